Background: an optimization exercise with open tools, aiming at small area. Do not read the settings as production practice.
RTL that was checked went through simulation tests only; none was proved equivalent to the original.
Runs are listed by start time; runs that overlapped did not see each other's results, and the first one shown may already differ from the original design.
Not every run is shown, and edits may drop behaviour that the tests do not exercise.
For run 1, only the layout was checked, not whether the RTL still works.
The flow treats the clock pin as an ideal source. Dropping or thinning the clock tree relies on that and would not hold on a real chip.
Power figures rest on the tool's default switching activity, not on a simulated workload.

[config.mk]
export PLATFORM = sky130hd
export DESIGN_NAME = Top_Level2
export DESIGN_NICKNAME = Top_Level2
export VERILOG_FILES = /design/flow/design.v
export SDC_FILE = /design/flow/constraint.sdc
export NUM_CORES = 4
export LEC_CHECK = 0
export CAP_MARGIN = 20
export CORE_MARGIN = 2
export CORE_UTILIZATION = 40
export PLACE_DENSITY = 0.6
export SLEW_MARGIN = 20
[constraint.sdc]
create_clock -name core_clock -period 10.0 [get_ports {CLK}]
set_input_delay 2.0000 -clock core_clock [delete_from_list [all_inputs] [get_ports {CLK}]]
set_output_delay 2.0000 -clock core_clock [all_outputs]
set_load 0.01 [all_outputs]
[design.v]
module clr_mux(input logic d0,
					input logic sel,
					input logic d1,
					output logic y);
					assign y= sel? d1:d0;
endmodule
module comparator #(parameter N = 8, M = 17, F = 2)
							(input logic [N-1:0] a,
							 input logic [M-1:0]c,
							output logic eq, neq, lt, lte, gt, gte);
			assign eq = (a == c);
			assign neq = (a != c);
			assign lt = (a < c);
			assign lte = (a <= F*c);
			assign gt = (a > c);
			assign gte = (a >= F*c);
endmodule
module counter #(parameter N = 8)
						(input logic clk,
						input logic reset,
						output logic [N-1:0] q);
				always_ff @(posedge clk)
					if (reset)		q <= 0;
					else				q <= q + 1;
endmodule
module decoder #(parameter N = 8, M = 10)(input logic [N-1:0] in,
														 output logic [16:0] y);
			always_comb	
			case(in)
			28: y = 22727;  
			27: y = 21452;  
			35: y = 20248;  
			43: y = 19111;  
			52: y = 18038;  
			51: y = 17026;  
			59: y = 16071;  
			66: y = 15169;  
			75: y = 14317;  
			76: y = 13513;  
			82: y = 12755;  
			90: y = 12039;  
			21: y = 23393;  
			29: y = 22080;  
			36: y = 20841;  
			45: y = 19671;  
			44: y = 18567;  
			53: y = 17525;  
			60: y = 16543;  
			67: y = 15613;  
			68: y = 14737;  
			77: y = 13910;  
			84: y = 13129;  
			91: y = 12392;  
			18: y = 22080;  
			26: y = 20841;  
			34: y = 19671;  
			33: y = 18567;  
			42: y = 17525;  
			50: y = 16542;  
			49: y = 15613;  
			58: y = 14736;  
			65: y = 13910;  
			73: y = 13129;  
			74: y = 12391;  
			89: y = 11697;  
			default: y=0;
			endcase
endmodule
				module SIPO2 #(parameter N = 10) (input logic in, clk, en, res,
										   output logic [7:0] out);
				logic [3:0] count;
				logic [N-1: 0] inter;
				logic [7:0] previous; 
				logic trigger;
				always_ff @ (posedge clk)
				begin 
					if (res)
					begin
						count <= 0;
						trigger <= 1'b0;
						previous <= 8'b0;
						inter <= '0;
					end
					else if (en)
					begin
						if (count == N)
						begin
							count <= 0;
							trigger <= (previous == 8'b11110000);
							previous <= inter[8:1];
						end
						else
						begin
							inter[count] <= in;
							count <= count + 1;
						end
					end
				end
				always_comb
				case(trigger)
				0: out = inter[8:1];
				1: out = 8'b0;
				endcase
endmodule
module Top_Level2(
	CLK,
	rst,
	ps2_clk,
	Data,
	out
);
input wire	CLK;
input wire	rst;
input wire	ps2_clk;
input wire	Data;
output wire	out;
wire	wire_1;
wire	wire_2;
wire	[16:0] y;
wire	SYNTHESIZED_WIRE_7;
wire	[16:0] SYNTHESIZED_WIRE_8;
wire	[16:0] SYNTHESIZED_WIRE_3;
wire	[7:0] SYNTHESIZED_WIRE_4;
wire	SYNTHESIZED_WIRE_6;
reg	[2:0] kclk_s;
reg	[1:0] kdat_s;
wire	kclk_fall;
always @(posedge CLK)
begin
	if (rst)
	begin
		kclk_s <= 3'b111;
		kdat_s <= 2'b11;
	end
	else
	begin
		kclk_s <= {kclk_s[1:0], ps2_clk};
		kdat_s <= {kdat_s[0], Data};
	end
end
assign	kclk_fall = kclk_s[2] & ~kclk_s[1];
SIPO2	b2v_inst(
	.in(kdat_s[1]),
	.clk(CLK),
	.en(kclk_fall),
	.res(rst),
	.out(SYNTHESIZED_WIRE_4));
	defparam	b2v_inst.N = 10;
assign	wire_2 =  ~SYNTHESIZED_WIRE_7;
comparator	b2v_inst14(
	.a(SYNTHESIZED_WIRE_8),
	.c(y),
	.lte(SYNTHESIZED_WIRE_6)
	);
	defparam	b2v_inst14.F = 1;
	defparam	b2v_inst14.M = 17;
	defparam	b2v_inst14.N = 17;
comparator	b2v_inst15(
	.a(SYNTHESIZED_WIRE_8),
	.c(y),
	.gte(wire_1));
	defparam	b2v_inst15.F = 2;
	defparam	b2v_inst15.M = 17;
	defparam	b2v_inst15.N = 17;
comparator	b2v_inst16(
	.a(SYNTHESIZED_WIRE_3),
	.c(y),
	.lte(SYNTHESIZED_WIRE_7)
	);
	defparam	b2v_inst16.F = 2;
	defparam	b2v_inst16.M = 17;
	defparam	b2v_inst16.N = 17;
counter	b2v_inst3(
	.clk(CLK),
	.reset(wire_1 | rst),
	.q(SYNTHESIZED_WIRE_8));
	defparam	b2v_inst3.N = 17;
counter	b2v_inst5(
	.clk(CLK),
	.reset(wire_2 | rst),
	.q(SYNTHESIZED_WIRE_3));
	defparam	b2v_inst5.N = 17;
decoder	b2v_inst8(
	.in(SYNTHESIZED_WIRE_4),
	.y(y));
	defparam	b2v_inst8.M = 10;
	defparam	b2v_inst8.N = 8;
clr_mux	b2v_inst9(
	.d0(SYNTHESIZED_WIRE_7),
	.sel(SYNTHESIZED_WIRE_6),
	.d1(wire_1),
	.y(out));
endmodule
[run.sh]
#!/bin/bash
# synth_recipe.tcl (not shown) runs the flow's synth.tcl, then flattens the netlist and writes it again
# the make line also repeats each setting of config.mk as NAME=value (left out here)
make -C /OpenROAD-flow-scripts/flow DESIGN_CONFIG=/design/flow/config.mk WORK_HOME=/design/flow/orfs CLKGATE_MAP_FILE= SYNTH_SCRIPT=/design/flow/synth_recipe.tcl finish
==> run notes, run 1 <==
- For this run, asynchronously set or reset flops after synthesis account for 0%.
- Synthesis produced a netlist with a net count of 692.
- The tree is rooted in a sky130_fd_sc_hd__clkbuf_16.
- The worst register-to-register path ends at b2v_inst3.q[12].
- Gates resized during post-CTS repair numbered 0.
- The area of the mapped netlist is 0.00482 sq mm.
- The number of flip-flops and latches in the synthesized netlist is 60.
- After detailed placement, the total cell area comes to 0.00491 sq mm.
- The setup path with the least slack is of type reg -> out.
- The analysis attributes to cell leakage a power of 2.02 nW.
- The post-route setup TNS is 0 ns.
- The worst relative slew slack is 35.8%.
- The count of final hold-check violations came to 0.
- The startpoint identified for the worst hold timing path is kdat_s[0].
- The first global-routing pass estimated 22.4 mm of wire.
- The cell family contributing the most delay on the critical path is compound AO/OA/AOI/OAI gates.
- The die boundary height is 114 um.
- The final weighted congestion of routability-driven global placement is 0.984.
- For this block, the initial DRC count from the detailed router was 310.
- The highest-delay cell along the critical path is sky130_fd_sc_hd__dfxtp_1.
- The arrival time at the worst endpoint is 5.53 ns.
- Of the available clock period, the critical path in the final layout requires 75.3%.
- The worst reg-to-reg setup slack is 4.95 ns.
- The number of post-CTS setup repair buffers is 0.
- The post-CTS clock slew at the launch and capture registers of the worst setup and hold paths is 0.05 ns.
- The clock reaches the later pin of the worst-skew pair after 0.33 ns.
- The highest net fanout along the worst path is 24.
- Subtracting the final worst setup slack from the clock period gives 7.53 ns.
- Sorting the synthesized cells by area gives the leading types as sky130_fd_sc_hd__dfxtp_1, sky130_fd_sc_hd__ha_1, sky130_fd_sc_hd__nor2_1, sky130_fd_sc_hd__a21oi_1, sky130_fd_sc_hd__o21ai_0.
- The via count of the first global-routing pass was 4310.
- Global routing used 30.4% of the available met1 tracks.
- After detailed routing, the average wire length per cell comes to 17.6 um.
- The mean number of vias per cell is 5.95.
- At the end of the flow, the number of nets in the layout was 676.
- In this run the worst hold path is classified as reg -> reg.
- The worst setup path is captured at a primary output.
- The number of pins with negative max-slew slack in the final report is 0.
- The die is 114 um wide.
- The measured slew at the worst slew-check pin is 0.959 ns.
- The pre-antenna-repair detailed-routing pass consisted of 7 iterations.
- The met2 track demand over resource in global routing is 32.8%.
- Global routing consumed, over all layers together, 21.8% of the routing resources.
- The endpoint of the worst hold path is kdat_s[1].
- Walking the worst path, the cells encountered are nor2b_1 > inv_1 > ha_1 > and3b_1 > a21oi_1 > o21ai_0 > o22ai_1 > ha_1 > a21o_1 > a21o_1 > a211o_1 > a221oi_2 > o21ai_0 > mux2_2 > clkdlybuf4s50_1.
- The clock tree synthesis step divided the H-tree into 3 levels.
- Buffers inserted during clock tree synthesis total 9.
- The area growth from synthesis to layout is 9.19%.
- The clock tree from TritonCTS is built.
- Once layout is complete, the utilization of the core stands at 44.3%.
- The global routing stage identified its most utilized layer as met2.
- The depth of the worst register-to-register path is 16.
- With fillers left out, the area of the finished cells amounts to 0.00526 sq mm.
- The number of enable-type register cells in the synthesized netlist is 0.
- The initial antenna violation count is 0.
- The flip-flop cell with the highest count after synthesis is sky130_fd_sc_hd__dfxtp_1.
- The commonest cells after synthesis are sky130_fd_sc_hd__nor2_1, sky130_fd_sc_hd__dfxtp_1, sky130_fd_sc_hd__ha_1.
- The overflow left after global routing is 0.
- The die covers 0.0129 sq mm.
- Setup repair after global routing left no endpoint under its margin.
- Cells with a size suffix above 1 make up 5.98% of the layout.
- The number of instances in the synthesized netlist is 630.
- The sort of element at the start of the critical path is a register.
- The power density over cell area is 123 mW/mm^2.
- The count of hold-fix buffers inserted at cts is 0.
- The number of violations of the max-capacitance limit is 0.
- The detailed placer's ending HPWL is 9.94 mm.
- The maximum number of pins on one net before global-route repair is 28.
- The worst reg2reg path startpoint is b2v_inst.trigger.
- Summed over all instances, the cell type with the most area after synthesis is sky130_fd_sc_hd__dfxtp_1.
- The unique cell type count in the Yosys netlist is 61.
- The area of the placeable core is 0.0119 sq mm.
- After the flow finishes, the layout carries non-filler instances totaling 766.
- For met3 alone, demand over resource in global routing was 3.99%.
- STA puts the critical path data required time at 8.00 ns.
- The count of input and output buffers is 4.
- The maximum clock insertion buffer count is 2.
- Pin placement for this block handled 5 I/O pins.
- The worst vdd rail ir drop is 116 uV.
- Along the worst hold path, the cell count comes to 1.
- On the worst path, the slowest cell contributes a delay of 0.54 ns.
- For this block, the routed nets add up to 13.5 mm of wire.
- Once detail routing completed, the nets flagged for antenna violations numbered 0.
- The number of failing setup endpoints in the final timing report is 0.
- For the final database, setup skew stands at 0.00561 ns.
- The most common cell in the synthesized netlist is sky130_fd_sc_hd__nor2_1.
- The run finished with no timing, DRC or antenna violations.
- The via count is 4555.
- The antenna diode instance count is 0.
- For this run, the register share of the synthesized area comes to 24.9%.
- Derived from the worst setup path, the maximum achievable clock frequency is 0.133 GHz.
- In the routed design, unresolved DRC markers number 0.
- The row count is 40.
- CTS saw 60 sinks.
- The buffer and inverter count on the worst path is 2.
- Of the post-synthesis cell area, the dominant cell type holds 24.9%.
- After synthesis, the mean cell area works out to 7.65 sq um.
- The initial utilization of the core area, before any placement, comes to 40.6%.
- The number of synthesis warnings is 4.
- The number of cells in the design after placement is 750.
[cells in the final DEF, fill, tap and decap left out, types with 4 or more instances in the layout]
| master | Yosys | routed |
|---|---|---|
| sky130_fd_sc_hd__a21oi_1 | 53 | 53 |
| sky130_fd_sc_hd__nand3_1 | 29 | 29 |
| sky130_fd_sc_hd__inv_1 | 17 | 17 |
| sky130_fd_sc_hd__a21o_1 | 12 | 12 |
| sky130_fd_sc_hd__and3_1 | 4 | 4 |
| sky130_fd_sc_hd__dfxtp_1 | 60 | 60 |
| sky130_fd_sc_hd__nor2b_1 | 12 | 12 |
| sky130_fd_sc_hd__or2_2 | 7 | 7 |
| sky130_fd_sc_hd__ha_1 | 58 | 58 |
| sky130_fd_sc_hd__a31oi_1 | 7 | 7 |
| sky130_fd_sc_hd__clkdlybuf4s50_1 | 0 | 4 |
| sky130_fd_sc_hd__xor2_1 | 18 | 18 |
| sky130_fd_sc_hd__o21ai_0 | 38 | 38 |
| sky130_fd_sc_hd__clkbuf_16 | 0 | 9 |
| sky130_fd_sc_hd__nor3_1 | 8 | 8 |
| sky130_fd_sc_hd__mux2i_1 | 12 | 12 |
| sky130_fd_sc_hd__and4_1 | 4 | 4 |
| sky130_fd_sc_hd__nor2_1 | 92 | 92 |
| sky130_fd_sc_hd__nand2b_1 | 11 | 11 |
| sky130_fd_sc_hd__a311oi_1 | 4 | 4 |
| sky130_fd_sc_hd__a211oi_1 | 6 | 6 |
| sky130_fd_sc_hd__or3_1 | 5 | 5 |
| sky130_fd_sc_hd__xnor2_1 | 15 | 15 |
| sky130_fd_sc_hd__nand4_1 | 16 | 16 |
| sky130_fd_sc_hd__and2_1 | 4 | 4 |
| sky130_fd_sc_hd__nand2_1 | 48 | 48 |
| sky130_fd_sc_hd__o22ai_1 | 9 | 9 |
[flip-flops by register name (all words and copies together), names as in the netlist]
signal / count
b2v_inst.count: 4
b2v_inst.inter: 8
b2v_inst.previous: 8
b2v_inst.trigger: 1
b2v_inst3.q: 17
b2v_inst5.q: 17
kclk_s: 3
kdat_s: 2
[per-layer routing]
layer | routed length [um] | part of all wire [%]
met4 | 458 | 3.4
met5 | 0 | 0
met2 | 5970 | 44
met1 | 6150 | 46
met3 | 875 | 6.5
[cell families after synthesis]
kind of cell	after synthesis	share of synthesized area [%]
AND/OR/NAND/NOR	257	26.2
AO/OA/AOI/OAI	155	19.9
flip-flops	60	24.9
adder cells (fa/ha/maj)	58	15.1
buffers and inverters	53	4.70
XOR/XNOR	33	6.00
multiplexers	14	3.19
[worst max-delay path by stage]
stage          depth (start not counted)  slack (ns)  end        startpoint
3_5_place_dp                          15        2.89  out  b2v_inst.trigger
4_1_cts                               15        2.53  out  b2v_inst.trigger
2_1_floorplan                         16        4.01  out  b2v_inst.trigger
5_1_grt                               15        2.11  out  b2v_inst.trigger
3_3_place_gp                          15        2.96  out  b2v_inst.trigger
6_report                              15        2.47  out  b2v_inst.trigger
[where the power goes]
part           total, mW  internal [mW]  switching (mW)
registers          0.250          0.245         0.00530
clock network      0.363          0.256           0.107
logic             0.0348         0.0123          0.0225
[layout make-up]
cell class / instances / area (sq um)
multi-input combinational: 517 / 3390
tap: 147 / 184
timing repair buffer: 7 / 62.6
clock inverter: 4 / 95.1
sequential: 60 / 1200
fill: 1150 / 6600
inverter: 19 / 71.3
clock buffer: 12 / 256
[metrics by stage]
stage | hold WS [ns] | total power [mW] | setup WS (ns)
floorplan | 0.389 | 0.280 | 4.01
global placement | 0.395 | 0.289 | 2.96
detailed placement | 0.405 | 0.289 | 2.89
CTS | 0.419 | 0.654 | 2.53
global route | 0.433 | 0.669 | 2.11
finish | 0.412 | 0.648 | 2.47
==> inputs of run 2 (changes only) <==
==> design.v (replaced) <==
module Top_Level2(
	CLK,
	rst,
	ps2_clk,
	Data,
	out
);
input wire	CLK;
input wire	rst;
input wire	ps2_clk;
input wire	Data;
output wire	out;
reg	[2:0] kclk_s;
reg	[1:0] kdat_s;
always @(posedge CLK)
begin
	kdat_s <= {kdat_s[0], Data};
	kclk_s[2] <= kclk_s[1];
	if (rst)
		kclk_s[1:0] <= 2'b11;
	else
		kclk_s[1:0] <= {kclk_s[0], ps2_clk};
end
wire	kclk_fall = kclk_s[2] & ~kclk_s[1];
reg	[3:0] count;
reg	[8:1] inter;
reg	prev_f0;	 
reg	trigger;
wire	stop = count[3] & count[1];
always @(posedge CLK)
begin
	if (rst)
	begin
		count <= 4'd0;
		inter <= 8'd0;
		prev_f0 <= 1'b0;
		trigger <= 1'b0;
	end
	else if (kclk_fall)
	begin
		if (stop)
		begin
			count <= 4'd0;
			trigger <= prev_f0;
			prev_f0 <= (inter == 8'hF0);
		end
		else
		begin
			count <= count + 4'd1;
			if (~count[3] & (count[2:0] == 3'd1)) inter[1] <= kdat_s[1];
			if (~count[3] & (count[2:0] == 3'd2)) inter[2] <= kdat_s[1];
			if (~count[3] & (count[2:0] == 3'd3)) inter[3] <= kdat_s[1];
			if (~count[3] & (count[2:0] == 3'd4)) inter[4] <= kdat_s[1];
			if (~count[3] & (count[2:0] == 3'd5)) inter[5] <= kdat_s[1];
			if (~count[3] & (count[2:0] == 3'd6)) inter[6] <= kdat_s[1];
			if (~count[3] & (count[2:0] == 3'd7)) inter[7] <= kdat_s[1];
			if (count[3] & ~count[0]) inter[8] <= kdat_s[1];
		end
	end
end
wire	[7:0] code = trigger ? 8'd0 : inter;
reg	[14:0] y;
always @(*)
	case (code)
	28: y = 22727; 27: y = 21452; 35: y = 20248; 43: y = 19111;
	52: y = 18038; 51: y = 17026; 59: y = 16071; 66: y = 15169;
	75: y = 14317; 76: y = 13513; 82: y = 12755; 90: y = 12039;
	21: y = 23393; 29: y = 22080; 36: y = 20841; 45: y = 19671;
	44: y = 18567; 53: y = 17525; 60: y = 16543; 67: y = 15613;
	68: y = 14737; 77: y = 13910; 84: y = 13129; 91: y = 12392;
	18: y = 22080; 26: y = 20841; 34: y = 19671; 33: y = 18567;
	42: y = 17525; 50: y = 16542; 49: y = 15613; 58: y = 14736;
	65: y = 13910; 73: y = 13129; 74: y = 12391; 89: y = 11697;
	default: y = 0;
	endcase
reg	[15:0] a;
reg	[15:0] b;
wire	a_ge_2y = (a >= {y, 1'b0});
wire	b_gt_2y = (b > {y, 1'b0});
wire	a_le_y = (a <= {1'b0, y});
always @(posedge CLK)
begin
	if (rst | a_ge_2y)
		a <= 16'd0;
	else
		a <= a + 16'd1;
	if (rst | b_gt_2y)
		b <= 16'd0;
	else
		b <= b + 16'd1;
end
assign	out = a_le_y ? a_ge_2y : ~b_gt_2y;
endmodule
==> run 2 against run 1 <==
  * Wire length shrank 12%
  * Via count shrank 8.5%
  * Synthesized cell count shrank 11%
  * Non-clock buffer count shrank 1
  * First-iteration DRC count grew 35%
  * Setup slack gained 0.44 ns
  * Clock skew grew 0.010 ns
  * Count of clock-buffer cells in the layout shrank 6
  * Synthesized area shrank 11%
  * Die area shrank 11%
  * Global-route usage shrank 0.74 points
  * Critical path depth shrank 2
  * Critical path type unchanged
  * Largest power group is now sequential cells
==> run notes, run 2 <==
- The run finished with no timing, DRC or antenna violations.
- The count of hold-fix buffers inserted at cts is 0 (unchanged).
- The number of violations of the max-capacitance limit was 0 (unchanged).
- The cell chosen for the clock root is sky130_fd_sc_hd__clkbuf_8.
- The wire length of the first global-routing pass is 19.3 mm (-14%).
- The number of synthesis warnings is 1 (-3).
- The initial standard-cell utilization of the core is 41.3% (+0.66 points).
- The worst setup margin was 2.91 ns (+0.441 ns).
- The number of flip-flops and latches in the synthesized netlist is 51 (-15%).
- The area of the placeable core is 0.0104 sq mm (-13%).
- The post-CTS clock slew at the launch and capture registers of the worst setup and hold paths came to 0.09 ns (+0.04 ns).
- The area of the mapped netlist is 0.00428 sq mm (-11%).
- The total of fill cells in the finished design is 1102 (-4.2%).
- The count of input and output buffers is 4 (unchanged).
- In the final layout, the registers with the most flip-flops are a (16), b (16), inter (8).
- The antenna diode instance count is 0 (unchanged).
- The worst relative slew slack came to 36.7% (+0.82 points).
- The cell family contributing the most delay on the critical path is compound AO/OA/AOI/OAI gates.
- By instance count, the leading cell after synthesis is sky130_fd_sc_hd__nor2_1.
- The worst clock skew on the final layout is 0.0161 ns (+0.0104 ns).
- The maximum clock insertion buffer count is 2 (unchanged).
- The DRC marker count from the first detailed-route iteration came to 418 (+35%).
- The cell type with the largest total area after synthesis is sky130_fd_sc_hd__dfxtp_1.
- Leaving out fill and tap cells, the most frequent cells in the layout are sky130_fd_sc_hd__nor2_1, sky130_fd_sc_hd__ha_1, sky130_fd_sc_hd__nand2_1, sky130_fd_sc_hd__dfxtp_1, sky130_fd_sc_hd__a21oi_1.
- The clock tree from TritonCTS is built.
- The number of post-CTS setup repair buffers came to 0 (unchanged).
- The final weighted congestion of routability-driven global placement is 0.995 (+1.1%).
- The row count was 37 (-7.5%).
- The kind of end point of the critical path is a primary output.
- The global-route total usage across every layer is 21.1% (-0.74 points).
- The average footprint of a synthesized cell is 7.62 sq um (-0.39%).
- The detailed placer's ending HPWL is 9.06 mm (-8.8%).
- The highest net fanout along the worst path is 22 (-8.3%).
- The overflow left after global routing is 0 (unchanged).
- The share of the clock period used by the worst path came to 70.9% (-4.4 points).
- After synthesis, the cell types taking the most area are sky130_fd_sc_hd__dfxtp_1, sky130_fd_sc_hd__ha_1, sky130_fd_sc_hd__nor2_1, sky130_fd_sc_hd__a21oi_1, sky130_fd_sc_hd__nand2_1.
- The mean number of vias per cell came to 6.08 (+2.3%).
- Compared with the post-synthesis result, the final layout area differs by 4.97%.
- The initial antenna violation count is 0 (unchanged).
- The via count of the first global-routing pass is 3777 (-12%).
- The leakage power of the design is 1.80 nW (-11%).
- The post-detailed-routing wire length is 11.9 mm (-12%).
- Among the stages of the critical path, the cell type that occurs most often is sky130_fd_sc_hd__a21oi_1.
- The number of sinks on the clock net was 51 (-15%).
- The measured slew at the worst slew-check pin was 0.944 ns (-0.0156 ns).
- The full die area is 0.0115 sq mm (-11%).
- The maximum clock frequency was 0.141 GHz (+6.2%).
- The insertion delay of the later-clocked pin in the worst-skew pair came to 0.31 ns (-0.02 ns).
- The delay of the slowest cell on the worst path is 0.78 ns (+0.24 ns).
- The number of pins with negative max-slew slack in the final report was 0 (unchanged).
- The wire length per cell after detailed routing came to 17.4 um (-1.1%).
- The area fraction of the dominant cell type after synthesis is 23.9% (-1.1 points).
- The total DRC errors in the routed layout is 0 (unchanged).
- The unique cell type count in the Yosys netlist came to 59 (-3.3%).
- The number of ports placed on the die boundary was 5 (unchanged).
- Traced cell by cell, the critical path runs through clkinv_1 > nand2_1 > o21ai_0 > o21ai_0 > a21oi_1 > o32ai_1 > ha_1 > a21oi_1 > a21oi_1 > o31a_1 > o41a_1 > mux2i_1 > clkdlybuf4s50_1.
- Setup repair after global routing left no endpoint under its margin.
- The share of the yosys chip area belonging to registers is 23.9% (-1.1 points).
- The via count is 4167 (-8.5%).
- The number of instances in the synthesized netlist was 562 (-11%).
- The buffer and inverter count on the worst path is 2 (unchanged).
- The count of final hold-check violations was 0 (unchanged).
- The count of nets after finishing is 608 (-10%).
- The share of layout cells above drive strength 1 is 4.01% (-2.0 points).
- The horizontal extent of the die was 107 um (-5.5%).
- The number of buffers created by CTS came to 5 (-4).
- The minimum period implied by the final worst setup slack is 7.09 ns (-0.441 ns).
- The die boundary height is 107 um (-5.5%).
- The proportion of synthesized flip-flops having asynchronous set or reset is 0% (unchanged).
- The number of failing setup endpoints in the final timing report came to 0 (unchanged).
- The power density over cell area is 88.8 mW/mm^2 (-28%).
- After synthesis, the most frequently instantiated cells are sky130_fd_sc_hd__nor2_1, sky130_fd_sc_hd__ha_1, sky130_fd_sc_hd__dfxtp_1, sky130_fd_sc_hd__nand2_1, sky130_fd_sc_hd__a21oi_1.
- The worst vdd rail ir drop came to 77.8 uV (-33%).
- The depth of the CTS H-tree is 2 (-1).
- The critical path data required time came to 8.00 ns (about the same).
- The worst setup slack before clock tree synthesis came to 3.36 ns (+0.464 ns).
- The type of the worst setup path is reg -> out.
- The post-route setup TNS is 0 ns (unchanged).
- The maximum number of pins on one net before global-route repair is 30 (+7.1%).
- The highest-delay cell along the critical path is sky130_fd_sc_hd__dfxtp_1.
- The min-delay analysis places its worst path in the category reg -> reg.
- Leaving out fill and tap cells, the most frequent cell in the layout is sky130_fd_sc_hd__nor2_1.
- The arrival time at the worst endpoint was 5.09 ns (-0.44 ns).
- The detailed-router iteration count before antenna repair is 6 (-1).
- The sort of element at the start of the critical path is a register.
- The number of enable-type register cells in the synthesized netlist is 0 (unchanged).
- The number of nets with antenna violations after routing is 0 (unchanged).
- The number of gates resized after CTS came to 0 (unchanged).
- The post-synthesis net count was 622 (-10%).
- The flip-flop cell with the highest count after synthesis is sky130_fd_sc_hd__dfxtp_1.
-- run 2: power breakdown --
group	internal [mW]	leakage, nW	switching, mW
Sequential	0.208	0.413	0.00603
Clock	0.0811	0.0612	0.0691
Combinational	0.0135	1.33	0.0211
-- run 2: metrics by stage --
step / hold slack [ns] / instance area [sq um] / power [mW] / std cells / utilization [%]
6_report: 0.337 / 4490 / 0.399 / 685 / 43.3
5_1_grt: 0.349 / 4490 / 0.420 / 685 / 43.3
4_1_cts: 0.339 / 4490 / 0.407 / 685 / 43.3
3_5_place_dp: 0.320 / 4380 / 0.254 / 677 / 42.2
3_3_place_gp: 0.312 / 4380 / 0.253 / 677 / 42.2
2_1_floorplan: 0.310 / 4280 / 0.252 / 562 / -
-- run 2: final timing paths --
path	cells after the start	end	slack [ns]	startpoint
hold / removal	0	kdat_s[1]	0.34	kdat_s[0]
setup / recovery	13	out	2.91	trigger
hold reg to reg	0	kdat_s[1]	0.34	kdat_s[0]
setup reg to reg	13	b[2]	5.28	trigger
-- run 2: cells by family after synthesis --
family                   synth area share (%)
AO/OA/AOI/OAI                            19.7
adder cells (fa/ha/maj)                  16.4
AND/OR/NAND/NOR                          26.3
multiplexers                             3.07
buffers and inverters                    4.36
XOR/XNOR                                 6.34
flip-flops                               23.9
-- run 2: layout make-up --
cell class	instances	area [sq um]	share of cell area, %
timing repair buffer	6	55.1	1.23
multi-input combinational	469	3070	68.4
tap	136	170	3.79
sequential	51	1020	22.7
inverter	15	56.3	1.25
clock buffer	6	82.6	1.84
clock inverter	2	35.0	0.780
-- run 2: per-layer routing --
layer  vias to the layer above  global-route usage [%]  share of wire, %
li1                       1998                       -                 -
met1                      1918                    28.4                46
met2                       197                    31.4                42
met3                        54                    4.54               7.1
met4                         0                    11.1               5.1
met5                         -                       0                 0
-- run 2: worst reg2reg max path, delay by kind of cell, from the launching register on --
kind / cells / cell delay [ns]
and+or+nand+nor: 3 / 0.97
buffers and inverters: 1 / 0.51
DFF: 1 / 0.78
adders and majority gates: 1 / 0.39
AOI/OAI and AO/OA: 8 / 2.00
==> inputs of run 3 (changes only) <==
==> flow/run.sh (new file) <==
#!/bin/bash
# Standard synthesis, then an area-oriented re-mapping of its combinational
# logic (registers untouched), then the standard layout from that netlist.
set -euo pipefail
R=orfs/results/${FLOW_PLATFORM}/Top_Level2/base
bash standard.sh synth > synth_std.log 2>&1
cp $R/1_2_yosys.v std.v
cp $FLOW_HOME/platforms/${FLOW_PLATFORM}/lib/sky130_fd_sc_hd__tt_025C_1v80.lib lib.lib
yosys -s flow/reopt.ys > reopt.log 2>&1
cp new.v $R/1_2_yosys.v
bash standard.sh finish > layout.log 2>&1
==> flow/deep.abc (new file) <==
strash
&get -n
&deepsyn -T 60
&put
dch -f
map -a
topo
==> flow/reopt.ys (new file) <==
# Re-map the combinational logic of the standard synthesis for area.
# Flip-flops (and tie cells) are kept as black boxes, so every register
# keeps its instance name and cell type.
read_liberty -ignore_miss_func lib.lib
blackbox sky130_fd_sc_hd__df* sky130_fd_sc_hd__sdf* sky130_fd_sc_hd__edf* sky130_fd_sc_hd__dl* sky130_fd_sc_hd__conb*
read_verilog std.v
hierarchy -top Top_Level2
flatten
opt -purge
abc -liberty lib.lib -dont_use sky130_fd_sc_hd__probe_p_8 -dont_use sky130_fd_sc_hd__probec_p_8 -dont_use sky130_fd_sc_hd__lpflow_bleeder_1 -dont_use sky130_fd_sc_hd__lpflow_clkbufkapwr_1 -dont_use sky130_fd_sc_hd__lpflow_clkbufkapwr_16 -dont_use sky130_fd_sc_hd__lpflow_clkbufkapwr_2 -dont_use sky130_fd_sc_hd__lpflow_clkbufkapwr_4 -dont_use sky130_fd_sc_hd__lpflow_clkbufkapwr_8 -dont_use sky130_fd_sc_hd__lpflow_clkinvkapwr_1 -dont_use sky130_fd_sc_hd__lpflow_clkinvkapwr_16 -dont_use sky130_fd_sc_hd__lpflow_clkinvkapwr_2 -dont_use sky130_fd_sc_hd__lpflow_clkinvkapwr_4 -dont_use sky130_fd_sc_hd__lpflow_clkinvkapwr_8 -dont_use sky130_fd_sc_hd__lpflow_decapkapwr_12 -dont_use sky130_fd_sc_hd__lpflow_decapkapwr_3 -dont_use sky130_fd_sc_hd__lpflow_decapkapwr_4 -dont_use sky130_fd_sc_hd__lpflow_decapkapwr_6 -dont_use sky130_fd_sc_hd__lpflow_decapkapwr_8 -dont_use sky130_fd_sc_hd__lpflow_inputiso0n_1 -dont_use sky130_fd_sc_hd__lpflow_inputiso0p_1 -dont_use sky130_fd_sc_hd__lpflow_inputiso1n_1 -dont_use sky130_fd_sc_hd__lpflow_inputiso1p_1 -dont_use sky130_fd_sc_hd__lpflow_inputisolatch_1 -dont_use sky130_fd_sc_hd__lpflow_isobufsrc_1 -dont_use sky130_fd_sc_hd__lpflow_isobufsrc_16 -dont_use sky130_fd_sc_hd__lpflow_isobufsrc_2 -dont_use sky130_fd_sc_hd__lpflow_isobufsrc_4 -dont_use sky130_fd_sc_hd__lpflow_isobufsrc_8 -dont_use sky130_fd_sc_hd__lpflow_isobufsrckapwr_16 -dont_use sky130_fd_sc_hd__lpflow_lsbuf_lh_hl_isowell_tap_1 -dont_use sky130_fd_sc_hd__lpflow_lsbuf_lh_hl_isowell_tap_2 -dont_use sky130_fd_sc_hd__lpflow_lsbuf_lh_hl_isowell_tap_4 -dont_use sky130_fd_sc_hd__lpflow_lsbuf_lh_isowell_4 -dont_use sky130_fd_sc_hd__lpflow_lsbuf_lh_isowell_tap_1 -dont_use sky130_fd_sc_hd__lpflow_lsbuf_lh_isowell_tap_2 -dont_use sky130_fd_sc_hd__lpflow_lsbuf_lh_isowell_tap_4  -script flow/deep.abc
opt_clean -purge
hilomap -singleton -hicell sky130_fd_sc_hd__conb_1 HI -locell sky130_fd_sc_hd__conb_1 LO
splitnets
opt_clean -purge
stat -liberty lib.lib
write_verilog -noattr -nohex -nodec new.v
==> standard.sh (new file) <==
#!/bin/bash
# synth_recipe.tcl (not shown) runs the flow's synth.tcl, then flattens the netlist and writes it again
# the make line also repeats each setting of config.mk as NAME=value (left out here)
make -C /OpenROAD-flow-scripts/flow DESIGN_CONFIG=/design/flow/config.mk WORK_HOME=/design/flow/orfs CLKGATE_MAP_FILE= SYNTH_SCRIPT=/design/flow/synth_recipe.tcl "${@:-finish}"
removed: run.sh
==> run 3 against run 2 <==
  * Critical path type unchanged
  * Sequential share of layout area is 7.9 points higher
  * Worst hold slack got worse by 0.0084 ns
  * Synthesized cell count is 12% lower
  * Still clean
  * Cell count decreased by 11%
==> run notes, run 3 <==
- The area of the placeable core came to 0.00761 sq mm (-27%).
- The most common cell after layout, fill and taps aside is sky130_fd_sc_hd__nor2_1.
- The post-detailed-routing wire length is 8.57 mm (-28%).
- The detailed placer's ending HPWL was 6.84 mm (-25%).
- The final weighted congestion of routability-driven global placement came to 1.00 (+0.75%).
- The share of layout cells above drive strength 1 came to 2.77% (-1.2 points).
- The total of fill cells in the finished design came to 828 (-25%).
- The horizontal extent of the die was 92.0 um (-14%).
- The highest net fanout along the worst path is 9 (-59%).
- The highest-delay cell along the critical path is sky130_fd_sc_hd__dfxtp_1.
- The flow ran to the end and the layout has no timing, DRC or antenna violations.
- The full die area came to 0.00846 sq mm (-27%).
- The via count of the first global-routing pass is 3019 (-20%).
- The antenna diode instance count was 0 (unchanged).
- The maximum clock frequency came to 0.126 GHz (-11%).
- The cell sitting at the root of the clock tree is a sky130_fd_sc_hd__clkbuf_8.
- The row count is 32 (-14%).
- The insertion delay of the later-clocked pin in the worst-skew pair was 0.30 ns (about the same).
- The top cell types in the final layout, fill and taps aside, are sky130_fd_sc_hd__nor2_1, sky130_fd_sc_hd__clkinv_1, sky130_fd_sc_hd__nand2_1, sky130_fd_sc_hd__dfxtp_1, sky130_fd_sc_hd__nor3_1.
- The count of input and output buffers is 4 (unchanged).
- The wire length of the first global-routing pass came to 14.5 mm (-25%).
- The DRC marker count from the first detailed-route iteration is 198 (-53%).
- The initial antenna violation count is 0 (unchanged).
- The net switching power is 0.0826 mW (-14%).
- The via count is 3337 (-20%).
- The number of synthesis warnings was 1 (unchanged).
- The post-CTS clock slew at the launch and capture registers of the worst setup and hold paths is 0.09 ns (about the same).
- Counting stages on the worst path, the most repeated cell is sky130_fd_sc_hd__nand2_1.
- The mean number of vias per cell is 5.49 (-9.8%).
- The tightest min-delay check is of the reg -> reg type.
- TritonCTS built the clock tree.
- The count of final hold-check violations was 0 (unchanged).
- The count of nets after finishing is 511 (-16%).
- The number of failing setup endpoints in the final timing report is 0 (unchanged).
- The sequential standard cell area is 0.00102 sq mm (unchanged).
- The delay of the slowest cell on the worst path is 0.57 ns (-0.21 ns).
- The worst setup slack before clock tree synthesis is 2.58 ns (-0.779 ns).
- The area growth from synthesis to layout is 7.76%.
- The kind of end point of the critical path is a primary output.
- The sequential power share is 60.3% (+6.6 points).
- The global-route total usage across every layer is 21.0% (-0.099 points).
- The arrival time at the worst endpoint is 5.94 ns (+0.85 ns).
- The depth of the CTS H-tree is 2 (unchanged).
- The average footprint of a synthesized cell was 6.24 sq um (-18%).
- The initial standard-cell utilization of the core is 40.7% (-0.57 points).
- The wire length per cell after detailed routing is 14.1 um (-19%).
- The type of the worst setup path is reg -> out.
- The power density over cell area is 104 mW/mm^2 (+17%).
- The detailed-router iteration count before antenna repair is 6 (unchanged).
- The number of violations of the max-capacitance limit was 0 (unchanged).
- The number of sinks on the clock net was 51 (unchanged).
- Setup repair after global routing left no endpoint under its margin.
- The number of ports placed on the die boundary is 5 (unchanged).
- The number of pins with negative max-slew slack in the final report came to 0 (unchanged).
- The number of post-CTS setup repair buffers came to 0 (unchanged).
- The leakage power of the design was 1.09 nW (-40%).
- The post-synthesis net count is 500 (-20%).
- The relative contribution of the clock network to total power came to 30.9% (-6.7 points).
- The count of hold-fix buffers inserted at cts is 0 (unchanged).
- The footprint of the multi-input gates is 0.00178 sq mm (-42%).
- The worst setup margin is 2.06 ns (-0.844 ns).
- The worst relative slew slack is 56.7% (+20 points).
- The number of instances in the synthesized netlist is 496 (-12%).
- The maximum clock insertion buffer count was 2 (unchanged).
- The combinational group share of total power is 8.8% (about the same).
- The number of nets with antenna violations after routing came to 0 (unchanged).
- The share of the clock period used by the worst path is 79.4% (+8.4 points).
- The minimum period implied by the final worst setup slack is 7.94 ns (+0.844 ns).
- The die boundary height came to 92.0 um (-14%).
- The post-route setup TNS was 0 ns (unchanged).
- The measured slew at the worst slew-check pin is 0.645 ns (-0.298 ns).
- The overflow left after global routing is 0 (unchanged).
- The internal power component is 0.265 mW (-13%).
- The worst vdd rail ir drop was 74.8 uV (-3.9%).
- The area of the mapped netlist came to 0.00310 sq mm (-28%).
- The number of buffers created by CTS is 5 (unchanged).
- The fraction of the core area covered by cells at the end of the flow came to 43.9% (+0.54 points).
- The total DRC errors in the routed layout was 0 (unchanged).
- The sort of element at the start of the critical path is a register.
- The number of gates resized after CTS was 0 (unchanged).
- The maximum number of pins on one net before global-route repair is 17 (-43%).
- The largest registers in the layout are a (16), b (16), inter (8).
- The critical path data required time is 8.00 ns (about the same).
- The worst clock skew on the final layout is 0.0140 ns (-0.00207 ns).
- The fraction of power spent switching nets is 23.8% (-0.30 points).
[run 3: cell count changes in the layout (fill, tap and decap cells not counted), sizes merged, moves of 13 or more]
cell / change
nor3: +21
inv: -13
nor2: +22
a21oi: -20
xor2: -20
nand2: +23
clkinv: +75
ha: -56
[run 3: metal layers]
metal  track usage [%]  vias to the layer above  wire length, um
met5                 0                        -                0
met4              6.97                        0              163
met3              3.70                       12              571
met2              32.8                      124             3750
met1              29.2                     1488             4090
li1                  -                     1713                -
[run 3: per-stage QoR]
step                      total power [mW]  instances  area (sq um)  hold WS, ns
after floorplan                      0.236        496          3100        0.310
after global placement               0.245        602          3260        0.313
after detailed placement             0.245        602          3260        0.314
after CTS                            0.354        608          3340        0.333
after global routing                 0.365        608          3340        0.348
final                                0.347        608          3340        0.329
[run 3: worst max-delay path: cells and delay by family, from the launching register on]
family / cells / cell delay (ns)
and+or+nand+nor: 12 / 1.94
AOI/OAI and AO/OA: 12 / 1.98
DFF: 1 / 0.57
buffers and inverters: 4 / 1.16
[run 3: power by group through the flow]
| stage | logic [mW] | clock network (mW) | registers, mW |
|---|---|---|---|
| 3_5_place_dp | 0.0305 | 0 | 0.214 |
| 5_1_grt | 0.0342 | 0.121 | 0.210 |
| 6_report | 0.0305 | 0.107 | 0.210 |
| 4_1_cts | 0.0307 | 0.113 | 0.210 |
| 2_1_floorplan | 0.0221 | 0 | 0.214 |
| 3_3_place_gp | 0.0307 | 0 | 0.214 |
[run 3: final timing paths]
kind / slack, ns / to / startpoint / cells after the start
worst max-delay path: 2.06 / out / inter[1] / 28
worst min-delay path: 0.33 / kdat_s[1] / kdat_s[0] / 0
worst max register to register: 4.32 / a[4] / inter[1] / 28
worst min register to register: 0.33 / kdat_s[1] / kdat_s[0] / 0
[run 3: cell type report]
type | count | share of cell area [%]
clock buffer | 6 | 2.17
inverter | 78 | 8.77
multi-input combinational | 367 | 53.4
sequential | 51 | 30.6
tap | 102 | 3.82
timing repair buffer | 4 | 1.20
==> inputs of run 4 (changes only) <==
==> flow/run.sh (replaced) <==
#!/bin/bash
# Standard synthesis; an area search over ABC resynthesis of its
# combinational logic (registers untouched, checked equivalent); then the
# standard layout from that netlist.
set -euo pipefail
R=orfs/results/${FLOW_PLATFORM}/Top_Level2/base
bash standard.sh synth > synth_std.log 2>&1
cp $R/1_2_yosys.v std.v
cp $FLOW_HOME/platforms/${FLOW_PLATFORM}/lib/sky130_fd_sc_hd__tt_025C_1v80.lib lib.lib
yosys -s flow/p1.ys > p1.log 2>&1
python3 flow/search.py lib.lib 3 40 ${NUM_CORES:-4} > search.log 2>&1
yosys -s flow/p2.ys > p2.log 2>&1
yosys -s flow/equiv.ys > equiv.log 2>&1
cp new.v $R/1_2_yosys.v
bash standard.sh finish > layout.log 2>&1
rm -f lib.lib
==> flow/dont_use.txt (new file) <==
sky130_fd_sc_hd__probe_p_8 sky130_fd_sc_hd__probec_p_8 sky130_fd_sc_hd__lpflow_bleeder_1 sky130_fd_sc_hd__lpflow_clkbufkapwr_1 sky130_fd_sc_hd__lpflow_clkbufkapwr_16 sky130_fd_sc_hd__lpflow_clkbufkapwr_2 sky130_fd_sc_hd__lpflow_clkbufkapwr_4 sky130_fd_sc_hd__lpflow_clkbufkapwr_8 sky130_fd_sc_hd__lpflow_clkinvkapwr_1 sky130_fd_sc_hd__lpflow_clkinvkapwr_16 sky130_fd_sc_hd__lpflow_clkinvkapwr_2 sky130_fd_sc_hd__lpflow_clkinvkapwr_4 sky130_fd_sc_hd__lpflow_clkinvkapwr_8 sky130_fd_sc_hd__lpflow_decapkapwr_12 sky130_fd_sc_hd__lpflow_decapkapwr_3 sky130_fd_sc_hd__lpflow_decapkapwr_4 sky130_fd_sc_hd__lpflow_decapkapwr_6 sky130_fd_sc_hd__lpflow_decapkapwr_8 sky130_fd_sc_hd__lpflow_inputiso0n_1 sky130_fd_sc_hd__lpflow_inputiso0p_1 sky130_fd_sc_hd__lpflow_inputiso1n_1 sky130_fd_sc_hd__lpflow_inputiso1p_1 sky130_fd_sc_hd__lpflow_inputisolatch_1 sky130_fd_sc_hd__lpflow_isobufsrc_1 sky130_fd_sc_hd__lpflow_isobufsrc_16 sky130_fd_sc_hd__lpflow_isobufsrc_2 sky130_fd_sc_hd__lpflow_isobufsrc_4 sky130_fd_sc_hd__lpflow_isobufsrc_8 sky130_fd_sc_hd__lpflow_isobufsrckapwr_16 sky130_fd_sc_hd__lpflow_lsbuf_lh_hl_isowell_tap_1 sky130_fd_sc_hd__lpflow_lsbuf_lh_hl_isowell_tap_2 sky130_fd_sc_hd__lpflow_lsbuf_lh_hl_isowell_tap_4 sky130_fd_sc_hd__lpflow_lsbuf_lh_isowell_4 sky130_fd_sc_hd__lpflow_lsbuf_lh_isowell_tap_1 sky130_fd_sc_hd__lpflow_lsbuf_lh_isowell_tap_2 sky130_fd_sc_hd__lpflow_lsbuf_lh_isowell_tap_4 
==> flow/dump.abc (new file) <==
strash
write_blif raw.blif
==> flow/equiv.ys (new file) <==
# Check that the re-mapped netlist does what the standard netlist does
# (registers are matched by name).
read_liberty -ignore_miss_func lib.lib
read_verilog std.v
rename Top_Level2 gold
read_verilog new.v
rename Top_Level2 gate
hierarchy -check
flatten
opt_clean
equiv_make gold gate equiv
hierarchy -top equiv
equiv_simple -seq 1
equiv_induct
equiv_status -assert
==> flow/load.abc (new file) <==
read_blif best.blif
==> flow/p1.ys (new file) <==
# Pass 1: the standard synthesis's netlist, with flip-flops and tie cells as
# black boxes; ABC only writes out the combinational logic between them.
read_liberty -ignore_miss_func lib.lib
blackbox sky130_fd_sc_hd__df* sky130_fd_sc_hd__sdf* sky130_fd_sc_hd__edf* sky130_fd_sc_hd__dl* sky130_fd_sc_hd__conb*
read_verilog std.v
hierarchy -top Top_Level2
flatten
opt -purge
stat -liberty lib.lib
abc -liberty lib.lib -script flow/dump.abc
==> flow/p2.ys (new file) <==
# Pass 2: the same extraction, with ABC returning the searched netlist
# (best.blif); registers keep their instance names and cell types.
read_liberty -ignore_miss_func lib.lib
blackbox sky130_fd_sc_hd__df* sky130_fd_sc_hd__sdf* sky130_fd_sc_hd__edf* sky130_fd_sc_hd__dl* sky130_fd_sc_hd__conb*
read_verilog std.v
hierarchy -top Top_Level2
flatten
opt -purge
abc -liberty lib.lib -script flow/load.abc
opt_clean -purge
hilomap -singleton -hicell sky130_fd_sc_hd__conb_1 HI -locell sky130_fd_sc_hd__conb_1 LO
splitnets
opt_clean -purge
stat -liberty lib.lib
write_verilog -noattr -nohex -nodec new.v
==> flow/search.py (new file) <==
#!/usr/bin/env python3
"""Area search over ABC resynthesis of the combinational logic.

Reads raw.blif (the standard synthesis's combinational logic, written by
p1.ys), runs rounds of parallel ABC jobs (deepsyn with different seeds, then
area mapping) starting from the best netlist so far, and writes best.blif.
Each ABC run's output goes to abc_R_S.log in the current folder.
"""
import os, re, subprocess, sys
from concurrent.futures import ThreadPoolExecutor

lib, rounds, secs, jobs = sys.argv[1], int(sys.argv[2]), int(sys.argv[3]), int(sys.argv[4])
dont_use = open(os.path.join(os.path.dirname(__file__), "dont_use.txt")).read().split()
readlib = "read_lib " + " ".join("-X " + c for c in dont_use) + " -w " + lib

def run(src, dst, script, log):
    cmd = f"{readlib}; read_blif {src}; {script}; print_stats; write_blif {dst}"
    out = subprocess.run(["yosys-abc", "-c", cmd], capture_output=True, text=True).stdout
    open(log, "w").write(out)
    m = re.findall(r"area =\s*([0-9.]+)", out)
    return float(m[-1]) if m and os.path.exists(dst) else float("inf")

best, best_area = "raw.blif", float("inf")
# plain area mapping of the input as a fallback
a = run("raw.blif", "cand_0_0.blif", "strash; dch -f; map -a", "abc_0_0.log")
best, best_area = "cand_0_0.blif", a
print(f"start: {a}", flush=True)
for r in range(1, rounds + 1):
    def job(s):
        dst = f"cand_{r}_{s}.blif"
        script = f"strash; &get -n; &deepsyn -T {secs} -S {s + r * jobs}; &dch -f; &nf -R 1000; &put"
        return run(best, dst, script, f"abc_{r}_{s}.log"), dst
    with ThreadPoolExecutor(jobs) as ex:
        res = list(ex.map(job, range(1, jobs + 1)))
    a, dst = min(res)
    print(f"round {r}: " + " ".join(f"{x:.1f}" for x, _ in res), flush=True)
    if a < best_area:
        best, best_area = dst, a
print(f"best: {best} {best_area}", flush=True)
subprocess.run(["cp", best, "best.blif"], check=True)
removed: flow/deep.abc
removed: flow/reopt.ys
==> run 4 against run 3 <==
  * Highest routed layer unchanged
  * Non-clock buffer count unchanged
  * Synthesized cell count decreased by 21%
  * Combinational power increased by 56%
  * Power increased by 19%
  * Sequential power about the same
  * Clock power increased by 43%
  * Global-route usage decreased by 1.5 points
  * Still clean
  * Wire length decreased by 9.8%
  * Cell count decreased by 17%
  * Setup slack got worse by 0.81 ns
==> run notes, run 4 <==
- The flow ran to the end and the layout has no timing, DRC or antenna violations.
- The arrival time at the worst endpoint is 6.75 ns (+0.81 ns).
- The path class of the tightest hold or removal check is reg -> reg.
- The via count is 2979 (-11%).
- The initial antenna violation count came to 0 (unchanged).
- The detailed-router iteration count before antenna repair is 7 (+1).
- The count of nets after finishing is 409 (-20%).
- The number of ports placed on the die boundary came to 5 (unchanged).
- The sort of element at the start of the critical path is a register.
- Leaving out fill and tap cells, the most frequent cell in the layout is sky130_fd_sc_hd__nor2_1.
- The die boundary height is 89.1 um (-3.1%).
- The depth of the CTS H-tree is 2 (unchanged).
- The power density over cell area is 129 mW/mm^2 (+24%).
- The area of the placeable core was 0.00714 sq mm (-6.2%).
- The worst reg-to-reg setup slack is 3.80 ns (-0.52 ns).
- The depth of the worst register-to-register path was 24 (-14%).
- The detailed placer's ending HPWL was 5.61 mm (-18%).
- The full die area was 0.00794 sq mm (-6.1%).
- The maximum number of pins on one net before global-route repair is 18 (+1).
- The path with the worst hold slack has its endpoint at kdat_s[1].
- The maximum clock insertion buffer count is 2 (unchanged).
- The number of pins with negative max-slew slack in the final report was 0 (unchanged).
- The overflow left after global routing is 0 (unchanged).
- The number of failing setup endpoints in the final timing report was 0 (unchanged).
- The clock tree from TritonCTS is built.
- The number of instances in the synthesized netlist came to 394 (-21%).
- The share of layout cells above drive strength 1 is 2.22% (-0.55 points).
- The via count of the first global-routing pass is 2587 (-14%).
- The post-detailed-routing wire length is 7.73 mm (-9.8%).
- The count of input and output buffers is 4 (unchanged).
- The post-route setup TNS is 0 ns (unchanged).
- In the layout the commonest cells are sky130_fd_sc_hd__nor2_1, sky130_fd_sc_hd__dfxtp_1, sky130_fd_sc_hd__nand2_1, sky130_fd_sc_hd__a21oi_1, sky130_fd_sc_hd__o21ai_0.
- The wire length of the first global-routing pass was 12.3 mm (-15%).
- The cell family contributing the most delay on the critical path is compound AO/OA/AOI/OAI gates.
- The leakage power of the design is 1.09 nW (-0.41%).
- Counting stages on the worst path, the most repeated cell is sky130_fd_sc_hd__o21ai_0.
- The global-route total usage across every layer is 19.4% (-1.5 points).
- The wire length per cell after detailed routing is 15.3 um (+8.6%).
- The horizontal extent of the die is 89.1 um (-3.1%).
- The insertion delay of the later-clocked pin in the worst-skew pair is 0.31 ns (about the same).
- The row count is 31 (-3.1%).
- The number of nets with antenna violations after routing is 0 (unchanged).
- The highest net fanout along the worst path is 14 (+5).
- The final non-filler cell area is 0.00320 sq mm (-4.1%).
- The critical path is of the reg -> out type.
- The worst clock skew on the final layout is 0.0163 ns (+0.00235 ns).
- The number of synthesis warnings is 1 (unchanged).
- The delay of the slowest cell on the worst path was 0.67 ns (+0.10 ns).
- The measured slew at the worst slew-check pin came to 0.805 ns (+0.160 ns).
- The hold-critical path depth came to 0 (unchanged).
- The maximum clock frequency is 0.114 GHz (-9.3%).
- The final weighted congestion of routability-driven global placement is 1.01 (+0.68%).
- The number of gates resized after CTS was 0 (unchanged).
- The total of fill cells in the finished design is 754 (-8.9%).
- In the final layout, the registers with the most flip-flops are a (16), b (16), inter (8).
- The share of the clock period used by the worst path is 87.5% (+8.1 points).
- The count of final hold-check violations is 0 (unchanged).
- The worst vdd rail ir drop is 104 uV (+39%).
- The worst register-to-register path ends at b[10].
- The worst setup slack before clock tree synthesis is 1.75 ns (-0.830 ns).
- The average footprint of a synthesized cell is 7.35 sq um (+18%).
- The total DRC errors in the routed layout was 0 (unchanged).
- The number of buffers created by CTS was 5 (unchanged).
- The synthesis-to-layout area growth is 10.4%.
- The antenna diode instance count is 0 (unchanged).
- In this run the critical register-to-register path is launched from inter[4].
- The number of post-CTS setup repair buffers is 0 (unchanged).
- The cell area after placement is 0.00307 sq mm (-6.0%).
- The kind of end point of the critical path is a primary output.
- The critical path data required time is 8.00 ns (about the same).
- The worst relative slew slack is 45.7% (-11 points).
- The buffer and inverter count on the worst path is 1 (-3).
- The worst hold path begins at kdat_s[0].
- The DRC marker count from the first detailed-route iteration came to 291 (+47%).
- The area of the mapped netlist is 0.00290 sq mm (-6.4%).
- The minimum period implied by the final worst setup slack is 8.75 ns (+0.812 ns).
- Setup repair after global routing left no endpoint under its margin.
- The number of violations of the max-capacitance limit is 0 (unchanged).
- The number of sinks on the clock net came to 51 (unchanged).
- The post-CTS clock slew at the launch and capture registers of the worst setup and hold paths is 0.08 ns (about the same).
- The initial standard-cell utilization of the core is 40.6% (-0.10 points).
- The slowest stage of the critical path is the sky130_fd_sc_hd__dfxtp_1 cell.
- The mean number of vias per cell came to 5.90 (+7.5%).
- The count of hold-fix buffers inserted at cts is 0 (unchanged).
- The root buffer cell chosen for the clock tree is sky130_fd_sc_hd__clkbuf_8.
- The post-synthesis net count is 398 (-20%).
- The worst setup margin is 1.25 ns (-0.812 ns).
run 4: how the worst max path moves through the flow:
stage | startpoint | end | slack, ns | depth (start not counted)
global route | inter[4] | out | 0.86 | 25
CTS | inter[4] | out | 1.37 | 25
global placement | inter[4] | out | 1.60 | 25
floorplan | inter[5] | out | 3.40 | 25
finish | inter[4] | out | 1.25 | 25
detailed placement | inter[4] | out | 1.75 | 25
run 4: worst reg2reg max path, cell delays in order (launching register included):
cell and delay (ns):
sky130_fd_sc_hd__dfxtp_1 0.67, sky130_fd_sc_hd__nand2b_1 0.26, sky130_fd_sc_hd__or2_0 0.25, sky130_fd_sc_hd__o21bai_1 0.19, sky130_fd_sc_hd__nand2_1 0.11, sky130_fd_sc_hd__nor3_1 0.52, sky130_fd_sc_hd__o21ai_0 0.34, sky130_fd_sc_hd__a21oi_1 0.21
sky130_fd_sc_hd__o221ai_1 0.20, sky130_fd_sc_hd__nor3b_1 0.24, sky130_fd_sc_hd__a311oi_1 0.44, sky130_fd_sc_hd__o31a_1 0.33, sky130_fd_sc_hd__nor2b_1 0.16, sky130_fd_sc_hd__o21ai_0 0.09, sky130_fd_sc_hd__o31ai_1 0.18, sky130_fd_sc_hd__o22ai_1 0.17
sky130_fd_sc_hd__o21ai_0 0.16, sky130_fd_sc_hd__o21ai_0 0.11, sky130_fd_sc_hd__a21oi_1 0.14, sky130_fd_sc_hd__a21oi_1 0.06, sky130_fd_sc_hd__o21ai_0 0.22, sky130_fd_sc_hd__a222oi_1 0.11, sky130_fd_sc_hd__o21ai_0 0.26, sky130_fd_sc_hd__nand2b_1 0.54
sky130_fd_sc_hd__nor3_1 0.13
run 4: area by class of cell:
cell class                 count  area [sq um]  share of cell area (%)
sequential                    51          1020                    31.9
inverter                       5          18.8                   0.586
timing repair buffer           4          40.0                    1.25
tap                           99           124                    3.87
clock inverter                 2          38.8                    1.21
clock buffer                   6          82.6                    2.58
multi-input combinational    338          1880                    58.6
run 4: power breakdown:
group / switching (mW) / total, mW / internal (mW) / leakage, nW
combinational: 0.0273 / 0.0475 / 0.0202 / 0.611
sequential: 0.00479 / 0.213 / 0.208 / 0.413
clock: 0.0703 / 0.153 / 0.0824 / 0.0618
total: 0.102 / 0.413 / 0.311 / 1.09
run 4: metal layers:
layer / global-route usage [%] / wire length (um) / up-vias
met3: 3.79 / 438 / 35
met5: 0 / 0 / -
met1: 25.7 / 3620 / 1341
li1: - / - / 1482
met2: 30.4 / 3380 / 121
met4: 9.36 / 296 / 0
run 4: stage by stage:
step                      std cells  util [%]  hold slack (ns)  total power, mW
final                           505      44.8            0.331            0.413
after global routing            505      44.8            0.345            0.432
after CTS                       505      44.7            0.335            0.417
after detailed placement        497      43.0            0.315            0.265
after global placement          497      43.0            0.312            0.264
after floorplan                 394         -            0.310            0.253
==> inputs of run 5 (changes only) <==
--- a/flow/run.sh
+++ b/flow/run.sh
@@ -14,2 +14,3 @@
 cp new.v $R/1_2_yosys.v
+export BUFFER_PORTS_ARGS="-buffer_cell sky130_fd_sc_hd__buf_1"
 bash standard.sh finish > layout.log 2>&1
--- a/config.mk
+++ b/config.mk
@@ -10,2 +10,4 @@
 export CORE_UTILIZATION = 40
+export CTS_CLUSTER_DIAMETER = 500
+export CTS_CLUSTER_SIZE = 100
 export PLACE_DENSITY = 0.6
==> run 5 against run 4 <==
  * Maximum frequency rose by 2.6%
  * Worst hold slack improved by 0.00076 ns
  * Via count is the same
  * Cell count down 0.20%
==> run notes, run 5 <==
- The run finished with no timing, DRC or antenna violations.
- The number of sinks on the clock net is 51 (unchanged).
- The area of the mapped netlist came to 0.00290 sq mm (unchanged).
- The kind of end point of the critical path is a primary output.
- The depth of the CTS H-tree is 2 (unchanged).
- The final weighted congestion of routability-driven global placement is 0.982 (-2.7%).
- The worst hold margin was 0.332 ns (+0.000758 ns).
- The global-route total usage across every layer is 20.0% (+0.55 points).
- The worst clock skew on the final layout is 0.0219 ns (+0.00559 ns).
- The post-CTS clock slew at the launch and capture registers of the worst setup and hold paths is 0.08 ns (about the same).
- The row count is 31 (unchanged).
- The worst relative slew slack is 51.1% (+5.4 points).
- The share of the clock period used by the worst path is 85.3% (-2.2 points).
- The maximum number of pins on one net before global-route repair is 18 (unchanged).
- The worst setup path is launched from a register.
- The number of failing setup endpoints in the final timing report is 0 (unchanged).
- In this run the clock root is driven by a sky130_fd_sc_hd__clkbuf_8.
- The top cell types in the final layout, fill and taps aside, are sky130_fd_sc_hd__nor2_1, sky130_fd_sc_hd__dfxtp_1, sky130_fd_sc_hd__nand2_1, sky130_fd_sc_hd__a21oi_1, sky130_fd_sc_hd__o21ai_0.
- The fraction of the core area covered by cells at the end of the flow was 44.0% (-0.89 points).
- The most common cell after layout, fill and taps aside is sky130_fd_sc_hd__nor2_1.
- The number of nets with antenna violations after routing is 0 (unchanged).
- The count of final hold-check violations is 0 (unchanged).
- The horizontal extent of the die is 89.1 um (unchanged).
- The initial antenna violation count is 0 (unchanged).
- The wire length per cell after detailed routing is 15.1 um (-1.1%).
- The measured slew at the worst slew-check pin was 0.731 ns (-0.0739 ns).
- The critical path data required time is 8.00 ns (about the same).
- The maximum clock frequency is 0.117 GHz (+2.6%).
- The mean number of vias per cell was 5.91 (+0.20%).
- The DRC marker count from the first detailed-route iteration came to 321 (+10%).
- The area of the placeable core was 0.00714 sq mm (unchanged).
- The number of pins with negative max-slew slack in the final report is 0 (unchanged).
- The arrival time at the worst endpoint is 6.53 ns (-0.22 ns).
- The antenna diode instance count came to 0 (unchanged).
- The full die area is 0.00794 sq mm (unchanged).
- The clock tree from TritonCTS is built.
- The number of post-CTS setup repair buffers is 0 (unchanged).
- The total of fill cells in the finished design is 754 (unchanged).
- The via count of the first global-routing pass is 2633 (+1.8%).
- The number of instances in the synthesized netlist is 394 (unchanged).
- The average footprint of a synthesized cell is 7.35 sq um (unchanged).
- The wire length of the first global-routing pass was 12.7 mm (+3.4%).
- The insertion delay of the later-clocked pin in the worst-skew pair is 0.31 ns (about the same).
- The total DRC errors in the routed layout is 0 (unchanged).
- The number of ports placed on the die boundary is 5 (unchanged).
- The number of buffers created by CTS is 5 (unchanged).
- The path class of the tightest hold or removal check is reg -> reg.
- The highest net fanout along the worst path is 14 (unchanged).
- The worst vdd rail ir drop is 74.7 uV (-28%).
- The count of hold-fix buffers inserted at cts is 0 (unchanged).
- The number of synthesis warnings is 1 (unchanged).
- The leakage power of the design is 1.06 nW (-2.7%).
- The power density over cell area is 120 mW/mm^2 (-7.0%).
- Setup repair after global routing left no endpoint under its margin.
- The post-route setup TNS is 0 ns (unchanged).
- The maximum clock insertion buffer count is 2 (unchanged).
- The overflow left after global routing is 0 (unchanged).
- The worst setup slack before clock tree synthesis came to 2.07 ns (+0.322 ns).
- The minimum period implied by the final worst setup slack is 8.53 ns (-0.220 ns).
- The number of violations of the max-capacitance limit is 0 (unchanged).
- Relative to the synthesized area, the layout overhead comes to 8.25%.
- The count of nets after finishing came to 409 (unchanged).
- The detailed placer's ending HPWL is 5.63 mm (+0.26%).
- In the final layout, the registers with the most flip-flops are a (16), b (16), inter (8).
- The share of layout cells above drive strength 1 is 1.98% (-0.24 points).
- The post-detailed-routing wire length was 7.63 mm (-1.3%).
- The post-synthesis net count is 398 (unchanged).
- The initial standard-cell utilization of the core is 40.6% (unchanged).
- The worst setup path is of the reg -> out kind.
- The die boundary height came to 89.1 um (unchanged).
- The worst setup margin is 1.47 ns (+0.220 ns).
- The detailed-router iteration count before antenna repair came to 5 (-2).
- The count of input and output buffers is 4 (unchanged).
- The number of gates resized after CTS is 0 (unchanged).
- The via count is 2979 (unchanged).
==> run 5: final timing paths <==
| path | slack [ns] | cells past startpoint | start | endpoint |
|---|---|---|---|---|
| setup / recovery | 1.47 | 25 | inter[4] | out |
| hold / removal | 0.33 | 0 | kdat_s[0] | kdat_s[1] |
| setup reg to reg | 3.61 | 24 | inter[4] | b[5] |
| hold reg to reg | 0.33 | 0 | kdat_s[0] | kdat_s[1] |
==> run 5: report_power, final <==
part	leakage [nW]	internal (mW)	switching, mW
combinational	0.600	0.0194	0.0270
clock	0.0440	0.0480	0.0688
sequential	0.413	0.208	0.00516
==> run 5: stage by stage <==
| step | power [mW] | cells | instance area (sq um) |
|---|---|---|---|
| global route | 0.398 | 504 | 3140 |
| global placement | 0.264 | 497 | 3040 |
| detailed placement | 0.264 | 497 | 3040 |
| CTS | 0.381 | 504 | 3130 |
| floorplan | 0.253 | 394 | 2900 |
| finish | 0.377 | 504 | 3140 |
==> run 5: cell type report <==
class / instances / area, sq um / share of cell area [%]
clock buffer: 5 / 68.8 / 2.19
clock inverter: 2 / 13.8 / 0.439
inverter: 5 / 18.8 / 0.598
multi-input combinational: 338 / 1880 / 59.8
sequential: 51 / 1020 / 32.5
tap: 99 / 124 / 3.95
timing repair buffer: 4 / 15.0 / 0.479
==> run 5: layer usage <==
| layer | global-route usage [%] | share of wire [%] | vias to the layer above |
|---|---|---|---|
| met5 | 0 | 0 | - |
| met4 | 7.73 | 2.9 | 0 |
| met3 | 3.42 | 5.1 | 25 |
| met2 | 31.6 | 45 | 113 |
| met1 | 27.2 | 47 | 1361 |
| li1 | - | - | 1480 |
==> run 5: critical path, stage by stage, from the launching register on <==
cell                       delay, ns
sky130_fd_sc_hd__dfxtp_1        0.67
sky130_fd_sc_hd__nand2b_1       0.27
sky130_fd_sc_hd__or2_0          0.26
sky130_fd_sc_hd__o21bai_1       0.17
sky130_fd_sc_hd__nand2_1        0.10
sky130_fd_sc_hd__nor3_1         0.59
sky130_fd_sc_hd__o21ai_0        0.35
sky130_fd_sc_hd__a21oi_1        0.21
sky130_fd_sc_hd__o221ai_1       0.20
sky130_fd_sc_hd__nor3b_1        0.24
sky130_fd_sc_hd__a311oi_1       0.47
sky130_fd_sc_hd__o31a_1         0.34
sky130_fd_sc_hd__o21ai_0        0.11
sky130_fd_sc_hd__o21ai_0        0.17
sky130_fd_sc_hd__o31ai_1        0.18
sky130_fd_sc_hd__a221oi_1       0.35
sky130_fd_sc_hd__o21ai_0        0.12
sky130_fd_sc_hd__o21ai_0        0.10
sky130_fd_sc_hd__a21oi_1        0.10
sky130_fd_sc_hd__maj3_1         0.35
sky130_fd_sc_hd__o21ai_0        0.08
sky130_fd_sc_hd__a21oi_1        0.09
sky130_fd_sc_hd__a221oi_1       0.23
sky130_fd_sc_hd__o22ai_1        0.15
sky130_fd_sc_hd__mux2i_1        0.16
sky130_fd_sc_hd__buf_1          0.17
==> inputs of run 6 (changes only) <==
--- a/flow/run.sh
+++ b/flow/run.sh
@@ -10,3 +10,3 @@
 yosys -s flow/p1.ys > p1.log 2>&1
-python3 flow/search.py lib.lib 3 40 ${NUM_CORES:-4} > search.log 2>&1
+python3 flow/search.py lib.lib 4 90 ${NUM_CORES:-4} > search.log 2>&1
 yosys -s flow/p2.ys > p2.log 2>&1
@@ -15,3 +15,3 @@
 export BUFFER_PORTS_ARGS="-buffer_cell sky130_fd_sc_hd__buf_1"
-bash standard.sh finish > layout.log 2>&1
+bash standard.sh POST_CTS_TCL=$PWD/flow/post_cts.tcl finish > layout.log 2>&1
 rm -f lib.lib
==> flow/post_cts.tcl (new file) <==
set block [ord::get_db_block]
set clk_net [$block findNet CLK]
set root ""
set n 0
foreach it [$clk_net getITerms] { set root [$it getInst]; incr n }
if { $n == 1 && [string match "*clkbuf*" [[$root getMaster] getName]] } {
  set root_out [[$root findITerm X] getNet]
  set leaves {}
  set others 0
  foreach it [$root_out getITerms] {
    set l [$it getInst]
    if { $l == $root || [string match "clkload*" [$l getName]] } { continue }
    if { [string match "*clkbuf*" [[$l getMaster] getName]] && [$it isInputSignal] } {
      lappend leaves $l
    } else {
      incr others
    }
  }
  if { $others == 0 && [llength $leaves] >= 1 && [llength $leaves] <= 4 } {
    foreach it [$root_out getITerms] {
      set l [$it getInst]
      if { [string match "clkload*" [$l getName]] } { odb::dbInst_destroy $l }
    }
    foreach l $leaves {
      set it [$l findITerm A]
      $it disconnect
      $it connect $clk_net
      foreach lit [[[$l findITerm X] getNet] getITerms] {
        if { [string match "clkload*" [[$lit getInst] getName]] } {
          odb::dbInst_destroy [$lit getInst]
        }
      }
    }
    odb::dbInst_destroy $root
    odb::dbNet_destroy $root_out
    puts "post_cts: removed the root buffer; [llength $leaves] leaf buffers on the clock port"
    foreach l $leaves {
      set name [$l getName]
      set pins [get_pins -of_objects [get_nets -of_objects [get_pins $name/X]] -filter "direction == input"]
      foreach c {clkbuf_4 clkbuf_8 clkbuf_16} {
        replace_cell $name sky130_fd_sc_hd__$c
        estimate_parasitics -placement
        set mx 0
        foreach p $pins {
          set s [get_property $p slew_max]
          if { $s > $mx } { set mx $s }
        }
        if { $mx < 0.105 } { break }
      }
      puts "post_cts: $name -> $c ([llength $pins] sinks, slew $mx)"
    }
    detailed_placement
    check_placement -verbose
    estimate_parasitics -placement
    report_clock_skew
  }
}
==> run 6 against run 5 <==
  * Register-to-register slack better by 0.52 ns
  * Setup slack better by 1.2 ns
  * First-iteration DRC count is 2.5% lower
  * Via count is 5.6% lower
  * Wire length is 8.0% lower
  * Final area is 3.9% lower
  * Sequential power hardly changed
  * Highest routed layer unchanged
  * Flip-flop and latch count stayed put
  * Non-clock buffer count stayed put
  * Clock skew is 0.0060 ns lower
  * Power is 9.3% lower
  * Critical endpoint unchanged
  * Still clean
  * Cell count is 6.3% lower
==> run notes, run 6 <==
- The measured slew at the worst slew-check pin is 0.902 ns (+0.170 ns).
- The number of pins with negative max-slew slack in the final report is 0 (unchanged).
- The initial standard-cell utilization of the core is 41.4% (+0.84 points).
- The wire length per cell after detailed routing is 14.9 um (-1.7%).
- The post-synthesis net count was 372 (-6.5%).
- For this design, the slowest cell found on the critical path is sky130_fd_sc_hd__dfxtp_1.
- The cell type with the highest occurrence count on the critical path is sky130_fd_sc_hd__o21ai_0.
- The number of sinks on the clock net came to 51 (unchanged).
- The number of nets with antenna violations after routing is 0 (unchanged).
- The tightest min-delay check is of the reg -> reg type.
- The delay of the slowest cell on the worst path is 0.57 ns (-0.10 ns).
- The number of violations of the max-capacitance limit was 0 (unchanged).
- The number of failing setup endpoints in the final timing report is 0 (unchanged).
- The arrival time at the worst endpoint is 5.37 ns (-1.16 ns).
- The sequential standard cell area is 0.00102 sq mm (unchanged).
- The highest net fanout along the worst path is 11 (-3).
- The minimum period implied by the final worst setup slack is 7.37 ns (-1.16 ns).
- The initial antenna violation count is 0 (unchanged).
- The worst setup path is launched from a register.
- The overflow left after global routing is 0 (unchanged).
- Setup repair after global routing left no endpoint under its margin.
- The synthesis-to-layout area growth is 6.50%.
- The footprint of the multi-input gates came to 0.00179 sq mm (-4.5%).
- The worst clock skew on the final layout was 0.0159 ns (-0.00601 ns).
- The most common cell after layout, fill and taps aside is sky130_fd_sc_hd__nor2_1.
- The worst relative slew slack is 39.9% (-11 points).
- The horizontal extent of the die is 88.1 um (-1.1%).
- The wire length of the first global-routing pass is 12.0 mm (-5.3%).
- The average footprint of a synthesized cell came to 7.69 sq um (+4.6%).
- The number of ports placed on the die boundary is 5 (unchanged).
- The share of layout cells above drive strength 1 was 1.06% (-0.91 points).
- The area of the placeable core is 0.00683 sq mm (-4.3%).
- The post-detailed-routing wire length is 7.02 mm (-8.0%).
- The worst setup slack before clock tree synthesis is 2.93 ns (+0.861 ns).
- The full die area was 0.00777 sq mm (-2.2%).
- The number of instances in the synthesized netlist is 368 (-6.6%).
- The post-CTS clock slew at the launch and capture registers of the worst setup and hold paths is 0.10 ns (+0.02 ns).
- The run finished with no timing, DRC or antenna violations.
- The worst setup margin was 2.63 ns (+1.16 ns).
- The count of input and output buffers came to 4 (unchanged).
- The area of the mapped netlist is 0.00283 sq mm (-2.3%).
- The share of the clock period used by the worst path is 73.7% (-12 points).
- The largest registers in the layout are a (16), b (16), inter (8).
- The total DRC errors in the routed layout is 0 (unchanged).
- The post-route setup TNS was 0 ns (unchanged).
- The leakage power of the design is 1.00 nW (-5.3%).
- In the layout the commonest cells are sky130_fd_sc_hd__nor2_1, sky130_fd_sc_hd__dfxtp_1, sky130_fd_sc_hd__a21oi_1, sky130_fd_sc_hd__nand2_1, sky130_fd_sc_hd__o21ai_0.
- The critical path data required time is 8.00 ns (about the same).
- The worst hold margin is 0.348 ns (+0.0166 ns).
- The die boundary height is 88.1 um (-1.1%).
- The total of fill cells in the finished design was 705 (-6.5%).
- The worst vdd rail ir drop came to 86.3 uV (+16%).
- The DRC marker count from the first detailed-route iteration came to 313 (-2.5%).
- The detailed placer's ending HPWL is 5.19 mm (-7.8%).
- The antenna diode instance count was 0 (unchanged).
- The detailed-router iteration count before antenna repair is 5 (unchanged).
- The count of nets after finishing was 382 (-6.6%).
- The worst setup path is captured at a primary output.
- The mean number of vias per cell is 5.96 (+0.83%).
- The power density over cell area was 113 mW/mm^2 (-5.7%).
- The final weighted congestion of routability-driven global placement is 0.900 (-8.3%).
- The maximum clock frequency is 0.136 GHz (+16%).
- The via count of the first global-routing pass is 2603 (-1.1%).
- The global-route total usage across every layer is 18.9% (-1.1 points).
- The number of synthesis warnings was 1 (unchanged).
- The row count was 30 (-3.2%).
- The insertion delay of the later-clocked pin in the worst-skew pair is 0.16 ns (-0.15 ns).
- The maximum number of pins on one net before global-route repair is 17 (-1).
- Traced cell by cell, the critical path runs through nor2_1 > o21ai_0 > o311ai_0 > o21ai_0 > clkinv_1 > o21ai_0 > nand3_1 > a21o_1 > o21ai_0 > nand2_1 > nand2_1 > nand2_1 > a221oi_1 > o21ai_0 > o221ai_1 > a21oi_1 > a221oi_1 > o21ai_0 > o221ai_1 > a21oi_1 > maj3_1 > maj3_1 > mux2i_1 > buf_1.
- The count of final hold-check violations is 0 (unchanged).
- The type of the worst setup path is reg -> out.
- The via count came to 2813 (-5.6%).
[run 6: report_power, final]
part           switching [mW]  leakage [nW]  internal [mW]
registers             0.00665         0.413          0.208
clock network          0.0509        0.0262         0.0324
logic                  0.0235         0.561         0.0197
[run 6: critical path: cells and delay by family, from the launching register on]
family / cells / cell delay [ns]
buf+inv: 2 / 0.26
mux: 1 / 0.13
compound gates: 14 / 2.87
simple gates: 5 / 0.64
fa+ha+maj: 2 / 0.74
flops: 1 / 0.57
[run 6: worst paths after layout]
| kind | from | end | slack (ns) | cells after the start |
|---|---|---|---|---|
| setup / recovery | inter[1] | out | 2.63 | 24 |
| hold / removal | kdat_s[0] | kdat_s[1] | 0.35 | 0 |
| setup reg to reg | inter[1] | b[6] | 4.13 | 24 |
| hold reg to reg | kdat_s[0] | kdat_s[1] | 0.35 | 0 |
[run 6: final cells by class]
class                           count  area share, %
Sequential cell                    51           33.9
Timing Repair Buffer                4          0.498
Clock buffer                        4           1.62
Inverter                            5          0.622
Multi-Input combinational cell    312           59.4
Tap cell                           96           3.98
[run 6: metrics by stage]
step	instances	instance area [sq um]	util (%)	total power [mW]
final	472	3020	44.1	0.341
after detailed placement	468	2970	43.4	0.262
after global routing	472	3020	44.1	0.358
after floorplan	368	2830	-	0.253
after global placement	468	2970	43.4	0.262
[run 6: layer usage]
metal	vias to the layer above	part of all wire (%)	GRT usage (%)
li1	1403	-	-
met1	1287	49	26.5
met2	101	43	30.2
met3	22	4.8	2.26
met4	0	2.6	6.47
met5	-	0	0
==> inputs of run 7 (changes only) <==
--- a/flow/run.sh
+++ b/flow/run.sh
@@ -10,3 +10,3 @@
 yosys -s flow/p1.ys > p1.log 2>&1
-python3 flow/search.py lib.lib 4 90 ${NUM_CORES:-4} > search.log 2>&1
+python3 flow/search.py lib.lib 4 60 ${NUM_CORES:-4} > search.log 2>&1
 yosys -s flow/p2.ys > p2.log 2>&1
--- a/flow/search.py
+++ b/flow/search.py
@@ -12,2 +12,3 @@
 lib, rounds, secs, jobs = sys.argv[1], int(sys.argv[2]), int(sys.argv[3]), int(sys.argv[4])
+remaps = int(sys.argv[5]) if len(sys.argv) > 5 else 8
 dont_use = open(os.path.join(os.path.dirname(__file__), "dont_use.txt")).read().split()
@@ -15,10 +16,22 @@
 
-def run(src, dst, script, log):
-    cmd = f"{readlib}; read_blif {src}; {script}; print_stats; write_blif {dst}"
+MAP = "&get -n; &dch -f; &nf -R 1000; &put"
+
+def run(src, dst, script, log, remaps=0):
+    """Run script on src, then remap the result remaps times; every mapped
+    netlist is written out, and the smallest is copied to dst. Returns its area."""
+    cmd = f"{readlib}; read_blif {src}; {script}; print_stats; write_blif {dst}.0"
+    for i in range(1, remaps + 1):
+        cmd += f"; strash; {MAP}; print_stats; write_blif {dst}.{i}"
     out = subprocess.run(["yosys-abc", "-c", cmd], capture_output=True, text=True).stdout
     open(log, "w").write(out)
-    m = re.findall(r"area =\s*([0-9.]+)", out)
-    return float(m[-1]) if m and os.path.exists(dst) else float("inf")
+    areas = [float(x) for x in re.findall(r"area =\s*([0-9.]+)", out)]
+    best = None
+    for i, a in enumerate(areas):
+        if os.path.exists(f"{dst}.{i}") and (best is None or a < areas[best]):
+            best = i
+    if best is None:
+        return float("inf")
+    subprocess.run(["cp", f"{dst}.{best}", dst], check=True)
+    return areas[best]
 
-best, best_area = "raw.blif", float("inf")
 # plain area mapping of the input as a fallback
@@ -30,4 +43,4 @@
         dst = f"cand_{r}_{s}.blif"
-        script = f"strash; &get -n; &deepsyn -T {secs} -S {s + r * jobs}; &dch -f; &nf -R 1000; &put"
-        return run(best, dst, script, f"abc_{r}_{s}.log"), dst
+        script = f"strash; &get -n; &deepsyn -T {secs} -S {s + r * jobs}; {MAP}"
+        return run(best, dst, script, f"abc_{r}_{s}.log", remaps), dst
     with ThreadPoolExecutor(jobs) as ex:
==> run 7 against run 6 <==
  * Cell count increased by 0.21%
  * Combinational power decreased by 25%
  * Sequential power decreased by 2%
  * Sequential share of layout area decreased by 0.098 points
  * Critical path depth increased by 7
  * Core utilization increased by 0.37 points
  * Wire length decreased by 0.31%
  * Register-to-register slack got worse by 1.6 ns
  * Count of clock-buffer cells in the layout unchanged
  * Critical path type unchanged
  * Largest cell class unchanged
  * Largest power group unchanged
  * Highest routed layer unchanged
==> run notes, run 7 <==
- The number of ports placed on the die boundary is 5 (unchanged).
- The post-CTS clock slew at the launch and capture registers of the worst setup and hold paths came to 0.10 ns (about the same).
- The largest registers in the layout are a (16), b (16), inter (8).
- The met2 track demand over resource in global routing is 29.2% (-0.96 points).
- The endpoint of the worst hold path is kclk_s[2].
- The measured slew at the worst slew-check pin is 0.880 ns (-0.0215 ns).
- The worst hold margin was 0.356 ns (+0.00799 ns).
- The overflow left after global routing is 0 (unchanged).
- The insertion delay of the later-clocked pin in the worst-skew pair is 0.16 ns (about the same).
- The power density over cell area is 108 mW/mm^2 (-4.9%).
- The number of synthesis warnings came to 1 (unchanged).
- The count of input and output buffers came to 4 (unchanged).
- The worst register-to-register path begins at inter[4].
- The kind of end point of the critical path is a primary output.
- Setup repair after global routing left no endpoint under its margin.
- The via count is 2697 (-4.1%).
- The post-synthesis net count is 371 (-0.27%).
- The met1 global-route usage is 24.6% (-1.9 points).
- By startpoint and endpoint, the worst setup path is classified as reg -> out.
- The synthesis-to-layout area growth is 7.28%.
- The leakage power of the design is 1.02 nW (+2.2%).
- The wire length of the first global-routing pass was 11.3 mm (-5.9%).
- The highest net fanout along the worst path was 12 (+1).
- The minimum period implied by the final worst setup slack is 8.91 ns (+1.54 ns).
- The worst min-delay path category is reg -> reg.
- The number of failing setup endpoints in the final timing report is 0 (unchanged).
- The arrival time at the worst endpoint was 6.91 ns (+1.54 ns).
- The average footprint of a synthesized cell is 7.68 sq um (-0.17%).
- The hold-critical path depth came to 0 (unchanged).
- The number of instances in the synthesized netlist is 367 (-0.27%).
- The critical path data required time is 8.00 ns (about the same).
- The post-detailed-routing wire length is 7.00 mm (-0.31%).
- The initial antenna violation count is 0 (unchanged).
- The initial standard-cell utilization of the core was 41.5% (+0.045 points).
- The full die area is 0.00774 sq mm (-0.42%).
- The via count of the first global-routing pass is 2422 (-7.0%).
- The worst vdd rail ir drop was 53.7 uV (-38%).
- In this run the most critical hold path is launched from kclk_s[1].
- The count of nets after finishing was 383 (+0.26%).
- The worst relative slew slack is 40.9% (+1.0 points).
- The highest-delay cell along the critical path is sky130_fd_sc_hd__dfxtp_1.
- The row count is 30 (unchanged).
- The area of the placeable core is 0.00679 sq mm (-0.55%).
- The number of pins with negative max-slew slack in the final report is 0 (unchanged).
- The DRC marker count from the first detailed-route iteration came to 121 (-61%).
- The run finished with no timing, DRC or antenna violations.
- The share of layout cells above drive strength 1 is 1.86% (+0.79 points).
- The detailed placer's ending HPWL was 5.26 mm (+1.5%).
- The fraction of met3 tracks used by global routing is 3.02% (+0.75 points).
- The share of the clock period used by the worst path is 89.1% (+15 points).
- The delay of the slowest cell on the worst path is 0.61 ns (+0.04 ns).
- The antenna diode instance count is 0 (unchanged).
- The depth of the worst register-to-register path is 32 (+33%).
- The wire length per cell after detailed routing is 14.8 um (-0.52%).
- The sort of element at the start of the critical path is a register.
- The final weighted congestion of routability-driven global placement is 0.881 (-2.1%).
- The die boundary height came to 88.0 um (-0.21%).
- The worst clock skew on the final layout came to 0.0184 ns (+0.00250 ns).
- Tracing the worst setup path back leads to its startpoint at inter[4].
- The horizontal extent of the die is 88.0 um (-0.21%).
- The area of the mapped netlist is 0.00282 sq mm (-0.44%).
- The count of final hold-check violations is 0 (unchanged).
- After global routing, the most crowded layer is met2.
- The post-route setup TNS came to 0 ns (unchanged).
- The mean number of vias per cell is 5.70 (-4.3%).
- The number of nets with antenna violations after routing is 0 (unchanged).
- The global-route total usage across every layer is 18.2% (-0.68 points).
- The worst reg-to-reg setup slack was 2.51 ns (-1.62 ns).
- Leaving out fill and tap cells, the most frequent cells in the layout are sky130_fd_sc_hd__nor2_1, sky130_fd_sc_hd__dfxtp_1, sky130_fd_sc_hd__a21oi_1, sky130_fd_sc_hd__nand2_1, sky130_fd_sc_hd__o21ai_0.
- The number of sinks on the clock net is 51 (unchanged).
- The maximum number of pins on one net before global-route repair is 19 (+2).
- The maximum clock frequency is 0.112 GHz (-17%).
- The number of violations of the max-capacitance limit is 0 (unchanged).
- The endpoint of the worst-slack reg-to-reg timing path is b[13].
- The detailed-router iteration count before antenna repair is 4 (-1).
- The total DRC errors in the routed layout is 0 (unchanged).
[run 7: worst max path at each step]
stage / to / slack, ns / cells after the start
final: out / 1.09 / 31
after global routing: out / 0.28 / 31
after detailed placement: out / 1.13 / 31
after global placement: out / 1.36 / 31
after floorplan: out / 2.08 / 27
[run 7: per-stage QoR]
stage / total power, mW / area [sq um] / util (%) / setup WS, ns / std cells
floorplan: 0.240 / 2820 / - / 2.08 / 367
global placement: 0.248 / 2970 / 43.7 / 1.36 / 469
detailed placement: 0.248 / 2970 / 43.7 / 1.13 / 469
global route: 0.343 / 3020 / 44.5 / 0.281 / 473
finish: 0.326 / 3020 / 44.5 / 1.09 / 473
[run 7: report_power, final]
part | switching [mW] | internal (mW)
Combinational | 0.0189 | 0.0136
Clock | 0.0502 | 0.0324
Sequential | 0.00365 | 0.207
[run 7: final cells by class]
cell class	instances	area, sq um
clock buffer	4	48.8
fill	687	3770
sequential	51	1020
inverter	7	26.3
tap	96	120
multi-input combinational	309	1780
timing repair buffer	6	30.0
[run 7: layer usage]
| metal | share of wire [%] | up-vias |
|---|---|---|
| met5 | 0 | - |
| met4 | 1.2 | 0 |
| met3 | 4.2 | 9 |
| met2 | 46 | 58 |
| met1 | 49 | 1223 |
| li1 | - | 1407 |
[run 7: worst max-delay path: cells and delay by family (launching register included)]
family / cells / cell delay (ns)
buf+inv: 2 / 0.41
simple gates: 6 / 0.83
fa+ha+maj: 1 / 0.17
flops: 1 / 0.61
compound gates: 21 / 4.52
xor+xnor: 1 / 0.19
==> inputs of run 8 (changes only) <==
--- a/flow/run.sh
+++ b/flow/run.sh
@@ -10,3 +10,3 @@
 yosys -s flow/p1.ys > p1.log 2>&1
-python3 flow/search.py lib.lib 4 60 ${NUM_CORES:-4} > search.log 2>&1
+python3 flow/search.py lib.lib 6 60 ${NUM_CORES:-4} > search.log 2>&1
 yosys -s flow/p2.ys > p2.log 2>&1
--- a/flow/search.py
+++ b/flow/search.py
@@ -38,5 +38,9 @@
 a = run("raw.blif", "cand_0_0.blif", "strash; dch -f; map -a", "abc_0_0.log")
-best, best_area = "cand_0_0.blif", a
+pool = [(a, "cand_0_0.blif")]
 print(f"start: {a}", flush=True)
 for r in range(1, rounds + 1):
+    # half the jobs start from the best netlist so far, the rest from the
+    # next best ones, so that the search does not stall in one optimum
+    srcs = [pool[0][1] if s % 2 == 1 or len(pool) == 1 else pool[min(s // 2, len(pool) - 1)][1]
+            for s in range(1, jobs + 1)]
     def job(s):
@@ -44,9 +48,8 @@
         script = f"strash; &get -n; &deepsyn -T {secs} -S {s + r * jobs}; {MAP}"
-        return run(best, dst, script, f"abc_{r}_{s}.log", remaps), dst
+        return run(srcs[s - 1], dst, script, f"abc_{r}_{s}.log", remaps), dst
     with ThreadPoolExecutor(jobs) as ex:
         res = list(ex.map(job, range(1, jobs + 1)))
-    a, dst = min(res)
     print(f"round {r}: " + " ".join(f"{x:.1f}" for x, _ in res), flush=True)
-    if a < best_area:
-        best, best_area = dst, a
+    pool = sorted(pool + [x for x in res if x[0] < float("inf")])[:jobs]
+best_area, best = pool[0]
 print(f"best: {best} {best_area}", flush=True)
==> run 8 against run 7 <==
  * Critical endpoint unchanged
  * Via count increased by 4.0%
  * Critical path depth decreased by 2
  * Flip-flop and latch count unchanged
  * Power increased by 2.4%
  * Clock skew increased by 0.0041 ns
  * First-iteration DRC count increased by 140%
  * Register-to-register slack improved by 2.1 ns
  * Highest routed layer unchanged
  * Die area decreased by 0.56%
==> run notes, run 8 <==
- The overall power is 0.334 mW (+2.4%).
- The count of nets after finishing came to 388 (+1.3%).
- The count of input and output buffers is 4 (unchanged).
- The net switching power is 0.0763 mW (+4.9%).
- The sort of element at the start of the critical path is a register.
- The detailed-router iteration count before antenna repair came to 5 (+1).
- The depth of the worst register-to-register path is 28 (-13%).
- The mean number of vias per cell came to 5.87 (+3.0%).
- The row count is 30 (unchanged).
- The post-route setup TNS is 0 ns (unchanged).
- In this run the most critical hold path is launched from kdat_s[0].
- In this run the worst setup path begins at inter[2].
- The library cells used most frequently in the layout, excluding fill and tap cells, are sky130_fd_sc_hd__nor2_1, sky130_fd_sc_hd__dfxtp_1, sky130_fd_sc_hd__nand2_1, sky130_fd_sc_hd__a21oi_1, sky130_fd_sc_hd__o21ai_0.
- The maximum clock frequency came to 0.140 GHz (+24%).
- The fraction of the core area covered by cells at the end of the flow is 44.4% (-0.092 points).
- The wire length per cell after detailed routing came to 14.1 um (-4.7%).
- The number of failing setup endpoints in the final timing report is 0 (unchanged).
- The post-synthesis net count is 377 (+1.6%).
- The antenna diode instance count was 0 (unchanged).
- The number of stages on the worst setup path is 29 (-6.5%).
- The wire length of the first global-routing pass is 11.7 mm (+3.2%).
- The total DRC errors in the routed layout is 0 (unchanged).
- The DRC marker count from the first detailed-route iteration is 293 (+140%).
- The share of the clock period used by the worst path is 71.7% (-17 points).
- The detailed placer's ending HPWL is 5.02 mm (-4.7%).
- The cell area after placement is 0.00295 sq mm (-0.55%).
- By startpoint and endpoint, the worst setup path is classified as reg -> out.
- The power density over cell area is 111 mW/mm^2 (+2.6%).
- The area of the placeable core is 0.00679 sq mm (unchanged).
- The worst relative slew slack is 50.5% (+9.5 points).
- The sequential power share came to 63.4% (-1.3 points).
- The measured slew at the worst slew-check pin came to 0.735 ns (-0.145 ns).
- The critical path data required time is 8.00 ns (about the same).
- Setup repair after global routing left no endpoint under its margin.
- The buffer and inverter count on the worst path came to 2 (unchanged).
- The worst vdd rail ir drop was 67.8 uV (+26%).
- The maximum number of pins on one net before global-route repair came to 17 (-2).
- The full die area is 0.00769 sq mm (-0.56%).
- The library cell used most frequently in the layout, excluding fill and tap cells, is sky130_fd_sc_hd__nor2_1.
- The post-detailed-routing wire length is 6.74 mm (-3.7%).
- The via count of the first global-routing pass was 2476 (+2.2%).
- The average footprint of a synthesized cell is 7.51 sq um (-2.2%).
- The arrival time at the worst endpoint is 5.17 ns (-1.74 ns).
- The combinational group share of total power was 9.6% (-0.4 points).
- On the critical path, the stage with the largest delay is an instance of sky130_fd_sc_hd__dfxtp_1.
- The global-route total usage across every layer is 18.5% (+0.30 points).
- The via count is 2806 (+4.0%).
- The final weighted congestion of routability-driven global placement is 1.04 (+18%).
- The number of synthesis warnings came to 1 (unchanged).
- The fraction of power spent switching nets came to 22.9% (+0.54 points).
- The number of violations of the max-capacitance limit came to 0 (unchanged).
- Relative to the synthesized area, the layout overhead comes to 7.68%.
- The initial antenna violation count was 0 (unchanged).
- The delay of the slowest cell on the worst path is 0.57 ns (-0.04 ns).
- The sequential standard cell area is 0.00102 sq mm (unchanged).
- The post-CTS clock slew at the launch and capture registers of the worst setup and hold paths came to 0.09 ns (about the same).
- The worst clock skew on the final layout is 0.0225 ns (+0.00410 ns).
- The final non-filler cell area is 0.00302 sq mm (-0.21%).
- The cell family contributing the most delay on the critical path is compound AO/OA/AOI/OAI gates.
- The overflow left after global routing was 0 (unchanged).
- The worst setup slack before clock tree synthesis is 3.10 ns (+1.97 ns).
- The number of sinks on the clock net was 51 (unchanged).
- The initial standard-cell utilization of the core came to 41.3% (-0.24 points).
- The internal power component is 0.257 mW (+1.7%).
- The insertion delay of the later-clocked pin in the worst-skew pair is 0.15 ns (about the same).
- In the final layout, the registers with the most flip-flops are a (16), b (16), inter (8).
- The run finished with no timing, DRC or antenna violations.
- The die boundary height was 87.7 um (-0.28%).
- The count of final hold-check violations is 0 (unchanged).
- The minimum period implied by the final worst setup slack came to 7.17 ns (-1.75 ns).
- The number of pins with negative max-slew slack in the final report came to 0 (unchanged).
- The area of the mapped netlist came to 0.00280 sq mm (-0.58%).
- The horizontal extent of the die is 87.7 um (-0.28%).
- The number of instances in the synthesized netlist is 373 (+1.6%).
- The relative contribution of the clock network to total power is 27.0% (+1.6 points).
- The worst setup margin is 2.83 ns (+1.75 ns).
- The total of fill cells in the finished design is 697 (+1.5%).
- The hold-critical path depth was 0 (unchanged).
- The kind of end point of the critical path is a primary output.
- The most numerous cell type found on the critical path is sky130_fd_sc_hd__nor2_1.
- The number of nets with antenna violations after routing is 0 (unchanged).
- The leakage power of the design is 0.974 nW (-4.7%).
- The share of layout cells above drive strength 1 is 1.57% (-0.29 points).
- The tightest min-delay check is of the reg -> reg type.
- The number of ports placed on the die boundary was 5 (unchanged).
- The worst reg2reg path startpoint is inter[2].
- The highest net fanout along the worst path came to 12 (unchanged).
- The footprint of the multi-input gates is 0.00178 sq mm (+0.14%).
==> run 8: cell types whose count changed in the layout (fill, tap and decap cells not counted), sizes merged, moves of 5 or more <==
cell    before  now
nand3        5   16
a311oi       5    0
nand2       32   42
nor3        20   14
a31oi        8    2
o21ai       21   33
==> run 8: worst paths after layout <==
check | endpoint | slack, ns
setup reg to reg | b[1] | 4.57
hold / removal | kdat_s[1] | 0.35
setup / recovery | out | 2.83
hold reg to reg | kdat_s[1] | 0.35
==> run 8: per-stage QoR <==
stage	hold slack (ns)	std cells
floorplan	0.310	373
global placement	0.313	474
finish	0.349	478
detailed placement	0.314	474
global route	0.359	478
==> run 8: layer usage <==
metal	global-route usage, %	wire length (um)	vias to the layer above	part of all wire [%]
met4	5.87	150	0	2.2
met2	28.5	2930	93	43
met3	3.11	373	16	5.5
met1	26.5	3290	1276	49
met5	0	0	-	0
li1	-	-	1421	-
==> run 8: power groups by stage <==
stage	logic, mW	registers (mW)	clock network [mW]
after detailed placement	0.0321	0.216	0
after floorplan	0.0255	0.215	0
after global placement	0.0320	0.216	0
after global routing	0.0382	0.213	0.101
final	0.0322	0.211	0.0901
==> run 8: cell type report <==
class | instances | share of cell area (%)
Multi-Input combinational cell | 317 | 59.0
Sequential cell | 51 | 33.8
Tap cell | 96 | 3.98
Clock buffer | 4 | 1.82
Timing Repair Buffer | 5 | 0.746
Inverter | 5 | 0.622
==> run 8: worst reg2reg max path, delay by kind of cell (launching register included) <==
| family | cells | cell delay, ns |
|---|---|---|
| buffers and inverters | 1 | 0.20 |
| AND/OR/NAND/NOR | 12 | 2.32 |
| AO/OA/AOI/OAI | 15 | 2.27 |
| flip-flops | 1 | 0.57 |
==> inputs of run 9 (changes only) <==
--- a/flow/run.sh
+++ b/flow/run.sh
@@ -1,5 +1,2 @@
 #!/bin/bash
-# Standard synthesis; an area search over ABC resynthesis of its
-# combinational logic (registers untouched, checked equivalent); then the
-# standard layout from that netlist.
 set -euo pipefail
@@ -10,3 +7,3 @@
 yosys -s flow/p1.ys > p1.log 2>&1
-python3 flow/search.py lib.lib 6 60 ${NUM_CORES:-4} > search.log 2>&1
+python3 flow/search.py lib.lib 3 60 ${NUM_CORES:-4} > search.log 2>&1
 yosys -s flow/p2.ys > p2.log 2>&1
--- a/flow/search.py
+++ b/flow/search.py
@@ -8,3 +8,3 @@
 """
-import os, re, subprocess, sys
+import glob, os, re, subprocess, sys
 from concurrent.futures import ThreadPoolExecutor
@@ -13,2 +13,3 @@
 remaps = int(sys.argv[5]) if len(sys.argv) > 5 else 8
+offset = int(sys.argv[6]) if len(sys.argv) > 6 else 0
 dont_use = open(os.path.join(os.path.dirname(__file__), "dont_use.txt")).read().split()
@@ -40,2 +41,15 @@
 print(f"start: {a}", flush=True)
+# netlists kept from earlier runs of this search (flow/seed*.blif) join the
+# pool if ABC proves them equivalent to this run's logic
+for seed in sorted(glob.glob(os.path.join(os.path.dirname(__file__), "seed*.blif"))):
+    out = subprocess.run(["yosys-abc", "-c", f"{readlib}; read_blif {seed}; print_stats; cec raw.blif"],
+                         capture_output=True, text=True).stdout
+    m = re.findall(r"area =\s*([0-9.]+)", out)
+    ok = "Networks are equivalent" in out and m
+    print(f"seed {os.path.basename(seed)}: " + (f"equivalent, {m[-1]}" if ok else "not used"), flush=True)
+    if ok:
+        dst = "cand_seed_" + os.path.basename(seed)
+        subprocess.run(["cp", seed, dst], check=True)
+        pool.append((float(m[-1]), dst))
+pool.sort()
 for r in range(1, rounds + 1):
@@ -47,3 +61,3 @@
         dst = f"cand_{r}_{s}.blif"
-        script = f"strash; &get -n; &deepsyn -T {secs} -S {s + r * jobs}; {MAP}"
+        script = f"strash; &get -n; &deepsyn -T {secs} -S {(s + r * jobs + offset) % 101}; {MAP}"
         return run(srcs[s - 1], dst, script, f"abc_{r}_{s}.log", remaps), dst
==> flow/seed1.blif (new file) <==
.model netlist
.inputs ys__n29 ys__n57 ys__n64 ys__n90 ys__n118 ys__n142 ys__n160 ys__n176 \
 ys__n182 ys__n209 ys__n214 ys__n253 ys__n286 ys__n331 ys__n364 ys__n375 \
 ys__n395 ys__n422 ys__n431 ys__n436 ys__n445 ys__n519 ys__n521 ys__n549 \
 ys__n555 ys__n569 ys__n590 ys__n636 ys__n637 ys__n703 ys__n710 ys__n718 \
 ys__n743 ys__n769 ys__n795 ys__n803 ys__n842 ys__n844 ys__n872 ys__n884 \
 ys__n1034 ys__n1061 ys__n1063 ys__n1104 ys__n1233 ys__n1294 ys__n1325 \
 ys__n1384 ys__n1434 ys__n1442 ys__n1475 ys__n1596
.outputs ys__n284 ys__n386 ys__n528 ys__n595 ys__n655 ys__n713 ys__n750 \
 ys__n821 ys__n868 ys__n906 ys__n931 ys__n962 ys__n1008 ys__n1017 ys__n1039 \
 ys__n1098 ys__n1100 ys__n1137 ys__n1164 ys__n1188 ys__n1245 ys__n1276 \
 ys__n1284 ys__n1300 ys__n1307 ys__n1342 ys__n1354 ys__n1370 ys__n1385 \
 ys__n1388 ys__n1418 ys__n1435 ys__n1446 ys__n1460 ys__n1470 ys__n1484 \
 ys__n1495 ys__n1519 ys__n1533 ys__n1545 ys__n1561 ys__n1569 ys__n1571 \
 ys__n1575 ys__n1592 ys__n1608 ys__n1626 ys__n1631 ys__n1635
.gate sky130_fd_sc_hd__clkinv_1        A=ys__n364 Y=new_n102
.gate sky130_fd_sc_hd__clkinv_1        A=ys__n1063 Y=new_n103
.gate sky130_fd_sc_hd__nor2_1          A=ys__n182 B=ys__n1233 Y=new_n104
.gate sky130_fd_sc_hd__nand2b_1        A_N=ys__n160 B=ys__n286 Y=new_n105
.gate sky130_fd_sc_hd__nor2_1          A=ys__n436 B=new_n103 Y=new_n106
.gate sky130_fd_sc_hd__nand2b_1        A_N=ys__n436 B=ys__n1063 Y=new_n107
.gate sky130_fd_sc_hd__nor2_1          A=ys__n176 B=ys__n182 Y=new_n108
.gate sky130_fd_sc_hd__nor4_1          A=ys__n176 B=ys__n182 C=ys__n519 D=new_n107 Y=new_n109
.gate sky130_fd_sc_hd__nor2_1          A=ys__n286 B=ys__n519 Y=new_n110
.gate sky130_fd_sc_hd__nor2_1          A=ys__n519 B=ys__n1063 Y=new_n111
.gate sky130_fd_sc_hd__nand3_1         A=ys__n436 B=new_n103 C=new_n110 Y=new_n112
.gate sky130_fd_sc_hd__nand2_1         A=ys__n286 B=ys__n519 Y=new_n113
.gate sky130_fd_sc_hd__and2_0          A=ys__n160 B=ys__n1063 X=new_n114
.gate sky130_fd_sc_hd__o31ai_1         A1=ys__n436 A2=new_n113 A3=new_n114 B1=new_n112 Y=new_n115
.gate sky130_fd_sc_hd__a22oi_1         A1=new_n105 A2=new_n109 B1=new_n115 B2=new_n108 Y=new_n116
.gate sky130_fd_sc_hd__o21ai_0         A1=ys__n182 A2=ys__n1233 B1=new_n116 Y=new_n117
.gate sky130_fd_sc_hd__nand2_1         A=ys__n160 B=ys__n519 Y=new_n118
.gate sky130_fd_sc_hd__nand3_1         A=new_n106 B=new_n108 C=new_n118 Y=new_n119
.gate sky130_fd_sc_hd__xnor2_1         A=ys__n519 B=ys__n1063 Y=new_n120
.gate sky130_fd_sc_hd__nand2_1         A=ys__n436 B=ys__n519 Y=new_n121
.gate sky130_fd_sc_hd__or2_0           A=ys__n436 B=ys__n519 X=new_n122
.gate sky130_fd_sc_hd__nand3_1         A=new_n120 B=new_n121 C=new_n122 Y=new_n123
.gate sky130_fd_sc_hd__nor4_1          A=ys__n160 B=ys__n176 C=ys__n182 D=new_n123 Y=new_n124
.gate sky130_fd_sc_hd__nor2_1          A=new_n117 B=new_n124 Y=new_n125
.gate sky130_fd_sc_hd__and2_0          A=new_n119 B=new_n125 X=new_n126
.gate sky130_fd_sc_hd__nand2_1         A=new_n119 B=new_n125 Y=new_n127
.gate sky130_fd_sc_hd__a21oi_1         A1=new_n121 A2=new_n122 B1=new_n120 Y=new_n128
.gate sky130_fd_sc_hd__nor2b_1         A=ys__n549 B_N=ys__n160 Y=new_n129
.gate sky130_fd_sc_hd__nor2b_1         A=ys__n176 B_N=new_n129 Y=new_n130
.gate sky130_fd_sc_hd__nand2_1         A=new_n128 B=new_n130 Y=new_n131
.gate sky130_fd_sc_hd__nor2b_1         A=ys__n549 B_N=ys__n1233 Y=new_n132
.gate sky130_fd_sc_hd__nor2_1          A=new_n107 B=new_n113 Y=new_n133
.gate sky130_fd_sc_hd__nor2b_1         A=ys__n1063 B_N=ys__n286 Y=new_n134
.gate sky130_fd_sc_hd__a31oi_1         A1=ys__n436 A2=new_n118 A3=new_n134 B1=new_n133 Y=new_n135
.gate sky130_fd_sc_hd__nor2b_1         A=new_n135 B_N=new_n130 Y=new_n136
.gate sky130_fd_sc_hd__or2_0           A=new_n132 B=new_n136 X=new_n137
.gate sky130_fd_sc_hd__nand2b_1        A_N=new_n137 B=new_n131 Y=new_n138
.gate sky130_fd_sc_hd__o21ai_0         A1=ys__n160 A2=new_n122 B1=new_n105 Y=new_n139
.gate sky130_fd_sc_hd__nor2_1          A=ys__n286 B=ys__n1063 Y=new_n140
.gate sky130_fd_sc_hd__a21oi_1         A1=ys__n286 A2=new_n106 B1=new_n140 Y=new_n141
.gate sky130_fd_sc_hd__o21ai_0         A1=new_n118 A2=new_n141 B1=new_n112 Y=new_n142
.gate sky130_fd_sc_hd__a21oi_1         A1=new_n128 A2=new_n139 B1=new_n142 Y=new_n143
.gate sky130_fd_sc_hd__nand2b_1        A_N=ys__n549 B=ys__n176 Y=new_n144
.gate sky130_fd_sc_hd__nor2_1          A=ys__n436 B=new_n111 Y=new_n145
.gate sky130_fd_sc_hd__or3_1           A=ys__n286 B=ys__n436 C=new_n120 X=new_n146
.gate sky130_fd_sc_hd__a21oi_1         A1=new_n135 A2=new_n146 B1=new_n144 Y=new_n147
.gate sky130_fd_sc_hd__clkinv_1        A=new_n147 Y=new_n148
.gate sky130_fd_sc_hd__a21oi_1         A1=new_n131 A2=new_n148 B1=new_n143 Y=new_n149
.gate sky130_fd_sc_hd__nor2_1          A=new_n143 B=new_n144 Y=new_n150
.gate sky130_fd_sc_hd__nor2_1          A=new_n147 B=new_n150 Y=new_n151
.gate sky130_fd_sc_hd__nand2_1         A=new_n113 B=new_n118 Y=new_n152
.gate sky130_fd_sc_hd__nor2_1          A=new_n144 B=new_n152 Y=new_n153
.gate sky130_fd_sc_hd__a31oi_1         A1=new_n106 A2=new_n151 A3=new_n153 B1=new_n149 Y=new_n154
.gate sky130_fd_sc_hd__o21ai_0         A1=ys__n176 A2=new_n134 B1=new_n129 Y=new_n155
.gate sky130_fd_sc_hd__o21bai_1        A1=new_n123 A2=new_n155 B1_N=new_n132 Y=new_n156
.gate sky130_fd_sc_hd__nor4_1          A=ys__n160 B=ys__n286 C=new_n123 D=new_n144 Y=new_n157
.gate sky130_fd_sc_hd__mux2i_1         A0=ys__n160 A1=new_n157 S=new_n154 Y=new_n158
.gate sky130_fd_sc_hd__clkinv_1        A=new_n158 Y=new_n159
.gate sky130_fd_sc_hd__a21oi_1         A1=new_n147 A2=new_n158 B1=new_n156 Y=new_n160
.gate sky130_fd_sc_hd__a21oi_1         A1=ys__n436 A2=new_n134 B1=new_n145 Y=new_n161
.gate sky130_fd_sc_hd__nor2_1          A=ys__n160 B=new_n161 Y=new_n162
.gate sky130_fd_sc_hd__nor2_1          A=new_n137 B=new_n162 Y=new_n163
.gate sky130_fd_sc_hd__o21ai_0         A1=new_n160 A2=new_n163 B1=new_n154 Y=new_n164
.gate sky130_fd_sc_hd__nor2b_1         A=ys__n519 B_N=ys__n286 Y=new_n165
.gate sky130_fd_sc_hd__o21ai_0         A1=new_n164 A2=new_n165 B1=new_n138 Y=new_n166
.gate sky130_fd_sc_hd__clkinv_1        A=new_n166 Y=new_n167
.gate sky130_fd_sc_hd__a21oi_1         A1=ys__n160 A2=new_n110 B1=new_n151 Y=new_n168
.gate sky130_fd_sc_hd__o21ai_0         A1=new_n167 A2=new_n168 B1=new_n127 Y=new_n169
.gate sky130_fd_sc_hd__or2_0           A=new_n133 B=new_n162 X=new_n170
.gate sky130_fd_sc_hd__nand2_1         A=new_n108 B=new_n170 Y=new_n171
.gate sky130_fd_sc_hd__o21ai_0         A1=ys__n182 A2=ys__n1233 B1=new_n171 Y=new_n172
.gate sky130_fd_sc_hd__nand2_1         A=ys__n1233 B=new_n121 Y=new_n173
.gate sky130_fd_sc_hd__o21ai_0         A1=new_n140 A2=new_n173 B1=new_n172 Y=new_n174
.gate sky130_fd_sc_hd__o21ai_0         A1=ys__n160 A2=ys__n286 B1=new_n109 Y=new_n175
.gate sky130_fd_sc_hd__a21o_1          A1=new_n174 A2=new_n175 B1=new_n160 X=new_n176
.gate sky130_fd_sc_hd__a22oi_1         A1=ys__n872 A2=new_n169 B1=new_n176 B2=ys__n90 Y=new_n177
.gate sky130_fd_sc_hd__o21ai_0         A1=new_n110 A2=new_n119 B1=new_n174 Y=new_n178
.gate sky130_fd_sc_hd__nor2_1          A=new_n151 B=new_n157 Y=new_n179
.gate sky130_fd_sc_hd__o21ai_0         A1=new_n137 A2=new_n179 B1=new_n178 Y=new_n180
.gate sky130_fd_sc_hd__o22ai_1         A1=ys__n90 A2=new_n176 B1=new_n180 B2=ys__n57 Y=new_n181
.gate sky130_fd_sc_hd__o21ai_0         A1=ys__n519 A2=new_n103 B1=new_n174 Y=new_n182
.gate sky130_fd_sc_hd__nand2_1         A=ys__n1233 B=new_n182 Y=new_n183
.gate sky130_fd_sc_hd__a311oi_1        A1=ys__n286 A2=new_n106 A3=new_n130 B1=new_n132 C1=new_n157 Y=new_n184
.gate sky130_fd_sc_hd__o21ai_0         A1=new_n148 A2=new_n170 B1=new_n184 Y=new_n185
.gate sky130_fd_sc_hd__nand2b_1        A_N=ys__n286 B=ys__n160 Y=new_n186
.gate sky130_fd_sc_hd__o21bai_1        A1=new_n116 A2=new_n186 B1_N=new_n172 Y=new_n187
.gate sky130_fd_sc_hd__nand3_1         A=new_n183 B=new_n185 C=new_n187 Y=new_n188
.gate sky130_fd_sc_hd__a22oi_1         A1=ys__n57 A2=new_n180 B1=new_n188 B2=ys__n209 Y=new_n189
.gate sky130_fd_sc_hd__o21ai_0         A1=new_n177 A2=new_n181 B1=new_n189 Y=new_n190
.gate sky130_fd_sc_hd__nand2_1         A=new_n104 B=new_n106 Y=new_n191
.gate sky130_fd_sc_hd__a21boi_0        A1=new_n116 A2=new_n171 B1_N=new_n156 Y=new_n192
.gate sky130_fd_sc_hd__a22oi_1         A1=ys__n286 A2=new_n114 B1=new_n140 B2=ys__n160 Y=new_n193
.gate sky130_fd_sc_hd__nand2_1         A=new_n192 B=new_n193 Y=new_n194
.gate sky130_fd_sc_hd__o221ai_1        A1=ys__n160 A2=ys__n286 B1=new_n147 B2=new_n150 C1=new_n104 Y=new_n195
.gate sky130_fd_sc_hd__a22oi_1         A1=new_n121 A2=new_n139 B1=new_n194 B2=new_n195 Y=new_n196
.gate sky130_fd_sc_hd__mux2i_1         A0=new_n153 A1=new_n196 S=new_n191 Y=new_n197
.gate sky130_fd_sc_hd__o221ai_1        A1=ys__n209 A2=new_n188 B1=new_n197 B2=ys__n422 C1=new_n190 Y=new_n198
.gate sky130_fd_sc_hd__o21ai_0         A1=new_n114 A2=new_n151 B1=new_n166 Y=new_n199
.gate sky130_fd_sc_hd__nor2_1          A=ys__n160 B=new_n120 Y=new_n200
.gate sky130_fd_sc_hd__nor3_1          A=ys__n160 B=ys__n286 C=new_n120 Y=new_n201
.gate sky130_fd_sc_hd__o22ai_1         A1=new_n126 A2=new_n172 B1=new_n201 B2=new_n134 Y=new_n202
.gate sky130_fd_sc_hd__o311ai_0        A1=new_n134 A2=new_n172 A3=new_n201 B1=new_n202 C1=new_n199 Y=new_n203
.gate sky130_fd_sc_hd__a22oi_1         A1=ys__n422 A2=new_n197 B1=new_n203 B2=ys__n29 Y=new_n204
.gate sky130_fd_sc_hd__o21ai_0         A1=new_n138 A2=new_n150 B1=new_n187 Y=new_n205
.gate sky130_fd_sc_hd__o22ai_1         A1=ys__n29 A2=new_n203 B1=new_n205 B2=ys__n64 Y=new_n206
.gate sky130_fd_sc_hd__a21oi_1         A1=new_n198 A2=new_n204 B1=new_n206 Y=new_n207
.gate sky130_fd_sc_hd__nor2_1          A=new_n107 B=new_n155 Y=new_n208
.gate sky130_fd_sc_hd__o31a_1          A1=new_n137 A2=new_n147 A3=new_n208 B1=new_n104 X=new_n209
.gate sky130_fd_sc_hd__nor2_1          A=new_n194 B=new_n200 Y=new_n210
.gate sky130_fd_sc_hd__nor2_1          A=new_n209 B=new_n210 Y=new_n211
.gate sky130_fd_sc_hd__a221oi_1        A1=ys__n64 A2=new_n205 B1=new_n211 B2=ys__n118 C1=new_n207 Y=new_n212
.gate sky130_fd_sc_hd__o21ai_0         A1=new_n147 A2=new_n158 B1=new_n184 Y=new_n213
.gate sky130_fd_sc_hd__nand2_1         A=new_n117 B=new_n213 Y=new_n214
.gate sky130_fd_sc_hd__o22ai_1         A1=ys__n118 A2=new_n211 B1=new_n214 B2=ys__n142 Y=new_n215
.gate sky130_fd_sc_hd__o21bai_1        A1=new_n123 A2=new_n144 B1_N=new_n138 Y=new_n216
.gate sky130_fd_sc_hd__o21ai_0         A1=new_n116 A2=new_n196 B1=new_n174 Y=new_n217
.gate sky130_fd_sc_hd__o311ai_0        A1=ys__n519 A2=new_n169 A3=new_n174 B1=new_n216 C1=new_n217 Y=new_n218
.gate sky130_fd_sc_hd__a22oi_1         A1=ys__n142 A2=new_n214 B1=new_n218 B2=ys__n214 Y=new_n219
.gate sky130_fd_sc_hd__o21ai_0         A1=new_n212 A2=new_n215 B1=new_n219 Y=new_n220
.gate sky130_fd_sc_hd__o21ai_0         A1=new_n131 A2=new_n164 B1=new_n184 Y=new_n221
.gate sky130_fd_sc_hd__o31ai_1         A1=new_n110 A2=new_n126 A3=new_n200 B1=new_n174 Y=new_n222
.gate sky130_fd_sc_hd__o221ai_1        A1=new_n164 A2=new_n184 B1=new_n221 B2=new_n150 C1=new_n222 Y=new_n223
.gate sky130_fd_sc_hd__o221ai_1        A1=ys__n214 A2=new_n218 B1=new_n223 B2=ys__n253 C1=new_n220 Y=new_n224
.gate sky130_fd_sc_hd__a21bo_1         A1=new_n105 A2=new_n186 B1_N=ys__n1233 X=new_n225
.gate sky130_fd_sc_hd__nand3_1         A=new_n127 B=new_n164 C=new_n225 Y=new_n226
.gate sky130_fd_sc_hd__a22oi_1         A1=ys__n253 A2=new_n223 B1=new_n226 B2=ys__n331 Y=new_n227
.gate sky130_fd_sc_hd__o22ai_1         A1=new_n138 A2=new_n159 B1=new_n187 B2=new_n124 Y=new_n228
.gate sky130_fd_sc_hd__o22ai_1         A1=ys__n331 A2=new_n226 B1=new_n228 B2=ys__n375 Y=new_n229
.gate sky130_fd_sc_hd__a21oi_1         A1=new_n224 A2=new_n227 B1=new_n229 Y=new_n230
.gate sky130_fd_sc_hd__a21oi_1         A1=new_n159 A2=new_n209 B1=new_n192 Y=new_n231
.gate sky130_fd_sc_hd__a221oi_1        A1=ys__n375 A2=new_n228 B1=new_n231 B2=ys__n555 C1=new_n230 Y=new_n232
.gate sky130_fd_sc_hd__o311ai_0        A1=new_n147 A2=new_n150 A3=new_n216 B1=new_n231 C1=new_n104 Y=new_n233
.gate sky130_fd_sc_hd__o22ai_1         A1=ys__n555 A2=new_n231 B1=new_n233 B2=ys__n590 Y=new_n234
.gate sky130_fd_sc_hd__a21oi_1         A1=ys__n590 A2=new_n233 B1=ys__n637 Y=new_n235
.gate sky130_fd_sc_hd__o21ai_0         A1=new_n232 A2=new_n234 B1=new_n235 Y=new_n236
.gate sky130_fd_sc_hd__o22ai_1         A1=ys__n90 A2=new_n169 B1=new_n176 B2=ys__n57 Y=new_n237
.gate sky130_fd_sc_hd__a22oi_1         A1=ys__n57 A2=new_n176 B1=new_n180 B2=ys__n209 Y=new_n238
.gate sky130_fd_sc_hd__o22ai_1         A1=ys__n209 A2=new_n180 B1=new_n188 B2=ys__n422 Y=new_n239
.gate sky130_fd_sc_hd__a21oi_1         A1=new_n237 A2=new_n238 B1=new_n239 Y=new_n240
.gate sky130_fd_sc_hd__a221oi_1        A1=ys__n422 A2=new_n188 B1=new_n197 B2=ys__n29 C1=new_n240 Y=new_n241
.gate sky130_fd_sc_hd__o22ai_1         A1=ys__n29 A2=new_n197 B1=new_n203 B2=ys__n64 Y=new_n242
.gate sky130_fd_sc_hd__nor2_1          A=new_n241 B=new_n242 Y=new_n243
.gate sky130_fd_sc_hd__a221oi_1        A1=ys__n64 A2=new_n203 B1=new_n205 B2=ys__n118 C1=new_n243 Y=new_n244
.gate sky130_fd_sc_hd__o22ai_1         A1=ys__n118 A2=new_n205 B1=new_n211 B2=ys__n142 Y=new_n245
.gate sky130_fd_sc_hd__a22oi_1         A1=ys__n142 A2=new_n211 B1=new_n214 B2=ys__n214 Y=new_n246
.gate sky130_fd_sc_hd__o21ai_0         A1=new_n244 A2=new_n245 B1=new_n246 Y=new_n247
.gate sky130_fd_sc_hd__o221ai_1        A1=ys__n214 A2=new_n214 B1=new_n218 B2=ys__n253 C1=new_n247 Y=new_n248
.gate sky130_fd_sc_hd__a22oi_1         A1=ys__n253 A2=new_n218 B1=new_n223 B2=ys__n331 Y=new_n249
.gate sky130_fd_sc_hd__o22ai_1         A1=ys__n331 A2=new_n223 B1=new_n226 B2=ys__n375 Y=new_n250
.gate sky130_fd_sc_hd__a21oi_1         A1=new_n248 A2=new_n249 B1=new_n250 Y=new_n251
.gate sky130_fd_sc_hd__a221oi_1        A1=ys__n375 A2=new_n226 B1=new_n228 B2=ys__n555 C1=new_n251 Y=new_n252
.gate sky130_fd_sc_hd__o22ai_1         A1=ys__n555 A2=new_n228 B1=new_n231 B2=ys__n590 Y=new_n253
.gate sky130_fd_sc_hd__nor2_1          A=new_n252 B=new_n253 Y=new_n254
.gate sky130_fd_sc_hd__o21ai_0         A1=ys__n637 A2=new_n233 B1=new_n254 Y=new_n255
.gate sky130_fd_sc_hd__o21ai_0         A1=ys__n431 A2=ys__n445 B1=new_n169 Y=new_n256
.gate sky130_fd_sc_hd__a22oi_1         A1=ys__n431 A2=ys__n445 B1=ys__n844 B2=new_n176 Y=new_n257
.gate sky130_fd_sc_hd__o22ai_1         A1=ys__n844 A2=new_n176 B1=new_n180 B2=ys__n803 Y=new_n258
.gate sky130_fd_sc_hd__a21oi_1         A1=new_n256 A2=new_n257 B1=new_n258 Y=new_n259
.gate sky130_fd_sc_hd__a221oi_1        A1=ys__n803 A2=new_n180 B1=new_n188 B2=ys__n743 C1=new_n259 Y=new_n260
.gate sky130_fd_sc_hd__o22ai_1         A1=ys__n743 A2=new_n188 B1=new_n197 B2=ys__n703 Y=new_n261
.gate sky130_fd_sc_hd__a22oi_1         A1=ys__n703 A2=new_n197 B1=new_n203 B2=ys__n636 Y=new_n262
.gate sky130_fd_sc_hd__o21ai_0         A1=new_n260 A2=new_n261 B1=new_n262 Y=new_n263
.gate sky130_fd_sc_hd__o221ai_1        A1=ys__n636 A2=new_n203 B1=new_n205 B2=ys__n521 C1=new_n263 Y=new_n264
.gate sky130_fd_sc_hd__a22oi_1         A1=ys__n521 A2=new_n205 B1=new_n211 B2=ys__n1325 Y=new_n265
.gate sky130_fd_sc_hd__o22ai_1         A1=ys__n1325 A2=new_n211 B1=new_n214 B2=ys__n795 Y=new_n266
.gate sky130_fd_sc_hd__a21oi_1         A1=new_n264 A2=new_n265 B1=new_n266 Y=new_n267
.gate sky130_fd_sc_hd__a221oi_1        A1=ys__n795 A2=new_n214 B1=new_n218 B2=ys__n1294 C1=new_n267 Y=new_n268
.gate sky130_fd_sc_hd__o22ai_1         A1=ys__n1294 A2=new_n218 B1=new_n223 B2=ys__n884 Y=new_n269
.gate sky130_fd_sc_hd__a22oi_1         A1=ys__n884 A2=new_n223 B1=new_n226 B2=ys__n1061 Y=new_n270
.gate sky130_fd_sc_hd__o21ai_0         A1=new_n268 A2=new_n269 B1=new_n270 Y=new_n271
.gate sky130_fd_sc_hd__o22a_1          A1=ys__n1061 A2=new_n226 B1=new_n228 B2=ys__n769 X=new_n272
.gate sky130_fd_sc_hd__a222oi_1        A1=ys__n769 A2=new_n228 B1=new_n271 B2=new_n272 C1=new_n231 C2=ys__n569 Y=new_n273
.gate sky130_fd_sc_hd__o22ai_1         A1=ys__n569 A2=new_n231 B1=new_n233 B2=ys__n395 Y=new_n274
.gate sky130_fd_sc_hd__nand2_1         A=ys__n395 B=new_n233 Y=new_n275
.gate sky130_fd_sc_hd__o21ai_0         A1=new_n273 A2=new_n274 B1=new_n275 Y=new_n276
.gate sky130_fd_sc_hd__mux2i_1         A0=new_n255 A1=new_n276 S=new_n236 Y=ys__n284
.gate sky130_fd_sc_hd__o21ai_0         A1=ys__n590 A2=new_n233 B1=ys__n637 Y=new_n278
.gate sky130_fd_sc_hd__nand3_1         A=new_n102 B=new_n255 C=new_n278 Y=new_n279
.gate sky130_fd_sc_hd__nor2_1          A=ys__n872 B=new_n279 Y=ys__n386
.gate sky130_fd_sc_hd__nand2b_1        A_N=new_n276 B=new_n102 Y=new_n281
.gate sky130_fd_sc_hd__and3_1          A=ys__n431 B=ys__n445 C=ys__n844 X=new_n282
.gate sky130_fd_sc_hd__and3_1          A=ys__n743 B=ys__n803 C=new_n282 X=new_n283
.gate sky130_fd_sc_hd__and3_1          A=ys__n636 B=ys__n703 C=new_n283 X=new_n284
.gate sky130_fd_sc_hd__xnor2_1         A=ys__n521 B=new_n284 Y=new_n285
.gate sky130_fd_sc_hd__nor2_1          A=new_n281 B=new_n285 Y=ys__n528
.gate sky130_fd_sc_hd__nor2b_1         A=ys__n1475 B_N=ys__n842 Y=new_n287
.gate sky130_fd_sc_hd__nor2b_1         A=ys__n1104 B_N=ys__n1034 Y=new_n288
.gate sky130_fd_sc_hd__nand2_1         A=ys__n718 B=new_n288 Y=new_n289
.gate sky130_fd_sc_hd__nor2_1          A=ys__n710 B=new_n289 Y=new_n290
.gate sky130_fd_sc_hd__nand2_1         A=new_n287 B=new_n290 Y=new_n291
.gate sky130_fd_sc_hd__nand2_1         A=new_n102 B=ys__n1442 Y=new_n292
.gate sky130_fd_sc_hd__nand3_1         A=ys__n160 B=new_n102 C=new_n291 Y=new_n293
.gate sky130_fd_sc_hd__o21ai_0         A1=new_n291 A2=new_n292 B1=new_n293 Y=ys__n595
.gate sky130_fd_sc_hd__a21oi_1         A1=ys__n703 A2=new_n283 B1=ys__n636 Y=new_n295
.gate sky130_fd_sc_hd__nor3_1          A=new_n281 B=new_n284 C=new_n295 Y=ys__n655
.gate sky130_fd_sc_hd__xnor2_1         A=ys__n703 B=new_n283 Y=new_n297
.gate sky130_fd_sc_hd__nor2_1          A=new_n281 B=new_n297 Y=ys__n713
.gate sky130_fd_sc_hd__a21oi_1         A1=ys__n803 A2=new_n282 B1=ys__n743 Y=new_n299
.gate sky130_fd_sc_hd__nor3_1          A=new_n281 B=new_n283 C=new_n299 Y=ys__n750
.gate sky130_fd_sc_hd__xnor2_1         A=ys__n803 B=new_n282 Y=new_n301
.gate sky130_fd_sc_hd__nor2_1          A=new_n281 B=new_n301 Y=ys__n821
.gate sky130_fd_sc_hd__a21oi_1         A1=ys__n431 A2=ys__n445 B1=ys__n844 Y=new_n303
.gate sky130_fd_sc_hd__nor3_1          A=new_n281 B=new_n282 C=new_n303 Y=ys__n868
.gate sky130_fd_sc_hd__xnor2_1         A=ys__n90 B=ys__n872 Y=new_n305
.gate sky130_fd_sc_hd__nor2_1          A=new_n279 B=new_n305 Y=ys__n906
.gate sky130_fd_sc_hd__a21oi_1         A1=ys__n90 A2=ys__n872 B1=ys__n57 Y=new_n307
.gate sky130_fd_sc_hd__and3_1          A=ys__n57 B=ys__n90 C=ys__n872 X=new_n308
.gate sky130_fd_sc_hd__nor3_1          A=new_n279 B=new_n307 C=new_n308 Y=ys__n931
.gate sky130_fd_sc_hd__xnor2_1         A=ys__n209 B=new_n308 Y=new_n310
.gate sky130_fd_sc_hd__nor2_1          A=new_n279 B=new_n310 Y=ys__n962
.gate sky130_fd_sc_hd__a21oi_1         A1=ys__n209 A2=new_n308 B1=ys__n422 Y=new_n312
.gate sky130_fd_sc_hd__and3_1          A=ys__n209 B=ys__n422 C=new_n308 X=new_n313
.gate sky130_fd_sc_hd__nor3_1          A=new_n279 B=new_n312 C=new_n313 Y=ys__n1008
.gate sky130_fd_sc_hd__and3_1          A=ys__n521 B=ys__n1325 C=new_n284 X=new_n315
.gate sky130_fd_sc_hd__and3_1          A=ys__n795 B=ys__n1294 C=new_n315 X=new_n316
.gate sky130_fd_sc_hd__and3_1          A=ys__n884 B=ys__n1061 C=new_n316 X=new_n317
.gate sky130_fd_sc_hd__nand3_1         A=ys__n569 B=ys__n769 C=new_n317 Y=new_n318
.gate sky130_fd_sc_hd__xor2_1          A=ys__n395 B=new_n318 X=new_n319
.gate sky130_fd_sc_hd__nor2_1          A=new_n281 B=new_n319 Y=ys__n1017
.gate sky130_fd_sc_hd__xnor2_1         A=ys__n29 B=new_n313 Y=new_n321
.gate sky130_fd_sc_hd__nor2_1          A=new_n279 B=new_n321 Y=ys__n1039
.gate sky130_fd_sc_hd__nand3_1         A=ys__n710 B=ys__n1475 C=new_n288 Y=new_n323
.gate sky130_fd_sc_hd__a31oi_1         A1=ys__n710 A2=ys__n1475 A3=new_n288 B1=ys__n364 Y=new_n324
.gate sky130_fd_sc_hd__nand2_1         A=new_n102 B=new_n323 Y=new_n325
.gate sky130_fd_sc_hd__nor2_1          A=ys__n364 B=new_n323 Y=new_n326
.gate sky130_fd_sc_hd__a22o_1          A1=ys__n549 A2=new_n324 B1=new_n326 B2=ys__n1596 X=ys__n1098
.gate sky130_fd_sc_hd__a21oi_1         A1=ys__n29 A2=new_n313 B1=ys__n64 Y=new_n328
.gate sky130_fd_sc_hd__and3_1          A=ys__n29 B=ys__n64 C=new_n313 X=new_n329
.gate sky130_fd_sc_hd__nor3_1          A=new_n279 B=new_n328 C=new_n329 Y=ys__n1100
.gate sky130_fd_sc_hd__xnor2_1         A=ys__n118 B=new_n329 Y=new_n331
.gate sky130_fd_sc_hd__nor2_1          A=new_n279 B=new_n331 Y=ys__n1137
.gate sky130_fd_sc_hd__and3_1          A=ys__n710 B=ys__n718 C=new_n288 X=new_n333
.gate sky130_fd_sc_hd__a21oi_1         A1=ys__n842 A2=new_n333 B1=ys__n1475 Y=new_n334
.gate sky130_fd_sc_hd__nor2_1          A=new_n325 B=new_n334 Y=ys__n1164
.gate sky130_fd_sc_hd__a21oi_1         A1=ys__n118 A2=new_n329 B1=ys__n142 Y=new_n336
.gate sky130_fd_sc_hd__and3_1          A=ys__n118 B=ys__n142 C=new_n329 X=new_n337
.gate sky130_fd_sc_hd__nor3_1          A=new_n279 B=new_n336 C=new_n337 Y=ys__n1188
.gate sky130_fd_sc_hd__nor2_1          A=ys__n214 B=new_n337 Y=new_n339
.gate sky130_fd_sc_hd__nand2_1         A=ys__n214 B=new_n337 Y=new_n340
.gate sky130_fd_sc_hd__nor3b_1         A=new_n279 B=new_n339 C_N=new_n340 Y=ys__n1245
.gate sky130_fd_sc_hd__nor3_1          A=ys__n718 B=ys__n842 C=ys__n1475 Y=new_n342
.gate sky130_fd_sc_hd__nand3_1         A=ys__n710 B=new_n288 C=new_n342 Y=new_n343
.gate sky130_fd_sc_hd__nand3_1         A=new_n102 B=ys__n1063 C=new_n343 Y=new_n344
.gate sky130_fd_sc_hd__o21ai_0         A1=new_n292 A2=new_n343 B1=new_n344 Y=ys__n1276
.gate sky130_fd_sc_hd__xor2_1          A=ys__n253 B=new_n340 X=new_n346
.gate sky130_fd_sc_hd__nor2_1          A=new_n279 B=new_n346 Y=ys__n1284
.gate sky130_fd_sc_hd__xnor2_1         A=ys__n842 B=new_n333 Y=new_n348
.gate sky130_fd_sc_hd__nor2_1          A=new_n325 B=new_n348 Y=ys__n1561
.gate sky130_fd_sc_hd__nand2_1         A=new_n333 B=ys__n1561 Y=new_n350
.gate sky130_fd_sc_hd__nand2_1         A=ys__n436 B=new_n350 Y=new_n351
.gate sky130_fd_sc_hd__nand3_1         A=ys__n1442 B=new_n333 C=ys__n1561 Y=new_n352
.gate sky130_fd_sc_hd__o21ai_0         A1=ys__n364 A2=new_n351 B1=new_n352 Y=ys__n1300
.gate sky130_fd_sc_hd__nor3b_1         A=ys__n710 B=ys__n718 C_N=new_n288 Y=new_n354
.gate sky130_fd_sc_hd__nand2_1         A=new_n287 B=new_n354 Y=new_n355
.gate sky130_fd_sc_hd__nand3_1         A=ys__n286 B=new_n102 C=new_n355 Y=new_n356
.gate sky130_fd_sc_hd__o21ai_0         A1=new_n292 A2=new_n355 B1=new_n356 Y=ys__n1307
.gate sky130_fd_sc_hd__a31oi_1         A1=ys__n214 A2=ys__n253 A3=new_n337 B1=ys__n331 Y=new_n358
.gate sky130_fd_sc_hd__and4_1          A=ys__n214 B=ys__n253 C=ys__n331 D=new_n337 X=new_n359
.gate sky130_fd_sc_hd__nor3_1          A=new_n279 B=new_n358 C=new_n359 Y=ys__n1342
.gate sky130_fd_sc_hd__xnor2_1         A=ys__n375 B=new_n359 Y=new_n361
.gate sky130_fd_sc_hd__nor2_1          A=new_n279 B=new_n361 Y=ys__n1354
.gate sky130_fd_sc_hd__a21oi_1         A1=ys__n375 A2=new_n359 B1=ys__n555 Y=new_n363
.gate sky130_fd_sc_hd__and3_1          A=ys__n375 B=ys__n555 C=new_n359 X=new_n364
.gate sky130_fd_sc_hd__nor3_1          A=new_n279 B=new_n363 C=new_n364 Y=ys__n1370
.gate sky130_fd_sc_hd__or2_0           A=ys__n364 B=ys__n1384 X=ys__n1385
.gate sky130_fd_sc_hd__xnor2_1         A=ys__n590 B=new_n364 Y=new_n367
.gate sky130_fd_sc_hd__nor2_1          A=new_n279 B=new_n367 Y=ys__n1388
.gate sky130_fd_sc_hd__a21oi_1         A1=ys__n521 A2=new_n284 B1=ys__n1325 Y=new_n369
.gate sky130_fd_sc_hd__nor3_1          A=new_n281 B=new_n315 C=new_n369 Y=ys__n1418
.gate sky130_fd_sc_hd__or2_0           A=ys__n364 B=ys__n1434 X=ys__n1435
.gate sky130_fd_sc_hd__xnor2_1         A=ys__n795 B=new_n315 Y=new_n372
.gate sky130_fd_sc_hd__nor2_1          A=new_n281 B=new_n372 Y=ys__n1446
.gate sky130_fd_sc_hd__a21oi_1         A1=ys__n795 A2=new_n315 B1=ys__n1294 Y=new_n374
.gate sky130_fd_sc_hd__nor3_1          A=new_n281 B=new_n316 C=new_n374 Y=ys__n1460
.gate sky130_fd_sc_hd__xnor2_1         A=ys__n884 B=new_n316 Y=new_n376
.gate sky130_fd_sc_hd__nor2_1          A=new_n281 B=new_n376 Y=ys__n1470
.gate sky130_fd_sc_hd__a21oi_1         A1=ys__n884 A2=new_n316 B1=ys__n1061 Y=new_n378
.gate sky130_fd_sc_hd__nor3_1          A=new_n281 B=new_n317 C=new_n378 Y=ys__n1484
.gate sky130_fd_sc_hd__a21oi_1         A1=ys__n769 A2=new_n317 B1=new_n281 Y=new_n380
.gate sky130_fd_sc_hd__o21a_1          A1=ys__n769 A2=new_n317 B1=new_n380 X=ys__n1495
.gate sky130_fd_sc_hd__a21oi_1         A1=ys__n769 A2=new_n317 B1=ys__n569 Y=new_n382
.gate sky130_fd_sc_hd__nor3b_1         A=new_n382 B=new_n281 C_N=new_n318 Y=ys__n1519
.gate sky130_fd_sc_hd__o21ai_0         A1=ys__n718 A2=new_n288 B1=new_n324 Y=new_n384
.gate sky130_fd_sc_hd__a21oi_1         A1=ys__n718 A2=new_n288 B1=new_n384 Y=ys__n1533
.gate sky130_fd_sc_hd__a21oi_1         A1=ys__n718 A2=new_n288 B1=ys__n710 Y=new_n386
.gate sky130_fd_sc_hd__nor3_1          A=new_n325 B=new_n333 C=new_n386 Y=ys__n1545
.gate sky130_fd_sc_hd__nor2_1          A=ys__n431 B=new_n281 Y=ys__n1569
.gate sky130_fd_sc_hd__xnor2_1         A=ys__n431 B=ys__n445 Y=new_n389
.gate sky130_fd_sc_hd__nor2_1          A=new_n281 B=new_n389 Y=ys__n1571
.gate sky130_fd_sc_hd__a21oi_1         A1=ys__n590 A2=new_n364 B1=ys__n637 Y=new_n391
.gate sky130_fd_sc_hd__nor2_1          A=new_n279 B=new_n391 Y=ys__n1575
.gate sky130_fd_sc_hd__nand2_1         A=ys__n1596 B=new_n324 Y=new_n393
.gate sky130_fd_sc_hd__nand3_1         A=ys__n182 B=ys__n1233 C=new_n326 Y=new_n394
.gate sky130_fd_sc_hd__nand4_1         A=ys__n160 B=ys__n176 C=new_n140 D=new_n143 Y=new_n395
.gate sky130_fd_sc_hd__o21ai_0         A1=new_n394 A2=new_n395 B1=new_n393 Y=ys__n1592
.gate sky130_fd_sc_hd__nand2_1         A=ys__n1475 B=new_n354 Y=new_n397
.gate sky130_fd_sc_hd__nand3_1         A=ys__n182 B=new_n102 C=new_n397 Y=new_n398
.gate sky130_fd_sc_hd__o21ai_0         A1=new_n292 A2=new_n397 B1=new_n398 Y=ys__n1608
.gate sky130_fd_sc_hd__nand2_1         A=new_n287 B=new_n333 Y=new_n400
.gate sky130_fd_sc_hd__nand3_1         A=new_n102 B=ys__n1233 C=new_n400 Y=new_n401
.gate sky130_fd_sc_hd__o21ai_0         A1=new_n292 A2=new_n400 B1=new_n401 Y=ys__n1626
.gate sky130_fd_sc_hd__nor4_1          A=ys__n710 B=ys__n842 C=ys__n1475 D=new_n289 Y=new_n403
.gate sky130_fd_sc_hd__nand2_1         A=new_n102 B=ys__n519 Y=new_n404
.gate sky130_fd_sc_hd__mux2i_1         A0=new_n404 A1=new_n292 S=new_n403 Y=ys__n1631
.gate sky130_fd_sc_hd__nand4b_1        A_N=ys__n718 B=new_n287 C=new_n288 D=ys__n710 Y=new_n406
.gate sky130_fd_sc_hd__nand3_1         A=ys__n176 B=new_n102 C=new_n406 Y=new_n407
.gate sky130_fd_sc_hd__o21ai_0         A1=new_n292 A2=new_n406 B1=new_n407 Y=ys__n1635
.end
--- a/config.mk
+++ b/config.mk
@@ -12,2 +12,3 @@
 export CTS_CLUSTER_SIZE = 100
+export GPL_TIMING_DRIVEN = 0
 export PLACE_DENSITY = 0.6
==> run 9 against run 8 <==
  * Still clean
  * Cell count fell by 6.7%
  * Non-clock buffer count shrank 1
  * Maximum frequency fell by 10%
  * Power is 3.5% higher
  * Critical endpoint unchanged
==> run notes, run 9 <==
- The arrival time at the worst endpoint is 5.98 ns (+0.81 ns).
- The area of the mapped netlist came to 0.00278 sq mm (-0.80%).
- The count of final hold-check violations is 0 (unchanged).
- The number of ports placed on the die boundary is 5 (unchanged).
- The sequential power share is 62.0% (-1.4 points).
- The share of layout cells above drive strength 1 is 1.09% (-0.48 points).
- The overall power was 0.345 mW (+3.5%).
- The count of nets after finishing came to 372 (-4.1%).
- The total DRC errors in the routed layout is 0 (unchanged).
- The fraction of power spent switching nets is 23.9% (+1.0 points).
- The wire length per cell after detailed routing is 15.3 um (+8.3%).
- The maximum number of pins on one net before global-route repair came to 19 (+2).
- The average footprint of a synthesized cell is 7.77 sq um (+3.4%).
- The minimum period implied by the final worst setup slack is 7.98 ns (+0.818 ns).
- The maximum clock frequency is 0.125 GHz (-10%).
- The type of the worst setup path is reg -> out.
- The wire length of the first global-routing pass is 11.5 mm (-1.5%).
- The most common cell after layout, fill and taps aside is sky130_fd_sc_hd__dfxtp_1.
- The number of failing setup endpoints in the final timing report is 0 (unchanged).
- The die boundary height is 87.4 um (-0.38%).
- The full die area is 0.00763 sq mm (-0.76%).
- The via count is 2747 (-2.1%).
- The final weighted congestion of routability-driven global placement is 0.901 (-13%).
- Setup repair after global routing left no endpoint under its margin.
- The number of nets with antenna violations after routing is 0 (unchanged).
- The share of the clock period used by the worst path was 79.8% (+8.2 points).
- The post-route setup TNS is 0 ns (unchanged).
- The count of input and output buffers is 4 (unchanged).
- The number of violations of the max-capacitance limit came to 0 (unchanged).
- The area of the placeable core is 0.00676 sq mm (-0.55%).
- The library cells used most frequently in the layout, excluding fill and tap cells, are sky130_fd_sc_hd__dfxtp_1, sky130_fd_sc_hd__nor2_1, sky130_fd_sc_hd__o21ai_0, sky130_fd_sc_hd__a21oi_1, sky130_fd_sc_hd__nand2_1.
- The row count came to 30 (unchanged).
- The critical path data required time is 8.00 ns (about the same).
- The number of instances in the synthesized netlist was 358 (-4.0%).
- The post-CTS clock slew at the launch and capture registers of the worst setup and hold paths came to 0.07 ns (-0.02 ns).
- The relative contribution of the clock network to total power is 25.9% (-1.1 points).
- The worst reg-to-reg setup slack is 3.67 ns (-0.90 ns).
- The area growth from synthesis to layout is 6.12%.
- The depth of the worst register-to-register path is 25 (-11%).
- The post-synthesis net count is 362 (-4.0%).
- The mean number of vias per cell is 6.16 (+4.9%).
- STA classifies the critical path startpoint as a register.
- The kind of end point of the critical path is a primary output.
- The measured slew at the worst slew-check pin is 0.808 ns (+0.0725 ns).
- The insertion delay of the later-clocked pin in the worst-skew pair came to 0.16 ns (about the same).
- The startpoint identified for the worst register-to-register timing path is inter[1].
- The antenna diode instance count is 0 (unchanged).
- In this run the worst setup path terminates at out.
- The detailed placer's ending HPWL came to 4.94 mm (-1.6%).
- The highest net fanout along the worst path is 12 (unchanged).
- The horizontal extent of the die came to 87.4 um (-0.38%).
- The endpoint identified for the worst register-to-register timing path is b[13].
- The post-detailed-routing wire length is 6.81 mm (+1.1%).
- The power density over cell area is 117 mW/mm^2 (+5.9%).
- The internal power component was 0.263 mW (+2.1%).
- The initial antenna violation count is 0 (unchanged).
- The number of sinks on the clock net is 51 (unchanged).
- The global-route total usage across every layer came to 18.5% (-0.071 points).
- The leakage power of the design is 0.919 nW (-5.6%).
- In the final layout, the registers with the most flip-flops are a (16), b (16), inter (8).
- The via count of the first global-routing pass is 2426 (-2.0%).
- The combinational group share of total power was 12.1% (+2.5 points).
- The net switching power came to 0.0826 mW (+8.2%).
- The worst clock skew on the final layout is 0.0337 ns (+0.0112 ns).
- The flow ran to the end and the layout has no timing, DRC or antenna violations.
- The number of pins with negative max-slew slack in the final report is 0 (unchanged).
- The hold-critical path depth came to 0 (unchanged).
- The initial standard-cell utilization of the core is 41.1% (-0.10 points).
- The worst relative slew slack is 45.3% (-5.2 points).
- The number of synthesis warnings is 1 (unchanged).
- In this run the worst hold path is classified as reg -> reg.
- The startpoint of the most critical setup path is inter[1].
- The DRC marker count from the first detailed-route iteration was 326 (+11%).
- The overflow left after global routing came to 0 (unchanged).
- The worst vdd rail ir drop came to 71.8 uV (+5.8%).
- The detailed-router iteration count before antenna repair is 5 (unchanged).
==> run 9: power by group through the flow <==
stage                     Combinational (mW)  Sequential [mW]  Clock, mW
final                                 0.0419            0.214     0.0893
after global routing                  0.0489            0.215     0.0997
after global placement                0.0411            0.219          0
after floorplan                       0.0327            0.217          0
after detailed placement              0.0412            0.219          0
==> run 9: final cells by class <==
| cell class | instances | area (sq um) |
|---|---|---|
| flip-flops and latches | 51 | 1020 |
| well taps | 80 | 100 |
| multi-input cells | 302 | 1740 |
| inverters | 5 | 18.8 |
| repair buffers | 4 | 15.0 |
| clock buffers | 4 | 55.1 |
| fillers | 696 | 3810 |
==> run 9: critical path, stage by stage, from the launching register on <==
cell and delay [ns]:
sky130_fd_sc_hd__dfxtp_1 0.63, sky130_fd_sc_hd__xnor2_1 0.30, sky130_fd_sc_hd__or3_1 0.37, sky130_fd_sc_hd__a21oi_1 0.51, sky130_fd_sc_hd__clkinv_1 0.18, sky130_fd_sc_hd__a21oi_1 0.20
sky130_fd_sc_hd__a31oi_1 0.09, sky130_fd_sc_hd__mux2i_1 0.20, sky130_fd_sc_hd__a21oi_1 0.24, sky130_fd_sc_hd__o21ai_0 0.22, sky130_fd_sc_hd__o21ai_0 0.28, sky130_fd_sc_hd__clkinv_1 0.09
sky130_fd_sc_hd__o21ai_0 0.52, sky130_fd_sc_hd__a22oi_1 0.17, sky130_fd_sc_hd__o21ai_0 0.22, sky130_fd_sc_hd__o221ai_1 0.15, sky130_fd_sc_hd__a21oi_1 0.18, sky130_fd_sc_hd__a221oi_1 0.07
sky130_fd_sc_hd__o21ai_0 0.22, sky130_fd_sc_hd__o221ai_1 0.14, sky130_fd_sc_hd__a21oi_1 0.17, sky130_fd_sc_hd__a221oi_1 0.06, sky130_fd_sc_hd__o21ai_0 0.24, sky130_fd_sc_hd__mux2i_1 0.21
sky130_fd_sc_hd__buf_1 0.17
==> run 9: metal layers <==
metal	part of all wire [%]	up-vias	global-route usage (%)
met4	1.9	0	6.43
met3	5.0	15	3.41
li1	-	1385	-
met5	0	-	0
met2	44	87	28.2
met1	49	1260	26.0
==> run 9: stage by stage <==
step	std cells	setup WS, ns	hold slack (ns)	utilization [%]	instance area, sq um
6_report	446	2.02	0.331	43.7	2950
5_1_grt	446	1.46	0.356	43.7	2950
3_5_place_dp	442	2.13	0.317	42.9	2900
3_3_place_gp	442	1.92	0.314	42.9	2900
2_1_floorplan	358	3.54	0.310	-	2780
==> run 9: worst min-delay path by stage <==
stage	startpoint	to	slack, ns
after floorplan	kdat_s[0]	kdat_s[1]	0.31
after global placement	kdat_s[0]	kdat_s[1]	0.31
after detailed placement	kdat_s[0]	kdat_s[1]	0.32
after global routing	kdat_s[0]	kdat_s[1]	0.36
final	kdat_s[0]	kdat_s[1]	0.33
==> inputs of run 10 (changes only) <==
--- a/flow/post_cts.tcl
+++ b/flow/post_cts.tcl
@@ -35,2 +35,45 @@
     odb::dbNet_destroy $root_out
+    # with 4 leaves, hand the smallest leaf's registers to the nearest of
+    # the others and move each remaining leaf to the middle of its registers
+    if { [llength $leaves] == 4 } {
+      set small ""
+      set nsmall 1000000
+      foreach l $leaves {
+        set k [expr {[llength [[[$l findITerm X] getNet] getITerms]] - 1}]
+        if { $k < $nsmall } { set small $l; set nsmall $k }
+      }
+      set rest {}
+      foreach l $leaves { if { $l != $small } { lappend rest $l } }
+      set small_out [[$small findITerm X] getNet]
+      foreach it [$small_out getITerms] {
+        if { [$it getInst] == $small } { continue }
+        set xy [[$it getInst] getLocation]
+        set best ""
+        set bd 1e18
+        foreach l $rest {
+          set lxy [$l getLocation]
+          set d [expr {abs([lindex $xy 0] - [lindex $lxy 0]) + abs([lindex $xy 1] - [lindex $lxy 1])}]
+          if { $d < $bd } { set bd $d; set best $l }
+        }
+        $it disconnect
+        $it connect [[$best findITerm X] getNet]
+      }
+      odb::dbInst_destroy $small
+      odb::dbNet_destroy $small_out
+      set leaves $rest
+      foreach l $leaves {
+        set sx 0
+        set sy 0
+        set n 0
+        foreach it [[[$l findITerm X] getNet] getITerms] {
+          if { [$it getInst] == $l } { continue }
+          set xy [[$it getInst] getLocation]
+          set sx [expr {$sx + [lindex $xy 0]}]
+          set sy [expr {$sy + [lindex $xy 1]}]
+          incr n
+        }
+        $l setLocation [expr {$sx / $n}] [expr {$sy / $n}]
+      }
+      puts "post_cts: merged the smallest leaf into the other [llength $leaves]"
+    }
     puts "post_cts: removed the root buffer; [llength $leaves] leaf buffers on the clock port"
@@ -47,3 +90,3 @@
         }
-        if { $mx < 0.105 } { break }
+        if { $mx < 0.115 } { break }
       }
==> run 10 against run 9 <==
  * Critical path type unchanged
  * Critical endpoint unchanged
  * Wire length shrank 0.32%
  * Non-clock buffer count is the same
  * Core utilization shrank 0.20 points
  * Cell count shrank 0.22%
  * Die area is the same
==> run notes, run 10 <==
- The flow ran to the end and the layout has no timing, DRC or antenna violations.
- The area of the placeable core is 0.00676 sq mm (unchanged).
- The mean number of vias per cell came to 6.16 (about the same).
- The worst clock skew on the final layout is 0.00507 ns (-0.0287 ns).
- The number of sinks on the clock net came to 51 (unchanged).
- The row count is 30 (unchanged).
- The global-route total usage across every layer came to 18.5% (unchanged).
- The detailed-router iteration count before antenna repair is 5 (unchanged).
- The number of instances in the synthesized netlist came to 358 (unchanged).
- The synthesis-to-layout area growth is 5.63%.
- The cell type with the highest occurrence count on the critical path is sky130_fd_sc_hd__o21ai_0.
- The wire length of the first global-routing pass was 11.4 mm (-0.60%).
- The antenna diode instance count is 0 (unchanged).
- The detailed placer's ending HPWL is 4.94 mm (unchanged).
- The worst relative slew slack is 44.2% (-1.1 points).
- The number of nets with antenna violations after routing came to 0 (unchanged).
- The area of the mapped netlist was 0.00278 sq mm (unchanged).
- The post-detailed-routing wire length is 6.79 mm (-0.32%).
- The initial standard-cell utilization of the core is 41.1% (unchanged).
- Setup repair after global routing left no endpoint under its margin.
- The full die area came to 0.00763 sq mm (unchanged).
- Leaving out fill and tap cells, the most frequent cells in the layout are sky130_fd_sc_hd__dfxtp_1, sky130_fd_sc_hd__nor2_1, sky130_fd_sc_hd__o21ai_0, sky130_fd_sc_hd__a21oi_1, sky130_fd_sc_hd__nand2_1.
- The insertion delay of the later-clocked pin in the worst-skew pair is 0.16 ns (about the same).
- The worst vdd rail ir drop is 123 uV (+71%).
- In this run the worst hold path is classified as reg -> reg.
- The buffer and inverter count on the worst path is 3 (unchanged).
- The number of ports placed on the die boundary is 5 (unchanged).
- The DRC marker count from the first detailed-route iteration was 386 (+18%).
- The sort of element at the start of the critical path is a register.
- The overall power is 0.334 mW (-3.3%).
- Traced cell by cell, the critical path runs through xnor2_1 > or3_1 > a21oi_1 > clkinv_1 > a21oi_1 > a31oi_1 > mux2i_1 > a21oi_1 > o21ai_0 > o21ai_0 > clkinv_1 > o21ai_0 > a22oi_1 > o21ai_0 > o221ai_1 > a21oi_1 > a221oi_1 > o21ai_0 > o221ai_1 > a21oi_1 > a221oi_1 > o21ai_0 > mux2i_1 > buf_1.
- The final weighted congestion of routability-driven global placement came to 0.901 (unchanged).
- The horizontal extent of the die is 87.4 um (unchanged).
- The count of input and output buffers is 4 (unchanged).
- The average footprint of a synthesized cell is 7.77 sq um (unchanged).
- The post-route setup TNS was 0 ns (unchanged).
- The minimum period implied by the final worst setup slack was 8.03 ns (+0.0497 ns).
- The worst hold margin was 0.340 ns (+0.00975 ns).
- The number of violations of the max-capacitance limit came to 0 (unchanged).
- The kind of end point of the critical path is a primary output.
- The total DRC errors in the routed layout is 0 (unchanged).
- The post-synthesis net count is 362 (unchanged).
- Leaving out fill and tap cells, the most frequent cell in the layout is sky130_fd_sc_hd__dfxtp_1.
- The setup path with the least slack is of type reg -> out.
- The critical path data required time was 8.00 ns (about the same).
- The count of nets after finishing is 371 (-0.27%).
- The arrival time at the worst endpoint is 6.03 ns (+0.05 ns).
- The overflow left after global routing was 0 (unchanged).
- The via count is 2743 (-0.15%).
- The highest net fanout along the worst path is 12 (unchanged).
- The number of failing setup endpoints in the final timing report came to 0 (unchanged).
- The leakage power of the design came to 0.912 nW (-0.78%).
- The power density over cell area is 114 mW/mm^2 (-2.9%).
- The post-CTS clock slew at the launch and capture registers of the worst setup and hold paths is 0.10 ns (+0.03 ns).
- The die boundary height is 87.4 um (unchanged).
- The highest-delay cell along the critical path is sky130_fd_sc_hd__dfxtp_1.
- The wire length per cell after detailed routing is 15.2 um (about the same).
- The count of final hold-check violations is 0 (unchanged).
- The share of the clock period used by the worst path came to 80.3% (+0.50 points).
- The initial antenna violation count was 0 (unchanged).
- The cell family contributing the most delay on the critical path is compound AO/OA/AOI/OAI gates.
- The number of synthesis warnings is 1 (unchanged).
- The share of layout cells above drive strength 1 was 0.822% (-0.27 points).
- The largest registers in the layout are a (16), b (16), inter (8).
- The maximum clock frequency is 0.124 GHz (-0.62%).
- The delay of the slowest cell on the worst path is 0.63 ns (about the same).
- The via count of the first global-routing pass is 2419 (-0.29%).
- The measured slew at the worst slew-check pin is 0.824 ns (+0.0159 ns).
- The number of pins with negative max-slew slack in the final report is 0 (unchanged).
- The maximum number of pins on one net before global-route repair was 20 (+1).
run 10: changes by cell type in the layout (fill, tap and decap cells not counted):
cell	change
sky130_fd_sc_hd__clkbuf_8	-1
run 10: area by class of cell:
type	instances	area, sq um
clock buffers	3	41.3
fillers	695	3820
inverters	5	18.8
multi-input cells	302	1740
flip-flops and latches	51	1020
well taps	80	100
repair buffers	4	15.0
run 10: metal layers:
layer	vias up	GRT usage, %	part of all wire, %
li1	1387	-	-
met1	1259	25.8	49
met2	82	28.0	43
met3	15	3.41	5.0
met4	0	7.27	2.3
met5	-	0	0
run 10: metrics by stage:
step / std cells / cell area [sq um] / utilization [%] / worst slack, ns
finish: 445 / 2940 / 43.5 / 1.97
global route: 445 / 2940 / 43.5 / 1.41
detailed placement: 442 / 2900 / 42.9 / 2.13
global placement: 442 / 2900 / 42.9 / 1.92
floorplan: 358 / 2780 / - / 3.54
run 10: final timing paths:
kind | startpoint | endpoint | slack [ns] | depth (start not counted)
hold / removal | kdat_s[0] | kdat_s[1] | 0.34 | 0
setup / recovery | inter[1] | out | 1.97 | 24
setup reg to reg | inter[1] | b[13] | 3.62 | 25
hold reg to reg | kdat_s[0] | kdat_s[1] | 0.34 | 0
run 10: power breakdown:
part	internal, mW	switching (mW)	total, mW
registers	0.208	0.00599	0.214
clock network	0.0279	0.0499	0.0778
logic	0.0178	0.0242	0.0420
==> inputs of run 11 (changes only) <==
--- a/flow/run.sh
+++ b/flow/run.sh
@@ -7,3 +7,3 @@
 yosys -s flow/p1.ys > p1.log 2>&1
-python3 flow/search.py lib.lib 3 60 ${NUM_CORES:-4} > search.log 2>&1
+python3 flow/search.py lib.lib 1 60 ${NUM_CORES:-4} > search.log 2>&1
 yosys -s flow/p2.ys > p2.log 2>&1
==> flow/seed1.blif (replaced) <==
.model netlist
.inputs ys__n29 ys__n57 ys__n64 ys__n90 ys__n118 ys__n142 ys__n160 ys__n176 \
 ys__n182 ys__n209 ys__n214 ys__n253 ys__n286 ys__n331 ys__n364 ys__n375 \
 ys__n395 ys__n422 ys__n431 ys__n436 ys__n445 ys__n519 ys__n521 ys__n549 \
 ys__n555 ys__n569 ys__n590 ys__n636 ys__n637 ys__n703 ys__n710 ys__n718 \
 ys__n743 ys__n769 ys__n795 ys__n803 ys__n842 ys__n844 ys__n872 ys__n884 \
 ys__n1034 ys__n1061 ys__n1063 ys__n1104 ys__n1233 ys__n1294 ys__n1325 \
 ys__n1384 ys__n1434 ys__n1442 ys__n1475 ys__n1596
.outputs ys__n284 ys__n386 ys__n528 ys__n595 ys__n655 ys__n713 ys__n750 \
 ys__n821 ys__n868 ys__n906 ys__n931 ys__n962 ys__n1008 ys__n1017 ys__n1039 \
 ys__n1098 ys__n1100 ys__n1137 ys__n1164 ys__n1188 ys__n1245 ys__n1276 \
 ys__n1284 ys__n1300 ys__n1307 ys__n1342 ys__n1354 ys__n1370 ys__n1385 \
 ys__n1388 ys__n1418 ys__n1435 ys__n1446 ys__n1460 ys__n1470 ys__n1484 \
 ys__n1495 ys__n1519 ys__n1533 ys__n1545 ys__n1561 ys__n1569 ys__n1571 \
 ys__n1575 ys__n1592 ys__n1608 ys__n1626 ys__n1631 ys__n1635
.gate sky130_fd_sc_hd__clkinv_1        A=ys__n176 Y=new_n102
.gate sky130_fd_sc_hd__clkinv_1        A=ys__n286 Y=new_n103
.gate sky130_fd_sc_hd__clkinv_1        A=ys__n364 Y=new_n104
.gate sky130_fd_sc_hd__clkinv_1        A=ys__n1063 Y=new_n105
.gate sky130_fd_sc_hd__or2_0           A=ys__n519 B=ys__n1063 X=new_n106
.gate sky130_fd_sc_hd__nor2_1          A=ys__n436 B=new_n106 Y=new_n107
.gate sky130_fd_sc_hd__a2111oi_0       A1=ys__n436 A2=ys__n1063 B1=new_n107 C1=ys__n549 D1=ys__n182 Y=new_n108
.gate sky130_fd_sc_hd__nor2b_1         A=ys__n1233 B_N=new_n108 Y=new_n109
.gate sky130_fd_sc_hd__a21oi_1         A1=ys__n286 A2=ys__n1063 B1=ys__n436 Y=new_n110
.gate sky130_fd_sc_hd__nor2_1          A=ys__n286 B=ys__n519 Y=new_n111
.gate sky130_fd_sc_hd__nand2_1         A=ys__n436 B=new_n111 Y=new_n112
.gate sky130_fd_sc_hd__a21oi_1         A1=ys__n519 A2=new_n110 B1=ys__n176 Y=new_n113
.gate sky130_fd_sc_hd__and3_1          A=ys__n160 B=new_n112 C=new_n113 X=new_n114
.gate sky130_fd_sc_hd__nand2_1         A=new_n109 B=new_n114 Y=new_n115
.gate sky130_fd_sc_hd__nor2_1          A=new_n103 B=ys__n436 Y=new_n116
.gate sky130_fd_sc_hd__o311ai_0        A1=new_n103 A2=ys__n436 A3=ys__n1063 B1=new_n109 C1=ys__n176 Y=new_n117
.gate sky130_fd_sc_hd__nor2_1          A=ys__n160 B=ys__n1063 Y=new_n118
.gate sky130_fd_sc_hd__nand2_1         A=ys__n160 B=ys__n1063 Y=new_n119
.gate sky130_fd_sc_hd__clkinv_1        A=new_n119 Y=new_n120
.gate sky130_fd_sc_hd__o21ai_0         A1=ys__n286 A2=new_n120 B1=ys__n519 Y=new_n121
.gate sky130_fd_sc_hd__xor2_1          A=new_n118 B=new_n121 X=new_n122
.gate sky130_fd_sc_hd__nand2b_1        A_N=new_n117 B=new_n122 Y=new_n123
.gate sky130_fd_sc_hd__nand2_1         A=ys__n519 B=ys__n1063 Y=new_n124
.gate sky130_fd_sc_hd__a21oi_1         A1=new_n106 A2=new_n124 B1=new_n102 Y=new_n125
.gate sky130_fd_sc_hd__o22ai_1         A1=new_n103 A2=ys__n519 B1=new_n114 B2=new_n125 Y=new_n126
.gate sky130_fd_sc_hd__nor2_1          A=ys__n286 B=new_n105 Y=new_n127
.gate sky130_fd_sc_hd__nor2_1          A=ys__n286 B=ys__n1063 Y=new_n128
.gate sky130_fd_sc_hd__o21ai_0         A1=ys__n286 A2=ys__n1063 B1=ys__n160 Y=new_n129
.gate sky130_fd_sc_hd__o21ai_0         A1=ys__n286 A2=new_n105 B1=new_n129 Y=new_n130
.gate sky130_fd_sc_hd__nor2b_1         A=ys__n286 B_N=ys__n160 Y=new_n131
.gate sky130_fd_sc_hd__o21ai_0         A1=ys__n519 A2=new_n131 B1=new_n130 Y=new_n132
.gate sky130_fd_sc_hd__nor2_1          A=new_n111 B=new_n116 Y=new_n133
.gate sky130_fd_sc_hd__nand2_1         A=ys__n160 B=new_n133 Y=new_n134
.gate sky130_fd_sc_hd__and3_1          A=new_n103 B=ys__n436 C=ys__n519 X=new_n135
.gate sky130_fd_sc_hd__nand2_1         A=ys__n1233 B=new_n134 Y=new_n136
.gate sky130_fd_sc_hd__nor3_1          A=ys__n176 B=new_n135 C=new_n136 Y=new_n137
.gate sky130_fd_sc_hd__nand2_1         A=new_n132 B=new_n137 Y=new_n138
.gate sky130_fd_sc_hd__o21ai_0         A1=ys__n1233 A2=new_n126 B1=new_n138 Y=new_n139
.gate sky130_fd_sc_hd__nand2_1         A=new_n108 B=new_n139 Y=new_n140
.gate sky130_fd_sc_hd__o21ai_0         A1=new_n102 A2=new_n140 B1=new_n123 Y=new_n141
.gate sky130_fd_sc_hd__nand3_1         A=new_n109 B=new_n114 C=new_n132 Y=new_n142
.gate sky130_fd_sc_hd__o31ai_1         A1=ys__n160 A2=new_n117 A3=new_n135 B1=new_n142 Y=new_n143
.gate sky130_fd_sc_hd__nor2_1          A=new_n141 B=new_n143 Y=new_n144
.gate sky130_fd_sc_hd__nand2_1         A=ys__n160 B=new_n141 Y=new_n145
.gate sky130_fd_sc_hd__nor3_1          A=ys__n436 B=new_n127 C=new_n145 Y=new_n146
.gate sky130_fd_sc_hd__a21o_1          A1=new_n115 A2=new_n144 B1=new_n146 X=new_n147
.gate sky130_fd_sc_hd__o311ai_0        A1=ys__n160 A2=ys__n519 A3=new_n127 B1=new_n139 C1=new_n108 Y=new_n148
.gate sky130_fd_sc_hd__and3_1          A=ys__n286 B=ys__n1063 C=new_n148 X=new_n149
.gate sky130_fd_sc_hd__nor2_1          A=new_n144 B=new_n149 Y=new_n150
.gate sky130_fd_sc_hd__nor3_1          A=new_n103 B=new_n105 C=new_n140 Y=new_n151
.gate sky130_fd_sc_hd__nand2_1         A=new_n108 B=new_n137 Y=new_n152
.gate sky130_fd_sc_hd__o31ai_1         A1=new_n111 A2=new_n116 A3=new_n152 B1=new_n123 Y=new_n153
.gate sky130_fd_sc_hd__xnor2_1         A=ys__n519 B=new_n152 Y=new_n154
.gate sky130_fd_sc_hd__nor2_1          A=new_n120 B=new_n154 Y=new_n155
.gate sky130_fd_sc_hd__a221oi_1        A1=new_n140 A2=new_n150 B1=new_n153 B2=new_n155 C1=new_n151 Y=new_n156
.gate sky130_fd_sc_hd__a21oi_1         A1=new_n108 A2=new_n137 B1=new_n146 Y=new_n157
.gate sky130_fd_sc_hd__nor2b_1         A=new_n143 B_N=new_n157 Y=new_n158
.gate sky130_fd_sc_hd__nand2b_1        A_N=new_n156 B=new_n158 Y=new_n159
.gate sky130_fd_sc_hd__nor2_1          A=new_n115 B=new_n159 Y=new_n160
.gate sky130_fd_sc_hd__a21oi_1         A1=ys__n286 A2=new_n115 B1=new_n158 Y=new_n161
.gate sky130_fd_sc_hd__a21oi_1         A1=new_n156 A2=new_n161 B1=new_n160 Y=new_n162
.gate sky130_fd_sc_hd__or2_0           A=ys__n519 B=new_n162 X=new_n163
.gate sky130_fd_sc_hd__a21oi_1         A1=ys__n160 A2=new_n124 B1=new_n152 Y=new_n164
.gate sky130_fd_sc_hd__clkinv_1        A=new_n164 Y=new_n165
.gate sky130_fd_sc_hd__nand3_1         A=new_n115 B=new_n163 C=new_n165 Y=new_n166
.gate sky130_fd_sc_hd__nor2_1          A=new_n146 B=new_n166 Y=new_n167
.gate sky130_fd_sc_hd__a21oi_1         A1=ys__n519 A2=ys__n1063 B1=new_n148 Y=new_n168
.gate sky130_fd_sc_hd__nor3_1          A=new_n149 B=new_n152 C=new_n168 Y=new_n169
.gate sky130_fd_sc_hd__nand3_1         A=ys__n1063 B=new_n163 C=new_n169 Y=new_n170
.gate sky130_fd_sc_hd__nor3_1          A=ys__n286 B=new_n114 C=new_n164 Y=new_n171
.gate sky130_fd_sc_hd__a21oi_1         A1=ys__n286 A2=new_n164 B1=new_n171 Y=new_n172
.gate sky130_fd_sc_hd__nor2_1          A=new_n158 B=new_n172 Y=new_n173
.gate sky130_fd_sc_hd__nor3_1          A=ys__n1233 B=new_n125 C=new_n143 Y=new_n174
.gate sky130_fd_sc_hd__or2_0           A=new_n156 B=new_n174 X=new_n175
.gate sky130_fd_sc_hd__clkinv_1        A=new_n175 Y=new_n176
.gate sky130_fd_sc_hd__nand2_1         A=new_n173 B=new_n175 Y=new_n177
.gate sky130_fd_sc_hd__o21ai_0         A1=new_n128 A2=new_n159 B1=new_n177 Y=new_n178
.gate sky130_fd_sc_hd__o21ai_0         A1=new_n103 A2=new_n163 B1=new_n170 Y=new_n179
.gate sky130_fd_sc_hd__nor2_1          A=new_n178 B=new_n179 Y=new_n180
.gate sky130_fd_sc_hd__o31ai_1         A1=new_n118 A2=new_n130 A3=new_n144 B1=new_n163 Y=new_n181
.gate sky130_fd_sc_hd__clkinv_1        A=new_n181 Y=new_n182
.gate sky130_fd_sc_hd__a21oi_1         A1=new_n152 A2=new_n182 B1=ys__n1063 Y=new_n183
.gate sky130_fd_sc_hd__a21oi_1         A1=new_n163 A2=new_n175 B1=new_n183 Y=new_n184
.gate sky130_fd_sc_hd__a21oi_1         A1=new_n175 A2=new_n183 B1=new_n184 Y=new_n185
.gate sky130_fd_sc_hd__o21ai_0         A1=ys__n431 A2=ys__n445 B1=new_n185 Y=new_n186
.gate sky130_fd_sc_hd__a21oi_1         A1=ys__n519 A2=ys__n1063 B1=new_n152 Y=new_n187
.gate sky130_fd_sc_hd__o22ai_1         A1=new_n120 A2=new_n176 B1=new_n187 B2=new_n150 Y=new_n188
.gate sky130_fd_sc_hd__a22oi_1         A1=ys__n431 A2=ys__n445 B1=ys__n844 B2=new_n188 Y=new_n189
.gate sky130_fd_sc_hd__o22ai_1         A1=ys__n803 A2=new_n156 B1=new_n188 B2=ys__n844 Y=new_n190
.gate sky130_fd_sc_hd__a21oi_1         A1=new_n186 A2=new_n189 B1=new_n190 Y=new_n191
.gate sky130_fd_sc_hd__nand2_1         A=new_n169 B=new_n173 Y=new_n192
.gate sky130_fd_sc_hd__o21ai_0         A1=new_n153 A2=new_n169 B1=new_n192 Y=new_n193
.gate sky130_fd_sc_hd__nand2_1         A=ys__n703 B=new_n193 Y=new_n194
.gate sky130_fd_sc_hd__a221o_1         A1=ys__n803 A2=new_n156 B1=new_n180 B2=ys__n743 C1=new_n191 X=new_n195
.gate sky130_fd_sc_hd__o21ai_0         A1=ys__n743 A2=new_n180 B1=new_n195 Y=new_n196
.gate sky130_fd_sc_hd__a211oi_1        A1=ys__n160 A2=new_n176 B1=new_n181 C1=new_n118 Y=new_n197
.gate sky130_fd_sc_hd__mux2i_1         A0=new_n197 A1=new_n181 S=new_n152 Y=new_n198
.gate sky130_fd_sc_hd__o22ai_1         A1=ys__n703 A2=new_n193 B1=new_n198 B2=ys__n636 Y=new_n199
.gate sky130_fd_sc_hd__a21oi_1         A1=new_n194 A2=new_n196 B1=new_n199 Y=new_n200
.gate sky130_fd_sc_hd__nand2_1         A=ys__n436 B=new_n164 Y=new_n201
.gate sky130_fd_sc_hd__or2_0           A=new_n146 B=new_n169 X=new_n202
.gate sky130_fd_sc_hd__nor2b_1         A=new_n129 B_N=new_n168 Y=new_n203
.gate sky130_fd_sc_hd__a221oi_1        A1=new_n129 A2=new_n153 B1=new_n202 B2=ys__n519 C1=new_n203 Y=new_n204
.gate sky130_fd_sc_hd__nand2_1         A=ys__n519 B=new_n116 Y=new_n205
.gate sky130_fd_sc_hd__xnor2_1         A=new_n119 B=new_n205 Y=new_n206
.gate sky130_fd_sc_hd__o21a_1          A1=new_n157 A2=new_n206 B1=new_n162 X=new_n207
.gate sky130_fd_sc_hd__nor2b_1         A=new_n204 B_N=new_n207 Y=new_n208
.gate sky130_fd_sc_hd__a21oi_1         A1=new_n166 A2=new_n201 B1=new_n208 Y=new_n209
.gate sky130_fd_sc_hd__a221oi_1        A1=ys__n636 A2=new_n198 B1=new_n209 B2=ys__n521 C1=new_n200 Y=new_n210
.gate sky130_fd_sc_hd__a21oi_1         A1=new_n150 A2=new_n162 B1=new_n202 Y=new_n211
.gate sky130_fd_sc_hd__mux2_1          A0=new_n128 A1=new_n211 S=new_n159 X=new_n212
.gate sky130_fd_sc_hd__o22ai_1         A1=ys__n521 A2=new_n209 B1=new_n212 B2=ys__n1325 Y=new_n213
.gate sky130_fd_sc_hd__a22oi_1         A1=ys__n795 A2=new_n207 B1=new_n212 B2=ys__n1325 Y=new_n214
.gate sky130_fd_sc_hd__o21ai_0         A1=new_n210 A2=new_n213 B1=new_n214 Y=new_n215
.gate sky130_fd_sc_hd__o221ai_1        A1=ys__n1294 A2=new_n148 B1=new_n207 B2=ys__n795 C1=new_n215 Y=new_n216
.gate sky130_fd_sc_hd__a22oi_1         A1=ys__n1294 A2=new_n148 B1=new_n204 B2=ys__n884 Y=new_n217
.gate sky130_fd_sc_hd__a2111oi_0       A1=new_n105 A2=new_n152 B1=new_n209 C1=new_n127 D1=new_n146 Y=new_n218
.gate sky130_fd_sc_hd__nor2_1          A=new_n158 B=new_n218 Y=new_n219
.gate sky130_fd_sc_hd__o21ai_0         A1=new_n163 A2=new_n164 B1=new_n219 Y=new_n220
.gate sky130_fd_sc_hd__o22ai_1         A1=ys__n884 A2=new_n204 B1=new_n220 B2=ys__n1061 Y=new_n221
.gate sky130_fd_sc_hd__a21oi_1         A1=new_n216 A2=new_n217 B1=new_n221 Y=new_n222
.gate sky130_fd_sc_hd__a221o_1         A1=ys__n769 A2=new_n167 B1=new_n220 B2=ys__n1061 C1=new_n222 X=new_n223
.gate sky130_fd_sc_hd__o21ai_0         A1=ys__n769 A2=new_n167 B1=new_n223 Y=new_n224
.gate sky130_fd_sc_hd__nand2_1         A=ys__n569 B=new_n157 Y=new_n225
.gate sky130_fd_sc_hd__o22ai_1         A1=ys__n395 A2=new_n147 B1=new_n157 B2=ys__n569 Y=new_n226
.gate sky130_fd_sc_hd__a21oi_1         A1=new_n224 A2=new_n225 B1=new_n226 Y=new_n227
.gate sky130_fd_sc_hd__a21oi_1         A1=ys__n395 A2=new_n147 B1=new_n227 Y=new_n228
.gate sky130_fd_sc_hd__nor2_1          A=ys__n118 B=new_n212 Y=new_n229
.gate sky130_fd_sc_hd__a22oi_1         A1=ys__n872 A2=new_n185 B1=new_n188 B2=ys__n90 Y=new_n230
.gate sky130_fd_sc_hd__o22ai_1         A1=ys__n57 A2=new_n156 B1=new_n188 B2=ys__n90 Y=new_n231
.gate sky130_fd_sc_hd__a22oi_1         A1=ys__n57 A2=new_n156 B1=new_n180 B2=ys__n209 Y=new_n232
.gate sky130_fd_sc_hd__o21ai_0         A1=new_n230 A2=new_n231 B1=new_n232 Y=new_n233
.gate sky130_fd_sc_hd__o221ai_1        A1=ys__n209 A2=new_n180 B1=new_n193 B2=ys__n422 C1=new_n233 Y=new_n234
.gate sky130_fd_sc_hd__a22oi_1         A1=ys__n422 A2=new_n193 B1=new_n198 B2=ys__n29 Y=new_n235
.gate sky130_fd_sc_hd__o22ai_1         A1=ys__n29 A2=new_n198 B1=new_n209 B2=ys__n64 Y=new_n236
.gate sky130_fd_sc_hd__a21oi_1         A1=new_n234 A2=new_n235 B1=new_n236 Y=new_n237
.gate sky130_fd_sc_hd__a21oi_1         A1=ys__n64 A2=new_n209 B1=new_n237 Y=new_n238
.gate sky130_fd_sc_hd__a22oi_1         A1=ys__n142 A2=new_n207 B1=new_n212 B2=ys__n118 Y=new_n239
.gate sky130_fd_sc_hd__o21ai_0         A1=new_n229 A2=new_n238 B1=new_n239 Y=new_n240
.gate sky130_fd_sc_hd__o221ai_1        A1=ys__n214 A2=new_n148 B1=new_n207 B2=ys__n142 C1=new_n240 Y=new_n241
.gate sky130_fd_sc_hd__a22oi_1         A1=ys__n214 A2=new_n148 B1=new_n204 B2=ys__n253 Y=new_n242
.gate sky130_fd_sc_hd__o22ai_1         A1=ys__n253 A2=new_n204 B1=new_n220 B2=ys__n331 Y=new_n243
.gate sky130_fd_sc_hd__a21oi_1         A1=new_n241 A2=new_n242 B1=new_n243 Y=new_n244
.gate sky130_fd_sc_hd__a221oi_1        A1=ys__n375 A2=new_n167 B1=new_n220 B2=ys__n331 C1=new_n244 Y=new_n245
.gate sky130_fd_sc_hd__nor2_1          A=ys__n375 B=new_n167 Y=new_n246
.gate sky130_fd_sc_hd__a21oi_1         A1=ys__n555 A2=new_n147 B1=ys__n590 Y=new_n247
.gate sky130_fd_sc_hd__or3_1           A=new_n245 B=new_n246 C=new_n247 X=new_n248
.gate sky130_fd_sc_hd__o21a_1          A1=ys__n590 A2=new_n157 B1=new_n147 X=new_n249
.gate sky130_fd_sc_hd__nor2_1          A=ys__n637 B=new_n249 Y=new_n250
.gate sky130_fd_sc_hd__nand2_1         A=ys__n555 B=ys__n590 Y=new_n251
.gate sky130_fd_sc_hd__nand3_1         A=new_n248 B=new_n250 C=new_n251 Y=new_n252
.gate sky130_fd_sc_hd__nor3_1          A=ys__n555 B=ys__n590 C=ys__n637 Y=new_n253
.gate sky130_fd_sc_hd__a32o_1          A1=new_n245 A2=new_n249 A3=new_n253 B1=new_n252 B2=new_n228 X=ys__n284
.gate sky130_fd_sc_hd__nor2_1          A=ys__n253 B=new_n148 Y=new_n255
.gate sky130_fd_sc_hd__a211oi_1        A1=ys__n57 A2=new_n188 B1=new_n185 C1=ys__n90 Y=new_n256
.gate sky130_fd_sc_hd__o22ai_1         A1=ys__n209 A2=new_n156 B1=new_n188 B2=ys__n57 Y=new_n257
.gate sky130_fd_sc_hd__nor2_1          A=new_n256 B=new_n257 Y=new_n258
.gate sky130_fd_sc_hd__a221oi_1        A1=ys__n209 A2=new_n156 B1=new_n180 B2=ys__n422 C1=new_n258 Y=new_n259
.gate sky130_fd_sc_hd__o22ai_1         A1=ys__n422 A2=new_n180 B1=new_n193 B2=ys__n29 Y=new_n260
.gate sky130_fd_sc_hd__nand2_1         A=ys__n29 B=new_n193 Y=new_n261
.gate sky130_fd_sc_hd__o21ai_0         A1=new_n259 A2=new_n260 B1=new_n261 Y=new_n262
.gate sky130_fd_sc_hd__maj3_1          A=ys__n64 B=new_n198 C=new_n262 X=new_n263
.gate sky130_fd_sc_hd__o21ai_0         A1=ys__n118 A2=new_n209 B1=new_n263 Y=new_n264
.gate sky130_fd_sc_hd__a22oi_1         A1=ys__n118 A2=new_n209 B1=new_n212 B2=ys__n142 Y=new_n265
.gate sky130_fd_sc_hd__o22ai_1         A1=ys__n214 A2=new_n207 B1=new_n212 B2=ys__n142 Y=new_n266
.gate sky130_fd_sc_hd__a21oi_1         A1=new_n264 A2=new_n265 B1=new_n266 Y=new_n267
.gate sky130_fd_sc_hd__a21oi_1         A1=ys__n214 A2=new_n207 B1=new_n267 Y=new_n268
.gate sky130_fd_sc_hd__a22oi_1         A1=ys__n253 A2=new_n148 B1=new_n204 B2=ys__n331 Y=new_n269
.gate sky130_fd_sc_hd__o21ai_0         A1=new_n255 A2=new_n268 B1=new_n269 Y=new_n270
.gate sky130_fd_sc_hd__o22a_1          A1=ys__n331 A2=new_n204 B1=new_n220 B2=ys__n375 X=new_n271
.gate sky130_fd_sc_hd__a222oi_1        A1=ys__n555 A2=new_n167 B1=new_n270 B2=new_n271 C1=new_n220 C2=ys__n375 Y=new_n272
.gate sky130_fd_sc_hd__nor2_1          A=ys__n555 B=new_n167 Y=new_n273
.gate sky130_fd_sc_hd__o21ai_0         A1=ys__n590 A2=new_n147 B1=ys__n637 Y=new_n274
.gate sky130_fd_sc_hd__o311ai_0        A1=new_n250 A2=new_n272 A3=new_n273 B1=new_n274 C1=new_n104 Y=new_n275
.gate sky130_fd_sc_hd__nor2_1          A=ys__n872 B=new_n275 Y=ys__n386
.gate sky130_fd_sc_hd__nand2_1         A=new_n104 B=new_n228 Y=new_n277
.gate sky130_fd_sc_hd__and3_1          A=ys__n431 B=ys__n445 C=ys__n844 X=new_n278
.gate sky130_fd_sc_hd__and3_1          A=ys__n743 B=ys__n803 C=new_n278 X=new_n279
.gate sky130_fd_sc_hd__and3_1          A=ys__n636 B=ys__n703 C=new_n279 X=new_n280
.gate sky130_fd_sc_hd__xnor2_1         A=ys__n521 B=new_n280 Y=new_n281
.gate sky130_fd_sc_hd__nor2_1          A=new_n277 B=new_n281 Y=ys__n528
.gate sky130_fd_sc_hd__nor2b_1         A=ys__n1475 B_N=ys__n842 Y=new_n283
.gate sky130_fd_sc_hd__nand2b_1        A_N=ys__n1475 B=ys__n842 Y=new_n284
.gate sky130_fd_sc_hd__nor2b_1         A=ys__n1104 B_N=ys__n1034 Y=new_n285
.gate sky130_fd_sc_hd__nand2_1         A=ys__n718 B=new_n285 Y=new_n286
.gate sky130_fd_sc_hd__nor3_1          A=ys__n710 B=new_n284 C=new_n286 Y=new_n287
.gate sky130_fd_sc_hd__nand2_1         A=new_n104 B=ys__n1442 Y=new_n288
.gate sky130_fd_sc_hd__nand2_1         A=ys__n160 B=new_n104 Y=new_n289
.gate sky130_fd_sc_hd__mux2i_1         A0=new_n289 A1=new_n288 S=new_n287 Y=ys__n595
.gate sky130_fd_sc_hd__a21oi_1         A1=ys__n703 A2=new_n279 B1=ys__n636 Y=new_n291
.gate sky130_fd_sc_hd__nor3_1          A=new_n277 B=new_n280 C=new_n291 Y=ys__n655
.gate sky130_fd_sc_hd__xnor2_1         A=ys__n703 B=new_n279 Y=new_n293
.gate sky130_fd_sc_hd__nor2_1          A=new_n277 B=new_n293 Y=ys__n713
.gate sky130_fd_sc_hd__a21oi_1         A1=ys__n803 A2=new_n278 B1=ys__n743 Y=new_n295
.gate sky130_fd_sc_hd__nor3_1          A=new_n277 B=new_n279 C=new_n295 Y=ys__n750
.gate sky130_fd_sc_hd__xnor2_1         A=ys__n803 B=new_n278 Y=new_n297
.gate sky130_fd_sc_hd__nor2_1          A=new_n277 B=new_n297 Y=ys__n821
.gate sky130_fd_sc_hd__a21oi_1         A1=ys__n431 A2=ys__n445 B1=ys__n844 Y=new_n299
.gate sky130_fd_sc_hd__nor3_1          A=new_n277 B=new_n278 C=new_n299 Y=ys__n868
.gate sky130_fd_sc_hd__xnor2_1         A=ys__n90 B=ys__n872 Y=new_n301
.gate sky130_fd_sc_hd__nor2_1          A=new_n275 B=new_n301 Y=ys__n906
.gate sky130_fd_sc_hd__a21oi_1         A1=ys__n90 A2=ys__n872 B1=ys__n57 Y=new_n303
.gate sky130_fd_sc_hd__and3_1          A=ys__n57 B=ys__n90 C=ys__n872 X=new_n304
.gate sky130_fd_sc_hd__nor3_1          A=new_n275 B=new_n303 C=new_n304 Y=ys__n931
.gate sky130_fd_sc_hd__xnor2_1         A=ys__n209 B=new_n304 Y=new_n306
.gate sky130_fd_sc_hd__nor2_1          A=new_n275 B=new_n306 Y=ys__n962
.gate sky130_fd_sc_hd__a21oi_1         A1=ys__n209 A2=new_n304 B1=ys__n422 Y=new_n308
.gate sky130_fd_sc_hd__and3_1          A=ys__n209 B=ys__n422 C=new_n304 X=new_n309
.gate sky130_fd_sc_hd__nor3_1          A=new_n275 B=new_n308 C=new_n309 Y=ys__n1008
.gate sky130_fd_sc_hd__and3_1          A=ys__n521 B=ys__n1325 C=new_n280 X=new_n311
.gate sky130_fd_sc_hd__and3_1          A=ys__n795 B=ys__n1294 C=new_n311 X=new_n312
.gate sky130_fd_sc_hd__and3_1          A=ys__n884 B=ys__n1061 C=new_n312 X=new_n313
.gate sky130_fd_sc_hd__nand2_1         A=ys__n769 B=new_n313 Y=new_n314
.gate sky130_fd_sc_hd__a31oi_1         A1=ys__n569 A2=ys__n769 A3=new_n313 B1=ys__n395 Y=new_n315
.gate sky130_fd_sc_hd__nor2_1          A=new_n277 B=new_n315 Y=ys__n1017
.gate sky130_fd_sc_hd__xnor2_1         A=ys__n29 B=new_n309 Y=new_n317
.gate sky130_fd_sc_hd__nor2_1          A=new_n275 B=new_n317 Y=ys__n1039
.gate sky130_fd_sc_hd__nand2_1         A=ys__n710 B=new_n285 Y=new_n319
.gate sky130_fd_sc_hd__nand3_1         A=ys__n710 B=ys__n1475 C=new_n285 Y=new_n320
.gate sky130_fd_sc_hd__mux2i_1         A0=ys__n1596 A1=ys__n549 S=new_n320 Y=new_n321
.gate sky130_fd_sc_hd__nor2_1          A=ys__n364 B=new_n321 Y=ys__n1098
.gate sky130_fd_sc_hd__a21oi_1         A1=ys__n29 A2=new_n309 B1=ys__n64 Y=new_n323
.gate sky130_fd_sc_hd__and3_1          A=ys__n29 B=ys__n64 C=new_n309 X=new_n324
.gate sky130_fd_sc_hd__nor3_1          A=new_n275 B=new_n323 C=new_n324 Y=ys__n1100
.gate sky130_fd_sc_hd__xnor2_1         A=ys__n118 B=new_n324 Y=new_n326
.gate sky130_fd_sc_hd__nor2_1          A=new_n275 B=new_n326 Y=ys__n1137
.gate sky130_fd_sc_hd__nand2_1         A=new_n104 B=new_n320 Y=new_n328
.gate sky130_fd_sc_hd__and3_1          A=ys__n710 B=ys__n718 C=new_n285 X=new_n329
.gate sky130_fd_sc_hd__nor2_1          A=ys__n842 B=ys__n1475 Y=new_n330
.gate sky130_fd_sc_hd__a21oi_1         A1=ys__n842 A2=new_n329 B1=ys__n1475 Y=new_n331
.gate sky130_fd_sc_hd__nor2_1          A=new_n328 B=new_n331 Y=ys__n1164
.gate sky130_fd_sc_hd__a21oi_1         A1=ys__n118 A2=new_n324 B1=ys__n142 Y=new_n333
.gate sky130_fd_sc_hd__and3_1          A=ys__n118 B=ys__n142 C=new_n324 X=new_n334
.gate sky130_fd_sc_hd__nor3_1          A=new_n275 B=new_n333 C=new_n334 Y=ys__n1188
.gate sky130_fd_sc_hd__nor2_1          A=ys__n214 B=new_n334 Y=new_n336
.gate sky130_fd_sc_hd__and2_0          A=ys__n214 B=new_n334 X=new_n337
.gate sky130_fd_sc_hd__nor3_1          A=new_n275 B=new_n336 C=new_n337 Y=ys__n1245
.gate sky130_fd_sc_hd__nor4_1          A=ys__n718 B=ys__n842 C=ys__n1475 D=new_n319 Y=new_n339
.gate sky130_fd_sc_hd__nand2_1         A=new_n104 B=ys__n1063 Y=new_n340
.gate sky130_fd_sc_hd__mux2i_1         A0=new_n340 A1=new_n288 S=new_n339 Y=ys__n1276
.gate sky130_fd_sc_hd__xnor2_1         A=ys__n253 B=new_n337 Y=new_n342
.gate sky130_fd_sc_hd__nor2_1          A=new_n275 B=new_n342 Y=ys__n1284
.gate sky130_fd_sc_hd__nand2_1         A=new_n329 B=new_n330 Y=new_n344
.gate sky130_fd_sc_hd__nand3_1         A=ys__n1442 B=new_n329 C=new_n330 Y=new_n345
.gate sky130_fd_sc_hd__nand2_1         A=ys__n436 B=new_n344 Y=new_n346
.gate sky130_fd_sc_hd__a21oi_1         A1=new_n345 A2=new_n346 B1=ys__n364 Y=ys__n1300
.gate sky130_fd_sc_hd__nor3b_1         A=ys__n710 B=ys__n718 C_N=new_n285 Y=new_n348
.gate sky130_fd_sc_hd__nand2_1         A=new_n283 B=new_n348 Y=new_n349
.gate sky130_fd_sc_hd__nand3_1         A=ys__n286 B=new_n104 C=new_n349 Y=new_n350
.gate sky130_fd_sc_hd__o21ai_0         A1=new_n288 A2=new_n349 B1=new_n350 Y=ys__n1307
.gate sky130_fd_sc_hd__a21oi_1         A1=ys__n253 A2=new_n337 B1=ys__n331 Y=new_n352
.gate sky130_fd_sc_hd__and3_1          A=ys__n253 B=ys__n331 C=new_n337 X=new_n353
.gate sky130_fd_sc_hd__nor3_1          A=new_n275 B=new_n352 C=new_n353 Y=ys__n1342
.gate sky130_fd_sc_hd__nor2_1          A=ys__n375 B=new_n353 Y=new_n355
.gate sky130_fd_sc_hd__nand2_1         A=ys__n375 B=new_n353 Y=new_n356
.gate sky130_fd_sc_hd__nor3b_1         A=new_n275 B=new_n355 C_N=new_n356 Y=ys__n1354
.gate sky130_fd_sc_hd__xor2_1          A=ys__n555 B=new_n356 X=new_n358
.gate sky130_fd_sc_hd__nor2_1          A=new_n275 B=new_n358 Y=ys__n1370
.gate sky130_fd_sc_hd__or2_0           A=ys__n364 B=ys__n1384 X=ys__n1385
.gate sky130_fd_sc_hd__a31oi_1         A1=ys__n375 A2=ys__n555 A3=new_n353 B1=ys__n590 Y=new_n361
.gate sky130_fd_sc_hd__nor2_1          A=new_n251 B=new_n356 Y=new_n362
.gate sky130_fd_sc_hd__nor3_1          A=new_n275 B=new_n361 C=new_n362 Y=ys__n1388
.gate sky130_fd_sc_hd__a21oi_1         A1=ys__n521 A2=new_n280 B1=ys__n1325 Y=new_n364
.gate sky130_fd_sc_hd__nor3_1          A=new_n277 B=new_n311 C=new_n364 Y=ys__n1418
.gate sky130_fd_sc_hd__or2_0           A=ys__n364 B=ys__n1434 X=ys__n1435
.gate sky130_fd_sc_hd__xnor2_1         A=ys__n795 B=new_n311 Y=new_n367
.gate sky130_fd_sc_hd__nor2_1          A=new_n277 B=new_n367 Y=ys__n1446
.gate sky130_fd_sc_hd__a21oi_1         A1=ys__n795 A2=new_n311 B1=ys__n1294 Y=new_n369
.gate sky130_fd_sc_hd__nor3_1          A=new_n277 B=new_n312 C=new_n369 Y=ys__n1460
.gate sky130_fd_sc_hd__xnor2_1         A=ys__n884 B=new_n312 Y=new_n371
.gate sky130_fd_sc_hd__nor2_1          A=new_n277 B=new_n371 Y=ys__n1470
.gate sky130_fd_sc_hd__a21oi_1         A1=ys__n884 A2=new_n312 B1=ys__n1061 Y=new_n373
.gate sky130_fd_sc_hd__nor3_1          A=new_n277 B=new_n313 C=new_n373 Y=ys__n1484
.gate sky130_fd_sc_hd__nor2_1          A=ys__n769 B=new_n313 Y=new_n375
.gate sky130_fd_sc_hd__nor3b_1         A=new_n375 B=new_n277 C_N=new_n314 Y=ys__n1495
.gate sky130_fd_sc_hd__xor2_1          A=ys__n569 B=new_n314 X=new_n377
.gate sky130_fd_sc_hd__nor2_1          A=new_n277 B=new_n377 Y=ys__n1519
.gate sky130_fd_sc_hd__nor2_1          A=ys__n718 B=new_n285 Y=new_n379
.gate sky130_fd_sc_hd__nor3b_1         A=new_n328 B=new_n379 C_N=new_n286 Y=ys__n1533
.gate sky130_fd_sc_hd__a21oi_1         A1=ys__n718 A2=new_n285 B1=ys__n710 Y=new_n381
.gate sky130_fd_sc_hd__nor3_1          A=new_n328 B=new_n329 C=new_n381 Y=ys__n1545
.gate sky130_fd_sc_hd__nand2_1         A=new_n283 B=new_n329 Y=new_n383
.gate sky130_fd_sc_hd__nand3_1         A=ys__n842 B=new_n320 C=new_n383 Y=new_n384
.gate sky130_fd_sc_hd__a21oi_1         A1=new_n344 A2=new_n384 B1=ys__n364 Y=ys__n1561
.gate sky130_fd_sc_hd__nor2_1          A=ys__n431 B=new_n277 Y=ys__n1569
.gate sky130_fd_sc_hd__xnor2_1         A=ys__n431 B=ys__n445 Y=new_n387
.gate sky130_fd_sc_hd__nor2_1          A=new_n277 B=new_n387 Y=ys__n1571
.gate sky130_fd_sc_hd__nor2_1          A=ys__n637 B=new_n362 Y=new_n389
.gate sky130_fd_sc_hd__nor2_1          A=new_n275 B=new_n389 Y=ys__n1575
.gate sky130_fd_sc_hd__nand3_1         A=new_n104 B=ys__n1596 C=new_n320 Y=new_n391
.gate sky130_fd_sc_hd__nand2_1         A=ys__n182 B=new_n104 Y=new_n392
.gate sky130_fd_sc_hd__nor2_1          A=ys__n286 B=new_n392 Y=new_n393
.gate sky130_fd_sc_hd__nand4_1         A=ys__n160 B=new_n107 C=new_n328 D=new_n393 Y=new_n394
.gate sky130_fd_sc_hd__o21ai_0         A1=new_n139 A2=new_n394 B1=new_n391 Y=ys__n1592
.gate sky130_fd_sc_hd__nand2_1         A=ys__n1475 B=new_n348 Y=new_n396
.gate sky130_fd_sc_hd__mux2i_1         A0=new_n288 A1=new_n392 S=new_n396 Y=ys__n1608
.gate sky130_fd_sc_hd__nand3_1         A=ys__n1442 B=new_n283 C=new_n329 Y=new_n398
.gate sky130_fd_sc_hd__nand2_1         A=ys__n1233 B=new_n383 Y=new_n399
.gate sky130_fd_sc_hd__a21oi_1         A1=new_n398 A2=new_n399 B1=ys__n364 Y=ys__n1626
.gate sky130_fd_sc_hd__nor4_1          A=ys__n710 B=ys__n842 C=ys__n1475 D=new_n286 Y=new_n401
.gate sky130_fd_sc_hd__nand2_1         A=new_n104 B=ys__n519 Y=new_n402
.gate sky130_fd_sc_hd__mux2i_1         A0=new_n402 A1=new_n288 S=new_n401 Y=ys__n1631
.gate sky130_fd_sc_hd__nor3_1          A=ys__n718 B=new_n284 C=new_n319 Y=new_n404
.gate sky130_fd_sc_hd__nand2_1         A=ys__n176 B=new_n104 Y=new_n405
.gate sky130_fd_sc_hd__mux2i_1         A0=new_n405 A1=new_n288 S=new_n404 Y=ys__n1635
.end
==> run 11 against run 10 <==
  * Wire length down 9.0%
  * Clock power is 13% higher
  * Power shrank 1.2%
  * Count of clock-buffer cells in the layout stayed put
  * Critical path depth increased by 4
  * Synthesized area shrank 1.9%
  * Register-to-register slack worse by 0.47 ns
  * Cell count shrank 0.67%
  * Flip-flop and latch count unchanged
  * Via count shrank 5.2%
  * Synthesized cell count fell by 1.1%
  * Worst hold slack lost 0.0063 ns
==> run notes, run 11 <==
- The flow ran to the end and the layout has no timing, DRC or antenna violations.
- The leakage power of the design is 0.965 nW (+5.8%).
- The number of pins with negative max-slew slack in the final report came to 0 (unchanged).
- The delay of the slowest cell on the worst path came to 0.83 ns (+0.20 ns).
- The highest net fanout along the worst path came to 12 (unchanged).
- The initial standard-cell utilization of the core was 40.8% (-0.34 points).
- The number of violations of the max-capacitance limit is 0 (unchanged).
- The measured slew at the worst slew-check pin is 1.04 ns (+0.218 ns).
- The top cell types in the final layout, fill and taps aside, are sky130_fd_sc_hd__nor2_1, sky130_fd_sc_hd__dfxtp_1, sky130_fd_sc_hd__a21oi_1, sky130_fd_sc_hd__nand2_1, sky130_fd_sc_hd__nor3_1.
- The horizontal extent of the die was 86.6 um (-0.93%).
- The critical path data required time came to 8.00 ns (about the same).
- The global-route total usage across every layer is 17.4% (-1.0 points).
- The count of final hold-check violations is 0 (unchanged).
- The critical path is of the reg -> out type.
- The cell that appears most often on the critical path is sky130_fd_sc_hd__a21oi_1.
- The total DRC errors in the routed layout came to 0 (unchanged).
- The wire length per cell after detailed routing came to 14.0 um (-8.4%).
- The number of ports placed on the die boundary is 5 (unchanged).
- The number of sinks on the clock net is 51 (unchanged).
- The detailed placer's ending HPWL is 4.45 mm (-9.9%).
- The number of nets with antenna violations after routing was 0 (unchanged).
- The worst clock skew on the final layout is 0.00834 ns (+0.00327 ns).
- In this run the worst hold path is classified as reg -> reg.
- The worst setup slack before clock tree synthesis was 1.29 ns (-0.842 ns).
- The library cell used most frequently in the layout, excluding fill and tap cells, is sky130_fd_sc_hd__nor2_1.
- The power density over cell area is 113 mW/mm^2 (-0.31%).
- The area of the placeable core came to 0.00668 sq mm (-1.1%).
- The final non-filler cell area is 0.00291 sq mm (-0.94%).
- The full die area came to 0.00749 sq mm (-1.8%).
- The share of the clock period used by the worst path came to 89.9% (+9.6 points).
- The number of failing setup endpoints in the final timing report is 0 (unchanged).
- The overflow left after global routing is 0 (unchanged).
- The met2 track demand over resource in global routing is 25.5% (-2.5 points).
- The sort of element at the start of the critical path is a register.
- The insertion delay of the later-clocked pin in the worst-skew pair is 0.15 ns (about the same).
- The number of instances in the synthesized netlist is 354 (-1.1%).
- The arrival time at the worst endpoint is 6.99 ns (+0.96 ns).
- The post-CTS clock slew at the launch and capture registers of the worst setup and hold paths was 0.09 ns (about the same).
- The final weighted congestion of routability-driven global placement is 0.891 (-1.1%).
- The post-detailed-routing wire length is 6.17 mm (-9.0%).
- The minimum period implied by the final worst setup slack is 8.99 ns (+0.960 ns).
- The met1 global-route usage came to 26.3% (+0.52 points).
- The antenna diode instance count came to 0 (unchanged).
- The area of the mapped netlist came to 0.00273 sq mm (-1.9%).
- The worst setup margin is 1.01 ns (-0.960 ns).
- The cell area after placement is 0.00286 sq mm (-1.3%).
- The fraction of the core area covered by cells at the end of the flow is 43.5% (+0.076 points).
- The global routing stage identified its most utilized layer as met1.
- The buffer and inverter count on the worst path is 3 (unchanged).
- The via count of the first global-routing pass is 2297 (-5.0%).
- The row count is 30 (unchanged).
- The mean number of vias per cell is 5.88 (-4.6%).
- The post-synthesis net count is 358 (-1.1%).
- The average footprint of a synthesized cell was 7.70 sq um (-0.83%).
- Among all stages on the critical path, the largest delay is contributed by sky130_fd_sc_hd__a221oi_1.
- The DRC marker count from the first detailed-route iteration is 246 (-36%).
- The maximum number of pins on one net before global-route repair is 24 (+20%).
- The fraction of met3 tracks used by global routing is 3.43% (+0.016 points).
- The number of synthesis warnings is 1 (unchanged).
- The via count came to 2600 (-5.2%).
- The share of layout cells above drive strength 1 is 1.38% (+0.56 points).
- Setup repair after global routing left no endpoint under its margin.
- The worst relative slew slack is 30.6% (-14 points).
- The detailed-router iteration count before antenna repair is 5 (unchanged).
- The largest registers in the layout are a (16), b (16), inter (8).
- The cell family contributing the most delay on the critical path is compound AO/OA/AOI/OAI gates.
- The post-route setup TNS is 0 ns (unchanged).
- The die boundary height came to 86.6 um (-0.93%).
- The kind of end point of the critical path is a primary output.
- The count of input and output buffers is 4 (unchanged).
- The synthesis-to-layout area growth is 6.70%.
- The wire length of the first global-routing pass was 10.8 mm (-5.0%).
- The maximum clock frequency came to 0.111 GHz (-11%).
- The count of nets after finishing is 368 (-0.81%).
- The worst vdd rail ir drop is 95.4 uV (-23%).
- The initial antenna violation count is 0 (unchanged).
-- run 11: stage by stage --
step	std cells	total power, mW	hold slack, ns
final	442	0.330	0.334
after detailed placement	439	0.246	0.315
after global routing	442	0.345	0.352
after floorplan	354	0.239	0.310
after global placement	438	0.246	0.311
-- run 11: worst paths after layout --
path / start / endpoint / slack [ns] / depth (start not counted)
max: inter[2] / out / 1.01 / 28
min: kdat_s[0] / kdat_s[1] / 0.33 / 0
max reg2reg: inter[2] / a[4] / 3.15 / 27
min reg2reg: kdat_s[0] / kdat_s[1] / 0.33 / 0
-- run 11: report_power, final --
| group | switching, mW | total, mW | internal (mW) | leakage, nW |
|---|---|---|---|---|
| sequential | 0.00425 | 0.211 | 0.207 | 0.413 |
| combinational | 0.0185 | 0.0305 | 0.0120 | 0.526 |
| clock | 0.0512 | 0.0880 | 0.0368 | 0.0267 |
| total | 0.0740 | 0.330 | 0.256 | 0.965 |
-- run 11: routing by layer --
layer / wire length (um) / vias up
met5: 0 / -
met4: 76 / 0
met3: 232 / 9
met2: 2590 / 56
met1: 3270 / 1182
li1: - / 1353
-- run 11: area by class of cell --
class / count / area, sq um
multi-input cells: 289 / 1660
flip-flops and latches: 51 / 1020
inverters: 14 / 52.6
repair buffers: 5 / 22.5
fillers: 683 / 3770
well taps: 80 / 100
clock buffers: 3 / 52.6
==> inputs of run 12 (changes only) <==
--- a/flow/search.py
+++ b/flow/search.py
@@ -4,4 +4,6 @@
 Reads raw.blif (the standard synthesis's combinational logic, written by
-p1.ys), runs rounds of parallel ABC jobs (deepsyn with different seeds, then
-area mapping) starting from the best netlist so far, and writes best.blif.
+p1.ys), runs rounds of parallel ABC jobs (deepsyn or eslim with different
+seeds, then area mapping) starting from the best netlists so far, and writes
+best.blif.
+usage: search.py LIB ROUNDS SECONDS JOBS [REMAPS [SEED_OFFSET [deepsyn|eslim]]]
 Each ABC run's output goes to abc_R_S.log in the current folder.
@@ -14,2 +16,4 @@
 offset = int(sys.argv[6]) if len(sys.argv) > 6 else 0
+# resynthesis engine: ABC's &deepsyn (default) or &eslim (SAT-based local improvement)
+engine = sys.argv[7] if len(sys.argv) > 7 else "deepsyn"
 dont_use = open(os.path.join(os.path.dirname(__file__), "dont_use.txt")).read().split()
@@ -61,3 +65,6 @@
         dst = f"cand_{r}_{s}.blif"
-        script = f"strash; &get -n; &deepsyn -T {secs} -S {(s + r * jobs + offset) % 101}; {MAP}"
+        if engine == "eslim":
+            script = f"strash; &get -n; &eslim -T {secs} -D 30 -Z {s + r * jobs + offset} -V 0; {MAP}"
+        else:
+            script = f"strash; &get -n; &deepsyn -T {secs} -S {(s + r * jobs + offset) % 101}; {MAP}"
         return run(srcs[s - 1], dst, script, f"abc_{r}_{s}.log", remaps), dst
==> flow/seed1.blif (replaced) <==
.model netlist
.inputs ys__n29 ys__n57 ys__n64 ys__n90 ys__n118 ys__n142 ys__n160 ys__n176 \
 ys__n182 ys__n209 ys__n214 ys__n253 ys__n286 ys__n331 ys__n364 ys__n375 \
 ys__n395 ys__n422 ys__n431 ys__n436 ys__n445 ys__n519 ys__n521 ys__n549 \
 ys__n555 ys__n569 ys__n590 ys__n636 ys__n637 ys__n703 ys__n710 ys__n718 \
 ys__n743 ys__n769 ys__n795 ys__n803 ys__n842 ys__n844 ys__n872 ys__n884 \
 ys__n1034 ys__n1061 ys__n1063 ys__n1104 ys__n1233 ys__n1294 ys__n1325 \
 ys__n1384 ys__n1434 ys__n1442 ys__n1475 ys__n1596
.outputs ys__n284 ys__n386 ys__n528 ys__n595 ys__n655 ys__n713 ys__n750 \
 ys__n821 ys__n868 ys__n906 ys__n931 ys__n962 ys__n1008 ys__n1017 ys__n1039 \
 ys__n1098 ys__n1100 ys__n1137 ys__n1164 ys__n1188 ys__n1245 ys__n1276 \
 ys__n1284 ys__n1300 ys__n1307 ys__n1342 ys__n1354 ys__n1370 ys__n1385 \
 ys__n1388 ys__n1418 ys__n1435 ys__n1446 ys__n1460 ys__n1470 ys__n1484 \
 ys__n1495 ys__n1519 ys__n1533 ys__n1545 ys__n1561 ys__n1569 ys__n1571 \
 ys__n1575 ys__n1592 ys__n1608 ys__n1626 ys__n1631 ys__n1635
.gate sky130_fd_sc_hd__clkinv_1        A=ys__n364 Y=new_n102
.gate sky130_fd_sc_hd__clkinv_1        A=ys__n436 Y=new_n103
.gate sky130_fd_sc_hd__clkinv_1        A=ys__n519 Y=new_n104
.gate sky130_fd_sc_hd__a211oi_1        A1=ys__n436 A2=ys__n1063 B1=ys__n549 C1=ys__n182 Y=new_n105
.gate sky130_fd_sc_hd__nor2_1          A=ys__n436 B=ys__n1063 Y=new_n106
.gate sky130_fd_sc_hd__nor2_1          A=ys__n519 B=ys__n1063 Y=new_n107
.gate sky130_fd_sc_hd__nand2_1         A=new_n104 B=new_n106 Y=new_n108
.gate sky130_fd_sc_hd__nand2_1         A=new_n105 B=new_n108 Y=new_n109
.gate sky130_fd_sc_hd__nand2_1         A=ys__n286 B=new_n103 Y=new_n110
.gate sky130_fd_sc_hd__or2_0           A=ys__n286 B=ys__n519 X=new_n111
.gate sky130_fd_sc_hd__nand2_1         A=ys__n436 B=ys__n519 Y=new_n112
.gate sky130_fd_sc_hd__nand2_1         A=ys__n286 B=ys__n519 Y=new_n113
.gate sky130_fd_sc_hd__nor2_1          A=ys__n286 B=new_n112 Y=new_n114
.gate sky130_fd_sc_hd__a311oi_1        A1=ys__n160 A2=new_n110 A3=new_n111 B1=new_n114 C1=ys__n176 Y=new_n115
.gate sky130_fd_sc_hd__nand2_1         A=ys__n1233 B=new_n115 Y=new_n116
.gate sky130_fd_sc_hd__nor2_1          A=new_n109 B=new_n116 Y=new_n117
.gate sky130_fd_sc_hd__nor2_1          A=ys__n1063 B=new_n110 Y=new_n118
.gate sky130_fd_sc_hd__nor4b_1         A=ys__n1233 B=new_n109 C=new_n118 D_N=ys__n176 Y=new_n119
.gate sky130_fd_sc_hd__nand3_1         A=ys__n160 B=new_n112 C=new_n119 Y=new_n120
.gate sky130_fd_sc_hd__nor2b_1         A=ys__n286 B_N=ys__n1063 Y=new_n121
.gate sky130_fd_sc_hd__nor3_1          A=ys__n436 B=new_n120 C=new_n121 Y=new_n122
.gate sky130_fd_sc_hd__nor2_1          A=new_n117 B=new_n122 Y=new_n123
.gate sky130_fd_sc_hd__nor2_1          A=ys__n286 B=ys__n1063 Y=new_n124
.gate sky130_fd_sc_hd__and2_0          A=ys__n519 B=ys__n1063 X=new_n125
.gate sky130_fd_sc_hd__nand2_1         A=ys__n519 B=ys__n1063 Y=new_n126
.gate sky130_fd_sc_hd__o21a_1          A1=new_n107 A2=new_n125 B1=ys__n286 X=new_n127
.gate sky130_fd_sc_hd__nor3_1          A=ys__n160 B=new_n124 C=new_n127 Y=new_n128
.gate sky130_fd_sc_hd__a21o_1          A1=ys__n160 A2=new_n124 B1=new_n128 X=new_n129
.gate sky130_fd_sc_hd__a32o_1          A1=new_n110 A2=new_n111 A3=new_n117 B1=new_n119 B2=new_n129 X=new_n130
.gate sky130_fd_sc_hd__nor2_1          A=ys__n160 B=new_n114 Y=new_n131
.gate sky130_fd_sc_hd__nor2_1          A=ys__n176 B=ys__n1233 Y=new_n132
.gate sky130_fd_sc_hd__nand3_1         A=ys__n160 B=new_n105 C=new_n132 Y=new_n133
.gate sky130_fd_sc_hd__nor2_1          A=ys__n286 B=new_n126 Y=new_n134
.gate sky130_fd_sc_hd__nor3_1          A=new_n106 B=new_n133 C=new_n134 Y=new_n135
.gate sky130_fd_sc_hd__a32oi_1         A1=new_n111 A2=new_n113 A3=new_n135 B1=new_n131 B2=new_n119 Y=new_n136
.gate sky130_fd_sc_hd__o21a_1          A1=new_n106 A2=new_n120 B1=new_n136 X=new_n137
.gate sky130_fd_sc_hd__nand2_1         A=new_n110 B=new_n112 Y=new_n138
.gate sky130_fd_sc_hd__a21oi_1         A1=new_n113 A2=new_n138 B1=new_n137 Y=new_n139
.gate sky130_fd_sc_hd__nor2_1          A=new_n130 B=new_n139 Y=new_n140
.gate sky130_fd_sc_hd__and2_0          A=new_n123 B=new_n136 X=new_n141
.gate sky130_fd_sc_hd__or2_0           A=ys__n519 B=new_n121 X=new_n142
.gate sky130_fd_sc_hd__a21oi_1         A1=ys__n160 A2=new_n142 B1=new_n134 Y=new_n143
.gate sky130_fd_sc_hd__nand2_1         A=new_n104 B=new_n124 Y=new_n144
.gate sky130_fd_sc_hd__nand2_1         A=ys__n176 B=new_n125 Y=new_n145
.gate sky130_fd_sc_hd__a21oi_1         A1=new_n144 A2=new_n145 B1=ys__n1233 Y=new_n146
.gate sky130_fd_sc_hd__a311oi_1        A1=ys__n1233 A2=new_n115 A3=new_n143 B1=new_n146 C1=new_n135 Y=new_n147
.gate sky130_fd_sc_hd__nor3_1          A=ys__n176 B=ys__n1233 C=new_n142 Y=new_n148
.gate sky130_fd_sc_hd__nor3_1          A=new_n109 B=new_n147 C=new_n148 Y=new_n149
.gate sky130_fd_sc_hd__nand2_1         A=ys__n1063 B=new_n149 Y=new_n150
.gate sky130_fd_sc_hd__nand2_1         A=new_n140 B=new_n150 Y=new_n151
.gate sky130_fd_sc_hd__nand2_1         A=ys__n286 B=ys__n1063 Y=new_n152
.gate sky130_fd_sc_hd__nor2_1          A=ys__n160 B=ys__n519 Y=new_n153
.gate sky130_fd_sc_hd__o211ai_1        A1=ys__n1063 A2=new_n153 B1=new_n152 C1=new_n149 Y=new_n154
.gate sky130_fd_sc_hd__nand2_1         A=new_n151 B=new_n154 Y=new_n155
.gate sky130_fd_sc_hd__nand2b_1        A_N=new_n141 B=new_n155 Y=new_n156
.gate sky130_fd_sc_hd__clkinv_1        A=new_n156 Y=new_n157
.gate sky130_fd_sc_hd__a211oi_1        A1=ys__n160 A2=new_n126 B1=new_n116 C1=new_n109 Y=new_n158
.gate sky130_fd_sc_hd__a21oi_1         A1=new_n111 A2=new_n133 B1=new_n158 Y=new_n159
.gate sky130_fd_sc_hd__nand2_1         A=new_n157 B=new_n159 Y=new_n160
.gate sky130_fd_sc_hd__o21ai_0         A1=ys__n286 A2=ys__n1063 B1=new_n135 Y=new_n161
.gate sky130_fd_sc_hd__nand2_1         A=new_n160 B=new_n161 Y=new_n162
.gate sky130_fd_sc_hd__o31ai_1         A1=new_n130 A2=new_n139 A3=new_n162 B1=new_n123 Y=new_n163
.gate sky130_fd_sc_hd__nand2_1         A=ys__n395 B=new_n163 Y=new_n164
.gate sky130_fd_sc_hd__nor2_1          A=ys__n160 B=new_n152 Y=new_n165
.gate sky130_fd_sc_hd__a21oi_1         A1=ys__n160 A2=new_n124 B1=new_n165 Y=new_n166
.gate sky130_fd_sc_hd__o21ai_0         A1=new_n155 A2=new_n166 B1=new_n160 Y=new_n167
.gate sky130_fd_sc_hd__o21ai_0         A1=ys__n286 A2=new_n106 B1=new_n158 Y=new_n168
.gate sky130_fd_sc_hd__a21oi_1         A1=new_n104 A2=new_n167 B1=new_n141 Y=new_n169
.gate sky130_fd_sc_hd__nand2_1         A=new_n168 B=new_n169 Y=new_n170
.gate sky130_fd_sc_hd__nand2_1         A=ys__n1061 B=new_n170 Y=new_n171
.gate sky130_fd_sc_hd__a2111oi_0       A1=ys__n160 A2=new_n125 B1=new_n153 C1=new_n110 D1=new_n123 Y=new_n172
.gate sky130_fd_sc_hd__o22ai_1         A1=new_n133 A2=new_n152 B1=new_n156 B2=ys__n286 Y=new_n173
.gate sky130_fd_sc_hd__nor2_1          A=new_n172 B=new_n173 Y=new_n174
.gate sky130_fd_sc_hd__nand2_1         A=ys__n795 B=new_n174 Y=new_n175
.gate sky130_fd_sc_hd__nand2_1         A=new_n117 B=new_n150 Y=new_n176
.gate sky130_fd_sc_hd__nor3_1          A=new_n143 B=new_n167 C=new_n176 Y=new_n177
.gate sky130_fd_sc_hd__a21oi_1         A1=new_n167 A2=new_n176 B1=new_n177 Y=new_n178
.gate sky130_fd_sc_hd__nor2_1          A=new_n123 B=new_n147 Y=new_n179
.gate sky130_fd_sc_hd__nor2_1          A=new_n167 B=new_n179 Y=new_n180
.gate sky130_fd_sc_hd__o21ai_0         A1=ys__n160 A2=new_n142 B1=new_n149 Y=new_n181
.gate sky130_fd_sc_hd__nand2_1         A=new_n117 B=new_n152 Y=new_n182
.gate sky130_fd_sc_hd__nand2_1         A=new_n120 B=new_n182 Y=new_n183
.gate sky130_fd_sc_hd__nand2_1         A=new_n181 B=new_n183 Y=new_n184
.gate sky130_fd_sc_hd__nand2_1         A=new_n127 B=new_n149 Y=new_n185
.gate sky130_fd_sc_hd__nand2_1         A=new_n184 B=new_n185 Y=new_n186
.gate sky130_fd_sc_hd__a31oi_1         A1=new_n139 A2=new_n144 A3=new_n156 B1=new_n186 Y=new_n187
.gate sky130_fd_sc_hd__nand2_1         A=new_n130 B=new_n147 Y=new_n188
.gate sky130_fd_sc_hd__o221a_1         A1=new_n130 A2=new_n180 B1=new_n187 B2=ys__n1063 C1=new_n188 X=new_n189
.gate sky130_fd_sc_hd__a21oi_1         A1=ys__n431 A2=ys__n445 B1=new_n189 Y=new_n190
.gate sky130_fd_sc_hd__a21oi_1         A1=new_n117 A2=new_n126 B1=new_n139 Y=new_n191
.gate sky130_fd_sc_hd__nand2_1         A=ys__n160 B=ys__n1063 Y=new_n192
.gate sky130_fd_sc_hd__a21o_1          A1=new_n155 A2=new_n192 B1=new_n191 X=new_n193
.gate sky130_fd_sc_hd__o22ai_1         A1=ys__n431 A2=ys__n445 B1=ys__n844 B2=new_n193 Y=new_n194
.gate sky130_fd_sc_hd__nand2_1         A=ys__n844 B=new_n193 Y=new_n195
.gate sky130_fd_sc_hd__o21ai_0         A1=new_n190 A2=new_n194 B1=new_n195 Y=new_n196
.gate sky130_fd_sc_hd__a22oi_1         A1=new_n168 A2=new_n169 B1=new_n186 B2=new_n157 Y=new_n197
.gate sky130_fd_sc_hd__o22ai_1         A1=new_n157 A2=new_n186 B1=new_n197 B2=new_n130 Y=new_n198
.gate sky130_fd_sc_hd__maj3_1          A=ys__n803 B=new_n155 C=new_n196 X=new_n199
.gate sky130_fd_sc_hd__o21ai_0         A1=ys__n743 A2=new_n198 B1=new_n199 Y=new_n200
.gate sky130_fd_sc_hd__nand2_1         A=ys__n436 B=new_n130 Y=new_n201
.gate sky130_fd_sc_hd__mux2i_1         A0=new_n201 A1=new_n130 S=new_n184 Y=new_n202
.gate sky130_fd_sc_hd__a22oi_1         A1=ys__n743 A2=new_n198 B1=new_n202 B2=ys__n703 Y=new_n203
.gate sky130_fd_sc_hd__nor2_1          A=ys__n703 B=new_n202 Y=new_n204
.gate sky130_fd_sc_hd__a21oi_1         A1=new_n200 A2=new_n203 B1=new_n204 Y=new_n205
.gate sky130_fd_sc_hd__a21oi_1         A1=ys__n636 A2=new_n178 B1=new_n205 Y=new_n206
.gate sky130_fd_sc_hd__nand2b_1        A_N=new_n187 B=new_n123 Y=new_n207
.gate sky130_fd_sc_hd__a21oi_1         A1=new_n106 A2=new_n181 B1=new_n156 Y=new_n208
.gate sky130_fd_sc_hd__a21oi_1         A1=new_n156 A2=new_n181 B1=new_n208 Y=new_n209
.gate sky130_fd_sc_hd__a21oi_1         A1=new_n207 A2=new_n209 B1=new_n130 Y=new_n210
.gate sky130_fd_sc_hd__clkinv_1        A=new_n210 Y=new_n211
.gate sky130_fd_sc_hd__a221oi_1        A1=new_n103 A2=new_n158 B1=new_n174 B2=new_n211 C1=new_n162 Y=new_n212
.gate sky130_fd_sc_hd__o22ai_1         A1=ys__n636 A2=new_n178 B1=new_n212 B2=ys__n521 Y=new_n213
.gate sky130_fd_sc_hd__a22oi_1         A1=ys__n1325 A2=new_n187 B1=new_n212 B2=ys__n521 Y=new_n214
.gate sky130_fd_sc_hd__o21ai_0         A1=new_n206 A2=new_n213 B1=new_n214 Y=new_n215
.gate sky130_fd_sc_hd__o21ai_0         A1=ys__n1325 A2=new_n187 B1=new_n215 Y=new_n216
.gate sky130_fd_sc_hd__o22ai_1         A1=ys__n795 A2=new_n174 B1=new_n181 B2=ys__n1294 Y=new_n217
.gate sky130_fd_sc_hd__a21oi_1         A1=new_n175 A2=new_n216 B1=new_n217 Y=new_n218
.gate sky130_fd_sc_hd__a221o_1         A1=ys__n1294 A2=new_n181 B1=new_n210 B2=ys__n884 C1=new_n218 X=new_n219
.gate sky130_fd_sc_hd__o21ai_0         A1=ys__n884 A2=new_n210 B1=new_n219 Y=new_n220
.gate sky130_fd_sc_hd__nor3_1          A=new_n122 B=new_n158 C=new_n162 Y=new_n221
.gate sky130_fd_sc_hd__o22ai_1         A1=ys__n1061 A2=new_n170 B1=new_n221 B2=ys__n769 Y=new_n222
.gate sky130_fd_sc_hd__a21oi_1         A1=new_n171 A2=new_n220 B1=new_n222 Y=new_n223
.gate sky130_fd_sc_hd__a221oi_1        A1=ys__n569 A2=new_n123 B1=new_n221 B2=ys__n769 C1=new_n223 Y=new_n224
.gate sky130_fd_sc_hd__o22ai_1         A1=ys__n569 A2=new_n123 B1=new_n163 B2=ys__n395 Y=new_n225
.gate sky130_fd_sc_hd__o21ai_0         A1=new_n224 A2=new_n225 B1=new_n164 Y=new_n226
.gate sky130_fd_sc_hd__nand2_1         A=ys__n331 B=new_n170 Y=new_n227
.gate sky130_fd_sc_hd__a22o_1          A1=ys__n872 A2=new_n189 B1=new_n193 B2=ys__n90 X=new_n228
.gate sky130_fd_sc_hd__o221ai_1        A1=ys__n57 A2=new_n155 B1=new_n193 B2=ys__n90 C1=new_n228 Y=new_n229
.gate sky130_fd_sc_hd__a22oi_1         A1=ys__n57 A2=new_n155 B1=new_n198 B2=ys__n209 Y=new_n230
.gate sky130_fd_sc_hd__o22ai_1         A1=ys__n209 A2=new_n198 B1=new_n202 B2=ys__n422 Y=new_n231
.gate sky130_fd_sc_hd__a21oi_1         A1=new_n229 A2=new_n230 B1=new_n231 Y=new_n232
.gate sky130_fd_sc_hd__a221oi_1        A1=ys__n29 A2=new_n178 B1=new_n202 B2=ys__n422 C1=new_n232 Y=new_n233
.gate sky130_fd_sc_hd__nand2_1         A=ys__n64 B=new_n212 Y=new_n234
.gate sky130_fd_sc_hd__o22ai_1         A1=ys__n29 A2=new_n178 B1=new_n212 B2=ys__n64 Y=new_n235
.gate sky130_fd_sc_hd__o21ai_0         A1=new_n233 A2=new_n235 B1=new_n234 Y=new_n236
.gate sky130_fd_sc_hd__o21ai_0         A1=ys__n118 A2=new_n187 B1=new_n236 Y=new_n237
.gate sky130_fd_sc_hd__a22oi_1         A1=ys__n142 A2=new_n174 B1=new_n187 B2=ys__n118 Y=new_n238
.gate sky130_fd_sc_hd__o22ai_1         A1=ys__n142 A2=new_n174 B1=new_n181 B2=ys__n214 Y=new_n239
.gate sky130_fd_sc_hd__a21oi_1         A1=new_n237 A2=new_n238 B1=new_n239 Y=new_n240
.gate sky130_fd_sc_hd__a221oi_1        A1=ys__n214 A2=new_n181 B1=new_n210 B2=ys__n253 C1=new_n240 Y=new_n241
.gate sky130_fd_sc_hd__o22ai_1         A1=ys__n331 A2=new_n170 B1=new_n210 B2=ys__n253 Y=new_n242
.gate sky130_fd_sc_hd__o21ai_0         A1=new_n241 A2=new_n242 B1=new_n227 Y=new_n243
.gate sky130_fd_sc_hd__nor4_1          A=ys__n375 B=ys__n555 C=ys__n590 D=ys__n637 Y=new_n244
.gate sky130_fd_sc_hd__nand2b_1        A_N=new_n243 B=new_n244 Y=new_n245
.gate sky130_fd_sc_hd__nor2b_1         A=new_n123 B_N=ys__n555 Y=new_n246
.gate sky130_fd_sc_hd__maj3_1          A=ys__n375 B=new_n221 C=new_n243 X=new_n247
.gate sky130_fd_sc_hd__o21ai_0         A1=ys__n590 A2=new_n246 B1=new_n247 Y=new_n248
.gate sky130_fd_sc_hd__or2_0           A=ys__n590 B=new_n123 X=new_n249
.gate sky130_fd_sc_hd__a21oi_1         A1=new_n163 A2=new_n249 B1=ys__n637 Y=new_n250
.gate sky130_fd_sc_hd__nand2_1         A=ys__n555 B=ys__n590 Y=new_n251
.gate sky130_fd_sc_hd__a32oi_1         A1=new_n248 A2=new_n250 A3=new_n251 B1=new_n245 B2=new_n226 Y=ys__n284
.gate sky130_fd_sc_hd__nand2_1         A=ys__n209 B=new_n155 Y=new_n253
.gate sky130_fd_sc_hd__a211oi_1        A1=ys__n57 A2=new_n193 B1=new_n189 C1=ys__n90 Y=new_n254
.gate sky130_fd_sc_hd__o22ai_1         A1=ys__n209 A2=new_n155 B1=new_n193 B2=ys__n57 Y=new_n255
.gate sky130_fd_sc_hd__o21ai_0         A1=new_n254 A2=new_n255 B1=new_n253 Y=new_n256
.gate sky130_fd_sc_hd__maj3_1          A=ys__n422 B=new_n198 C=new_n256 X=new_n257
.gate sky130_fd_sc_hd__a21oi_1         A1=ys__n29 A2=new_n202 B1=new_n257 Y=new_n258
.gate sky130_fd_sc_hd__o22ai_1         A1=ys__n64 A2=new_n178 B1=new_n202 B2=ys__n29 Y=new_n259
.gate sky130_fd_sc_hd__nand2_1         A=ys__n64 B=new_n178 Y=new_n260
.gate sky130_fd_sc_hd__o21ai_0         A1=new_n258 A2=new_n259 B1=new_n260 Y=new_n261
.gate sky130_fd_sc_hd__maj3_1          A=ys__n118 B=new_n212 C=new_n261 X=new_n262
.gate sky130_fd_sc_hd__o21ai_0         A1=ys__n142 A2=new_n187 B1=new_n262 Y=new_n263
.gate sky130_fd_sc_hd__a22oi_1         A1=ys__n214 A2=new_n174 B1=new_n187 B2=ys__n142 Y=new_n264
.gate sky130_fd_sc_hd__o22ai_1         A1=ys__n214 A2=new_n174 B1=new_n181 B2=ys__n253 Y=new_n265
.gate sky130_fd_sc_hd__a21oi_1         A1=new_n263 A2=new_n264 B1=new_n265 Y=new_n266
.gate sky130_fd_sc_hd__a221oi_1        A1=ys__n253 A2=new_n181 B1=new_n210 B2=ys__n331 C1=new_n266 Y=new_n267
.gate sky130_fd_sc_hd__o22ai_1         A1=ys__n375 A2=new_n170 B1=new_n210 B2=ys__n331 Y=new_n268
.gate sky130_fd_sc_hd__nor2_1          A=new_n267 B=new_n268 Y=new_n269
.gate sky130_fd_sc_hd__a221oi_1        A1=ys__n375 A2=new_n170 B1=new_n221 B2=ys__n555 C1=new_n269 Y=new_n270
.gate sky130_fd_sc_hd__nor2_1          A=ys__n555 B=new_n221 Y=new_n271
.gate sky130_fd_sc_hd__o31ai_1         A1=ys__n590 A2=new_n117 A3=new_n122 B1=ys__n637 Y=new_n272
.gate sky130_fd_sc_hd__o311ai_0        A1=new_n250 A2=new_n270 A3=new_n271 B1=new_n272 C1=new_n102 Y=new_n273
.gate sky130_fd_sc_hd__nor2_1          A=ys__n872 B=new_n273 Y=ys__n386
.gate sky130_fd_sc_hd__nand2b_1        A_N=new_n226 B=new_n102 Y=new_n275
.gate sky130_fd_sc_hd__and3_1          A=ys__n431 B=ys__n445 C=ys__n844 X=new_n276
.gate sky130_fd_sc_hd__and3_1          A=ys__n743 B=ys__n803 C=new_n276 X=new_n277
.gate sky130_fd_sc_hd__and3_1          A=ys__n636 B=ys__n703 C=new_n277 X=new_n278
.gate sky130_fd_sc_hd__xnor2_1         A=ys__n521 B=new_n278 Y=new_n279
.gate sky130_fd_sc_hd__nor2_1          A=new_n275 B=new_n279 Y=ys__n528
.gate sky130_fd_sc_hd__nor2b_1         A=ys__n1475 B_N=ys__n842 Y=new_n281
.gate sky130_fd_sc_hd__nor2b_1         A=ys__n1104 B_N=ys__n1034 Y=new_n282
.gate sky130_fd_sc_hd__nor2b_1         A=ys__n710 B_N=new_n282 Y=new_n283
.gate sky130_fd_sc_hd__nand2_1         A=ys__n718 B=new_n282 Y=new_n284
.gate sky130_fd_sc_hd__nor2_1          A=ys__n710 B=new_n284 Y=new_n285
.gate sky130_fd_sc_hd__nand2_1         A=new_n281 B=new_n285 Y=new_n286
.gate sky130_fd_sc_hd__nand2_1         A=new_n102 B=ys__n1442 Y=new_n287
.gate sky130_fd_sc_hd__nand3_1         A=ys__n160 B=new_n102 C=new_n286 Y=new_n288
.gate sky130_fd_sc_hd__o21ai_0         A1=new_n286 A2=new_n287 B1=new_n288 Y=ys__n595
.gate sky130_fd_sc_hd__a21oi_1         A1=ys__n703 A2=new_n277 B1=ys__n636 Y=new_n290
.gate sky130_fd_sc_hd__nor3_1          A=new_n275 B=new_n278 C=new_n290 Y=ys__n655
.gate sky130_fd_sc_hd__xnor2_1         A=ys__n703 B=new_n277 Y=new_n292
.gate sky130_fd_sc_hd__nor2_1          A=new_n275 B=new_n292 Y=ys__n713
.gate sky130_fd_sc_hd__a21oi_1         A1=ys__n803 A2=new_n276 B1=ys__n743 Y=new_n294
.gate sky130_fd_sc_hd__nor3_1          A=new_n275 B=new_n277 C=new_n294 Y=ys__n750
.gate sky130_fd_sc_hd__xnor2_1         A=ys__n803 B=new_n276 Y=new_n296
.gate sky130_fd_sc_hd__nor2_1          A=new_n275 B=new_n296 Y=ys__n821
.gate sky130_fd_sc_hd__a21oi_1         A1=ys__n431 A2=ys__n445 B1=ys__n844 Y=new_n298
.gate sky130_fd_sc_hd__nor3_1          A=new_n275 B=new_n276 C=new_n298 Y=ys__n868
.gate sky130_fd_sc_hd__xnor2_1         A=ys__n90 B=ys__n872 Y=new_n300
.gate sky130_fd_sc_hd__nor2_1          A=new_n273 B=new_n300 Y=ys__n906
.gate sky130_fd_sc_hd__a21oi_1         A1=ys__n90 A2=ys__n872 B1=ys__n57 Y=new_n302
.gate sky130_fd_sc_hd__and3_1          A=ys__n57 B=ys__n90 C=ys__n872 X=new_n303
.gate sky130_fd_sc_hd__nor3_1          A=new_n273 B=new_n302 C=new_n303 Y=ys__n931
.gate sky130_fd_sc_hd__xnor2_1         A=ys__n209 B=new_n303 Y=new_n305
.gate sky130_fd_sc_hd__nor2_1          A=new_n273 B=new_n305 Y=ys__n962
.gate sky130_fd_sc_hd__a21oi_1         A1=ys__n209 A2=new_n303 B1=ys__n422 Y=new_n307
.gate sky130_fd_sc_hd__and3_1          A=ys__n209 B=ys__n422 C=new_n303 X=new_n308
.gate sky130_fd_sc_hd__nor3_1          A=new_n273 B=new_n307 C=new_n308 Y=ys__n1008
.gate sky130_fd_sc_hd__and3_1          A=ys__n521 B=ys__n1325 C=new_n278 X=new_n310
.gate sky130_fd_sc_hd__and3_1          A=ys__n795 B=ys__n1294 C=new_n310 X=new_n311
.gate sky130_fd_sc_hd__and3_1          A=ys__n884 B=ys__n1061 C=new_n311 X=new_n312
.gate sky130_fd_sc_hd__nand2_1         A=ys__n769 B=new_n312 Y=new_n313
.gate sky130_fd_sc_hd__a31oi_1         A1=ys__n569 A2=ys__n769 A3=new_n312 B1=ys__n395 Y=new_n314
.gate sky130_fd_sc_hd__nor2_1          A=new_n275 B=new_n314 Y=ys__n1017
.gate sky130_fd_sc_hd__xnor2_1         A=ys__n29 B=new_n308 Y=new_n316
.gate sky130_fd_sc_hd__nor2_1          A=new_n273 B=new_n316 Y=ys__n1039
.gate sky130_fd_sc_hd__nand2_1         A=ys__n710 B=new_n282 Y=new_n318
.gate sky130_fd_sc_hd__and3_1          A=ys__n710 B=ys__n1475 C=new_n282 X=new_n319
.gate sky130_fd_sc_hd__mux2i_1         A0=ys__n549 A1=ys__n1596 S=new_n319 Y=new_n320
.gate sky130_fd_sc_hd__nor2_1          A=ys__n364 B=new_n320 Y=ys__n1098
.gate sky130_fd_sc_hd__and3_1          A=ys__n29 B=ys__n64 C=new_n308 X=new_n322
.gate sky130_fd_sc_hd__a21oi_1         A1=ys__n29 A2=new_n308 B1=ys__n64 Y=new_n323
.gate sky130_fd_sc_hd__nor3_1          A=new_n273 B=new_n322 C=new_n323 Y=ys__n1100
.gate sky130_fd_sc_hd__xnor2_1         A=ys__n118 B=new_n322 Y=new_n325
.gate sky130_fd_sc_hd__nor2_1          A=new_n273 B=new_n325 Y=ys__n1137
.gate sky130_fd_sc_hd__nor2b_1         A=ys__n718 B_N=new_n281 Y=new_n327
.gate sky130_fd_sc_hd__a21oi_1         A1=ys__n842 A2=new_n318 B1=new_n327 Y=new_n328
.gate sky130_fd_sc_hd__nor2_1          A=ys__n364 B=new_n319 Y=new_n329
.gate sky130_fd_sc_hd__nor2_1          A=ys__n842 B=ys__n1475 Y=new_n330
.gate sky130_fd_sc_hd__a21oi_1         A1=ys__n842 A2=new_n328 B1=ys__n1475 Y=new_n331
.gate sky130_fd_sc_hd__nor3_1          A=ys__n364 B=new_n319 C=new_n331 Y=ys__n1164
.gate sky130_fd_sc_hd__and3_1          A=ys__n118 B=ys__n142 C=new_n322 X=new_n333
.gate sky130_fd_sc_hd__a21oi_1         A1=ys__n118 A2=new_n322 B1=ys__n142 Y=new_n334
.gate sky130_fd_sc_hd__nor3_1          A=new_n273 B=new_n333 C=new_n334 Y=ys__n1188
.gate sky130_fd_sc_hd__nor2_1          A=ys__n214 B=new_n333 Y=new_n336
.gate sky130_fd_sc_hd__nand2_1         A=ys__n214 B=new_n333 Y=new_n337
.gate sky130_fd_sc_hd__nor3b_1         A=new_n273 B=new_n336 C_N=new_n337 Y=ys__n1245
.gate sky130_fd_sc_hd__nor4_1          A=ys__n718 B=ys__n842 C=ys__n1475 D=new_n318 Y=new_n339
.gate sky130_fd_sc_hd__nand2_1         A=new_n102 B=ys__n1063 Y=new_n340
.gate sky130_fd_sc_hd__mux2i_1         A0=new_n340 A1=new_n287 S=new_n339 Y=ys__n1276
.gate sky130_fd_sc_hd__xor2_1          A=ys__n253 B=new_n337 X=new_n342
.gate sky130_fd_sc_hd__nor2_1          A=new_n273 B=new_n342 Y=ys__n1284
.gate sky130_fd_sc_hd__nand4_1         A=ys__n710 B=ys__n718 C=new_n282 D=new_n330 Y=new_n344
.gate sky130_fd_sc_hd__nor2_1          A=ys__n1442 B=new_n344 Y=new_n345
.gate sky130_fd_sc_hd__a211oi_1        A1=new_n103 A2=new_n344 B1=new_n345 C1=ys__n364 Y=ys__n1300
.gate sky130_fd_sc_hd__nand2_1         A=new_n283 B=new_n327 Y=new_n347
.gate sky130_fd_sc_hd__nand3_1         A=ys__n286 B=new_n102 C=new_n347 Y=new_n348
.gate sky130_fd_sc_hd__o21ai_0         A1=new_n287 A2=new_n347 B1=new_n348 Y=ys__n1307
.gate sky130_fd_sc_hd__a31oi_1         A1=ys__n214 A2=ys__n253 A3=new_n333 B1=ys__n331 Y=new_n350
.gate sky130_fd_sc_hd__and4_1          A=ys__n214 B=ys__n253 C=ys__n331 D=new_n333 X=new_n351
.gate sky130_fd_sc_hd__nor3_1          A=new_n273 B=new_n350 C=new_n351 Y=ys__n1342
.gate sky130_fd_sc_hd__xnor2_1         A=ys__n375 B=new_n351 Y=new_n353
.gate sky130_fd_sc_hd__nor2_1          A=new_n273 B=new_n353 Y=ys__n1354
.gate sky130_fd_sc_hd__a21oi_1         A1=ys__n375 A2=new_n351 B1=ys__n555 Y=new_n355
.gate sky130_fd_sc_hd__and3_1          A=ys__n375 B=ys__n555 C=new_n351 X=new_n356
.gate sky130_fd_sc_hd__nor3_1          A=new_n273 B=new_n355 C=new_n356 Y=ys__n1370
.gate sky130_fd_sc_hd__or2_0           A=ys__n364 B=ys__n1384 X=ys__n1385
.gate sky130_fd_sc_hd__xnor2_1         A=ys__n590 B=new_n356 Y=new_n359
.gate sky130_fd_sc_hd__nor2_1          A=new_n273 B=new_n359 Y=ys__n1388
.gate sky130_fd_sc_hd__a21oi_1         A1=ys__n521 A2=new_n278 B1=ys__n1325 Y=new_n361
.gate sky130_fd_sc_hd__nor3_1          A=new_n275 B=new_n310 C=new_n361 Y=ys__n1418
.gate sky130_fd_sc_hd__or2_0           A=ys__n364 B=ys__n1434 X=ys__n1435
.gate sky130_fd_sc_hd__xnor2_1         A=ys__n795 B=new_n310 Y=new_n364
.gate sky130_fd_sc_hd__nor2_1          A=new_n275 B=new_n364 Y=ys__n1446
.gate sky130_fd_sc_hd__a21oi_1         A1=ys__n795 A2=new_n310 B1=ys__n1294 Y=new_n366
.gate sky130_fd_sc_hd__nor3_1          A=new_n275 B=new_n311 C=new_n366 Y=ys__n1460
.gate sky130_fd_sc_hd__xnor2_1         A=ys__n884 B=new_n311 Y=new_n368
.gate sky130_fd_sc_hd__nor2_1          A=new_n275 B=new_n368 Y=ys__n1470
.gate sky130_fd_sc_hd__a21oi_1         A1=ys__n884 A2=new_n311 B1=ys__n1061 Y=new_n370
.gate sky130_fd_sc_hd__nor3_1          A=new_n275 B=new_n312 C=new_n370 Y=ys__n1484
.gate sky130_fd_sc_hd__nor2_1          A=ys__n769 B=new_n312 Y=new_n372
.gate sky130_fd_sc_hd__nor3b_1         A=new_n372 B=new_n275 C_N=new_n313 Y=ys__n1495
.gate sky130_fd_sc_hd__xor2_1          A=ys__n569 B=new_n313 X=new_n374
.gate sky130_fd_sc_hd__nor2_1          A=new_n275 B=new_n374 Y=ys__n1519
.gate sky130_fd_sc_hd__o21ai_0         A1=ys__n718 A2=new_n282 B1=new_n329 Y=new_n376
.gate sky130_fd_sc_hd__a21oi_1         A1=ys__n718 A2=new_n282 B1=new_n376 Y=ys__n1533
.gate sky130_fd_sc_hd__xor2_1          A=ys__n710 B=new_n284 X=new_n378
.gate sky130_fd_sc_hd__nor3_1          A=ys__n364 B=new_n319 C=new_n378 Y=ys__n1545
.gate sky130_fd_sc_hd__a21oi_1         A1=new_n328 A2=new_n344 B1=ys__n364 Y=ys__n1561
.gate sky130_fd_sc_hd__nor2_1          A=ys__n431 B=new_n275 Y=ys__n1569
.gate sky130_fd_sc_hd__xnor2_1         A=ys__n431 B=ys__n445 Y=new_n382
.gate sky130_fd_sc_hd__nor2_1          A=new_n275 B=new_n382 Y=ys__n1571
.gate sky130_fd_sc_hd__a21oi_1         A1=ys__n590 A2=new_n356 B1=ys__n637 Y=new_n384
.gate sky130_fd_sc_hd__nor2_1          A=new_n273 B=new_n384 Y=ys__n1575
.gate sky130_fd_sc_hd__nand2_1         A=ys__n182 B=new_n102 Y=new_n386
.gate sky130_fd_sc_hd__nor3_1          A=new_n108 B=new_n166 C=new_n386 Y=new_n387
.gate sky130_fd_sc_hd__a32o_1          A1=new_n147 A2=new_n319 A3=new_n387 B1=new_n329 B2=ys__n1596 X=ys__n1592
.gate sky130_fd_sc_hd__nand2_1         A=ys__n1475 B=new_n283 Y=new_n389
.gate sky130_fd_sc_hd__nor2_1          A=ys__n718 B=new_n389 Y=new_n390
.gate sky130_fd_sc_hd__mux2i_1         A0=new_n386 A1=new_n287 S=new_n390 Y=ys__n1608
.gate sky130_fd_sc_hd__nand2_1         A=new_n281 B=new_n328 Y=new_n392
.gate sky130_fd_sc_hd__nor2_1          A=ys__n1442 B=new_n392 Y=new_n393
.gate sky130_fd_sc_hd__a21oi_1         A1=new_n281 A2=new_n328 B1=ys__n1233 Y=new_n394
.gate sky130_fd_sc_hd__nor3_1          A=ys__n364 B=new_n393 C=new_n394 Y=ys__n1626
.gate sky130_fd_sc_hd__nand2_1         A=new_n285 B=new_n330 Y=new_n396
.gate sky130_fd_sc_hd__nand2_1         A=ys__n519 B=new_n396 Y=new_n397
.gate sky130_fd_sc_hd__o22ai_1         A1=new_n287 A2=new_n396 B1=new_n397 B2=ys__n364 Y=ys__n1631
.gate sky130_fd_sc_hd__nand3_1         A=ys__n710 B=new_n282 C=new_n327 Y=new_n399
.gate sky130_fd_sc_hd__nand3_1         A=ys__n176 B=new_n102 C=new_n399 Y=new_n400
.gate sky130_fd_sc_hd__o21ai_0         A1=new_n287 A2=new_n399 B1=new_n400 Y=ys__n1635
.end
==> run 12 against run 11 <==
  * Critical path depth shrank 2
  * Clock power is essentially flat
  * Die area decreased by 1.4%
  * Flip-flop and latch count unchanged
  * Largest power group unchanged
  * Sequential share of layout area increased by 0.52 points
  * Still clean
  * Register-to-register slack better by 0.12 ns
  * Maximum frequency up 7.0%
  * Core utilization up 1.1 points
  * Power rose by 7.3%
  * Final area fell by 1.5%
==> run notes, run 12 <==
- The area of the placeable core is 0.00642 sq mm (-3.9%).
- The maximum number of pins on one net before global-route repair is 22 (-8.3%).
- The die boundary height is 86.0 um (-0.68%).
- The kind of end point of the critical path is a primary output.
- The via count of the first global-routing pass is 2256 (-1.8%).
- The detailed placer's ending HPWL is 4.44 mm (-0.24%).
- The horizontal extent of the die is 86.0 um (-0.68%).
- The arrival time at the worst endpoint is 6.40 ns (-0.59 ns).
- The row count was 29 (-3.3%).
- The DRC marker count from the first detailed-route iteration is 192 (-22%).
- The initial standard-cell utilization of the core is 41.8% (+1.0 points).
- The global-route total usage across every layer is 17.0% (-0.44 points).
- The highest net fanout along the worst path was 15 (+3).
- The overall power is 0.354 mW (+7.3%).
- The hold-critical path depth came to 0 (unchanged).
- The worst clock skew on the final layout is 0.0110 ns (+0.00269 ns).
- The overflow left after global routing came to 0 (unchanged).
- The path with the worst hold slack has its endpoint at kdat_s[1].
- The largest registers in the layout are a (16), b (16), inter (8).
- The wire length of the first global-routing pass is 10.6 mm (-2.5%).
- The antenna diode instance count is 0 (unchanged).
- The detailed-router iteration count before antenna repair came to 5 (unchanged).
- The share of layout cells above drive strength 1 is 1.39% (+0.012 points).
- The post-synthesis net count is 355 (-0.84%).
- The post-detailed-routing wire length is 6.00 mm (-2.8%).
- The insertion delay of the later-clocked pin in the worst-skew pair is 0.16 ns (about the same).
- The sort of element at the start of the critical path is a register.
- The number of violations of the max-capacitance limit is 0 (unchanged).
- The post-CTS clock slew at the launch and capture registers of the worst setup and hold paths is 0.08 ns (about the same).
- The number of ports placed on the die boundary is 5 (unchanged).
- The share of the clock period used by the worst path was 84.0% (-5.9 points).
- Setup repair after global routing left no endpoint under its margin.
- The synthesis-to-layout area growth is 6.66% (about the same).
- The depth of the worst register-to-register path is 27 (unchanged).
- The post-route setup TNS is 0 ns (unchanged).
- Leaving out fill and tap cells, the most frequent cell in the layout is sky130_fd_sc_hd__dfxtp_1.
- In the layout the commonest cells are sky130_fd_sc_hd__dfxtp_1, sky130_fd_sc_hd__nand2_1, sky130_fd_sc_hd__nor2_1, sky130_fd_sc_hd__a21oi_1, sky130_fd_sc_hd__nor3_1.
- The critical path data required time is 8.00 ns (about the same).
- The number of pins with negative max-slew slack in the final report is 0 (unchanged).
- The worst reg-to-reg setup slack is 3.27 ns (+0.12 ns).
- The worst hold path belongs to the class reg -> reg.
- The startpoint of the most critical setup path is inter[2].
- In this run the most critical hold path is launched from kdat_s[0].
- The wire length per cell after detailed routing was 13.8 um (-1.5%).
- The worst setup slack before clock tree synthesis is 1.89 ns (+0.599 ns).
- The count of nets after finishing came to 365 (-0.82%).
- The worst setup margin is 1.60 ns (+0.591 ns).
- The total DRC errors in the routed layout was 0 (unchanged).
- The initial antenna violation count is 0 (unchanged).
- In this run the critical register-to-register path is captured at b[2].
- The mean number of vias per cell is 5.86 (-0.30%).
- The worst relative slew slack came to 31.6% (+1.0 points).
- The final weighted congestion of routability-driven global placement is 0.910 (+2.1%).
- The number of synthesis warnings was 1 (unchanged).
- The count of input and output buffers was 4 (unchanged).
- The leakage power of the design was 0.946 nW (-2.0%).
- The worst vdd rail ir drop was 96.9 uV (+1.5%).
- The minimum period implied by the final worst setup slack is 8.40 ns (-0.591 ns).
- The fraction of the core area covered by cells at the end of the flow came to 44.6% (+1.1 points).
- The type of the worst setup path is reg -> out.
- The number of sinks on the clock net came to 51 (unchanged).
- The worst register-to-register path begins at inter[2].
- The maximum clock frequency came to 0.119 GHz (+7.0%).
- The power density over cell area is 123 mW/mm^2 (+8.8%).
- The number of instances in the synthesized netlist is 351 (-0.85%).
- The count of final hold-check violations is 0 (unchanged).
- The number of failing setup endpoints in the final timing report is 0 (unchanged).
- The full die area came to 0.00739 sq mm (-1.4%).
- The run finished with no timing, DRC or antenna violations.
- The via count was 2557 (-1.7%).
- The average footprint of a synthesized cell is 7.66 sq um (-0.58%).
- The area of the mapped netlist is 0.00269 sq mm (-1.4%).
- The number of nets with antenna violations after routing is 0 (unchanged).
- The measured slew at the worst slew-check pin came to 1.02 ns (-0.0263 ns).
run 12: cell types whose count changed in the layout (fill, tap and decap cells not counted), moves of 4 or more:
cell,delta
sky130_fd_sc_hd__a31oi_1,-6
sky130_fd_sc_hd__nand2_1,+25
sky130_fd_sc_hd__nor2_1,-9
sky130_fd_sc_hd__clkinv_1,-9
sky130_fd_sc_hd__a21oi_1,-9
sky130_fd_sc_hd__a21o_1,-4
sky130_fd_sc_hd__o21ai_0,+5
run 12: layout make-up:
cell class | instances | area (sq um)
inverters | 5 | 18.8
flip-flops and latches | 51 | 1020
clock buffers | 3 | 52.6
fillers | 651 | 3560
well taps | 77 | 96.3
multi-input cells | 295 | 1660
repair buffers | 5 | 22.5
run 12: power by group:
group	total (mW)	leakage, nW	switching (mW)	internal (mW)
clock	0.0878	0.0267	0.0511	0.0367
combinational	0.0492	0.506	0.0268	0.0224
sequential	0.217	0.413	0.00754	0.209
run 12: through the flow:
| step | area [sq um] | hold slack (ns) | cells |
|---|---|---|---|
| 2_1_floorplan | 2690 | 0.310 | 351 |
| 3_3_place_gp | 2800 | 0.311 | 432 |
| 3_5_place_dp | 2810 | 0.312 | 433 |
| 5_1_grt | 2870 | 0.352 | 436 |
| 6_report | 2870 | 0.333 | 436 |
run 12: worst max path at each step:
| stage | to | cells after the start |
|---|---|---|
| floorplan | out | 24 |
| global placement | out | 26 |
| detailed placement | out | 26 |
| global route | out | 26 |
| finish | out | 26 |
run 12: critical path, stage by stage (launching register included):
cell                       delay, ns
sky130_fd_sc_hd__dfxtp_1        0.63
sky130_fd_sc_hd__nor2_1         0.20
sky130_fd_sc_hd__nand2_1        0.14
sky130_fd_sc_hd__nand2_1        0.11
sky130_fd_sc_hd__nor4b_1        0.56
sky130_fd_sc_hd__nand3_1        0.23
sky130_fd_sc_hd__o21a_1         0.22
sky130_fd_sc_hd__a21oi_1        0.29
sky130_fd_sc_hd__nor2_1         0.08
sky130_fd_sc_hd__nand2_1        0.06
sky130_fd_sc_hd__nand2_1        0.17
sky130_fd_sc_hd__nand2b_1       0.22
sky130_fd_sc_hd__a31oi_1        0.27
sky130_fd_sc_hd__nand2b_1       0.24
sky130_fd_sc_hd__a21oi_1        0.43
sky130_fd_sc_hd__clkinv_1       0.13
sky130_fd_sc_hd__a221oi_1       0.65
sky130_fd_sc_hd__o22ai_1        0.17
sky130_fd_sc_hd__o21ai_0        0.17
sky130_fd_sc_hd__o21ai_0        0.11
sky130_fd_sc_hd__a21oi_1        0.16
sky130_fd_sc_hd__a221oi_1       0.07
sky130_fd_sc_hd__o21ai_0        0.28
sky130_fd_sc_hd__maj3_1         0.21
sky130_fd_sc_hd__o21ai_0        0.08
sky130_fd_sc_hd__a32oi_1        0.19
sky130_fd_sc_hd__buf_1          0.17
run 12: metal layers:
| layer | up-vias | track usage, % | routed length (um) |
|---|---|---|---|
| met2 | 32 | 26.4 | 2590 |
| met5 | - | 0 | 0 |
| met3 | 3 | 2.41 | 133 |
| met4 | 0 | 3.32 | 37 |
| li1 | 1328 | - | - |
| met1 | 1194 | 25.0 | 3240 |
==> inputs of run 13 (changes only) <==
==> flow/seed1.blif (replaced) <==
.model netlist
.inputs ys__n29 ys__n57 ys__n64 ys__n90 ys__n118 ys__n142 ys__n160 ys__n176 \
 ys__n182 ys__n209 ys__n214 ys__n253 ys__n286 ys__n331 ys__n364 ys__n375 \
 ys__n395 ys__n422 ys__n431 ys__n436 ys__n445 ys__n519 ys__n521 ys__n549 \
 ys__n555 ys__n569 ys__n590 ys__n636 ys__n637 ys__n703 ys__n710 ys__n718 \
 ys__n743 ys__n769 ys__n795 ys__n803 ys__n842 ys__n844 ys__n872 ys__n884 \
 ys__n1034 ys__n1061 ys__n1063 ys__n1104 ys__n1233 ys__n1294 ys__n1325 \
 ys__n1384 ys__n1434 ys__n1442 ys__n1475 ys__n1596
.outputs ys__n284 ys__n386 ys__n528 ys__n595 ys__n655 ys__n713 ys__n750 \
 ys__n821 ys__n868 ys__n906 ys__n931 ys__n962 ys__n1008 ys__n1017 ys__n1039 \
 ys__n1098 ys__n1100 ys__n1137 ys__n1164 ys__n1188 ys__n1245 ys__n1276 \
 ys__n1284 ys__n1300 ys__n1307 ys__n1342 ys__n1354 ys__n1370 ys__n1385 \
 ys__n1388 ys__n1418 ys__n1435 ys__n1446 ys__n1460 ys__n1470 ys__n1484 \
 ys__n1495 ys__n1519 ys__n1533 ys__n1545 ys__n1561 ys__n1569 ys__n1571 \
 ys__n1575 ys__n1592 ys__n1608 ys__n1626 ys__n1631 ys__n1635
.gate sky130_fd_sc_hd__clkinv_1        A=ys__n286 Y=new_n102
.gate sky130_fd_sc_hd__clkinv_1        A=ys__n519 Y=new_n103
.gate sky130_fd_sc_hd__clkinv_1        A=ys__n1063 Y=new_n104
.gate sky130_fd_sc_hd__clkinv_1        A=ys__n1475 Y=new_n105
.gate sky130_fd_sc_hd__clkinv_1        A=ys__n1596 Y=new_n106
.gate sky130_fd_sc_hd__nor2_1          A=ys__n436 B=ys__n1063 Y=new_n107
.gate sky130_fd_sc_hd__nor3_1          A=ys__n436 B=ys__n519 C=ys__n1063 Y=new_n108
.gate sky130_fd_sc_hd__a2111o_1        A1=ys__n436 A2=ys__n1063 B1=new_n108 C1=ys__n549 D1=ys__n182 X=new_n109
.gate sky130_fd_sc_hd__nand2_1         A=ys__n286 B=ys__n436 Y=new_n110
.gate sky130_fd_sc_hd__nand2_1         A=new_n102 B=ys__n519 Y=new_n111
.gate sky130_fd_sc_hd__nand2_1         A=new_n110 B=new_n111 Y=new_n112
.gate sky130_fd_sc_hd__nor2b_1         A=ys__n286 B_N=ys__n436 Y=new_n113
.gate sky130_fd_sc_hd__o21ai_0         A1=ys__n160 A2=new_n113 B1=new_n112 Y=new_n114
.gate sky130_fd_sc_hd__nand2_1         A=ys__n1233 B=new_n114 Y=new_n115
.gate sky130_fd_sc_hd__nor3_1          A=ys__n176 B=new_n109 C=new_n115 Y=new_n116
.gate sky130_fd_sc_hd__nor2_1          A=ys__n1233 B=new_n109 Y=new_n117
.gate sky130_fd_sc_hd__nand2_1         A=ys__n286 B=new_n107 Y=new_n118
.gate sky130_fd_sc_hd__nand3_1         A=ys__n176 B=new_n117 C=new_n118 Y=new_n119
.gate sky130_fd_sc_hd__nand2_1         A=ys__n286 B=ys__n519 Y=new_n120
.gate sky130_fd_sc_hd__xnor2_1         A=ys__n1063 B=new_n120 Y=new_n121
.gate sky130_fd_sc_hd__nor2_1          A=ys__n160 B=new_n121 Y=new_n122
.gate sky130_fd_sc_hd__nor2_1          A=new_n119 B=new_n122 Y=new_n123
.gate sky130_fd_sc_hd__o21ai_0         A1=ys__n286 A2=new_n104 B1=new_n103 Y=new_n124
.gate sky130_fd_sc_hd__nand2_1         A=ys__n160 B=new_n117 Y=new_n125
.gate sky130_fd_sc_hd__nor3_1          A=ys__n176 B=new_n107 C=new_n125 Y=new_n126
.gate sky130_fd_sc_hd__clkinv_1        A=new_n126 Y=new_n127
.gate sky130_fd_sc_hd__a211oi_1        A1=ys__n160 A2=new_n124 B1=new_n115 C1=ys__n176 Y=new_n128
.gate sky130_fd_sc_hd__nand2_1         A=ys__n519 B=ys__n1063 Y=new_n129
.gate sky130_fd_sc_hd__o22ai_1         A1=new_n126 A2=new_n128 B1=new_n129 B2=ys__n286 Y=new_n130
.gate sky130_fd_sc_hd__nor2_1          A=ys__n286 B=ys__n1063 Y=new_n131
.gate sky130_fd_sc_hd__nor3_1          A=ys__n286 B=ys__n519 C=ys__n1063 Y=new_n132
.gate sky130_fd_sc_hd__a31oi_1         A1=ys__n176 A2=ys__n519 A3=ys__n1063 B1=new_n132 Y=new_n133
.gate sky130_fd_sc_hd__o21ai_0         A1=ys__n1233 A2=new_n133 B1=new_n130 Y=new_n134
.gate sky130_fd_sc_hd__o21ai_0         A1=new_n124 A2=new_n127 B1=new_n134 Y=new_n135
.gate sky130_fd_sc_hd__nor2_1          A=new_n109 B=new_n135 Y=new_n136
.gate sky130_fd_sc_hd__o21ai_0         A1=ys__n160 A2=new_n124 B1=new_n136 Y=new_n137
.gate sky130_fd_sc_hd__clkinv_1        A=new_n137 Y=new_n138
.gate sky130_fd_sc_hd__nand2_1         A=ys__n286 B=new_n138 Y=new_n139
.gate sky130_fd_sc_hd__a21boi_0        A1=ys__n160 A2=new_n129 B1_N=new_n116 Y=new_n140
.gate sky130_fd_sc_hd__nand3_1         A=ys__n286 B=ys__n436 C=new_n126 Y=new_n141
.gate sky130_fd_sc_hd__nor2_1          A=new_n102 B=new_n104 Y=new_n142
.gate sky130_fd_sc_hd__nor2_1          A=new_n103 B=new_n114 Y=new_n143
.gate sky130_fd_sc_hd__o21a_1          A1=new_n142 A2=new_n143 B1=new_n129 X=new_n144
.gate sky130_fd_sc_hd__a21oi_1         A1=new_n119 A2=new_n141 B1=new_n144 Y=new_n145
.gate sky130_fd_sc_hd__a21o_1          A1=new_n119 A2=new_n141 B1=new_n144 X=new_n146
.gate sky130_fd_sc_hd__a21oi_1         A1=ys__n160 A2=new_n146 B1=new_n140 Y=new_n147
.gate sky130_fd_sc_hd__a211o_1         A1=ys__n160 A2=new_n140 B1=new_n147 C1=ys__n436 X=new_n148
.gate sky130_fd_sc_hd__a21boi_0        A1=new_n139 A2=new_n148 B1_N=new_n123 Y=new_n149
.gate sky130_fd_sc_hd__nor2_1          A=new_n116 B=new_n149 Y=new_n150
.gate sky130_fd_sc_hd__o21ai_0         A1=ys__n286 A2=ys__n1063 B1=ys__n160 Y=new_n151
.gate sky130_fd_sc_hd__a22o_1          A1=new_n112 A2=new_n116 B1=new_n123 B2=new_n151 X=new_n152
.gate sky130_fd_sc_hd__a31oi_1         A1=ys__n519 A2=ys__n1063 A3=new_n150 B1=new_n137 Y=new_n153
.gate sky130_fd_sc_hd__o32a_1          A1=new_n109 A2=new_n135 A3=new_n153 B1=new_n152 B2=new_n145 X=new_n154
.gate sky130_fd_sc_hd__a21oi_1         A1=new_n136 A2=new_n142 B1=new_n154 Y=new_n155
.gate sky130_fd_sc_hd__a21o_1          A1=ys__n519 A2=new_n104 B1=ys__n286 X=new_n156
.gate sky130_fd_sc_hd__nand3_1         A=new_n120 B=new_n126 C=new_n156 Y=new_n157
.gate sky130_fd_sc_hd__o211ai_1        A1=ys__n160 A2=new_n146 B1=new_n150 C1=new_n157 Y=new_n158
.gate sky130_fd_sc_hd__nand2_1         A=new_n155 B=new_n158 Y=new_n159
.gate sky130_fd_sc_hd__o21ai_0         A1=ys__n286 A2=ys__n519 B1=ys__n176 Y=new_n160
.gate sky130_fd_sc_hd__nand4_1         A=new_n120 B=new_n155 C=new_n158 D=new_n160 Y=new_n161
.gate sky130_fd_sc_hd__nor2_1          A=new_n140 B=new_n161 Y=new_n162
.gate sky130_fd_sc_hd__a21oi_1         A1=new_n111 A2=new_n126 B1=new_n140 Y=new_n163
.gate sky130_fd_sc_hd__o22ai_1         A1=new_n140 A2=new_n161 B1=new_n163 B2=new_n131 Y=new_n164
.gate sky130_fd_sc_hd__a21oi_1         A1=new_n153 A2=new_n159 B1=new_n152 Y=new_n165
.gate sky130_fd_sc_hd__clkinv_1        A=new_n165 Y=new_n166
.gate sky130_fd_sc_hd__a22o_1          A1=ys__n286 A2=new_n148 B1=new_n159 B2=new_n139 X=new_n167
.gate sky130_fd_sc_hd__a21oi_1         A1=new_n166 A2=new_n167 B1=new_n164 Y=new_n168
.gate sky130_fd_sc_hd__nand2_1         A=new_n146 B=new_n168 Y=new_n169
.gate sky130_fd_sc_hd__nand2_1         A=new_n150 B=new_n169 Y=new_n170
.gate sky130_fd_sc_hd__nand2_1         A=ys__n395 B=new_n170 Y=new_n171
.gate sky130_fd_sc_hd__o21ai_0         A1=ys__n160 A2=new_n142 B1=new_n151 Y=new_n172
.gate sky130_fd_sc_hd__nor2_1          A=new_n155 B=new_n172 Y=new_n173
.gate sky130_fd_sc_hd__nor2_1          A=new_n162 B=new_n173 Y=new_n174
.gate sky130_fd_sc_hd__nand2_1         A=new_n140 B=new_n156 Y=new_n175
.gate sky130_fd_sc_hd__o211ai_1        A1=ys__n519 A2=new_n174 B1=new_n175 C1=new_n158 Y=new_n176
.gate sky130_fd_sc_hd__nand2_1         A=ys__n1061 B=new_n176 Y=new_n177
.gate sky130_fd_sc_hd__nor2_1          A=ys__n1294 B=new_n137 Y=new_n178
.gate sky130_fd_sc_hd__a21oi_1         A1=new_n116 A2=new_n135 B1=new_n173 Y=new_n179
.gate sky130_fd_sc_hd__mux2_1          A0=new_n116 A1=new_n179 S=new_n161 X=new_n180
.gate sky130_fd_sc_hd__nand2_1         A=ys__n636 B=new_n180 Y=new_n181
.gate sky130_fd_sc_hd__nor2_1          A=ys__n519 B=new_n119 Y=new_n182
.gate sky130_fd_sc_hd__nand2_1         A=ys__n160 B=new_n182 Y=new_n183
.gate sky130_fd_sc_hd__a221o_1         A1=ys__n1233 A2=new_n142 B1=new_n150 B2=new_n183 C1=new_n138 X=new_n184
.gate sky130_fd_sc_hd__o21ai_0         A1=new_n129 A2=new_n155 B1=new_n184 Y=new_n185
.gate sky130_fd_sc_hd__o21ai_0         A1=ys__n436 A2=new_n159 B1=new_n185 Y=new_n186
.gate sky130_fd_sc_hd__o21ai_0         A1=new_n159 A2=new_n185 B1=new_n186 Y=new_n187
.gate sky130_fd_sc_hd__o21ai_0         A1=new_n152 A2=new_n176 B1=new_n187 Y=new_n188
.gate sky130_fd_sc_hd__nor2_1          A=ys__n743 B=new_n188 Y=new_n189
.gate sky130_fd_sc_hd__nor2_1          A=new_n132 B=new_n146 Y=new_n190
.gate sky130_fd_sc_hd__a21oi_1         A1=new_n159 A2=new_n190 B1=new_n185 Y=new_n191
.gate sky130_fd_sc_hd__nor2_1          A=ys__n1063 B=new_n191 Y=new_n192
.gate sky130_fd_sc_hd__nor2b_1         A=new_n135 B_N=new_n152 Y=new_n193
.gate sky130_fd_sc_hd__nor2_1          A=new_n135 B=new_n150 Y=new_n194
.gate sky130_fd_sc_hd__nor2_1          A=new_n152 B=new_n194 Y=new_n195
.gate sky130_fd_sc_hd__a21oi_1         A1=new_n174 A2=new_n195 B1=new_n193 Y=new_n196
.gate sky130_fd_sc_hd__nor2_1          A=new_n192 B=new_n196 Y=new_n197
.gate sky130_fd_sc_hd__o21ai_0         A1=ys__n431 A2=ys__n445 B1=new_n197 Y=new_n198
.gate sky130_fd_sc_hd__nand2_1         A=new_n116 B=new_n129 Y=new_n199
.gate sky130_fd_sc_hd__nand2_1         A=ys__n160 B=ys__n1063 Y=new_n200
.gate sky130_fd_sc_hd__a22o_1          A1=new_n146 A2=new_n199 B1=new_n200 B2=new_n155 X=new_n201
.gate sky130_fd_sc_hd__a22oi_1         A1=ys__n431 A2=ys__n445 B1=ys__n844 B2=new_n201 Y=new_n202
.gate sky130_fd_sc_hd__o22ai_1         A1=ys__n803 A2=new_n155 B1=new_n201 B2=ys__n844 Y=new_n203
.gate sky130_fd_sc_hd__a21oi_1         A1=new_n198 A2=new_n202 B1=new_n203 Y=new_n204
.gate sky130_fd_sc_hd__a21oi_1         A1=ys__n803 A2=new_n155 B1=new_n204 Y=new_n205
.gate sky130_fd_sc_hd__nor2_1          A=new_n189 B=new_n205 Y=new_n206
.gate sky130_fd_sc_hd__a21oi_1         A1=ys__n286 A2=new_n152 B1=new_n184 Y=new_n207
.gate sky130_fd_sc_hd__a21oi_1         A1=new_n152 A2=new_n184 B1=new_n207 Y=new_n208
.gate sky130_fd_sc_hd__a221oi_1        A1=ys__n743 A2=new_n188 B1=new_n208 B2=ys__n703 C1=new_n206 Y=new_n209
.gate sky130_fd_sc_hd__o22ai_1         A1=ys__n636 A2=new_n180 B1=new_n208 B2=ys__n703 Y=new_n210
.gate sky130_fd_sc_hd__o21ai_0         A1=new_n209 A2=new_n210 B1=new_n181 Y=new_n211
.gate sky130_fd_sc_hd__o21ai_0         A1=ys__n521 A2=new_n168 B1=new_n211 Y=new_n212
.gate sky130_fd_sc_hd__a22oi_1         A1=ys__n521 A2=new_n168 B1=new_n191 B2=ys__n1325 Y=new_n213
.gate sky130_fd_sc_hd__o22ai_1         A1=ys__n795 A2=new_n167 B1=new_n191 B2=ys__n1325 Y=new_n214
.gate sky130_fd_sc_hd__a21oi_1         A1=new_n212 A2=new_n213 B1=new_n214 Y=new_n215
.gate sky130_fd_sc_hd__a21oi_1         A1=ys__n795 A2=new_n167 B1=new_n215 Y=new_n216
.gate sky130_fd_sc_hd__a31oi_1         A1=new_n104 A2=new_n116 A3=new_n135 B1=new_n166 Y=new_n217
.gate sky130_fd_sc_hd__a22oi_1         A1=ys__n1294 A2=new_n137 B1=new_n217 B2=ys__n884 Y=new_n218
.gate sky130_fd_sc_hd__o21ai_0         A1=new_n178 A2=new_n216 B1=new_n218 Y=new_n219
.gate sky130_fd_sc_hd__o21ai_0         A1=ys__n884 A2=new_n217 B1=new_n219 Y=new_n220
.gate sky130_fd_sc_hd__nor3_1          A=new_n140 B=new_n149 C=new_n164 Y=new_n221
.gate sky130_fd_sc_hd__o22ai_1         A1=ys__n1061 A2=new_n176 B1=new_n221 B2=ys__n769 Y=new_n222
.gate sky130_fd_sc_hd__a21oi_1         A1=new_n177 A2=new_n220 B1=new_n222 Y=new_n223
.gate sky130_fd_sc_hd__a221oi_1        A1=ys__n569 A2=new_n150 B1=new_n221 B2=ys__n769 C1=new_n223 Y=new_n224
.gate sky130_fd_sc_hd__o22ai_1         A1=ys__n569 A2=new_n150 B1=new_n170 B2=ys__n395 Y=new_n225
.gate sky130_fd_sc_hd__o21ai_0         A1=new_n224 A2=new_n225 B1=new_n171 Y=new_n226
.gate sky130_fd_sc_hd__nand2_1         A=ys__n118 B=new_n191 Y=new_n227
.gate sky130_fd_sc_hd__o211ai_1        A1=ys__n90 A2=new_n201 B1=new_n197 C1=ys__n872 Y=new_n228
.gate sky130_fd_sc_hd__a22oi_1         A1=ys__n57 A2=new_n155 B1=new_n201 B2=ys__n90 Y=new_n229
.gate sky130_fd_sc_hd__nand2_1         A=new_n228 B=new_n229 Y=new_n230
.gate sky130_fd_sc_hd__o221ai_1        A1=ys__n57 A2=new_n155 B1=new_n188 B2=ys__n209 C1=new_n230 Y=new_n231
.gate sky130_fd_sc_hd__a22oi_1         A1=ys__n209 A2=new_n188 B1=new_n208 B2=ys__n422 Y=new_n232
.gate sky130_fd_sc_hd__o22ai_1         A1=ys__n29 A2=new_n180 B1=new_n208 B2=ys__n422 Y=new_n233
.gate sky130_fd_sc_hd__a21oi_1         A1=new_n231 A2=new_n232 B1=new_n233 Y=new_n234
.gate sky130_fd_sc_hd__a221oi_1        A1=ys__n64 A2=new_n168 B1=new_n180 B2=ys__n29 C1=new_n234 Y=new_n235
.gate sky130_fd_sc_hd__o22ai_1         A1=ys__n64 A2=new_n168 B1=new_n191 B2=ys__n118 Y=new_n236
.gate sky130_fd_sc_hd__o21ai_0         A1=new_n235 A2=new_n236 B1=new_n227 Y=new_n237
.gate sky130_fd_sc_hd__maj3_1          A=ys__n142 B=new_n167 C=new_n237 X=new_n238
.gate sky130_fd_sc_hd__a21oi_1         A1=ys__n214 A2=new_n137 B1=new_n238 Y=new_n239
.gate sky130_fd_sc_hd__o22ai_1         A1=ys__n214 A2=new_n137 B1=new_n217 B2=ys__n253 Y=new_n240
.gate sky130_fd_sc_hd__a22oi_1         A1=ys__n331 A2=new_n176 B1=new_n217 B2=ys__n253 Y=new_n241
.gate sky130_fd_sc_hd__o21ai_0         A1=new_n239 A2=new_n240 B1=new_n241 Y=new_n242
.gate sky130_fd_sc_hd__o221ai_1        A1=ys__n331 A2=new_n176 B1=new_n221 B2=ys__n375 C1=new_n242 Y=new_n243
.gate sky130_fd_sc_hd__nor2_1          A=ys__n590 B=ys__n637 Y=new_n244
.gate sky130_fd_sc_hd__o21ai_0         A1=new_n116 A2=new_n149 B1=new_n244 Y=new_n245
.gate sky130_fd_sc_hd__o21ai_0         A1=ys__n637 A2=new_n170 B1=new_n245 Y=new_n246
.gate sky130_fd_sc_hd__a22oi_1         A1=ys__n555 A2=ys__n590 B1=new_n221 B2=ys__n375 Y=new_n247
.gate sky130_fd_sc_hd__a31oi_1         A1=new_n243 A2=new_n246 A3=new_n247 B1=new_n226 Y=new_n248
.gate sky130_fd_sc_hd__nor3_1          A=ys__n375 B=ys__n555 C=new_n242 Y=new_n249
.gate sky130_fd_sc_hd__a21oi_1         A1=new_n244 A2=new_n249 B1=new_n248 Y=new_n250
.gate sky130_fd_sc_hd__o21ai_0         A1=ys__n555 A2=new_n150 B1=new_n170 Y=new_n251
.gate sky130_fd_sc_hd__a21oi_1         A1=new_n244 A2=new_n251 B1=new_n250 Y=ys__n284
.gate sky130_fd_sc_hd__nand2_1         A=ys__n29 B=new_n208 Y=new_n253
.gate sky130_fd_sc_hd__nand2_1         A=ys__n422 B=new_n188 Y=new_n254
.gate sky130_fd_sc_hd__a211oi_1        A1=ys__n57 A2=new_n201 B1=new_n197 C1=ys__n90 Y=new_n255
.gate sky130_fd_sc_hd__o22ai_1         A1=ys__n209 A2=new_n155 B1=new_n201 B2=ys__n57 Y=new_n256
.gate sky130_fd_sc_hd__nand2_1         A=ys__n209 B=new_n155 Y=new_n257
.gate sky130_fd_sc_hd__o21ai_0         A1=new_n255 A2=new_n256 B1=new_n257 Y=new_n258
.gate sky130_fd_sc_hd__o21ai_0         A1=ys__n422 A2=new_n188 B1=new_n258 Y=new_n259
.gate sky130_fd_sc_hd__o22ai_1         A1=ys__n64 A2=new_n180 B1=new_n208 B2=ys__n29 Y=new_n260
.gate sky130_fd_sc_hd__a31oi_1         A1=new_n253 A2=new_n254 A3=new_n259 B1=new_n260 Y=new_n261
.gate sky130_fd_sc_hd__a221oi_1        A1=ys__n118 A2=new_n168 B1=new_n180 B2=ys__n64 C1=new_n261 Y=new_n262
.gate sky130_fd_sc_hd__o22ai_1         A1=ys__n118 A2=new_n168 B1=new_n191 B2=ys__n142 Y=new_n263
.gate sky130_fd_sc_hd__a22oi_1         A1=ys__n214 A2=new_n167 B1=new_n191 B2=ys__n142 Y=new_n264
.gate sky130_fd_sc_hd__o21ai_0         A1=new_n262 A2=new_n263 B1=new_n264 Y=new_n265
.gate sky130_fd_sc_hd__o22a_1          A1=ys__n253 A2=new_n137 B1=new_n167 B2=ys__n214 X=new_n266
.gate sky130_fd_sc_hd__a222oi_1        A1=ys__n253 A2=new_n137 B1=new_n265 B2=new_n266 C1=new_n217 C2=ys__n331 Y=new_n267
.gate sky130_fd_sc_hd__o22ai_1         A1=ys__n375 A2=new_n176 B1=new_n217 B2=ys__n331 Y=new_n268
.gate sky130_fd_sc_hd__a22oi_1         A1=ys__n375 A2=new_n176 B1=new_n221 B2=ys__n555 Y=new_n269
.gate sky130_fd_sc_hd__o21ai_0         A1=new_n267 A2=new_n268 B1=new_n269 Y=new_n270
.gate sky130_fd_sc_hd__o21ai_0         A1=ys__n555 A2=new_n221 B1=new_n270 Y=new_n271
.gate sky130_fd_sc_hd__or3_1           A=ys__n590 B=new_n116 C=new_n149 X=new_n272
.gate sky130_fd_sc_hd__a21oi_1         A1=ys__n637 A2=new_n272 B1=ys__n364 Y=new_n273
.gate sky130_fd_sc_hd__o21ai_0         A1=new_n246 A2=new_n271 B1=new_n273 Y=new_n274
.gate sky130_fd_sc_hd__nor2_1          A=ys__n872 B=new_n274 Y=ys__n386
.gate sky130_fd_sc_hd__or2_0           A=ys__n364 B=new_n226 X=new_n276
.gate sky130_fd_sc_hd__and3_1          A=ys__n431 B=ys__n445 C=ys__n844 X=new_n277
.gate sky130_fd_sc_hd__and3_1          A=ys__n743 B=ys__n803 C=new_n277 X=new_n278
.gate sky130_fd_sc_hd__and3_1          A=ys__n636 B=ys__n703 C=new_n278 X=new_n279
.gate sky130_fd_sc_hd__xnor2_1         A=ys__n521 B=new_n279 Y=new_n280
.gate sky130_fd_sc_hd__nor2_1          A=new_n276 B=new_n280 Y=ys__n528
.gate sky130_fd_sc_hd__nor2b_1         A=ys__n1104 B_N=ys__n1034 Y=new_n282
.gate sky130_fd_sc_hd__and2_0          A=ys__n718 B=new_n282 X=new_n283
.gate sky130_fd_sc_hd__nor2_1          A=ys__n710 B=ys__n1475 Y=new_n284
.gate sky130_fd_sc_hd__nand3_1         A=ys__n842 B=new_n283 C=new_n284 Y=new_n285
.gate sky130_fd_sc_hd__nand2b_1        A_N=ys__n364 B=ys__n1442 Y=new_n286
.gate sky130_fd_sc_hd__nand3b_1        A_N=ys__n364 B=new_n285 C=ys__n160 Y=new_n287
.gate sky130_fd_sc_hd__o21ai_0         A1=new_n285 A2=new_n286 B1=new_n287 Y=ys__n595
.gate sky130_fd_sc_hd__a21oi_1         A1=ys__n703 A2=new_n278 B1=ys__n636 Y=new_n289
.gate sky130_fd_sc_hd__nor3_1          A=new_n276 B=new_n279 C=new_n289 Y=ys__n655
.gate sky130_fd_sc_hd__xnor2_1         A=ys__n703 B=new_n278 Y=new_n291
.gate sky130_fd_sc_hd__nor2_1          A=new_n276 B=new_n291 Y=ys__n713
.gate sky130_fd_sc_hd__a21oi_1         A1=ys__n803 A2=new_n277 B1=ys__n743 Y=new_n293
.gate sky130_fd_sc_hd__nor3_1          A=new_n276 B=new_n278 C=new_n293 Y=ys__n750
.gate sky130_fd_sc_hd__xnor2_1         A=ys__n803 B=new_n277 Y=new_n295
.gate sky130_fd_sc_hd__nor2_1          A=new_n276 B=new_n295 Y=ys__n821
.gate sky130_fd_sc_hd__a21oi_1         A1=ys__n431 A2=ys__n445 B1=ys__n844 Y=new_n297
.gate sky130_fd_sc_hd__nor3_1          A=new_n276 B=new_n277 C=new_n297 Y=ys__n868
.gate sky130_fd_sc_hd__xnor2_1         A=ys__n90 B=ys__n872 Y=new_n299
.gate sky130_fd_sc_hd__nor2_1          A=new_n274 B=new_n299 Y=ys__n906
.gate sky130_fd_sc_hd__a21oi_1         A1=ys__n90 A2=ys__n872 B1=ys__n57 Y=new_n301
.gate sky130_fd_sc_hd__and3_1          A=ys__n57 B=ys__n90 C=ys__n872 X=new_n302
.gate sky130_fd_sc_hd__nor3_1          A=new_n274 B=new_n301 C=new_n302 Y=ys__n931
.gate sky130_fd_sc_hd__xnor2_1         A=ys__n209 B=new_n302 Y=new_n304
.gate sky130_fd_sc_hd__nor2_1          A=new_n274 B=new_n304 Y=ys__n962
.gate sky130_fd_sc_hd__a21oi_1         A1=ys__n209 A2=new_n302 B1=ys__n422 Y=new_n306
.gate sky130_fd_sc_hd__and3_1          A=ys__n209 B=ys__n422 C=new_n302 X=new_n307
.gate sky130_fd_sc_hd__nor3_1          A=new_n274 B=new_n306 C=new_n307 Y=ys__n1008
.gate sky130_fd_sc_hd__and3_1          A=ys__n521 B=ys__n1325 C=new_n279 X=new_n309
.gate sky130_fd_sc_hd__and3_1          A=ys__n795 B=ys__n1294 C=new_n309 X=new_n310
.gate sky130_fd_sc_hd__and3_1          A=ys__n884 B=ys__n1061 C=new_n310 X=new_n311
.gate sky130_fd_sc_hd__and2_0          A=ys__n769 B=new_n311 X=new_n312
.gate sky130_fd_sc_hd__a21oi_1         A1=ys__n569 A2=new_n312 B1=ys__n395 Y=new_n313
.gate sky130_fd_sc_hd__nor2_1          A=new_n276 B=new_n313 Y=ys__n1017
.gate sky130_fd_sc_hd__xnor2_1         A=ys__n29 B=new_n307 Y=new_n315
.gate sky130_fd_sc_hd__nor2_1          A=new_n274 B=new_n315 Y=ys__n1039
.gate sky130_fd_sc_hd__nand3_1         A=ys__n710 B=ys__n1475 C=new_n282 Y=new_n317
.gate sky130_fd_sc_hd__nor2_1          A=new_n106 B=new_n317 Y=new_n318
.gate sky130_fd_sc_hd__a21oi_1         A1=ys__n549 A2=new_n317 B1=new_n318 Y=new_n319
.gate sky130_fd_sc_hd__nor2_1          A=ys__n364 B=new_n319 Y=ys__n1098
.gate sky130_fd_sc_hd__a21oi_1         A1=ys__n29 A2=new_n307 B1=ys__n64 Y=new_n321
.gate sky130_fd_sc_hd__and3_1          A=ys__n29 B=ys__n64 C=new_n307 X=new_n322
.gate sky130_fd_sc_hd__nor3_1          A=new_n274 B=new_n321 C=new_n322 Y=ys__n1100
.gate sky130_fd_sc_hd__xnor2_1         A=ys__n118 B=new_n322 Y=new_n324
.gate sky130_fd_sc_hd__nor2_1          A=new_n274 B=new_n324 Y=ys__n1137
.gate sky130_fd_sc_hd__nand2b_1        A_N=ys__n364 B=new_n317 Y=new_n326
.gate sky130_fd_sc_hd__nor2b_1         A=ys__n1475 B_N=ys__n710 Y=new_n327
.gate sky130_fd_sc_hd__nand3_1         A=ys__n842 B=new_n283 C=new_n327 Y=new_n328
.gate sky130_fd_sc_hd__a21oi_1         A1=new_n105 A2=new_n328 B1=new_n326 Y=ys__n1164
.gate sky130_fd_sc_hd__a21oi_1         A1=ys__n118 A2=new_n322 B1=ys__n142 Y=new_n330
.gate sky130_fd_sc_hd__and3_1          A=ys__n118 B=ys__n142 C=new_n322 X=new_n331
.gate sky130_fd_sc_hd__nor3_1          A=new_n274 B=new_n330 C=new_n331 Y=ys__n1188
.gate sky130_fd_sc_hd__xnor2_1         A=ys__n214 B=new_n331 Y=new_n333
.gate sky130_fd_sc_hd__nor2_1          A=new_n274 B=new_n333 Y=ys__n1245
.gate sky130_fd_sc_hd__nor2b_1         A=ys__n718 B_N=new_n282 Y=new_n335
.gate sky130_fd_sc_hd__nand2_1         A=new_n327 B=new_n335 Y=new_n336
.gate sky130_fd_sc_hd__o21ai_0         A1=ys__n842 A2=new_n336 B1=ys__n1063 Y=new_n337
.gate sky130_fd_sc_hd__o32ai_1         A1=ys__n842 A2=new_n286 A3=new_n336 B1=new_n337 B2=ys__n364 Y=ys__n1276
.gate sky130_fd_sc_hd__and3_1          A=ys__n214 B=ys__n253 C=new_n331 X=new_n339
.gate sky130_fd_sc_hd__a21oi_1         A1=ys__n214 A2=new_n331 B1=ys__n253 Y=new_n340
.gate sky130_fd_sc_hd__nor3_1          A=new_n274 B=new_n339 C=new_n340 Y=ys__n1284
.gate sky130_fd_sc_hd__nand3b_1        A_N=ys__n842 B=new_n283 C=new_n327 Y=new_n342
.gate sky130_fd_sc_hd__nand3b_1        A_N=ys__n364 B=ys__n436 C=new_n342 Y=new_n343
.gate sky130_fd_sc_hd__o21ai_0         A1=new_n286 A2=new_n342 B1=new_n343 Y=ys__n1300
.gate sky130_fd_sc_hd__nand3_1         A=ys__n842 B=new_n284 C=new_n335 Y=new_n345
.gate sky130_fd_sc_hd__nand3b_1        A_N=ys__n364 B=new_n345 C=ys__n286 Y=new_n346
.gate sky130_fd_sc_hd__o21ai_0         A1=new_n286 A2=new_n345 B1=new_n346 Y=ys__n1307
.gate sky130_fd_sc_hd__nor2_1          A=ys__n331 B=new_n339 Y=new_n348
.gate sky130_fd_sc_hd__and2_0          A=ys__n331 B=new_n339 X=new_n349
.gate sky130_fd_sc_hd__nor3_1          A=new_n274 B=new_n348 C=new_n349 Y=ys__n1342
.gate sky130_fd_sc_hd__xnor2_1         A=ys__n375 B=new_n349 Y=new_n351
.gate sky130_fd_sc_hd__nor2_1          A=new_n274 B=new_n351 Y=ys__n1354
.gate sky130_fd_sc_hd__a21oi_1         A1=ys__n375 A2=new_n349 B1=ys__n555 Y=new_n353
.gate sky130_fd_sc_hd__and3_1          A=ys__n375 B=ys__n555 C=new_n349 X=new_n354
.gate sky130_fd_sc_hd__nor3_1          A=new_n274 B=new_n353 C=new_n354 Y=ys__n1370
.gate sky130_fd_sc_hd__or2_0           A=ys__n364 B=ys__n1384 X=ys__n1385
.gate sky130_fd_sc_hd__a21oi_1         A1=ys__n590 A2=new_n354 B1=new_n274 Y=new_n357
.gate sky130_fd_sc_hd__o21a_1          A1=ys__n590 A2=new_n354 B1=new_n357 X=ys__n1388
.gate sky130_fd_sc_hd__a21oi_1         A1=ys__n521 A2=new_n279 B1=ys__n1325 Y=new_n359
.gate sky130_fd_sc_hd__nor3_1          A=new_n276 B=new_n309 C=new_n359 Y=ys__n1418
.gate sky130_fd_sc_hd__or2_0           A=ys__n364 B=ys__n1434 X=ys__n1435
.gate sky130_fd_sc_hd__xnor2_1         A=ys__n795 B=new_n309 Y=new_n362
.gate sky130_fd_sc_hd__nor2_1          A=new_n276 B=new_n362 Y=ys__n1446
.gate sky130_fd_sc_hd__a21oi_1         A1=ys__n795 A2=new_n309 B1=ys__n1294 Y=new_n364
.gate sky130_fd_sc_hd__nor3_1          A=new_n276 B=new_n310 C=new_n364 Y=ys__n1460
.gate sky130_fd_sc_hd__xnor2_1         A=ys__n884 B=new_n310 Y=new_n366
.gate sky130_fd_sc_hd__nor2_1          A=new_n276 B=new_n366 Y=ys__n1470
.gate sky130_fd_sc_hd__a21oi_1         A1=ys__n884 A2=new_n310 B1=ys__n1061 Y=new_n368
.gate sky130_fd_sc_hd__nor3_1          A=new_n276 B=new_n311 C=new_n368 Y=ys__n1484
.gate sky130_fd_sc_hd__nor2_1          A=ys__n769 B=new_n311 Y=new_n370
.gate sky130_fd_sc_hd__nor3_1          A=new_n276 B=new_n312 C=new_n370 Y=ys__n1495
.gate sky130_fd_sc_hd__xnor2_1         A=ys__n569 B=new_n312 Y=new_n372
.gate sky130_fd_sc_hd__nor2_1          A=new_n276 B=new_n372 Y=ys__n1519
.gate sky130_fd_sc_hd__nor2_1          A=ys__n718 B=new_n282 Y=new_n374
.gate sky130_fd_sc_hd__nor3_1          A=new_n283 B=new_n326 C=new_n374 Y=ys__n1533
.gate sky130_fd_sc_hd__a21oi_1         A1=ys__n710 A2=new_n283 B1=new_n326 Y=new_n376
.gate sky130_fd_sc_hd__o21a_1          A1=ys__n710 A2=new_n283 B1=new_n376 X=ys__n1545
.gate sky130_fd_sc_hd__nand2_1         A=ys__n842 B=new_n376 Y=new_n378
.gate sky130_fd_sc_hd__o21ai_0         A1=ys__n364 A2=new_n342 B1=new_n378 Y=ys__n1561
.gate sky130_fd_sc_hd__nor2_1          A=ys__n431 B=new_n276 Y=ys__n1569
.gate sky130_fd_sc_hd__xnor2_1         A=ys__n431 B=ys__n445 Y=new_n381
.gate sky130_fd_sc_hd__nor2_1          A=new_n276 B=new_n381 Y=ys__n1571
.gate sky130_fd_sc_hd__a21oi_1         A1=ys__n590 A2=new_n354 B1=ys__n637 Y=new_n383
.gate sky130_fd_sc_hd__nor2_1          A=new_n274 B=new_n383 Y=ys__n1575
.gate sky130_fd_sc_hd__nand2_1         A=ys__n1475 B=new_n335 Y=new_n385
.gate sky130_fd_sc_hd__nor2b_1         A=ys__n364 B_N=ys__n182 Y=new_n386
.gate sky130_fd_sc_hd__o21ai_0         A1=ys__n710 A2=new_n385 B1=new_n386 Y=new_n387
.gate sky130_fd_sc_hd__o31ai_1         A1=ys__n710 A2=new_n286 A3=new_n385 B1=new_n387 Y=ys__n1608
.gate sky130_fd_sc_hd__nor2_1          A=new_n172 B=new_n317 Y=new_n389
.gate sky130_fd_sc_hd__nand4_1         A=new_n108 B=new_n135 C=ys__n1608 D=new_n389 Y=new_n390
.gate sky130_fd_sc_hd__o21ai_0         A1=new_n106 A2=new_n326 B1=new_n390 Y=ys__n1592
.gate sky130_fd_sc_hd__mux2i_1         A0=ys__n1442 A1=ys__n1233 S=new_n328 Y=new_n392
.gate sky130_fd_sc_hd__nor2_1          A=ys__n364 B=new_n392 Y=ys__n1626
.gate sky130_fd_sc_hd__nand3b_1        A_N=ys__n842 B=new_n283 C=new_n284 Y=new_n394
.gate sky130_fd_sc_hd__nand3b_1        A_N=ys__n364 B=ys__n519 C=new_n394 Y=new_n395
.gate sky130_fd_sc_hd__o21ai_0         A1=new_n286 A2=new_n394 B1=new_n395 Y=ys__n1631
.gate sky130_fd_sc_hd__nand3_1         A=ys__n842 B=new_n327 C=new_n335 Y=new_n397
.gate sky130_fd_sc_hd__nand3b_1        A_N=ys__n364 B=new_n397 C=ys__n176 Y=new_n398
.gate sky130_fd_sc_hd__o21ai_0         A1=new_n286 A2=new_n397 B1=new_n398 Y=ys__n1635
.end
==> run 13 against run 12 <==
  * Still clean on timing, DRC and antenna
  * Core utilization rose by 0.84 points
  * Maximum frequency fell by 8.6%
  * Synthesized cell count fell by 0.57%
  * Sequential power barely moved
  * Clock power fell by 2.3%
  * Synthesized area fell by 0.37%
  * Setup slack got worse by 0.79 ns
  * Via count rose by 2.7%
  * Non-clock buffer count rose by 3
  * Sequential share of layout area fell by 0.57 points
  * Power fell by 2.2%
  * Wire length rose by 3.5%
  * Largest cell class unchanged
  * Largest power group unchanged
==> run notes, run 13 <==
- The run finished with no timing, DRC or antenna violations.
- The wire length per cell after detailed routing came to 14.2 um (+3.2%).
- The worst vdd rail ir drop came to 98.9 uV (+2.1%).
- The overflow left after global routing was 0 (unchanged).
- In the final layout, the registers with the most flip-flops are a (16), b (16), inter (8).
- The maximum number of pins on one net before global-route repair was 23 (+4.5%).
- The number of synthesis warnings was 1 (unchanged).
- The number of ports placed on the die boundary is 5 (unchanged).
- The type of the worst setup path is reg -> out.
- The initial antenna violation count was 0 (unchanged).
- Setup repair after global routing left no endpoint under its margin.
- The via count of the first global-routing pass is 2395 (+6.2%).
- The number of pins with negative max-slew slack in the final report is 0 (unchanged).
- The wire length of the first global-routing pass is 10.8 mm (+2.0%).
- The horizontal extent of the die is 85.8 um (-0.18%).
- The DRC marker count from the first detailed-route iteration is 167 (-13%).
- The worst hold margin is 0.337 ns (+0.00396 ns).
- The minimum period implied by the final worst setup slack came to 9.20 ns (+0.793 ns).
- The count of input and output buffers is 4 (unchanged).
- The total DRC errors in the routed layout came to 0 (unchanged).
- The number of sinks on the clock net is 51 (unchanged).
- The post-route setup TNS is 0 ns (unchanged).
- The post-synthesis net count is 353 (-0.56%).
- The area of the mapped netlist came to 0.00268 sq mm (-0.37%).
- The worst clock skew on the final layout is 0.00839 ns (-0.00263 ns).
- The number of failing setup endpoints in the final timing report came to 0 (unchanged).
- The via count is 2626 (+2.7%).
- The share of the clock period used by the worst path is 92.0% (+7.9 points).
- The post-detailed-routing wire length is 6.21 mm (+3.5%).
- The number of cells in the design after placement is 430 (-0.69%).
- The cell family contributing the most delay on the critical path is compound AO/OA/AOI/OAI gates.
- Counting stages on the worst path, the most repeated cell is sky130_fd_sc_hd__a21oi_1.
- The arrival time at the worst endpoint is 7.20 ns (+0.80 ns).
- The leakage power of the design was 0.937 nW (-0.95%).
- The number of violations of the max-capacitance limit was 0 (unchanged).
- The buffer and inverter count on the worst path is 3 (+1).
- The number of nets with antenna violations after routing is 0 (unchanged).
- The critical path data required time is 8.00 ns (about the same).
- The average footprint of a synthesized cell is 7.67 sq um (+0.20%).
- The highest net fanout along the worst path is 11 (-4).
- The maximum clock frequency came to 0.109 GHz (-8.6%).
- The area of the placeable core is 0.00642 sq mm (unchanged).
- The worst relative slew slack is 39.2% (+7.6 points).
- The count of placed standard cells in the final layout, fillers left out is 437 (+0.23%).
- The count of nets after finishing is 366 (+0.27%).
- The measured slew at the worst slew-check pin was 0.912 ns (-0.103 ns).
- The die boundary height is 85.8 um (-0.18%).
- The global-route total usage across every layer was 17.5% (+0.57 points).
- The detailed-router iteration count before antenna repair is 5 (unchanged).
- The final weighted congestion of routability-driven global placement is 0.874 (-3.9%).
- STA classifies the critical path endpoint as a primary output.
- The insertion delay of the later-clocked pin in the worst-skew pair was 0.15 ns (about the same).
- The initial standard-cell utilization of the core is 41.7% (-0.16 points).
- The post-CTS clock slew at the launch and capture registers of the worst setup and hold paths is 0.08 ns (about the same).
- On the critical path, the stage with the largest delay is an instance of sky130_fd_sc_hd__dfxtp_1.
- The top cell types in the final layout, fill and taps aside, are sky130_fd_sc_hd__dfxtp_1, sky130_fd_sc_hd__nor2_1, sky130_fd_sc_hd__a21oi_1, sky130_fd_sc_hd__o21ai_0, sky130_fd_sc_hd__nand2_1.
- The antenna diode instance count is 0 (unchanged).
- The detailed placer's ending HPWL was 4.31 mm (-2.7%).
- The row count is 29 (unchanged).
- The number of instances in the synthesized netlist came to 349 (-0.57%).
- The mean number of vias per cell came to 6.01 (+2.5%).
- From synthesis to final layout, the design area changed by 9.07%.
- The share of layout cells above drive strength 1 came to 4.72% (+3.3 points).
- The worst setup path is launched from a register.
- The most common cell after layout, fill and taps aside is sky130_fd_sc_hd__dfxtp_1.
- The delay of the slowest cell on the worst path came to 0.53 ns (-0.12 ns).
- The path class of the tightest hold or removal check is reg -> reg.
- The count of final hold-check violations is 0 (unchanged).
- The full die area came to 0.00736 sq mm (-0.36%).
- The power density over cell area is 118 mW/mm^2 (-4.1%).
run 13: layer usage:
layer,up-vias,global-route usage (%),part of all wire (%)
li1,1331,-,-
met1,1210,24.4,51
met2,77,28.5,43
met3,8,2.50,4.4
met4,0,4.91,1.3
met5,-,0,0
run 13: cell type report:
type                    instances  area (sq um)
clock buffers                   3          52.6
well taps                      77          96.3
fillers                       649          3500
inverters                       8          30.0
multi-input cells             290          1670
repair buffers                  8          45.0
flip-flops and latches         51          1020
run 13: metrics by stage:
step           total power, mW  setup slack, ns  util [%]  instance area, sq um
2_1_floorplan            0.253             1.28         -                  2680
3_3_place_gp             0.263           -0.749      43.4                  2790
3_5_place_dp             0.264           -0.854      43.5                  2790
5_1_grt                  0.366           0.0311      45.5                  2920
6_report                 0.346            0.804      45.5                  2920
run 13: where the power goes:
part	switching, mW	internal [mW]
sequential	0.00588	0.208
clock	0.0491	0.0367
combinational	0.0272	0.0189
total	0.0822	0.264
run 13: path summary, 6_finish.rpt:
check         endpoint  cells after the start  startpoint  slack (ns)
max                out                     38    inter[3]        0.80
min          kdat_s[1]                      0   kdat_s[0]        0.34
max reg2reg       b[8]                     36    inter[3]        2.29
min reg2reg  kdat_s[1]                      0   kdat_s[0]        0.34

==> afterwards: timing with drivers on the ports <==
The results above use ideal ports. As a check the final layouts listed here were re-extracted and re-timed, cells and wires unchanged.
Step 1, drivers: a clkbuf_16 drives CLK and a buf_2 each remaining input, both assumed.
Step 2 moves the port delays by t, midway between the first and last clock arrival at a register: inputs arrive t later, outputs are due t later. That takes back most of the time a late clock gives input paths.
a / b / c = ideal / step 1 / step 2; a / b = the first two.
| run | t (ns) | slack for setup (ns) | worst hold slack (ns) | cell pins on the clock port's net |
|---|---|---|---|---|
| run 1 | 0.366 | 2.466 / 2.427 / 2.793 | 0.412 / 0.412 / 0.412 | 1 |
| run 2 | 0.337 | 2.907 / 2.872 / 3.209 | 0.337 / 0.337 / 0.337 | 1 |
| run 3 | 0.316 | 2.062 / 2.036 / 2.352 | 0.329 / 0.329 / 0.329 | 1 |
| run 4 | 0.332 | 1.250 / 1.221 / 1.553 | 0.331 / 0.331 / 0.331 | 1 |
| run 5 | 0.331 | 1.471 / 1.442 / 1.773 | 0.332 / 0.332 / 0.332 | 1 |
| run 6 | 0.197 | 2.628 / 2.580 / 2.777 | 0.348 / 0.348 / 0.348 | 4 |
| run 7 | 0.197 | 1.086 / 1.038 / 1.235 | 0.356 / 0.356 / 0.356 | 4 |
| run 8 | 0.192 | 2.834 / 2.785 / 2.976 | 0.349 / 0.348 / 0.348 | 4 |
| run 9 | 0.196 | 2.017 / 1.964 / 2.160 | 0.331 / 0.331 / 0.331 | 4 |
| run 10 | 0.206 | 1.967 / 1.919 / 2.125 | 0.340 / 0.340 / 0.340 | 3 |
| run 11 | 0.202 | 1.007 / 0.955 / 1.157 | 0.334 / 0.334 / 0.334 | 3 |
| run 12 | 0.199 | 1.598 / 1.549 / 1.747 | 0.333 / 0.333 / 0.333 | 3 |
| run 13 | 0.201 | 0.804 / 0.751 / 0.952 | 0.337 / 0.337 / 0.337 | 3 |
After both steps setup and hold are still met in every run listed.
